From an optimization exercise on the open Yosys and OpenROAD flow, aimed at small area, a short achievable clock period and few clock cycles per item; shortcuts taken in it are not production practice.
Where RTL was checked, it was by simulation tests only, not by an equivalence proof against the original.
Runs are listed by start time; runs that overlapped did not see each other's results, and the first one shown may already differ from the original design.
The series may have gaps, and a smaller design here may also do less where the tests do not look.
For run 2, only the layout was checked, not whether the RTL still works.
Power is estimated from default activity; no workload was simulated.

==> flow/design.v <==
module question1_c(
            input clk,
            input [63:0] plain_text,
            input [79:0] master_key,
            input rst,
            input start,
            output reg [63:0] out,
            output reg done);
reg  [4:0] rcounter;
reg [63:0] plain_text_new;
wire [63:0] new_cipher_text;
reg [79:0] key_in;
wire [79:0] new_key;
reg [63:0] cipher_old;
reg [79:0] key_old;
    KEY_SCHEDULE p7 (.key(key_in),.rcounter(rcounter),.key_out(new_key));
    round_module o7 (.in(plain_text_new),.key_in(key_in),.out(new_cipher_text));
always @(posedge clk) begin
if(rst)
    begin
    done <=0;
    out <=0;
    rcounter <=0;
    plain_text_new<=plain_text;
    key_in<=master_key;
    end
else
    begin
            if(0<=rcounter <= 24 && !done)
            begin
                if(start)
                begin
                key_in<=new_key;
                plain_text_new <= new_cipher_text;
                rcounter <=rcounter+1;
                end
            end
        if(rcounter == 24)
        begin
        key_old <= new_key;
        cipher_old <= new_cipher_text;
        end
        if(rcounter == 24)
        begin
        out <= new_key ^new_cipher_text;
         done<=1;
        end 
    end
end
endmodule
module round_module(input [63:0] in,
                 input [79:0] key_in,
                 output [63:0] out
    );
wire [79:0] key;
wire [63:0] step1;
wire [3:0] S1,S2,S3,S4,S5,S6,S7,S8,S9,S10,S11,S12,S13,S14,S15,S16;
wire [3:0] Block1_1,Block1_2,Block1_3,Block1_4;
wire [3:0] Block2_1,Block2_2,Block2_3,Block2_4;
wire [3:0] Block3_1,Block3_2,Block3_3,Block3_4;
wire [3:0] Block4_1,Block4_2,Block4_3,Block4_4;
wire [15:0] BLOCK1_OUT,BLOCK1_OKAY;
wire [15:0] BLOCK2_OUT,BLOCK2_OKAY;
wire [15:0] BLOCK3_OUT,BLOCK3_OKAY;
wire [15:0] BLOCK4_OUT,BLOCK4_OKAY;
ADD_ROUND_KEY u1(.in(in),.key(key_in),.out(step1));
SBOX_Layer_64to4 u2(.in(step1),.S1(S1),.S2(S2),.S3(S3),.S4(S4),.S5(S5),.S6(S6),.S7(S7),.S8(S8),.S9(S9),.S10(S10),.S11(S11),.S12(S12),.S13(S13),.S14(S14),.S15(S15),.S16(S16)); 
SBOX_LAYER SBOX1_1(.in(S1),.out(Block1_1));
SBOX_LAYER SBOX1_2(.in(S2),.out(Block1_2));
SBOX_LAYER SBOX1_3(.in(S3),.out(Block1_3));
SBOX_LAYER SBOX1_4(.in(S4),.out(Block1_4));
SBOX_LAYER SBOX2_1(.in(S5),.out(Block2_1));
SBOX_LAYER SBOX2_2(.in(S6),.out(Block2_2));
SBOX_LAYER SBOX2_3(.in(S7),.out(Block2_3));
SBOX_LAYER SBOX2_4(.in(S8),.out(Block2_4));
SBOX_LAYER SBOX3_1(.in(S9),.out(Block3_1));
SBOX_LAYER SBOX3_2(.in(S10),.out(Block3_2));
SBOX_LAYER SBOX3_3(.in(S11),.out(Block3_3));
SBOX_LAYER SBOX3_4(.in(S12),.out(Block3_4));
SBOX_LAYER SBOX4_1(.in(S13),.out(Block4_1));
SBOX_LAYER SBOX4_2(.in(S14),.out(Block4_2));
SBOX_LAYER SBOX4_3(.in(S15),.out(Block4_3));
SBOX_LAYER SBOX4_4(.in(S16),.out(Block4_4));
BLOCK_SHUFFLE BLCK1(.in0(Block1_1),.in1(Block1_2),.in2(Block1_3),.in3(Block1_4),.out(BLOCK1_OUT));
BLOCK_SHUFFLE BLCK2(.in0(Block2_1),.in1(Block2_2),.in2(Block2_3),.in3(Block2_4),.out(BLOCK2_OUT));
BLOCK_SHUFFLE BLCK3(.in0(Block3_1),.in1(Block3_2),.in2(Block3_3),.in3(Block3_4),.out(BLOCK3_OUT));
BLOCK_SHUFFLE BLCK4(.in0(Block4_1),.in1(Block4_2),.in2(Block4_3),.in3(Block4_4),.out(BLOCK4_OUT));
ROUND_Permutation1 SHIFT1(.in(BLOCK1_OUT),.out(BLOCK1_OKAY));
ROUND_Permutation4 SHIFT4(.in(BLOCK2_OUT),.out(BLOCK2_OKAY));
ROUND_Permutation7 SHIFT7(.in(BLOCK3_OUT),.out(BLOCK3_OKAY));
ROUND_Permutation9 SHIFT9(.in(BLOCK4_OUT),.out(BLOCK4_OKAY));
XOR_LAYER ENDED(.in1(BLOCK1_OKAY),.in2(BLOCK2_OKAY), .in3(BLOCK3_OKAY), .in4(BLOCK4_OKAY),.out(out));
endmodule
module ADD_ROUND_KEY(input [63:0] in,
                     input [79:0] key,
                     output [63:0] out);
assign out = key[63:0]^in;
endmodule
module SBOX_Layer_64to4(input[63:0] in,
                        output [3:0] S1,S2,S3,S4,S5,S6,S7,S8,S9,S10,S11,S12,S13,S14,S15,S16);             
assign S1 = in[3:0];
assign S2 = in[7:4];
assign S3 = in[11:8];
assign S4 = in[15:12];
assign S5 = in[19:16];
assign S6 = in[23:20];
assign S7 = in[27:24];
assign S8 = in[31:28];
assign S9 = in[35:32];
assign S10 = in[39:36];
assign S11 = in[43:40];
assign S12 = in[47:44];
assign S13 = in[51:48];
assign S14 = in[55:52];
assign S15 = in[59:56];
assign S16  = in[63:60];
endmodule
module SBOX_LAYER(
input [3:0] in,
output [3:0] out
);
assign out[0] = (!in[3]&!in[2]&in[1]) || (!in[2]&in[1]&in[0]) | (!in[3]&in[2]&!in[1]) | (in[2]&!in[1]&in[0]) | (in[3]&!in[2]&!in[1]&!in[0]) | (in[3]&in[2]&in[1]&!in[0]);
assign out[1] = (!in[3]&!in[2]&!in[0]) | (!in[3]&!in[1]&!in[0]) | (in[2]&in[1]&in[0])| (in[3]&!in[2]&in[0]) | (in[3]&in[2]&in[1]);
assign out[2] =(!in[3]&!in[2]&!in[1]) | (!in[2]&!in[1]&!in[0]) | (!in[3]&in[2]&!in[0]) | (in[3]&in[1]&in[0]) | (in[3]&in[2]&in[0]);
assign out[3] =(!in[3]&!in[2]&!in[0]) | (!in[3]&in[1]&!in[0]) | (!in[3]&in[2]&in[0]) | (in[3]&!in[1]&!in[0]) | (in[3]&!in[2]&in[1]&in[0]);
endmodule
module BLOCK_SHUFFLE(
input [3:0] in0,in1,in2,in3,
output [15:0] out);
wire [3:0] P0,P1,P2,P3;
assign P0 = in0[3:0];
assign P1 = in1[3:0];
assign P2 = in2[3:0];
assign P3 = in3[3:0];
assign out[3:0] = P2;
assign out[7:4] = P3;
assign out[11:8] = P0;
assign out[15:12] = P1;
endmodule
module ROUND_Permutation1(input [15:0] in,
                         output [15:0] out);
                         wire [15:0] Block1;
                                    assign Block1 = in[15:0];
                                    assign out[0] = Block1[15];
                                    assign out[15:1] = Block1[14:0];
endmodule
module ROUND_Permutation4(input [15:0] in,
                         output [15:0] out);
wire [15:0] Block2;
assign Block2 = in[15:0];
assign out[3:0] = Block2[15:12];
assign out[15:4] = Block2[11:0];
endmodule
module ROUND_Permutation7(input [15:0] in,
                         output [15:0] out);
wire [15:0] Block3;
assign Block3 = in[15:0];
assign out[6:0] = Block3[15:9];
assign out[15:7] = Block3[8:0];
endmodule
module ROUND_Permutation9(input [15:0] in,
                         output [15:0] out);
wire [15:0] Block4;
assign Block4 = in[15:0];
assign out[8:0] = Block4[15:7];
assign out[15:9] = Block4[6:0];
endmodule
module XOR_LAYER(input [15:0] in1,in2,in3,in4,
                 output [63:0] out);
assign out[15:0] = in4^in2^in1;
assign out[31:16] = in4^in2;
assign out[47:32] = in3^in1;
assign out[63:48] = in4^in3^in1;
                 endmodule
module KEY_SCHEDULE (input[79:0] key,
                    input [4:0] rcounter,
                    output [79:0] key_out);
wire[79:0] key_memory;
assign key_memory[12:0] = key[79:67];
assign key_memory[79:13] = key[66:0];
assign key_out[0] = (!key_memory[3]&!key_memory[2]&key_memory[1]) || (!key_memory[2]&key_memory[1]&key_memory[0]) | (!key_memory[3]&key_memory[2]&!key_memory[1]) | (key_memory[2]&!key_memory[1]&key_memory[0]) | (key_memory[3]&!key_memory[2]&!key_memory[1]&!key_memory[0]) | (key_memory[3]&key_memory[2]&key_memory[1]&!key_memory[0]);
assign key_out[1] = (!key_memory[3]&!key_memory[2]&!key_memory[0]) | (!key_memory[3]&!key_memory[1]&!key_memory[0]) | (key_memory[2]&key_memory[1]&key_memory[0])| (key_memory[3]&!key_memory[2]&key_memory[0]) | (key_memory[3]&key_memory[2]&key_memory[1]);
assign key_out[2] =(!key_memory[3]&!key_memory[2]&!key_memory[1]) | (!key_memory[2]&!key_memory[1]&!key_memory[0]) | (!key_memory[3]&key_memory[2]&!key_memory[0]) | (key_memory[3]&key_memory[1]&key_memory[0]) | (key_memory[3]&key_memory[2]&key_memory[0]);
assign key_out[3] =(!key_memory[3]&!key_memory[2]&!key_memory[0]) | (!key_memory[3]&key_memory[1]&!key_memory[0]) | (!key_memory[3]&key_memory[2]&key_memory[0]) | (key_memory[3]&!key_memory[1]&!key_memory[0]) | (key_memory[3]&!key_memory[2]&key_memory[1]&key_memory[0]);
assign key_out[63:59] = key_memory[63:59]^rcounter;
assign key_out[79:64] = key_memory[79:64];
assign key_out[58:4] = key_memory[58:4];
endmodule
module decryption(input clk,
                  input start,
                  input[63:0] ciphertext,
                  input [79:0] key_in,
                  output reg done,
                  output reg [63:0] message);
reg startdecryption;
reg [4:0] rcounter; 
reg [63:0] ciphertext_new;
reg [63:0] ciphertext_1st;
wire [63:0] plain_text;
wire [79:0] key;
wire [79:0] new_key;
reg [79:0] neededkey;
reg [79:0] schedulekey;
round_d o7 (.ciphertext(ciphertext_new),.key_in(neededkey[63:0]),.out(plain_text));
KEY_SCHEDULE_d p7 (.key(schedulekey),.rcounter(rcounter),.key_out(new_key));
KEY_FINDER_d l7 (.key(neededkey),.rcounter(rcounter),.key_output(key));
always @(posedge clk) begin
if(!start)
    begin
        done <= 0;
        schedulekey <= key_in;
        ciphertext_new <= ciphertext;
        startdecryption <= 0;
        rcounter <=0;
    end
else
    begin
        if(!done)
            begin
                if(0<=rcounter<=24 && !startdecryption)
                    begin
                    schedulekey <= new_key;
                    rcounter <= rcounter+1;
                          if(rcounter == 24)
                            begin
                                neededkey <= new_key;
                                startdecryption<=1;
                                rcounter<=5'd24;
                            end
                    end 
                    if(0<=rcounter<=24 && startdecryption || rcounter==31)
                        begin
                            neededkey<=key;
                        if(rcounter == 24)
                                    begin
                                        ciphertext_new <= neededkey ^ ciphertext;            
                                    end
                         else
                         ciphertext_new <=plain_text;
                          if(rcounter==31)
                        begin
                        message<=plain_text;
                        done <=1;
                        end
                         rcounter<=rcounter-1;
                        end
            end
    end
end
endmodule
module round_d(input[63:0] ciphertext,
             input[63:0] key_in,
             output [63:0] out);
wire [3:0] Block1_1,Block1_2,Block1_3,Block1_4;
wire [3:0] Block2_1,Block2_2,Block2_3,Block2_4;
wire [3:0] Block3_1,Block3_2,Block3_3,Block3_4;
wire [3:0] Block4_1,Block4_2,Block4_3,Block4_4;            
wire [15:0] BLOCK1_OUT,BLOCK1_OKAY;
wire [15:0] BLOCK2_OUT,BLOCK2_OKAY;
wire [15:0] BLOCK3_OUT,BLOCK3_OKAY;
wire [15:0] BLOCK4_OUT,BLOCK4_OKAY;
wire [3:0] S1,S2,S3,S4,S5,S6,S7,S8,S9,S10,S11,S12,S13,S14,S15,S16;
wire [63:0] step1;
NOT_XOR_LAYER s1(.in(ciphertext),.out1(BLOCK1_OUT),.out2(BLOCK2_OUT),.out3(BLOCK3_OUT),.out4(BLOCK4_OUT));
ROUND_Permutation9_d s2_4(.in(BLOCK4_OUT),.out(BLOCK4_OKAY));
ROUND_Permutation7_d s2_3(.in(BLOCK3_OUT),.out(BLOCK3_OKAY));
ROUND_Permutation4_d s2_2(.in(BLOCK2_OUT),.out(BLOCK2_OKAY));
ROUND_Permutation1_d s2_1(.in(BLOCK1_OUT),.out(BLOCK1_OKAY));
BLOCK_SHUFFLE_d s3_4(.in(BLOCK4_OKAY),.out0(Block4_1),.out1(Block4_2),.out2(Block4_3),.out3(Block4_4));
BLOCK_SHUFFLE_d s3_3(.in(BLOCK3_OKAY),.out0(Block3_1),.out1(Block3_2),.out2(Block3_3),.out3(Block3_4));
BLOCK_SHUFFLE_d s3_2(.in(BLOCK2_OKAY),.out0(Block2_1),.out1(Block2_2),.out2(Block2_3),.out3(Block2_4));
BLOCK_SHUFFLE_d s3_1(.in(BLOCK1_OKAY),.out0(Block1_1),.out1(Block1_2),.out2(Block1_3),.out3(Block1_4));
SBOX_LAYER_d SBOX1_1(.in(Block1_1),.out(S1));
SBOX_LAYER_d SBOX1_2(.in(Block1_2),.out(S2));
SBOX_LAYER_d SBOX1_3(.in(Block1_3),.out(S3));
SBOX_LAYER_d SBOX1_4(.in(Block1_4),.out(S4));
SBOX_LAYER_d SBOX2_1(.in(Block2_1),.out(S5));
SBOX_LAYER_d SBOX2_2(.in(Block2_2),.out(S6));
SBOX_LAYER_d SBOX2_3(.in(Block2_3),.out(S7));
SBOX_LAYER_d SBOX2_4(.in(Block2_4),.out(S8));
SBOX_LAYER_d SBOX3_1(.in(Block3_1),.out(S9));
SBOX_LAYER_d SBOX3_2(.in(Block3_2),.out(S10));
SBOX_LAYER_d SBOX3_3(.in(Block3_3),.out(S11));
SBOX_LAYER_d SBOX3_4(.in(Block3_4),.out(S12));
SBOX_LAYER_d SBOX4_1(.in(Block4_1),.out(S13));
SBOX_LAYER_d SBOX4_2(.in(Block4_2),.out(S14));
SBOX_LAYER_d SBOX4_3(.in(Block4_3),.out(S15));
SBOX_LAYER_d SBOX4_4(.in(Block4_4),.out(S16));
SBOX_Layer_4to64 s5(.S1(S1),.S2(S2),.S3(S3),.S4(S4),.S5(S5),.S6(S6),.S7(S7),.S8(S8),.S9(S9),.S10(S10),.S11(S11),.S12(S12),.S13(S13),.S14(S14),.S15(S15),.S16(S16),.out(step1));
ADD_ROUND_KEY_d s6(.in(step1),.key({16'b0,key_in}),.out(out));
endmodule
module NOT_XOR_LAYER(output [15:0] out1,out2,out3,out4,
                 input [63:0] in);
assign out1 = in[31:16]^in[15:0];
assign out2 = in[63:48]^in[47:32]^in[31:16];
assign out3 = in[47:32]^in[31:16]^in[15:0];
assign out4 = in[47:32]^in[63:48];
endmodule                 
module SBOX_LAYER_d(input [3:0] in,
            output [3:0] out);
wire A,B,C,D;
assign A=in[3];
assign B=in[2];
assign C=in[1];
assign D=in[0];
assign out[0] = (!B&!C&D) | (!A&C&!D)|(!B&C&!D) | (!A&B&!C) | (A&B&C&D);
assign out[1] = (!A&!B&!C) | (!A&!B&D) |(A&!B&C) |(A&C&D) | (!A&B&C&!D) | (A&B&!C&!D);
assign out[2] = (!A&C&D) | (!A&B&D) |(!A&B&C)|(A&!B&!C) | (A&!B&!D) | (A&!C&!D);
assign out[3] = (!B&!C&!D) | (!A&!B&C) |(!A&C&!D) | (B&!C&D) | (A&B&D);
endmodule                 
module SBOX_Layer_4to64(output [63:0] out,
                        input [3:0] S1,S2,S3,S4,S5,S6,S7,S8,S9,S10,S11,S12,S13,S14,S15,S16);             
assign out[3:0]=S1;
assign out[7:4]=S2;
assign out[11:8]=S3;
assign out[15:12]=S4;
assign out[19:16]=S5;
assign out[23:20]=S6;
assign out[27:24]=S7;
assign out[31:28]=S8;
assign out[35:32]=S9;
assign out[39:36]=S10;
assign out[43:40]=S11;
assign out[47:44]=S12;
assign out[51:48]=S13;
assign out[55:52]=S14;
assign out[59:56]=S15;
assign out[63:60]=S16;
endmodule
module ROUND_Permutation1_d(input [15:0] in,
                         output [15:0] out);
                         wire [15:0] Block1;
                                    assign Block1 = in[15:0];
                                    assign out[15] = Block1[0];
                                    assign out[14:0] = Block1[15:1];
endmodule
module ROUND_Permutation4_d(input [15:0] in,
                         output [15:0] out);
wire [15:0] Block2;
assign Block2 = in[15:0];
assign out[15:12] = Block2[3:0];
assign out[11:0] = Block2[15:4];
endmodule
module ROUND_Permutation7_d(input [15:0] in,
                         output [15:0] out);
wire [15:0] Block3;
assign Block3 = in[15:0];
assign out[15:9] = Block3[6:0];
assign out[8:0] = Block3[15:7];
endmodule
module ROUND_Permutation9_d(input [15:0] in,
                         output [15:0] out);
wire [15:0] Block4;
assign Block4 = in[15:0];
assign out[15:7] = Block4[8:0];
assign out[6:0] = Block4[15:9];
endmodule
module BLOCK_SHUFFLE_d(
input [15:0] in,
output [3:0] out0,out1,out2,out3);
assign out2 = in[3:0];
assign out3 = in[7:4];
assign out0 = in[11:8];
assign out1 = in[15:12];
endmodule
module ADD_ROUND_KEY_d(input [63:0] in,
                     input [79:0] key,
                     output [63:0] out);
assign out = key[63:0]^in;
endmodule
module KEY_SCHEDULE_d (input[79:0] key,
                    input [4:0] rcounter,
                    output [79:0] key_out);
wire[79:0] key_memory;
assign key_memory[12:0] = key[79:67];
assign key_memory[79:13] = key[66:0];
assign key_out[0] = (!key_memory[3]&!key_memory[2]&key_memory[1]) || (!key_memory[2]&key_memory[1]&key_memory[0]) | (!key_memory[3]&key_memory[2]&!key_memory[1]) | (key_memory[2]&!key_memory[1]&key_memory[0]) | (key_memory[3]&!key_memory[2]&!key_memory[1]&!key_memory[0]) | (key_memory[3]&key_memory[2]&key_memory[1]&!key_memory[0]);
assign key_out[1] = (!key_memory[3]&!key_memory[2]&!key_memory[0]) | (!key_memory[3]&!key_memory[1]&!key_memory[0]) | (key_memory[2]&key_memory[1]&key_memory[0])| (key_memory[3]&!key_memory[2]&key_memory[0]) | (key_memory[3]&key_memory[2]&key_memory[1]);
assign key_out[2] =(!key_memory[3]&!key_memory[2]&!key_memory[1]) | (!key_memory[2]&!key_memory[1]&!key_memory[0]) | (!key_memory[3]&key_memory[2]&!key_memory[0]) | (key_memory[3]&key_memory[1]&key_memory[0]) | (key_memory[3]&key_memory[2]&key_memory[0]);
assign key_out[3] =(!key_memory[3]&!key_memory[2]&!key_memory[0]) | (!key_memory[3]&key_memory[1]&!key_memory[0]) | (!key_memory[3]&key_memory[2]&key_memory[0]) | (key_memory[3]&!key_memory[1]&!key_memory[0]) | (key_memory[3]&!key_memory[2]&key_memory[1]&key_memory[0]);
assign key_out[63:59] = key_memory[63:59]^rcounter;
assign key_out[79:64] = key_memory[79:64];
assign key_out[58:4] = key_memory[58:4];
endmodule
module KEY_FINDER_d (input[79:0] key,
                    input [4:0] rcounter,
                    output [79:0] key_output);
wire[79:0] key_memory;
wire A,B,C,D;
assign A = key[3];
assign B = key[2];
assign C = key[1];
assign D = key[0];
assign key_memory[63:59] = key[63:59]^rcounter;
assign key_memory[0] =(!B&!C&D) | (!A&C&!D)|(!B&C&!D) | (!A&B&!C) | (A&B&C&D);  
assign key_memory[1] = (!A&!B&!C) | (!A&!B&D) |(A&!B&C) |(A&C&D) | (!A&B&C&!D) | (A&B&!C&!D);
assign key_memory[2] = (!A&C&D) | (!A&B&D) |(!A&B&C)|(A&!B&!C) | (A&!B&!D) | (A&!C&!D);
assign key_memory[3] = (!B&!C&!D) | (!A&!B&C) |(!A&C&!D) | (B&!C&D) | (A&B&D);
assign key_memory[58:4] = key[58:4];
assign key_memory[79:64] = key[79:64];
assign key_output[79:67] = key_memory[12:0];
assign key_output[66:0] = key_memory[79:13];
endmodule
module boron_codec(
    input         clk,
    input         rst,
    input         enc_start,
    input  [63:0] enc_plain,
    input  [79:0] enc_key,
    output [63:0] enc_out,
    output        enc_done,
    input         dec_start,
    input  [63:0] dec_cipher,
    input  [79:0] dec_key,
    output [63:0] dec_out,
    output        dec_done
);
question1_c u_enc (.clk(clk),.plain_text(enc_plain),.master_key(enc_key),.rst(rst),.start(enc_start),.out(enc_out),.done(enc_done));
decryption  u_dec (.clk(clk),.start(dec_start),.ciphertext(dec_cipher),.key_in(dec_key),.done(dec_done),.message(dec_out));
endmodule
==> flow/run.sh <==
#!/bin/bash
# synth_recipe.tcl (not shown) runs the flow's synth.tcl, then flattens the netlist and writes it again
# the make line also repeats each setting of config.mk as NAME=value (left out here)
make -C /OpenROAD-flow-scripts/flow DESIGN_CONFIG=/design/flow/config.mk WORK_HOME=/design/flow/orfs CLKGATE_MAP_FILE= SYNTH_SCRIPT=/design/flow/synth_recipe.tcl finish
==> flow/config.mk <==
export PLATFORM = sky130hd
export DESIGN_NAME = boron_codec
export DESIGN_NICKNAME = boron_codec
export VERILOG_FILES = /design/flow/design.v
export SDC_FILE = /design/flow/constraint.sdc
export NUM_CORES = 4
export LEC_CHECK = 0
export CAP_MARGIN = 20
export CORE_MARGIN = 2
export CORE_UTILIZATION = 40
export PLACE_DENSITY = 0.6
export SLEW_MARGIN = 20
==> flow/constraint.sdc <==
create_clock -name core_clock -period 4.0 [get_ports {clk}]
set_input_delay 0.8000 -clock core_clock [delete_from_list [all_inputs] [get_ports {clk}]]
set_output_delay 0.8000 -clock core_clock [all_outputs]
set_load 0.01 [all_outputs]
==> flow_summary.html, run 1 <==
<table>
<tr><th>Metric</th><th>Value</th></tr>
<tr><th colspan="2">Status</th></tr>
<tr><td>Run status</td><td>finished clean</td></tr>
<tr><th colspan="2">Placed design</th></tr>
<tr><td>Placed cell count</td><td>3936</td></tr>
<tr><td>Cell Area, Placed</td><td>0.0346 mm²</td></tr>
<tr><td>Port Buffers</td><td>421</td></tr>
<tr><td>Routability congestion estimate from global placement</td><td>0.907</td></tr>
<tr><td>Detailed Place HPWL</td><td>75.6 mm</td></tr>
<tr><th colspan="2">Layout</th></tr>
<tr><td>Area of the multi-input gates</td><td>0.0143 mm²</td></tr>
<tr><td>Share of layout cells above drive strength 1</td><td>10.9%</td></tr>
<tr><td>Leading cell types in the layout, fill and taps excluded</td><td>edfxtp_1 (432), clkdlybuf4s50_1 (419), nand2_1 (393), xnor2_1 (265), nor2_1 (200)</td></tr>
<tr><td>Most frequent standard cell in the layout excluding fill and tap cells</td><td>edfxtp_1</td></tr>
<tr><td>Nets</td><td>3334</td></tr>
<tr><td>Total of fill cells in the finished design</td><td>6470</td></tr>
<tr><td>Synthesis-to-finish area growth</td><td>24.4%</td></tr>
<tr><td>Filler-free cell count of the finished design</td><td>4048</td></tr>
<tr><td>Final design instance area without fill</td><td>0.0364 mm²</td></tr>
<tr><td>Combined flip-flop and latch cell area</td><td>0.0145 mm²</td></tr>
<tr><td>Core Util, Final</td><td>50.0%</td></tr>
<tr><th colspan="2">Logic synthesis</th></tr>
<tr><td>Ys flop type</td><td>edfxtp_1</td></tr>
<tr><td>Cell types with the largest area share after synthesis</td><td>edfxtp_1 (44%), xnor2_1 (7.9%), mux2_2 (6.8%)</td></tr>
<tr><td>#FFs+latches synth</td><td>509</td></tr>
<tr><td>Number of nets produced by synthesis</td><td>2949</td></tr>
<tr><td>Unique masters post-synth</td><td>69</td></tr>
<tr><td>Cell taking the most area after synthesis</td><td>edfxtp_1</td></tr>
<tr><td>Post-synth EDFFs</td><td>432</td></tr>
<tr><td>Syn avg cell area</td><td>11.0 µm²</td></tr>
<tr><td>Top-area cell type share of the netlist area</td><td>44.3%</td></tr>
<tr><td>Portion of the post-synthesis area used by sequential elements</td><td>49.6%</td></tr>
<tr><td>Synth Instances</td><td>2652</td></tr>
<tr><td>Synthesis Warnings</td><td>2</td></tr>
<tr><td>Combined area of all synthesized cells</td><td>0.0293 mm²</td></tr>
<tr><td>Async set or reset register ratio after synthesis</td><td>0%</td></tr>
<tr><th colspan="2">Clock tree</th></tr>
<tr><td>Quantity of hold-fixing buffers added after cts</td><td>0</td></tr>
<tr><td>Total clock buffers created by CTS</td><td>58</td></tr>
<tr><td>Clock latency at the later pin of the worst-skew pair</td><td>0.64 ns</td></tr>
<tr><td>Clock-pin slew reported for the worst setup and hold paths after clock tree synthesis</td><td>0.06 ns</td></tr>
<tr><td># resized after CTS</td><td>0</td></tr>
<tr><td>H-tree levels</td><td>2</td></tr>
<tr><td>CTS tree</td><td>yes</td></tr>
<tr><td>Buffer levels on the longest clock path</td><td>3</td></tr>
<tr><td>Post-CTS setup buffer count</td><td>0</td></tr>
<tr><td>CTS Sinks</td><td>509</td></tr>
<tr><td>Clock root buffer</td><td>clkbuf_16</td></tr>
<tr><th colspan="2">Floorplan</th></tr>
<tr><td>Number of placed I/O pins</td><td>422</td></tr>
<tr><td>Full die area</td><td>0.0753 mm²</td></tr>
<tr><td>Starting utilization of the core area</td><td>40.2%</td></tr>
<tr><td>Die width</td><td>274 µm</td></tr>
<tr><td>Floorplan die height</td><td>274 µm</td></tr>
<tr><td>Total core area</td><td>0.0727 mm²</td></tr>
<tr><td>Row Count</td><td>99</td></tr>
<tr><th colspan="2">Global route</th></tr>
<tr><td>Via count of the first global-routing pass</td><td>21700</td></tr>
<tr><td>Number of antenna violations at the first check in global routing</td><td>7</td></tr>
<tr><td>GR Util met3</td><td>3.37%</td></tr>
<tr><td>Met1 track utilization from global routing</td><td>36.9%</td></tr>
<tr><td>Largest net degree at the start of global routing</td><td>107</td></tr>
<tr><td>M2 GR Usage</td><td>39.2%</td></tr>
<tr><td>Gr busiest metal</td><td>met2</td></tr>
<tr><td>Total track usage</td><td>25.7%</td></tr>
<tr><td>Remaining Overflow, GRT</td><td>0</td></tr>
<tr><td>Global-route wire length before repair</td><td>142 mm</td></tr>
<tr><th colspan="2">Critical path</th></tr>
<tr><td>CP Max Fanout</td><td>9</td></tr>
<tr><td>Crit start category</td><td>register</td></tr>
<tr><td>Endpoint kind of the worst setup timing path</td><td>register</td></tr>
<tr><td>Number of buffer and inverter stages on the critical path</td><td>0</td></tr>
<tr><td>Family with the most delay on the worst path</td><td>XOR/XNOR gates</td></tr>
<tr><td>Origin of the worst setup path</td><td>u_enc.key_in[26]</td></tr>
<tr><td>WS Path Type</td><td>register to register</td></tr>
<tr><td>Cell repeated most along the worst path</td><td>xnor2_1</td></tr>
<tr><td>Slowest cell on crit path</td><td>xnor2_1</td></tr>
<tr><td>R2r startpoint</td><td>u_enc.key_in[26]</td></tr>
<tr><td>Data arrival time of the worst path</td><td>3.44 ns</td></tr>
<tr><td>Req. time, crit path</td><td>4.39 ns</td></tr>
<tr><td>Worst path max stage delay</td><td>0.76 ns</td></tr>
<tr><td>Cell Chain, Critical Path</td><td>xnor2_1 -&gt; nand3_1 -&gt; a21boi_0 -&gt; xnor2_1 -&gt; xnor2_1 -&gt; mux2_2</td></tr>
<tr><td>Number of cells on the worst reg-to-reg path</td><td>6</td></tr>
<tr><td>CP Depth</td><td>6</td></tr>
<tr><th colspan="2">Drt</th></tr>
<tr><td>Detailed-route wire length per cell</td><td>24.6 µm</td></tr>
<tr><td>Final wirelength</td><td>99.5 mm</td></tr>
<tr><td>Via density per instance</td><td>5.57</td></tr>
<tr><td>Remaining antenna violation count</td><td>0</td></tr>
<tr><td>Router iterations before antenna repair</td><td>10</td></tr>
<tr><td>Routed vias</td><td>22600</td></tr>
<tr><td>Drc violations</td><td>0</td></tr>
<tr><td>Drt first-iter violations</td><td>2080</td></tr>
<tr><th colspan="2">Power and ir drop</th></tr>
<tr><td>IR drop worst, VDD</td><td>518 µV</td></tr>
<tr><td>Power density normalized to cell area</td><td>993 mW/mm²</td></tr>
<tr><td>Leakage component of the power</td><td>13.1 nW</td></tr>
<tr><th colspan="2">Min path</th></tr>
<tr><td>Path class of the lowest-slack min-delay path</td><td>register to register</td></tr>
<tr><td>Hold path startpoint</td><td>u_enc.out[50]</td></tr>
<tr><td>Min-Delay Path Depth</td><td>2</td></tr>
<tr><th colspan="2">Run</th></tr>
<tr><td>Number of maximum-capacitance constraint violations</td><td>0</td></tr>
<tr><th colspan="2">STA</th></tr>
<tr><td>Worst clock skew on the final layout</td><td>0.0321 ns</td></tr>
<tr><td>Minimum clock period</td><td>3.05 ns</td></tr>
<tr><td>Slew headroom</td><td>28.5%</td></tr>
<tr><td>Final hold violation count</td><td>0</td></tr>
<tr><td>Crit share post-route</td><td>76.3%</td></tr>
<tr><td>Unrepaired setup endpoints after global routing</td><td>no</td></tr>
<tr><td>Least-Margin Pin Slew</td><td>1.07 ns</td></tr>
<tr><td>Max-slew violation total from the final report</td><td>0</td></tr>
<tr><td>Number of endpoints failing setup at the final stage</td><td>0</td></tr>
<tr><td>Fmax</td><td>327 MHz</td></tr>
<tr><td>Post-Route Setup TNS</td><td>0 ns</td></tr>
</table>
==> through the flow <==
step / hold WS (ns) / power, mW / setup slack (ns)
global placement: 0.446 / 30.1 / 1.09
global route: 0.471 / 38.1 / 0.773
finish: 0.449 / 36.1 / 0.946
floorplan: 0.476 / 24.7 / 0.0113
CTS: 0.450 / 35.9 / 0.958
detailed placement: 0.442 / 30.6 / 0.966
==> flip-flops by register name (all words and copies together), names as in the netlist <==
name and cells:
u_enc.out 64, u_dec.message 64, u_dec.rcounter 5, u_enc.done 1
u_dec.done 1, u_dec.startdecryption 1, u_dec.neededkey 80, u_dec.ciphertext_new 64
u_enc.key_in 80, u_enc.rcounter 5, u_dec.schedulekey 80, u_enc.plain_text_new 64
==> layout make-up <==
cell class	instances	area share [%]
Clock inverter	31	0.736
Tap cell	959	3.30
Multi-Input combinational cell	2008	39.3
Sequential cell	509	39.9
Timing Repair Buffer	450	12.4
Antenna cell	4	0.0275
Inverter	10	0.103
Clock buffer	77	4.27
==> logic make-up (layout without fill, tap and decap cells) <==
| family | Yosys count | in the layout | synth area share [%] |
|---|---|---|---|
| AOI/OAI and AO/OA | 499 | 499 | 11.3 |
| xor gates and xnor gates | 492 | 492 | 17.1 |
| adders and majority gates | 8 | 8 | 0.316 |
| buffers and inverters | 135 | 568 | 1.73 |
| DFF | 509 | 509 | 49.6 |
| muxes | 198 | 198 | 7.53 |
| other | 0 | 4 | 0 |
| and+or+nand+nor | 811 | 811 | 12.4 |
==> final timing paths <==
kind	endpoint	slack, ns
worst max-delay path	u_enc.plain_text_new[5]	0.95
worst min-delay path	u_enc.out[50]	0.45
worst max register to register	u_enc.plain_text_new[5]	0.95
worst min register to register	u_enc.out[50]	0.45
==> synth_stat cells (33+ instances only) <==
cell type  count
edfxtp_1     432
o21a_1        40
nor2_1       201
a221o_1       33
o21ai_0      153
nand3_1       51
nand2_1      393
a21oi_1      107
a211oi_1      54
dfxtp_1       77
clkbuf_1     119
xor2_1       175
nor3_1        44
xnor2_1      265
mux2_2       177
==> routing by layer <==
layer | share of wire (%) | wire (µm)
met4 | 3.8 | 3760
met3 | 6.6 | 6530
met2 | 45 | 44600
met1 | 45 | 44700
met5 | 0.016 | 16
==> report_power, final <==
| group | switching [mW] | internal (mW) | total, mW |
|---|---|---|---|
| registers | 0.939 | 7.73 | 8.67 |
| logic | 12.6 | 9.64 | 22.2 |
| clock network | 2.30 | 2.93 | 5.23 |
| total | 15.8 | 20.3 | 36.1 |
==> worst reg2reg max path, cell delays in order (launching register included) <==
cell and delay (ns):
edfxtp_1 0.44, xnor2_1 0.63, nand3_1 0.22, a21boi_0 0.20
xnor2_1 0.76, xnor2_1 0.26, mux2_2 0.32
Testbench counts, summed over its fixed seeds: cycles 9,992, items 256.
==> inputs of run 2 (changes only) <==
==> flow/design.v (replaced) <==
module question1_c(
            input clk,
            input [63:0] plain_text,
            input [79:0] master_key,
            input rst,
            input start,
            output [63:0] out,
            output reg done);
function [3:0] sbox;
    input [3:0] x;
    case (x)
        4'h0: sbox = 4'hE; 4'h1: sbox = 4'h4; 4'h2: sbox = 4'hB; 4'h3: sbox = 4'h1;
        4'h4: sbox = 4'h7; 4'h5: sbox = 4'h9; 4'h6: sbox = 4'hC; 4'h7: sbox = 4'hA;
        4'h8: sbox = 4'hD; 4'h9: sbox = 4'h2; 4'hA: sbox = 4'h0; 4'hB: sbox = 4'hF;
        4'hC: sbox = 4'h8; 4'hD: sbox = 4'h5; 4'hE: sbox = 4'h3; default: sbox = 4'h6;
    endcase
endfunction
function [79:0] ks;
    input [79:0] k;
    input [4:0] r;
    reg [79:0] m;
    begin
        m = {k[66:0], k[79:67]};
        ks = {m[79:64], m[63:59] ^ r, m[58:4], sbox(m[3:0])};
    end
endfunction
function [15:0] rotl16;
    input [15:0] x;
    input integer n;
    rotl16 = (x << n) | (x >> (16 - n));
endfunction
function [63:0] rnd;
    input [63:0] x;
    reg [63:0] t;
    reg [15:0] b1, b2, b3, b4;
    integer i;
    begin
        for (i = 0; i < 16; i = i + 1)
            t[4*i +: 4] = sbox(x[4*i +: 4]);
        b1 = rotl16(t[15:0], 9);
        b2 = rotl16(t[31:16], 12);
        b3 = rotl16(t[47:32], 15);
        b4 = rotl16(t[63:48], 1);
        rnd = {b4 ^ b3 ^ b1, b3 ^ b1, b4 ^ b2, b4 ^ b2 ^ b1};
    end
endfunction
reg [63:0] state;
reg [79:0] key;
reg [4:0]  rcounter;
reg        fin, seen;
wire [79:0] next_key = ks(key, rcounter);
assign out = state;
always @(posedge clk) begin
    if (rst) begin
        state    <= plain_text ^ master_key[63:0];
        key      <= master_key;
        rcounter <= 5'd0;
        fin      <= 1'b0;
        seen     <= 1'b0;
        done     <= 1'b0;
    end else begin
        key      <= next_key;
        rcounter <= rcounter + 5'd1;
        if (!fin)
            state <= rnd(state) ^ next_key[63:0];
        if (rcounter == 5'd24)
            fin <= 1'b1;
        seen <= seen | start;
        done <= (fin | (rcounter == 5'd24)) & (seen | start);
    end
end
endmodule
module decryption(input clk,
                  input start,
                  input [63:0] ciphertext,
                  input [79:0] key_in,
                  output reg done,
                  output [63:0] message);
function [3:0] sbox;
    input [3:0] x;
    case (x)
        4'h0: sbox = 4'hE; 4'h1: sbox = 4'h4; 4'h2: sbox = 4'hB; 4'h3: sbox = 4'h1;
        4'h4: sbox = 4'h7; 4'h5: sbox = 4'h9; 4'h6: sbox = 4'hC; 4'h7: sbox = 4'hA;
        4'h8: sbox = 4'hD; 4'h9: sbox = 4'h2; 4'hA: sbox = 4'h0; 4'hB: sbox = 4'hF;
        4'hC: sbox = 4'h8; 4'hD: sbox = 4'h5; 4'hE: sbox = 4'h3; default: sbox = 4'h6;
    endcase
endfunction
function [3:0] isbox;
    input [3:0] x;
    case (x)
        4'hE: isbox = 4'h0; 4'h4: isbox = 4'h1; 4'hB: isbox = 4'h2; 4'h1: isbox = 4'h3;
        4'h7: isbox = 4'h4; 4'h9: isbox = 4'h5; 4'hC: isbox = 4'h6; 4'hA: isbox = 4'h7;
        4'hD: isbox = 4'h8; 4'h2: isbox = 4'h9; 4'h0: isbox = 4'hA; 4'hF: isbox = 4'hB;
        4'h8: isbox = 4'hC; 4'h5: isbox = 4'hD; 4'h3: isbox = 4'hE; default: isbox = 4'hF;
    endcase
endfunction
function [79:0] ks;
    input [79:0] k;
    input [4:0] r;
    reg [79:0] m;
    begin
        m = {k[66:0], k[79:67]};
        ks = {m[79:64], m[63:59] ^ r, m[58:4], sbox(m[3:0])};
    end
endfunction
function [79:0] kf;
    input [79:0] k;
    input [4:0] r;
    reg [79:0] m;
    begin
        m = {k[79:64], k[63:59] ^ r, k[58:4], isbox(k[3:0])};
        kf = {m[12:0], m[79:13]};
    end
endfunction
function [79:0] ks12;
    input [79:0] k;
    input hi;
    integer i;
    reg [79:0] t;
    begin
        t = k;
        for (i = 0; i < 12; i = i + 1)
            t = ks(t, hi ? 5'd13 + i : 5'd1 + i);
        ks12 = t;
    end
endfunction
function [15:0] rotr16;
    input [15:0] x;
    input integer n;
    rotr16 = (x >> n) | (x << (16 - n));
endfunction
function [63:0] irnd;
    input [63:0] x;
    reg [15:0] b1, b2, b3, b4;
    reg [63:0] t;
    integer i;
    begin
        b1 = rotr16(x[31:16] ^ x[15:0], 9);
        b2 = rotr16(x[63:48] ^ x[47:32] ^ x[31:16], 12);
        b3 = rotr16(x[47:32] ^ x[31:16] ^ x[15:0], 15);
        b4 = rotr16(x[47:32] ^ x[63:48], 1);
        t = {b4, b3, b2, b1};
        for (i = 0; i < 16; i = i + 1)
            irnd[4*i +: 4] = isbox(t[4*i +: 4]);
    end
endfunction
reg [63:0] state;
reg [79:0] key;
reg [4:0]  rcounter;
reg        sched1, sched2, run;
wire [79:0] key_s = ks12(key, sched2);
wire [79:0] key_f = kf(key, rcounter);
assign message = state;
always @(posedge clk) begin
    if (!start) begin
        key      <= ks(key_in, 5'd0);
        sched1   <= 1'b1;
        sched2   <= 1'b0;
        run      <= 1'b0;
        done     <= 1'b0;
        rcounter <= 5'd24;
    end else begin
        sched1 <= 1'b0;
        sched2 <= sched1;
        key <= (sched1 | sched2) ? key_s : key_f;
        if (sched2) begin
            state <= ciphertext ^ key_s[63:0];
            run   <= 1'b1;
        end
        if (run & !done) begin
            state    <= irnd(state) ^ key_f[63:0];
            rcounter <= rcounter - 5'd1;
            if (rcounter == 5'd0)
                done <= 1'b1;
        end
    end
end
endmodule
module boron_codec(
    input         clk,
    input         rst,
    input         enc_start,
    input  [63:0] enc_plain,
    input  [79:0] enc_key,
    output [63:0] enc_out,
    output        enc_done,
    input         dec_start,
    input  [63:0] dec_cipher,
    input  [79:0] dec_key,
    output [63:0] dec_out,
    output        dec_done
);
question1_c u_enc (.clk(clk),.plain_text(enc_plain),.master_key(enc_key),.rst(rst),.start(enc_start),.out(enc_out),.done(enc_done));
decryption  u_dec (.clk(clk),.start(dec_start),.ciphertext(dec_cipher),.key_in(dec_key),.done(dec_done),.message(dec_out));
endmodule
==> flow_summary.html, run 2 <==
<table>
<tr><th>Metric</th><th>Value</th></tr>
<tr><th colspan="2">STA</th></tr>
<tr><td>Unrepaired setup endpoints after global routing</td><td>no</td></tr>
<tr><td>Slew headroom</td><td>42.6% (+14 points)</td></tr>
<tr><td>Post-Route Setup TNS</td><td>0 ns (unchanged)</td></tr>
<tr><td>Worst clock skew on the final layout</td><td>0.0207 ns (-0.0114 ns)</td></tr>
<tr><td>Minimum clock period</td><td>2.94 ns (-0.110 ns)</td></tr>
<tr><td>Fmax</td><td>340 MHz (+3.7%)</td></tr>
<tr><td>Final hold violation count</td><td>0 (unchanged)</td></tr>
<tr><td>Number of endpoints failing setup at the final stage</td><td>0 (unchanged)</td></tr>
<tr><td>Max-slew violation total from the final report</td><td>0 (unchanged)</td></tr>
<tr><td>Crit share post-route</td><td>73.6% (-2.7 points)</td></tr>
<tr><td>Least-Margin Pin Slew</td><td>0.859 ns (-0.206 ns)</td></tr>
<tr><th colspan="2">Clock tree</th></tr>
<tr><td># resized after CTS</td><td>0 (unchanged)</td></tr>
<tr><td>Clock latency at the later pin of the worst-skew pair</td><td>0.61 ns (-0.03 ns)</td></tr>
<tr><td>Buffer levels on the longest clock path</td><td>3 (unchanged)</td></tr>
<tr><td>CTS Sinks</td><td>395 (-22%)</td></tr>
<tr><td>CTS tree</td><td>yes</td></tr>
<tr><td>Clock-pin slew reported for the worst setup and hold paths after clock tree synthesis</td><td>0.06 ns (about the same)</td></tr>
<tr><td>Quantity of hold-fixing buffers added after cts</td><td>0 (unchanged)</td></tr>
<tr><td>Clock root buffer</td><td>clkbuf_16</td></tr>
<tr><td>H-tree levels</td><td>2 (unchanged)</td></tr>
<tr><td>Total clock buffers created by CTS</td><td>48 (-17%)</td></tr>
<tr><td>Post-CTS setup buffer count</td><td>0 (unchanged)</td></tr>
<tr><th colspan="2">Drt</th></tr>
<tr><td>Router iterations before antenna repair</td><td>6 (-4)</td></tr>
<tr><td>Routed vias</td><td>21600 (-4.3%)</td></tr>
<tr><td>Final wirelength</td><td>95.5 mm (-4.1%)</td></tr>
<tr><td>Detailed-route wire length per cell</td><td>24.2 µm (-1.4%)</td></tr>
<tr><td>Remaining antenna violation count</td><td>0 (unchanged)</td></tr>
<tr><td>Drt first-iter violations</td><td>1859 (-11%)</td></tr>
<tr><td>Via density per instance</td><td>5.48 (-1.6%)</td></tr>
<tr><td>Drc violations</td><td>0 (unchanged)</td></tr>
<tr><th colspan="2">Global route</th></tr>
<tr><td>M2 GR Usage</td><td>45.0% (+5.8 points)</td></tr>
<tr><td>Met1 track utilization from global routing</td><td>35.6% (-1.3 points)</td></tr>
<tr><td>Global-route wire length before repair</td><td>137 mm (-3.8%)</td></tr>
<tr><td>GR Util met3</td><td>5.07% (+1.7 points)</td></tr>
<tr><td>Largest net degree at the start of global routing</td><td>115 (+7.5%)</td></tr>
<tr><td>Total track usage</td><td>27.7% (+2.0 points)</td></tr>
<tr><td>Number of antenna violations at the first check in global routing</td><td>4 (-3)</td></tr>
<tr><td>Remaining Overflow, GRT</td><td>0 (unchanged)</td></tr>
<tr><td>Gr busiest metal</td><td>met2</td></tr>
<tr><td>Via count of the first global-routing pass</td><td>21200 (-2.5%)</td></tr>
<tr><th colspan="2">Logic synthesis</th></tr>
<tr><td>Synthesis Warnings</td><td>2 (unchanged)</td></tr>
<tr><td>Synth cell count leaders</td><td>xnor2_1 (285), dfxtp_1 (267), nor2_1 (221), nand2_1 (181), a21oi_1 (174)</td></tr>
<tr><td>Synth Area in Compound Gates</td><td>14.0% (+2.7 points)</td></tr>
<tr><td>Async set or reset register ratio after synthesis</td><td>0% (unchanged)</td></tr>
<tr><td>Multiplexer fraction of the synthesized cell area</td><td>13.5% (+5.9 points)</td></tr>
<tr><td>Portion of the post-synthesis area used by sequential elements</td><td>35.6% (-14 points)</td></tr>
<tr><td>Main combinational cell family by area after synthesis</td><td>XOR/XNOR gates</td></tr>
<tr><td>Unique masters post-synth</td><td>96 (+39%)</td></tr>
<tr><td>Number of nets produced by synthesis</td><td>3021 (+2.4%)</td></tr>
<tr><td>#FFs+latches synth</td><td>395 (-22%)</td></tr>
<tr><td>Combined area of all synthesized cells</td><td>0.0258 mm² (-12%)</td></tr>
<tr><td>Adder-cell share of the synthesized area</td><td>4.27% (+4.0 points)</td></tr>
<tr><td>Cell with the most instances after synthesis</td><td>xnor2_1</td></tr>
<tr><td>Top-area cell type share of the netlist area</td><td>20.7% (-24 points)</td></tr>
<tr><td>Post-Synth XOR/XNOR Area</td><td>18.9% (+1.8 points)</td></tr>
<tr><td>Synth Instances</td><td>2653 (+0.038%)</td></tr>
<tr><td>Post-synth EDFFs</td><td>128 (-70%)</td></tr>
<tr><td>Cell types with the largest area share after synthesis</td><td>dfxtp_1 (21%), edfxtp_1 (15%), xnor2_1 (9.7%)</td></tr>
<tr><td>Ys flop type</td><td>dfxtp_1</td></tr>
<tr><td>Cell taking the most area after synthesis</td><td>dfxtp_1</td></tr>
<tr><td>Simple-gate share of the synthesized area</td><td>9.75% (-2.6 points)</td></tr>
<tr><td>Syn avg cell area</td><td>9.72 µm² (-12%)</td></tr>
<tr><th colspan="2">Floorplan</th></tr>
<tr><td>Floorplan die height</td><td>258 µm (-6.0%)</td></tr>
<tr><td>Row Count</td><td>93 (-6.1%)</td></tr>
<tr><td>Number of placed I/O pins</td><td>422 (unchanged)</td></tr>
<tr><td>Full die area</td><td>0.0665 mm² (-12%)</td></tr>
<tr><td>Starting utilization of the core area</td><td>40.2% (about the same)</td></tr>
<tr><td>Die width</td><td>258 µm (-6.0%)</td></tr>
<tr><td>Total core area</td><td>0.0641 mm² (-12%)</td></tr>
<tr><th colspan="2">Power and ir drop</th></tr>
<tr><td>Power density normalized to cell area</td><td>712 mW/mm² (-28%)</td></tr>
<tr><td>Leakage component of the power</td><td>12.8 nW (-2.2%)</td></tr>
<tr><td>IR drop worst, VDD</td><td>405 µV (-22%)</td></tr>
<tr><th colspan="2">Layout</th></tr>
<tr><td>Share of layout cells above drive strength 1</td><td>11.3% (+0.44 points)</td></tr>
<tr><td>Synthesis-to-finish area growth</td><td>25.5%</td></tr>
<tr><td>Filler-free cell count of the finished design</td><td>3937 (-2.7%)</td></tr>
<tr><td>Nets</td><td>3408 (+2.2%)</td></tr>
<tr><td>Final design instance area without fill</td><td>0.0324 mm² (-11%)</td></tr>
<tr><td>Most frequent standard cell in the layout excluding fill and tap cells</td><td>clkdlybuf4s50_1</td></tr>
<tr><td>Leading cell types in the layout, fill and taps excluded</td><td>clkdlybuf4s50_1 (419), xnor2_1 (285), dfxtp_1 (265), nor2_1 (221), nand2_1 (180)</td></tr>
<tr><td>Total of fill cells in the finished design</td><td>5867 (-9.3%)</td></tr>
<tr><th colspan="2">Critical path</th></tr>
<tr><td>WS Path Type</td><td>primary input to register</td></tr>
<tr><td>Endpoint kind of the worst setup timing path</td><td>register</td></tr>
<tr><td>Req. time, crit path</td><td>4.47 ns (+0.08 ns)</td></tr>
<tr><td>Cell Chain, Critical Path</td><td>clkdlybuf4s50_1 -&gt; inv_1 -&gt; ha_1 -&gt; mux2i_1 -&gt; nor2_1 -&gt; a211oi_1 -&gt; a21o_1 -&gt; inv_1 -&gt; ha_1 -&gt; inv_1 -&gt; mux4_2</td></tr>
<tr><td>Cell repeated most along the worst path</td><td>inv_1</td></tr>
<tr><td>Crit start category</td><td>primary input</td></tr>
<tr><td>Data arrival time of the worst path</td><td>3.41 ns (-0.03 ns)</td></tr>
<tr><td>CP Max Fanout</td><td>7 (-2)</td></tr>
<tr><td>Worst path max stage delay</td><td>0.57 ns (-0.19 ns)</td></tr>
<tr><td>Slowest cell on crit path</td><td>clkdlybuf4s50_1</td></tr>
<tr><th colspan="2">Placed design</th></tr>
<tr><td>Detailed Place HPWL</td><td>76.1 mm (+0.76%)</td></tr>
<tr><td>Routability congestion estimate from global placement</td><td>0.909 (+0.26%)</td></tr>
<tr><td>Placed cell count</td><td>3845 (-2.3%)</td></tr>
<tr><td>Cell Area, Placed</td><td>0.0309 mm² (-11%)</td></tr>
<tr><td>Port Buffers</td><td>421 (unchanged)</td></tr>
<tr><th colspan="2">Status</th></tr>
<tr><td>Run status</td><td>finished clean</td></tr>
<tr><th colspan="2">Min path</th></tr>
<tr><td>Path class of the lowest-slack min-delay path</td><td>register to register</td></tr>
<tr><th colspan="2">Run</th></tr>
<tr><td>Number of maximum-capacitance constraint violations</td><td>0 (unchanged)</td></tr>
</table>
==> run 2: cell count changes in the layout (fill, tap and decap cells not counted), sizes merged, moves of 31 or more <==
cell / delta
edfxtp: -304
nand2: -211
dfxtp: +190
mux2i: +105
inv: +99
ha: +71
a21oi: +69
a211oi: -38
a221o: -32
and4b: -31
nand2b: +31
==> run 2: stage by stage <==
step                      hold slack (ns)  total power, mW  util, %  setup WS [ns]
after floorplan                     0.421             14.8        -          0.284
after global placement              0.435             18.3     48.2          0.529
after detailed placement            0.447             18.7     48.2          0.430
after CTS                           0.458             23.1     50.5           1.06
after global routing                0.485             24.4     50.5          0.855
final                               0.462             23.1     50.5           1.06
==> run 2: area by class of cell <==
type                            count  area [µm²]  share of cell area, %
Timing Repair Buffer              464        4590                   14.2
Inverter                          109         409                   1.26
Antenna cell                        3        7.51                 0.0232
Tap cell                          855        1070                   3.30
Clock inverter                     20         156                  0.483
Sequential cell                   395        9190                   28.4
Multi-Input combinational cell   2022       15600                   48.2
Clock buffer                       69        1350                   4.17
==> run 2: cell families (layout without fill, tap and decap cells) <==
| kind of cell | Yosys count | count (layout) |
|---|---|---|
| muxes | 300 | 300 |
| xor gates and xnor gates | 496 | 496 |
| buffers and inverters | 236 | 662 |
| other | 0 | 3 |
| and+or+nand+nor | 567 | 567 |
| adders and majority gates | 91 | 91 |
| AOI/OAI and AO/OA | 568 | 568 |
| DFF | 395 | 395 |
==> run 2: worst paths after layout <==
kind	slack, ns	cells after the start	endpoint	startpoint
max	1.06	11	u_dec.key_f[68]	dec_key[67]
min	0.46	2	u_enc.seen	u_enc.seen
max reg2reg	1.16	8	u_dec.key_s[64]	u_dec.sched1
min reg2reg	0.46	2	u_enc.seen	u_enc.seen
==> run 2: where the power goes <==
part	switching (mW)	internal [mW]	leakage, nW	total (mW)
Clock	1.84	2.42	0.741	4.26
Combinational	6.06	5.76	8.58	11.8
Sequential	1.41	5.56	3.50	6.97
Total	9.31	13.7	12.8	23.1
==> run 2: critical path, delay by kind of cell <==
kind	cells	cell delay (ns)
adder cells (fa/ha/maj)	2	0.68
buffers and inverters	4	0.82
AO/OA/AOI/OAI	2	0.45
AND/OR/NAND/NOR	1	0.06
multiplexers	2	0.61
==> run 2: routing by layer <==
layer,vias up,share of wire [%]
li1,10100,-
met1,10400,42
met2,909,46
met3,198,7.5
met4,2,4.8
met5,-,0.014
==> inputs of run 3 (changes only) <==
--- a/flow/design.v
+++ b/flow/design.v
@@ -8,12 +8,11 @@
             output reg done);
 function [3:0] sbox;
     input [3:0] x;
-    case (x)
-        4'h0: sbox = 4'hE; 4'h1: sbox = 4'h4; 4'h2: sbox = 4'hB; 4'h3: sbox = 4'h1;
-        4'h4: sbox = 4'h7; 4'h5: sbox = 4'h9; 4'h6: sbox = 4'hC; 4'h7: sbox = 4'hA;
-        4'h8: sbox = 4'hD; 4'h9: sbox = 4'h2; 4'hA: sbox = 4'h0; 4'hB: sbox = 4'hF;
-        4'hC: sbox = 4'h8; 4'hD: sbox = 4'h5; 4'hE: sbox = 4'h3; default: sbox = 4'h6;
-    endcase
+    reg [63:0] tbl;
+    begin
+        tbl = 64'h6358F02DAC971B4E;
+        sbox = tbl[4*x +: 4];
+    end
 endfunction
 function [79:0] ks;
     input [79:0] k;
@@ -49,6 +48,7 @@
 reg [4:0]  rcounter;
 reg        fin, seen;
 wire [79:0] next_key = ks(key, rcounter);
+wire [63:0] next_state = rnd(state) ^ next_key[63:0];
 assign out = state;
 always @(posedge clk) begin
     if (rst) begin
@@ -62,7 +62,7 @@
         key      <= next_key;
         rcounter <= rcounter + 5'd1;
         if (!fin)
-            state <= rnd(state) ^ next_key[63:0];
+            state <= next_state;
         if (rcounter == 5'd24)
             fin <= 1'b1;
         seen <= seen | start;
@@ -78,21 +78,19 @@
                   output [63:0] message);
 function [3:0] sbox;
     input [3:0] x;
-    case (x)
-        4'h0: sbox = 4'hE; 4'h1: sbox = 4'h4; 4'h2: sbox = 4'hB; 4'h3: sbox = 4'h1;
-        4'h4: sbox = 4'h7; 4'h5: sbox = 4'h9; 4'h6: sbox = 4'hC; 4'h7: sbox = 4'hA;
-        4'h8: sbox = 4'hD; 4'h9: sbox = 4'h2; 4'hA: sbox = 4'h0; 4'hB: sbox = 4'hF;
-        4'hC: sbox = 4'h8; 4'hD: sbox = 4'h5; 4'hE: sbox = 4'h3; default: sbox = 4'h6;
-    endcase
+    reg [63:0] tbl;
+    begin
+        tbl = 64'h6358F02DAC971B4E;
+        sbox = tbl[4*x +: 4];
+    end
 endfunction
 function [3:0] isbox;
     input [3:0] x;
-    case (x)
-        4'hE: isbox = 4'h0; 4'h4: isbox = 4'h1; 4'hB: isbox = 4'h2; 4'h1: isbox = 4'h3;
-        4'h7: isbox = 4'h4; 4'h9: isbox = 4'h5; 4'hC: isbox = 4'h6; 4'hA: isbox = 4'h7;
-        4'hD: isbox = 4'h8; 4'h2: isbox = 4'h9; 4'h0: isbox = 4'hA; 4'hF: isbox = 4'hB;
-        4'h8: isbox = 4'hC; 4'h5: isbox = 4'hD; 4'h3: isbox = 4'hE; default: isbox = 4'hF;
-    endcase
+    reg [63:0] tbl;
+    begin
+        tbl = 64'hB086275C4FD1E93A;
+        isbox = tbl[4*x +: 4];
+    end
 endfunction
 function [79:0] ks;
     input [79:0] k;
@@ -150,10 +148,13 @@
 reg        sched1, sched2, run;
 wire [79:0] key_s = ks12(key, sched2);
 wire [79:0] key_f = kf(key, rcounter);
+wire [79:0] key_l = ks(key_in, 5'd0);
+wire [63:0] state_w = ciphertext ^ key_s[63:0];
+wire [63:0] state_r = irnd(state) ^ key_f[63:0];
 assign message = state;
 always @(posedge clk) begin
     if (!start) begin
-        key      <= ks(key_in, 5'd0);
+        key      <= key_l;
         sched1   <= 1'b1;
         sched2   <= 1'b0;
         run      <= 1'b0;
@@ -164,11 +165,11 @@
         sched2 <= sched1;
         key <= (sched1 | sched2) ? key_s : key_f;
         if (sched2) begin
-            state <= ciphertext ^ key_s[63:0];
+            state <= state_w;
             run   <= 1'b1;
         end
         if (run & !done) begin
-            state    <= irnd(state) ^ key_f[63:0];
+            state    <= state_r;
             rcounter <= rcounter - 5'd1;
             if (rcounter == 5'd0)
                 done <= 1'b1;
--- a/flow/config.mk
+++ b/flow/config.mk
@@ -5,8 +5,10 @@
 export SDC_FILE = /design/flow/constraint.sdc
 export NUM_CORES = 4
 export LEC_CHECK = 0
+export ABC_CLOCK_PERIOD_IN_PS = 1500
 export CAP_MARGIN = 20
 export CORE_MARGIN = 2
 export CORE_UTILIZATION = 40
 export PLACE_DENSITY = 0.6
+export SETUP_SLACK_MARGIN = 2.2
 export SLEW_MARGIN = 20
==> flow_summary.html, run 3 <==
<table>
<tr><th>Metric</th><th>Value</th></tr>
<tr><th colspan="2">Status</th></tr>
<tr><td>Run status</td><td>finished clean</td></tr>
<tr><th colspan="2">Layout</th></tr>
<tr><td>Core Util, Final</td><td>65.5% (+15 points)</td></tr>
<tr><td>Most frequent standard cell in the layout excluding fill and tap cells</td><td>buf_6</td></tr>
<tr><td>Leading cell types in the layout, fill and taps excluded</td><td>buf_6 (292), clkdlybuf4s50_1 (289), buf_4 (276), nand2_1 (200), nor2_1 (166)</td></tr>
<tr><td>Final design instance area without fill</td><td>0.0378 mm² (+17%)</td></tr>
<tr><td>Nets</td><td>3710 (+8.9%)</td></tr>
<tr><td>Largest registers</td><td>u_dec.key x80, u_enc.key x80</td></tr>
<tr><td>Count of inserted antenna diode cells</td><td>0 (-3)</td></tr>
<tr><td>Share of layout cells above drive strength 1</td><td>43.1% (+32 points)</td></tr>
<tr><td>Synthesis-to-finish area growth</td><td>61.8%</td></tr>
<tr><td>Filler-free cell count of the finished design</td><td>4061 (+3.1%)</td></tr>
<tr><th colspan="2">Critical path</th></tr>
<tr><td>Endpoint kind of the worst setup timing path</td><td>register</td></tr>
<tr><td>Req. time, crit path</td><td>4.39 ns (-0.08 ns)</td></tr>
<tr><td>Worst path max stage delay</td><td>0.52 ns (-0.05 ns)</td></tr>
<tr><td>CP Max Fanout</td><td>4 (-3)</td></tr>
<tr><td>Cell Chain, Critical Path</td><td>inv_4 -&gt; ha_4 -&gt; nor2_4 -&gt; a21oi_2 -&gt; nand2_1 -&gt; o21a_1 -&gt; inv_2 -&gt; ha_4 -&gt; inv_4 -&gt; mux4_2 -&gt; xnor2_2 -&gt; mux2i_1</td></tr>
<tr><td>Reg2Reg Setup Slack</td><td>1.43 ns (+0.27 ns)</td></tr>
<tr><td>R2r startpoint</td><td>u_dec.key[28]</td></tr>
<tr><td>Slowest cell on crit path</td><td>mux4_2</td></tr>
<tr><td>Number of cells on the worst reg-to-reg path</td><td>12 (+4)</td></tr>
<tr><td>Endpoint of the worst register-to-register path</td><td>u_dec.state[29]</td></tr>
<tr><td>WS Path Type</td><td>register to register</td></tr>
<tr><td>Crit start category</td><td>register</td></tr>
<tr><td>Origin of the worst setup path</td><td>u_dec.key[28]</td></tr>
<tr><td>Data arrival time of the worst path</td><td>2.96 ns (-0.45 ns)</td></tr>
<tr><th colspan="2">Placed design</th></tr>
<tr><td>Routability congestion estimate from global placement</td><td>0.929 (+2.2%)</td></tr>
<tr><td>Worst setup timing slack at the placement stage</td><td>1.03 ns (+0.605 ns)</td></tr>
<tr><td>Detailed Place HPWL</td><td>69.9 mm (-8.2%)</td></tr>
<tr><td>Placed cell count</td><td>3508 (-8.8%)</td></tr>
<tr><td>Cell Area, Placed</td><td>0.0294 mm² (-4.8%)</td></tr>
<tr><td>Port Buffers</td><td>421 (unchanged)</td></tr>
<tr><th colspan="2">Drt</th></tr>
<tr><td>Remaining antenna violation count</td><td>0 (unchanged)</td></tr>
<tr><td>Detailed-route wire length per cell</td><td>24.1 µm (-0.81%)</td></tr>
<tr><td>Drt first-iter violations</td><td>1548 (-17%)</td></tr>
<tr><td>Drc violations</td><td>0 (unchanged)</td></tr>
<tr><td>Final wirelength</td><td>97.7 mm (+2.3%)</td></tr>
<tr><td>Router iterations before antenna repair</td><td>5 (-1)</td></tr>
<tr><td>Via density per instance</td><td>5.40 (-1.6%)</td></tr>
<tr><td>Routed vias</td><td>21900 (+1.5%)</td></tr>
<tr><th colspan="2">Power and ir drop</th></tr>
<tr><td>Power Internal</td><td>18.4 mW (+34%)</td></tr>
<tr><td>Power density normalized to cell area</td><td>836 mW/mm² (+17%)</td></tr>
<tr><td>Proportion of total power due to net switching</td><td>41.9% (+1.5 points)</td></tr>
<tr><td>Leakage component of the power</td><td>15.5 nW (+21%)</td></tr>
<tr><td>Power share of the clock group</td><td>11.8% (-6.7 points)</td></tr>
<tr><td>Sequential fraction of design power</td><td>16.4% (-14 points)</td></tr>
<tr><td>Overall power</td><td>31.6 mW (+37%)</td></tr>
<tr><td>Combinational cell fraction of total power</td><td>71.8% (+20 points)</td></tr>
<tr><td>IR drop worst, VDD</td><td>589 µV (+45%)</td></tr>
<tr><td>Switching pwr</td><td>13.2 mW (+42%)</td></tr>
<tr><th colspan="2">Logic synthesis</th></tr>
<tr><td>Synth Instances</td><td>2436 (-8.2%)</td></tr>
<tr><td>Portion of the post-synthesis area used by sequential elements</td><td>31.6% (-4.0 points)</td></tr>
<tr><td>Top-area cell type share of the netlist area</td><td>16.5% (-4.3 points)</td></tr>
<tr><td>Synth Area in Compound Gates</td><td>11.5% (-2.5 points)</td></tr>
<tr><td>Unique masters post-synth</td><td>70 (-27%)</td></tr>
<tr><td>Multiplexer fraction of the synthesized cell area</td><td>13.7% (+0.29 points)</td></tr>
<tr><td>Syn avg cell area</td><td>9.59 µm² (-1.4%)</td></tr>
<tr><td>Cell taking the most area after synthesis</td><td>edfxtp_1</td></tr>
<tr><td>Cell types with the largest area share after synthesis</td><td>edfxtp_1 (16%), dfxtp_1 (15%), xnor2_1 (8.8%)</td></tr>
<tr><td>Cell with the most instances after synthesis</td><td>xnor2_1</td></tr>
<tr><td>Simple-gate share of the synthesized area</td><td>9.88% (+0.13 points)</td></tr>
<tr><td>Synthesis Warnings</td><td>2 (unchanged)</td></tr>
<tr><td>Combined area of all synthesized cells</td><td>0.0234 mm² (-9.5%)</td></tr>
<tr><td>Synth cell count leaders</td><td>xnor2_1 (235), nand2_1 (214), xor2_1 (192), nor2_1 (189), dfxtp_1 (177)</td></tr>
<tr><td>Main combinational cell family by area after synthesis</td><td>XOR/XNOR gates</td></tr>
<tr><td>Adder-cell share of the synthesized area</td><td>8.56% (+4.3 points)</td></tr>
<tr><td>Ys flop type</td><td>dfxtp_1</td></tr>
<tr><td>#FFs+latches synth</td><td>305 (-23%)</td></tr>
<tr><td>Async set or reset register ratio after synthesis</td><td>0% (unchanged)</td></tr>
<tr><td>Number of nets produced by synthesis</td><td>2882 (-4.6%)</td></tr>
<tr><td>Post-Synth XOR/XNOR Area</td><td>20.1% (+1.2 points)</td></tr>
<tr><td>Post-synth EDFFs</td><td>128 (unchanged)</td></tr>
<tr><th colspan="2">Global route</th></tr>
<tr><td>Remaining Overflow, GRT</td><td>0 (unchanged)</td></tr>
<tr><td>Largest net degree at the start of global routing</td><td>135 (+17%)</td></tr>
<tr><td>Global-route wire length before repair</td><td>138 mm (+1.3%)</td></tr>
<tr><td>Via count of the first global-routing pass</td><td>21700 (+2.6%)</td></tr>
<tr><td>Number of antenna violations at the first check in global routing</td><td>2 (-2)</td></tr>
<tr><td>Total track usage</td><td>30.9% (+3.2 points)</td></tr>
<tr><th colspan="2">Clock tree</th></tr>
<tr><td>Clock latency at the later pin of the worst-skew pair</td><td>0.59 ns (-0.02 ns)</td></tr>
<tr><td>H-tree levels</td><td>2 (unchanged)</td></tr>
<tr><td>Total clock buffers created by CTS</td><td>40 (-17%)</td></tr>
<tr><td>Clock-pin slew reported for the worst setup and hold paths after clock tree synthesis</td><td>0.06 ns (about the same)</td></tr>
<tr><td>CTS tree</td><td>yes</td></tr>
<tr><td>Quantity of hold-fixing buffers added after cts</td><td>0 (unchanged)</td></tr>
<tr><td>Clock root buffer</td><td>clkbuf_16</td></tr>
<tr><td>CTS Sinks</td><td>305 (-23%)</td></tr>
<tr><td>Buffer levels on the longest clock path</td><td>3 (unchanged)</td></tr>
<tr><th colspan="2">Min path</th></tr>
<tr><td>Min-Delay Path Depth</td><td>1 (-1)</td></tr>
<tr><td>Hold EP</td><td>u_enc.key[68]</td></tr>
<tr><td>Path class of the lowest-slack min-delay path</td><td>register to register</td></tr>
<tr><td>Hold path startpoint</td><td>u_enc.key[55]</td></tr>
<tr><th colspan="2">STA</th></tr>
<tr><td>Least-Margin Pin Slew</td><td>0.848 ns (-0.0104 ns)</td></tr>
<tr><td>Minimum clock period</td><td>2.57 ns (-0.372 ns)</td></tr>
<tr><td>Fin Hold WS</td><td>0.460 ns (-0.00201 ns)</td></tr>
<tr><td>Number of endpoints failing setup at the final stage</td><td>0 (unchanged)</td></tr>
<tr><td>Crit share post-route</td><td>64.3% (-9.3 points)</td></tr>
<tr><td>Worst clock skew on the final layout</td><td>0.0286 ns (+0.00784 ns)</td></tr>
<tr><td>Post-route setup slack</td><td>1.43 ns (+0.372 ns)</td></tr>
<tr><td>Slew headroom</td><td>43.4% (+0.74 points)</td></tr>
<tr><td>Max-slew violation total from the final report</td><td>0 (unchanged)</td></tr>
<tr><td>Unrepaired setup endpoints after global routing</td><td>yes</td></tr>
<tr><td>Post-Route Setup TNS</td><td>0 ns (unchanged)</td></tr>
<tr><td>Final hold violation count</td><td>0 (unchanged)</td></tr>
<tr><td>Fmax</td><td>389 MHz (+14%)</td></tr>
<tr><th colspan="2">Floorplan</th></tr>
<tr><td>Starting utilization of the core area</td><td>40.5% (+0.24 points)</td></tr>
<tr><td>Die width</td><td>246 µm (-4.8%)</td></tr>
<tr><td>Total core area</td><td>0.0577 mm² (-10%)</td></tr>
<tr><td>Floorplan die height</td><td>246 µm (-4.8%)</td></tr>
<tr><td>Full die area</td><td>0.0603 mm² (-9.3%)</td></tr>
<tr><td>Row Count</td><td>88 (-5.4%)</td></tr>
<tr><td>Number of placed I/O pins</td><td>422 (unchanged)</td></tr>
<tr><th colspan="2">Run</th></tr>
<tr><td>Number of maximum-capacitance constraint violations</td><td>0 (unchanged)</td></tr>
</table>
[run 3: cell count changes after synthesis, sizes merged, moves of 32 or more]
cell and delta:
nand2 +32, dfxtp -90, buf -51, inv +32
mux2i -58, ha +78, nor2 -33, mux4 +33
mux2 -38, clkbuf +50, xnor2 -55
[run 3: worst max path at each step]
stage                           end  slack (ns)  cells after the start
floorplan            u_dec.state[0]        1.42                      5
global placement     u_dec.state[0]        1.05                     10
detailed placement   u_dec.state[0]        1.03                     10
CTS                 u_dec.state[41]        1.45                     12
global route        u_dec.state[41]        1.34                     12
finish              u_dec.state[29]        1.43                     12
[run 3: cells by family (layout without fill, tap and decap cells)]
logic type               after synthesis  count (layout)
adder cells (fa/ha/maj)              161             161
AO/OA/AOI/OAI                        466             466
flip-flops                           305             305
buffers and inverters                266            1120
multiplexers                         237             238
XOR/XNOR                             468             470
AND/OR/NAND/NOR                      533             536
[run 3: power by group through the flow]
| stage | Sequential [mW] | Combinational [mW] | Clock, mW |
|---|---|---|---|
| after floorplan | 5.15 | 10.4 | 0 |
| after global placement | 5.66 | 14.2 | 0 |
| after detailed placement | 5.69 | 14.5 | 0 |
| after CTS | 5.10 | 20.2 | 3.78 |
| after global routing | 5.24 | 24.0 | 3.89 |
| final | 5.19 | 22.7 | 3.73 |
[run 3: repair_timing]
action	CTS	global route
pin swaps	190	172
gates cloned	3	3
gates resized for setup	1026	332
endpoints found under the setup margin	395	373
setup buffers	372	101
[run 3: layout make-up]
cell class                 instances  area, µm²
fill                            4463      19900
sequential                       305       7460
multi-input combinational       1871      18700
clock buffer                      53       1120
inverter                         140        627
timing repair buffer             906       8670
clock inverter                    21        211
tap                              765        957
[run 3: per-layer routing]
layer	track usage, %	wire length [µm]
met5	0	10
met2	51.7	47100
met3	4.61	6510
met4	11.9	4130
met1	40.0	39900
[run 3: worst max-delay path: cells and delay by family, from the launching register on]
kind                       cells  cell delay (ns)
and+or+nand+nor                2             0.22
buffers and inverters          3             0.15
xor gates and xnor gates       1             0.15
AOI/OAI and AO/OA              2             0.24
DFF                            1             0.35
muxes                          2             0.76
adders and majority gates      2             0.51
Testbench counts for the RTL of run 3, summed over its fixed seeds: cycles 6,920, items 256.
==> inputs of run 4 (changes only) <==
--- a/flow/config.mk
+++ b/flow/config.mk
@@ -5,10 +5,8 @@
 export SDC_FILE = /design/flow/constraint.sdc
 export NUM_CORES = 4
 export LEC_CHECK = 0
-export ABC_CLOCK_PERIOD_IN_PS = 1500
 export CAP_MARGIN = 20
 export CORE_MARGIN = 2
 export CORE_UTILIZATION = 40
 export PLACE_DENSITY = 0.6
-export SETUP_SLACK_MARGIN = 2.2
 export SLEW_MARGIN = 20
==> flow_summary.html, run 4 <==
<table>
<tr><th>Metric</th><th>Value</th></tr>
<tr><th colspan="2">Status</th></tr>
<tr><td>Run status</td><td>finished clean</td></tr>
<tr><th colspan="2">Global route</th></tr>
<tr><td>Via count of the first global-routing pass</td><td>19000 (-12%)</td></tr>
<tr><td>Largest net degree at the start of global routing</td><td>131 (-3.0%)</td></tr>
<tr><td>Number of antenna violations at the first check in global routing</td><td>10 (+8)</td></tr>
<tr><td>Total track usage</td><td>27.5% (-3.3 points)</td></tr>
<tr><td>Remaining Overflow, GRT</td><td>0 (unchanged)</td></tr>
<tr><td>Global-route wire length before repair</td><td>122 mm (-12%)</td></tr>
<tr><th colspan="2">Critical path</th></tr>
<tr><td>CP Max Fanout</td><td>7 (+3)</td></tr>
<tr><td>Number of cells on the worst reg-to-reg path</td><td>11 (-1)</td></tr>
<tr><td>WS Path Type</td><td>register to register</td></tr>
<tr><td>Origin of the worst setup path</td><td>u_dec.key[42]</td></tr>
<tr><td>Endpoint of the worst register-to-register path</td><td>u_dec.state[41]</td></tr>
<tr><td>Worst setup path end</td><td>u_dec.state[41]</td></tr>
<tr><td>Endpoint kind of the worst setup timing path</td><td>register</td></tr>
<tr><td>Data arrival time of the worst path</td><td>3.63 ns (+0.67 ns)</td></tr>
<tr><td>Req. time, crit path</td><td>4.30 ns (-0.09 ns)</td></tr>
<tr><td>Crit start category</td><td>register</td></tr>
<tr><td>Reg2Reg Setup Slack</td><td>0.67 ns (-0.76 ns)</td></tr>
<tr><td>R2r startpoint</td><td>u_dec.key[42]</td></tr>
<tr><th colspan="2">Floorplan</th></tr>
<tr><td>Die width</td><td>246 µm (unchanged)</td></tr>
<tr><td>Full die area</td><td>0.0603 mm² (unchanged)</td></tr>
<tr><td>Row Count</td><td>88 (unchanged)</td></tr>
<tr><td>Floorplan die height</td><td>246 µm (unchanged)</td></tr>
<tr><td>Starting utilization of the core area</td><td>40.5% (unchanged)</td></tr>
<tr><td>Number of placed I/O pins</td><td>422 (unchanged)</td></tr>
<tr><td>Total core area</td><td>0.0577 mm² (unchanged)</td></tr>
<tr><th colspan="2">STA</th></tr>
<tr><td>Number of endpoints failing setup at the final stage</td><td>0 (unchanged)</td></tr>
<tr><td>Crit share post-route</td><td>83.2% (+19 points)</td></tr>
<tr><td>Post-Route Setup TNS</td><td>0 ns (unchanged)</td></tr>
<tr><td>Unrepaired setup endpoints after global routing</td><td>no</td></tr>
<tr><td>Final hold violation count</td><td>0 (unchanged)</td></tr>
<tr><td>Minimum clock period</td><td>3.33 ns (+0.759 ns)</td></tr>
<tr><td>Slew headroom</td><td>35.3% (-8.1 points)</td></tr>
<tr><td>Fmax</td><td>300 MHz (-23%)</td></tr>
<tr><td>Post-route setup slack</td><td>0.670 ns (-0.759 ns)</td></tr>
<tr><td>Least-Margin Pin Slew</td><td>0.963 ns (+0.115 ns)</td></tr>
<tr><td>Max-slew violation total from the final report</td><td>0 (unchanged)</td></tr>
<tr><td>Worst clock skew on the final layout</td><td>0.0227 ns (-0.00592 ns)</td></tr>
<tr><th colspan="2">Logic synthesis</th></tr>
<tr><td>Synth cell count leaders</td><td>xnor2_1 (235), nand2_1 (214), xor2_1 (192), nor2_1 (189), dfxtp_1 (177)</td></tr>
<tr><td>Synthesis Warnings</td><td>2 (unchanged)</td></tr>
<tr><td>Synth Instances</td><td>2436 (unchanged)</td></tr>
<tr><td>Top-area cell type share of the netlist area</td><td>16.5% (unchanged)</td></tr>
<tr><td>Cell with the most instances after synthesis</td><td>xnor2_1</td></tr>
<tr><td>Async set or reset register ratio after synthesis</td><td>0% (unchanged)</td></tr>
<tr><td>Cell taking the most area after synthesis</td><td>edfxtp_1</td></tr>
<tr><td>Number of nets produced by synthesis</td><td>2882 (unchanged)</td></tr>
<tr><td>Post-synth EDFFs</td><td>128 (unchanged)</td></tr>
<tr><td>Cell types with the largest area share after synthesis</td><td>edfxtp_1 (16%), dfxtp_1 (15%), xnor2_1 (8.8%)</td></tr>
<tr><td>Portion of the post-synthesis area used by sequential elements</td><td>31.6% (unchanged)</td></tr>
<tr><td>Unique masters post-synth</td><td>70 (unchanged)</td></tr>
<tr><td>#FFs+latches synth</td><td>305 (unchanged)</td></tr>
<tr><td>Ys flop type</td><td>dfxtp_1</td></tr>
<tr><td>Syn avg cell area</td><td>9.59 µm² (unchanged)</td></tr>
<tr><td>Combined area of all synthesized cells</td><td>0.0234 mm² (unchanged)</td></tr>
<tr><th colspan="2">Clock tree</th></tr>
<tr><td>CTS Sinks</td><td>305 (unchanged)</td></tr>
<tr><td>H-tree levels</td><td>2 (unchanged)</td></tr>
<tr><td>Clock root buffer</td><td>clkbuf_16</td></tr>
<tr><td>Clock latency at the later pin of the worst-skew pair</td><td>0.57 ns (-0.02 ns)</td></tr>
<tr><td>Clock-pin slew reported for the worst setup and hold paths after clock tree synthesis</td><td>0.06 ns (about the same)</td></tr>
<tr><td>Post-CTS setup buffer count</td><td>0 (-100%)</td></tr>
<tr><td>Total clock buffers created by CTS</td><td>38 (-5.0%)</td></tr>
<tr><td>CTS tree</td><td>yes</td></tr>
<tr><td>Quantity of hold-fixing buffers added after cts</td><td>0 (unchanged)</td></tr>
<tr><td># resized after CTS</td><td>0 (-100%)</td></tr>
<tr><td>Buffer levels on the longest clock path</td><td>3 (unchanged)</td></tr>
<tr><th colspan="2">Power and ir drop</th></tr>
<tr><td>Switching pwr</td><td>9.44 mW (-29%)</td></tr>
<tr><td>Leakage component of the power</td><td>12.0 nW (-23%)</td></tr>
<tr><td>Proportion of total power due to net switching</td><td>42.4% (+0.50 points)</td></tr>
<tr><td>Combinational cell fraction of total power</td><td>57.8% (-14 points)</td></tr>
<tr><td>IR drop worst, VDD</td><td>390 µV (-34%)</td></tr>
<tr><td>Power share of the clock group</td><td>17.0% (+5.2 points)</td></tr>
<tr><td>Power density normalized to cell area</td><td>754 mW/mm² (-9.8%)</td></tr>
<tr><td>Sequential fraction of design power</td><td>25.1% (+8.7 points)</td></tr>
<tr><td>Power Internal</td><td>12.9 mW (-30%)</td></tr>
<tr><th colspan="2">Min path</th></tr>
<tr><td>Path class of the lowest-slack min-delay path</td><td>register to register</td></tr>
<tr><th colspan="2">Layout</th></tr>
<tr><td>Synthesis-to-finish area growth</td><td>26.7%</td></tr>
<tr><td>Most frequent standard cell in the layout excluding fill and tap cells</td><td>clkdlybuf4s50_1</td></tr>
<tr><td>Total of fill cells in the finished design</td><td>5331 (+19%)</td></tr>
<tr><td>Filler-free cell count of the finished design</td><td>3591 (-12%)</td></tr>
<tr><td>Nets</td><td>3235 (-13%)</td></tr>
<tr><td>Share of layout cells above drive strength 1</td><td>10.2% (-33 points)</td></tr>
<tr><td>Leading cell types in the layout, fill and taps excluded</td><td>clkdlybuf4s50_1 (419), xnor2_1 (235), nand2_1 (214), xor2_1 (192), nor2_1 (187)</td></tr>
<tr><td>Largest registers</td><td>u_dec.key x80, u_enc.key x80</td></tr>
<tr><th colspan="2">Drt</th></tr>
<tr><td>Routed vias</td><td>19500 (-11%)</td></tr>
<tr><td>Via density per instance</td><td>5.44 (+0.67%)</td></tr>
<tr><td>Drt first-iter violations</td><td>1526 (-1.4%)</td></tr>
<tr><td>Detailed-route wire length per cell</td><td>23.8 µm (-0.86%)</td></tr>
<tr><td>Router iterations before antenna repair</td><td>8 (+3)</td></tr>
<tr><td>Drc violations</td><td>0 (unchanged)</td></tr>
<tr><td>Remaining antenna violation count</td><td>0 (unchanged)</td></tr>
<tr><td>Final wirelength</td><td>85.6 mm (-12%)</td></tr>
<tr><th colspan="2">Placed design</th></tr>
<tr><td>Worst setup timing slack at the placement stage</td><td>0.669 ns (-0.366 ns)</td></tr>
<tr><td>Detailed Place HPWL</td><td>68.5 mm (-2.0%)</td></tr>
<tr><td>Port Buffers</td><td>421 (unchanged)</td></tr>
<tr><td>Routability congestion estimate from global placement</td><td>0.959 (+3.1%)</td></tr>
<tr><td>Placed cell count</td><td>3514 (+0.17%)</td></tr>
<tr><th colspan="2">Run</th></tr>
<tr><td>Number of maximum-capacitance constraint violations</td><td>0 (unchanged)</td></tr>
</table>
[run 4: cell counts after synthesis]
No cell type changed its count.
[run 4: cells by family (layout without fill, tap and decap cells)]
logic type / after synthesis / in the layout / synth area share, %
fa+ha+maj: 161 / 161 / 8.56
xor+xnor: 468 / 468 / 20.1
buf+inv: 266 / 649 / 4.54
mux: 237 / 237 / 13.7
simple gates: 533 / 533 / 9.88
other cells: 0 / 7 / 0
flops: 305 / 305 / 31.6
compound gates: 466 / 466 / 11.5
[run 4: power by group through the flow]
stage	clock network [mW]	logic (mW)	registers, mW
global route	3.96	14.0	5.69
detailed placement	0	12.7	5.63
finish	3.80	12.9	5.61
global placement	0	12.5	5.59
floorplan	0	9.14	5.09
CTS	3.85	12.9	5.57
[run 4: cell type report]
class	count	area [µm²]	share of cell area, %
Timing Repair Buffer	439	4390	14.8
Clock buffer	51	1160	3.91
Antenna cell	7	17.5	0.0592
Tap cell	765	957	3.24
Inverter	140	526	1.78
Multi-Input combinational cell	1865	14900	50.5
Sequential cell	305	7390	25.0
Clock inverter	19	225	0.761
[run 4: per-stage QoR]
stage                     instance area [µm²]  hold slack, ns  utilization (%)  power (mW)
after floorplan                         23400           0.421                -        14.2
after global placement                  28200           0.438             48.9        18.1
after detailed placement                28200           0.446             48.9        18.4
after CTS                               29600           0.462             51.2        22.3
after global routing                    29600           0.472             51.3        23.7
final                                   29600           0.458             51.3        22.3
[run 4: critical path, stage by stage (launching register included)]
cell and delay (ns):
dfxtp_1 0.44, inv_1 0.13, ha_1 0.32, nor2b_1 0.17
a221oi_1 0.53, inv_1 0.14, ha_1 0.34, nor2_1 0.21
nor4_1 0.09, a311oi_1 0.45, xnor2_1 0.17, o211ai_1 0.09
[run 4: metal layers]
metal | part of all wire [%] | vias up | global-route usage [%]
li1 | - | 9139 | -
met5 | 0.048 | - | 0
met1 | 43 | 9522 | 36.7
met4 | 3.7 | 6 | 10.8
met3 | 6.9 | 139 | 3.99
met2 | 47 | 714 | 44.9
[run 4: worst min-delay path by stage]
stage / startpoint / to / slack, ns / cells after the start
global route: u_enc.key[56] / u_enc.key[69] / 0.47 / 1
finish: u_enc.key[56] / u_enc.key[69] / 0.46 / 1
CTS: u_enc.key[61] / u_enc.key[74] / 0.46 / 1
floorplan: u_enc.seen / u_enc.seen / 0.42 / 2
detailed placement: u_enc.key[61] / u_enc.key[74] / 0.45 / 1
global placement: u_enc.seen / u_enc.seen / 0.44 / 2
==> inputs of run 5 (changes only) <==
==> flow/design.v (replaced) <==
module question1_c(
            input clk,
            input [63:0] plain_text,
            input [79:0] master_key,
            input rst,
            input start,
            output [63:0] out,
            output reg done);
reg  [63:0] state;
reg  [79:0] key;
reg  [4:0]  rcounter;
reg         fin, seen;
wire [79:0] next_key;
wire [63:0] next_state;
boron_ks    u_ks  (.k(key), .r(rcounter), .o(next_key));
boron_round u_rnd (.x(state), .k(next_key[63:0]), .o(next_state));
assign out = state;
always @(posedge clk) begin
    if (rst) begin
        state    <= plain_text ^ master_key[63:0];
        key      <= master_key;
        rcounter <= 5'd0;
        fin      <= 1'b0;
        seen     <= 1'b0;
        done     <= 1'b0;
    end else begin
        key      <= next_key;
        rcounter <= rcounter + 5'd1;
        if (!fin)
            state <= next_state;
        if (rcounter == 5'd24)
            fin <= 1'b1;
        seen <= seen | start;
        done <= (fin | (rcounter == 5'd24)) & (seen | start);
    end
end
endmodule
module boron_sbox(input [3:0] a, output [3:0] y);
wire [63:0] tbl = 64'h6358F02DAC971B4E;
assign y = tbl[4*a +: 4];
endmodule
module boron_isbox(input [3:0] a, output [3:0] y);
wire [63:0] tbl = 64'hB086275C4FD1E93A;
assign y = tbl[4*a +: 4];
endmodule
module boron_ks(input [79:0] k, input [4:0] r, output [79:0] o);
wire [79:0] m = {k[66:0], k[79:67]};
wire [3:0] s;
boron_sbox u_s (.a(m[3:0]), .y(s));
assign o = {m[79:64], m[63:59] ^ r, m[58:4], s};
endmodule
module boron_kf(input [79:0] k, input [4:0] r, output [79:0] o);
wire [3:0] s;
boron_isbox u_s (.a(k[3:0]), .y(s));
wire [79:0] m = {k[79:64], k[63:59] ^ r, k[58:4], s};
assign o = {m[12:0], m[79:13]};
endmodule
module boron_round(input [63:0] x, input [63:0] k, output [63:0] o);
wire [63:0] t;
genvar i;
generate for (i = 0; i < 16; i = i + 1) begin : g_s
    boron_sbox u_s (.a(x[4*i +: 4]), .y(t[4*i +: 4]));
end endgenerate
boron_mix u_mix (.t(t), .k(k), .o(o));
endmodule
module boron_mix(input [63:0] t, input [63:0] k, output [63:0] o);
wire [15:0] b1 = {t[6:0],   t[15:7]};     
wire [15:0] b2 = {t[19:16], t[31:20]};    
wire [15:0] b3 = {t[32],    t[47:33]};    
wire [15:0] b4 = {t[62:48], t[63]};       
assign o = {b4 ^ b3 ^ b1, b3 ^ b1, b4 ^ b2, b4 ^ b2 ^ b1} ^ k;
endmodule
module decryption(input clk,
                  input start,
                  input [63:0] ciphertext,
                  input [79:0] key_in,
                  output reg done,
                  output [63:0] message);
reg  [63:0] state;
reg  [79:0] key;
reg  [4:0]  rcounter;
reg         sched1, sched2, run;
wire [79:0] key_l, key_f;
wire [79:0] key_c [0:12];
wire [63:0] state_r;
boron_ks u_kl (.k(key_in), .r(5'd0), .o(key_l));
assign key_c[0] = key;
genvar i;
generate for (i = 0; i < 12; i = i + 1) begin : g_ks
    localparam [4:0] RA = 1 + i, RB = 13 + i;
    boron_ks u_k (.k(key_c[i]), .r(sched2 ? RB : RA), .o(key_c[i+1]));
end endgenerate
boron_kf     u_kf  (.k(key), .r(rcounter), .o(key_f));
boron_iround u_rnd (.x(state), .k(key_f[63:0]), .o(state_r));
assign message = state;
always @(posedge clk) begin
    if (!start) begin
        key      <= key_l;
        sched1   <= 1'b1;
        sched2   <= 1'b0;
        run      <= 1'b0;
        done     <= 1'b0;
        rcounter <= 5'd24;
    end else begin
        sched1 <= 1'b0;
        sched2 <= sched1;
        key <= (sched1 | sched2) ? key_c[12] : key_f;
        if (sched2) begin
            state <= ciphertext ^ key_c[12][63:0];
            run   <= 1'b1;
        end
        if (run & !done) begin
            state    <= state_r;
            rcounter <= rcounter - 5'd1;
            if (rcounter == 5'd0)
                done <= 1'b1;
        end
    end
end
endmodule
module boron_iround(input [63:0] x, input [63:0] k, output [63:0] o);
wire [63:0] t, s;
boron_imix u_mix (.x(x), .t(t));
genvar i;
generate for (i = 0; i < 16; i = i + 1) begin : g_s
    boron_isbox u_s (.a(t[4*i +: 4]), .y(s[4*i +: 4]));
end endgenerate
assign o = s ^ k;
endmodule
module boron_imix(input [63:0] x, output [63:0] t);
wire [15:0] a1 = x[31:16] ^ x[15:0];
wire [15:0] a2 = x[63:48] ^ x[47:32] ^ x[31:16];
wire [15:0] a3 = x[47:32] ^ x[31:16] ^ x[15:0];
wire [15:0] a4 = x[47:32] ^ x[63:48];
assign t = {{a4[0],    a4[15:1]},      
            {a3[14:0], a3[15]},        
            {a2[11:0], a2[15:12]},     
            {a1[8:0],  a1[15:9]}};     
endmodule
module boron_codec(
    input         clk,
    input         rst,
    input         enc_start,
    input  [63:0] enc_plain,
    input  [79:0] enc_key,
    output [63:0] enc_out,
    output        enc_done,
    input         dec_start,
    input  [63:0] dec_cipher,
    input  [79:0] dec_key,
    output [63:0] dec_out,
    output        dec_done
);
question1_c u_enc (.clk(clk),.plain_text(enc_plain),.master_key(enc_key),.rst(rst),.start(enc_start),.out(enc_out),.done(enc_done));
decryption  u_dec (.clk(clk),.start(dec_start),.ciphertext(dec_cipher),.key_in(dec_key),.done(dec_done),.message(dec_out));
endmodule
==> flow/flow/run.sh (new file) <==
#!/bin/bash
# The standard layout, with every port buffered by the smallest buffer
# (sky130_fd_sc_hd__buf_1) instead of the clock-delay buffer buffer_ports
# picks by default. ORFS writes each step's log under orfs/logs/; make's own
# output goes to standard.log.
set -euo pipefail
export BUFFER_PORTS_ARGS="-buffer_cell sky130_fd_sc_hd__buf_1"
bash standard.sh > standard.log 2>&1
==> flow/standard.sh (new file) <==
#!/bin/bash
# synth_recipe.tcl (not shown) runs the flow's synth.tcl, then flattens the netlist and writes it again
# the make line also repeats each setting of config.mk as NAME=value (left out here)
make -C /OpenROAD-flow-scripts/flow DESIGN_CONFIG=/design/flow/config.mk WORK_HOME=/design/flow/orfs CLKGATE_MAP_FILE= SYNTH_SCRIPT=/design/flow/synth_recipe.tcl "${@:-finish}"
--- a/flow/config.mk
+++ b/flow/config.mk
@@ -5,8 +5,10 @@
 export SDC_FILE = /design/flow/constraint.sdc
 export NUM_CORES = 4
 export LEC_CHECK = 0
+export ABC_AREA = 1
 export CAP_MARGIN = 20
 export CORE_MARGIN = 2
 export CORE_UTILIZATION = 40
 export PLACE_DENSITY = 0.6
+export SETUP_SLACK_MARGIN = 1.9
 export SLEW_MARGIN = 20
removed: flow/run.sh
==> flow_summary.html, run 5 <==
<table>
<tr><th>Metric</th><th>Value</th></tr>
<tr><th colspan="2">Layout</th></tr>
<tr><td>Largest registers</td><td>u_dec.key x80, u_enc.key x80</td></tr>
<tr><td>Synthesis-to-finish area growth</td><td>30.0%</td></tr>
<tr><td>Share of layout cells above drive strength 1</td><td>18.7% (+8.5 points)</td></tr>
<tr><td>Most frequent standard cell in the layout excluding fill and tap cells</td><td>nand2_1</td></tr>
<tr><td>Nets</td><td>4883 (+51%)</td></tr>
<tr><td>Final design instance area without fill</td><td>0.0320 mm² (+8.0%)</td></tr>
<tr><td>Leading cell types in the layout, fill and taps excluded</td><td>nand2_1 (1322), buf_1 (390), nand3_1 (358), inv_1 (317), buf_4 (231)</td></tr>
<tr><td>Total of fill cells in the finished design</td><td>6107 (+15%)</td></tr>
<tr><th colspan="2">Logic synthesis</th></tr>
<tr><td>Post-synth EDFFs</td><td>128 (unchanged)</td></tr>
<tr><td>Ys flop type</td><td>dfxtp_1</td></tr>
<tr><td>Portion of the post-synthesis area used by sequential elements</td><td>30.0% (-1.6 points)</td></tr>
<tr><td>Synth Instances</td><td>3836 (+57%)</td></tr>
<tr><td>#FFs+latches synth</td><td>305 (unchanged)</td></tr>
<tr><td>Async set or reset register ratio after synthesis</td><td>0% (unchanged)</td></tr>
<tr><td>Synth cell count leaders</td><td>nand2_1 (1467), nand3_1 (393), inv_1 (389), o21ai_0 (252)</td></tr>
<tr><td>Cell with the most instances after synthesis</td><td>nand2_1</td></tr>
<tr><td>Combined area of all synthesized cells</td><td>0.0246 mm² (+5.3%)</td></tr>
<tr><td>Unique masters post-synth</td><td>50 (-29%)</td></tr>
<tr><td>Synthesis Warnings</td><td>2 (unchanged)</td></tr>
<tr><td>Syn avg cell area</td><td>6.41 µm² (-33%)</td></tr>
<tr><td>Cell types with the largest area share after synthesis</td><td>nand2_1 (22%), edfxtp_1 (16%), dfxtp_1 (14%)</td></tr>
<tr><td>Number of nets produced by synthesis</td><td>4278 (+48%)</td></tr>
<tr><td>Top-area cell type share of the netlist area</td><td>22.4% (+5.9 points)</td></tr>
<tr><td>Cell taking the most area after synthesis</td><td>nand2_1</td></tr>
<tr><th colspan="2">Drt</th></tr>
<tr><td>Drc violations</td><td>0 (unchanged)</td></tr>
<tr><td>Final wirelength</td><td>104 mm (+21%)</td></tr>
<tr><td>Routed vias</td><td>27800 (+43%)</td></tr>
<tr><td>Router iterations before antenna repair</td><td>6 (-2)</td></tr>
<tr><td>Via density per instance</td><td>5.29 (-2.6%)</td></tr>
<tr><td>Detailed-route wire length per cell</td><td>19.7 µm (-17%)</td></tr>
<tr><td>Drt first-iter violations</td><td>2508 (+64%)</td></tr>
<tr><td>Remaining antenna violation count</td><td>0 (unchanged)</td></tr>
<tr><th colspan="2">Placed design</th></tr>
<tr><td>Detailed Place HPWL</td><td>78.7 mm (+15%)</td></tr>
<tr><td>Routability congestion estimate from global placement</td><td>0.973 (+1.5%)</td></tr>
<tr><td>Port Buffers</td><td>421 (unchanged)</td></tr>
<tr><td>Cell Area, Placed</td><td>0.0269 mm² (-4.4%)</td></tr>
<tr><th colspan="2">STA</th></tr>
<tr><td>Post-Route Setup TNS</td><td>0 ns (unchanged)</td></tr>
<tr><td>Unrepaired setup endpoints after global routing</td><td>yes</td></tr>
<tr><td>Least-Margin Pin Slew</td><td>0.976 ns (+0.0121 ns)</td></tr>
<tr><td>Crit share post-route</td><td>54.8% (-28 points)</td></tr>
<tr><td>Number of endpoints failing setup at the final stage</td><td>0 (unchanged)</td></tr>
<tr><td>Slew headroom</td><td>34.9% (-0.44 points)</td></tr>
<tr><td>Worst clock skew on the final layout</td><td>0.0317 ns (+0.00906 ns)</td></tr>
<tr><td>Max-slew violation total from the final report</td><td>0 (unchanged)</td></tr>
<tr><td>Final hold violation count</td><td>0 (unchanged)</td></tr>
<tr><td>Minimum clock period</td><td>2.19 ns (-1.14 ns)</td></tr>
<tr><td>Fmax</td><td>456 MHz (+52%)</td></tr>
<tr><th colspan="2">Critical path</th></tr>
<tr><td>Req. time, crit path</td><td>4.34 ns (+0.04 ns)</td></tr>
<tr><td>Number of buffer and inverter stages on the critical path</td><td>2 (unchanged)</td></tr>
<tr><td>Cell repeated most along the worst path</td><td>nand2_2</td></tr>
<tr><td>Worst path max stage delay</td><td>0.37 ns (-0.16 ns)</td></tr>
<tr><td>Data arrival time of the worst path</td><td>2.53 ns (-1.10 ns)</td></tr>
<tr><td>Endpoint kind of the worst setup timing path</td><td>register</td></tr>
<tr><td>Slowest cell on crit path</td><td>dfxtp_4</td></tr>
<tr><td>CP Max Fanout</td><td>4 (-3)</td></tr>
<tr><td>WS Path Type</td><td>register to register</td></tr>
<tr><td>Family with the most delay on the worst path</td><td>simple AND/OR/NAND/NOR gates</td></tr>
<tr><td>Crit start category</td><td>register</td></tr>
<tr><td>Cell Chain, Critical Path</td><td>inv_4 -&gt; ha_4 -&gt; nand2_4 -&gt; o211ai_1 -&gt; nand2_2 -&gt; inv_2 -&gt; ha_4 -&gt; nor2_4 -&gt; a21oi_2 -&gt; or2_4 -&gt; nand2_4 -&gt; nand2_2 -&gt; nand3_2 -&gt; nand2_2</td></tr>
<tr><th colspan="2">Global route</th></tr>
<tr><td>Via count of the first global-routing pass</td><td>24600 (+30%)</td></tr>
<tr><td>GR Util met3</td><td>4.63% (+0.64 points)</td></tr>
<tr><td>Gr busiest metal</td><td>met2</td></tr>
<tr><td>Number of antenna violations at the first check in global routing</td><td>6 (-4)</td></tr>
<tr><td>Largest net degree at the start of global routing</td><td>190 (+45%)</td></tr>
<tr><td>Met1 track utilization from global routing</td><td>40.3% (+3.6 points)</td></tr>
<tr><td>Total track usage</td><td>30.8% (+3.3 points)</td></tr>
<tr><td>Global-route wire length before repair</td><td>147 mm (+20%)</td></tr>
<tr><td>M2 GR Usage</td><td>49.3% (+4.4 points)</td></tr>
<tr><td>Remaining Overflow, GRT</td><td>0 (unchanged)</td></tr>
<tr><th colspan="2">Floorplan</th></tr>
<tr><td>Row Count</td><td>90 (+2.3%)</td></tr>
<tr><td>Number of placed I/O pins</td><td>422 (unchanged)</td></tr>
<tr><td>Total core area</td><td>0.0606 mm² (+5.0%)</td></tr>
<tr><td>Die width</td><td>252 µm (+2.6%)</td></tr>
<tr><td>Full die area</td><td>0.0635 mm² (+5.2%)</td></tr>
<tr><td>Floorplan die height</td><td>252 µm (+2.6%)</td></tr>
<tr><td>Starting utilization of the core area</td><td>40.6% (+0.11 points)</td></tr>
<tr><th colspan="2">Power and ir drop</th></tr>
<tr><td>Overall power</td><td>21.4 mW (-4.0%)</td></tr>
<tr><td>Switching pwr</td><td>10.3 mW (+9.2%)</td></tr>
<tr><td>Proportion of total power due to net switching</td><td>48.2% (+5.8 points)</td></tr>
<tr><td>Power density normalized to cell area</td><td>669 mW/mm² (-11%)</td></tr>
<tr><td>Power Internal</td><td>11.1 mW (-14%)</td></tr>
<tr><td>Sequential fraction of design power</td><td>23.2% (-1.9 points)</td></tr>
<tr><td>IR drop worst, VDD</td><td>423 µV (+8.6%)</td></tr>
<tr><td>Leakage component of the power</td><td>15.5 nW (+30%)</td></tr>
<tr><td>Combinational cell fraction of total power</td><td>59.3% (+1.5 points)</td></tr>
<tr><td>Power share of the clock group</td><td>17.5% (+0.5 points)</td></tr>
<tr><th colspan="2">Clock tree</th></tr>
<tr><td>Clock-pin slew reported for the worst setup and hold paths after clock tree synthesis</td><td>0.06 ns (about the same)</td></tr>
<tr><td>CTS tree</td><td>yes</td></tr>
<tr><td>Total clock buffers created by CTS</td><td>39 (+2.6%)</td></tr>
<tr><td>Clock latency at the later pin of the worst-skew pair</td><td>0.59 ns (+0.02 ns)</td></tr>
<tr><td>Quantity of hold-fixing buffers added after cts</td><td>0 (unchanged)</td></tr>
<tr><td>Buffer levels on the longest clock path</td><td>3 (unchanged)</td></tr>
<tr><td>CTS Sinks</td><td>305 (unchanged)</td></tr>
<tr><td>H-tree levels</td><td>2 (unchanged)</td></tr>
<tr><td>Clock root buffer</td><td>clkbuf_16</td></tr>
<tr><th colspan="2">Min path</th></tr>
<tr><td>Path class of the lowest-slack min-delay path</td><td>primary input to register</td></tr>
<tr><th colspan="2">Status</th></tr>
<tr><td>Run status</td><td>finished clean</td></tr>
<tr><th colspan="2">Run</th></tr>
<tr><td>Number of maximum-capacitance constraint violations</td><td>0 (unchanged)</td></tr>
</table>
==> run 5: kinds of logic (layout without fill, tap and decap cells) <==
logic type / after synthesis / count (layout) / synth area share, %
adders and majority gates: 150 / 150 / 7.63
and+or+nand+nor: 2144 / 2144 / 35.9
DFF: 305 / 305 / 30.0
xor gates and xnor gates: 167 / 167 / 5.98
AOI/OAI and AO/OA: 548 / 548 / 12.1
other: 0 / 5 / 0
buffers and inverters: 522 / 1158 / 8.38
==> run 5: cell type report <==
type	count	area, µm²	share of cell area (%)
Multi-Input combinational cell	3009	16900	52.8
Clock inverter	14	136	0.427
Clock buffer	58	1200	3.76
Tap cell	782	978	3.06
Timing Repair Buffer	674	3700	11.6
Sequential cell	305	7440	23.3
Antenna cell	5	12.5	0.0391
Inverter	412	1600	5.00
==> run 5: through the flow <==
step	cells	utilization [%]	worst slack, ns	hold WS (ns)
floorplan	3836	-	1.35	0.396
global placement	4945	44.5	1.39	0.404
detailed placement	4945	44.5	1.36	0.403
CTS	5126	49.1	1.79	0.389
global route	5259	52.8	1.72	0.419
finish	5259	52.8	1.81	0.411
==> run 5: worst reg2reg max path: stages, from the launching register on <==
cell and delay [ns]:
dfxtp_4 0.37, inv_4 0.05, ha_4 0.27, nand2_4 0.05
o211ai_1 0.12, nand2_2 0.10, inv_2 0.09, ha_4 0.22
nor2_4 0.10, a21oi_2 0.04, or2_4 0.26, nand2_4 0.06
nand2_2 0.05, nand3_2 0.07, nand2_2 0.09
==> run 5: timing repair <==
action                     CTS  global route
pin swaps                   59           131
gates resized for setup    208           368
buffers inserted           109           128
setup endpoints to repair  220           164
==> run 5: final timing paths <==
check                      from  slack (ns)  depth (start not counted)               to
setup / recovery  u_dec.key[15]        1.81                         14  u_dec.state[16]
hold / removal      enc_key[66]        0.41                          3    u_enc.key[66]
setup reg to reg  u_dec.key[15]        1.81                         14  u_dec.state[16]
hold reg to reg   u_enc.key[66]        0.42                          2    u_enc.key[79]
==> run 5: metal layers <==
layer | vias up | share of wire, %
li1 | 13600 | -
met1 | 12700 | 41
met2 | 1214 | 45
met3 | 242 | 7.8
met4 | 2 | 5.6
met5 | - | 0.015
==> run 5: power groups by stage <==
| stage | logic (mW) | clock network [mW] | registers [mW] |
|---|---|---|---|
| after floorplan | 7.05 | 0 | 4.85 |
| after detailed placement | 9.81 | 0 | 5.21 |
| after CTS | 10.9 | 3.79 | 4.95 |
| final | 12.7 | 3.74 | 4.96 |
| after global routing | 14.1 | 3.89 | 5.00 |
| after global placement | 9.74 | 0 | 5.22 |
Testbench counts for the RTL of run 5, summed over its fixed seeds: cycles 6,920, items 256.
==> inputs of run 6 (changes only) <==
--- a/flow/design.v
+++ b/flow/design.v
@@ -10,10 +10,17 @@
 reg  [79:0] key;
 reg  [4:0]  rcounter;
 reg         fin, seen;
-wire [79:0] next_key;
+wire [79:0] key_m = {key[66:0], key[79:67]};     
+wire [3:0]  key_s;
+wire [79:0] next_key = {key_m[79:64], key_m[63:59] ^ rcounter, key_m[58:4], key_s};
+wire [63:0] sb;
 wire [63:0] next_state;
-boron_ks    u_ks  (.k(key), .r(rcounter), .o(next_key));
-boron_round u_rnd (.x(state), .k(next_key[63:0]), .o(next_state));
+boron_sbox u_ks (.a(key_m[3:0]), .y(key_s));
+genvar i;
+generate for (i = 0; i < 16; i = i + 1) begin : g_s
+    boron_sbox u_s (.a(state[4*i +: 4]), .y(sb[4*i +: 4]));
+end endgenerate
+boron_mix u_mix (.t(sb), .k(next_key[63:0]), .o(next_state));
 assign out = state;
 always @(posedge clk) begin
     if (rst) begin
@@ -43,26 +50,6 @@
 wire [63:0] tbl = 64'hB086275C4FD1E93A;
 assign y = tbl[4*a +: 4];
 endmodule
-module boron_ks(input [79:0] k, input [4:0] r, output [79:0] o);
-wire [79:0] m = {k[66:0], k[79:67]};
-wire [3:0] s;
-boron_sbox u_s (.a(m[3:0]), .y(s));
-assign o = {m[79:64], m[63:59] ^ r, m[58:4], s};
-endmodule
-module boron_kf(input [79:0] k, input [4:0] r, output [79:0] o);
-wire [3:0] s;
-boron_isbox u_s (.a(k[3:0]), .y(s));
-wire [79:0] m = {k[79:64], k[63:59] ^ r, k[58:4], s};
-assign o = {m[12:0], m[79:13]};
-endmodule
-module boron_round(input [63:0] x, input [63:0] k, output [63:0] o);
-wire [63:0] t;
-genvar i;
-generate for (i = 0; i < 16; i = i + 1) begin : g_s
-    boron_sbox u_s (.a(x[4*i +: 4]), .y(t[4*i +: 4]));
-end endgenerate
-boron_mix u_mix (.t(t), .k(k), .o(o));
-endmodule
 module boron_mix(input [63:0] t, input [63:0] k, output [63:0] o);
 wire [15:0] b1 = {t[6:0],   t[15:7]};     
 wire [15:0] b2 = {t[19:16], t[31:20]};    
@@ -80,18 +67,30 @@
 reg  [79:0] key;
 reg  [4:0]  rcounter;
 reg         sched1, sched2, run;
-wire [79:0] key_l, key_f;
+wire [79:0] kl_m = {key_in[66:0], key_in[79:67]};
+wire [3:0]  kl_s;
+boron_sbox u_kl (.a(kl_m[3:0]), .y(kl_s));
+wire [79:0] key_l = {kl_m[79:64], kl_m[63:59], kl_m[58:4], kl_s};
 wire [79:0] key_c [0:12];
-wire [63:0] state_r;
-boron_ks u_kl (.k(key_in), .r(5'd0), .o(key_l));
 assign key_c[0] = key;
 genvar i;
 generate for (i = 0; i < 12; i = i + 1) begin : g_ks
     localparam [4:0] RA = 1 + i, RB = 13 + i;
-    boron_ks u_k (.k(key_c[i]), .r(sched2 ? RB : RA), .o(key_c[i+1]));
+    wire [79:0] m = {key_c[i][66:0], key_c[i][79:67]};
+    wire [3:0]  s;
+    boron_sbox u_s (.a(m[3:0]), .y(s));
+    assign key_c[i+1] = {m[79:64], m[63:59] ^ (sched2 ? RB : RA), m[58:4], s};
 end endgenerate
-boron_kf     u_kf  (.k(key), .r(rcounter), .o(key_f));
-boron_iround u_rnd (.x(state), .k(key_f[63:0]), .o(state_r));
+wire [3:0]  kf_s;
+boron_isbox u_kf (.a(key[3:0]), .y(kf_s));
+wire [79:0] kf_m = {key[79:64], key[63:59] ^ rcounter, key[58:4], kf_s};
+wire [79:0] key_f = {kf_m[12:0], kf_m[79:13]};
+wire [63:0] t, sb;
+boron_imix u_mix (.x(state), .t(t));
+generate for (i = 0; i < 16; i = i + 1) begin : g_s
+    boron_isbox u_s (.a(t[4*i +: 4]), .y(sb[4*i +: 4]));
+end endgenerate
+wire [63:0] state_r = sb ^ key_f[63:0];
 assign message = state;
 always @(posedge clk) begin
     if (!start) begin
@@ -117,15 +116,6 @@
         end
     end
 end
-endmodule
-module boron_iround(input [63:0] x, input [63:0] k, output [63:0] o);
-wire [63:0] t, s;
-boron_imix u_mix (.x(x), .t(t));
-genvar i;
-generate for (i = 0; i < 16; i = i + 1) begin : g_s
-    boron_isbox u_s (.a(t[4*i +: 4]), .y(s[4*i +: 4]));
-end endgenerate
-assign o = s ^ k;
 endmodule
 module boron_imix(input [63:0] x, output [63:0] t);
 wire [15:0] a1 = x[31:16] ^ x[15:0];
==> flow/flow/run.sh (replaced) <==
#!/bin/bash
# The standard layout (standard.sh) with two changes:
#  - synthesis maps with ABC's &nf mapper (nf.script) instead of the ORFS
#    speed script, without 4-input muxes and without half-adder extraction
#    (synth.tcl, otherwise the standard flow's own synth_recipe.tcl);
#  - every port is buffered by sky130_fd_sc_hd__buf_1 instead of the
#    clock-delay buffer buffer_ports picks by default.
# ORFS writes each step's log under orfs/logs/; make's output goes to
# standard.log.
set -euo pipefail
here=$(cd "$(dirname "${BASH_SOURCE[0]}")" && pwd)
export BUFFER_PORTS_ARGS="-buffer_cell sky130_fd_sc_hd__buf_1"
export MY_ABC_SCRIPT="$here/nf.script"
grep -q 'SYNTH_SCRIPT=' standard.sh
sed "s#SYNTH_SCRIPT=[^ ]*#SYNTH_SCRIPT=$here/synth.tcl#" standard.sh > my_standard.sh
grep -q "SYNTH_SCRIPT=$here/synth.tcl" my_standard.sh
bash my_standard.sh > standard.log 2>&1
==> flow/flow/nf.script (new file) <==
&get -n
&st
&dch
&nf
&put
topo
stime -c
==> flow/flow/synth.tcl (new file) <==
proc synth {args} { yosys synth -nofsm -noshare {*}$args }
# Technology mapping: ABC's &nf mapper (area recovery, no buffering) in place
# of the ORFS scripts, without the 4-input muxes, and no half-adder
# extraction; OpenROAD's repair sizes and buffers the critical paths.
proc abc {args} {
  set i [lsearch -exact $args -script]
  if {$i >= 0} { lset args [expr {$i + 1}] $::env(MY_ABC_SCRIPT) }
  foreach c {mux4_1 mux4_2 mux4_4} { lappend args -dont_use sky130_fd_sc_hd__$c }
  yosys abc {*}$args
}
proc extract_fa {args} {}
source $::env(SCRIPTS_DIR)/synth.tcl
# left out here: clear keep_hierarchy, flatten, clean up, hide names made inside functions, write 1_2_yosys.v
--- a/flow/config.mk
+++ b/flow/config.mk
@@ -5,10 +5,10 @@
 export SDC_FILE = /design/flow/constraint.sdc
 export NUM_CORES = 4
 export LEC_CHECK = 0
-export ABC_AREA = 1
 export CAP_MARGIN = 20
 export CORE_MARGIN = 2
 export CORE_UTILIZATION = 40
 export PLACE_DENSITY = 0.6
 export SETUP_SLACK_MARGIN = 1.9
 export SLEW_MARGIN = 20
+export SYNTH_HIERARCHICAL = 1
==> flow_summary.html, run 6 <==
<table>
<tr><th>Metric</th><th>Value</th></tr>
<tr><th colspan="2">Drt</th></tr>
<tr><td>Router iterations before antenna repair</td><td>5 (-1)</td></tr>
<tr><td>Remaining antenna violation count</td><td>0 (unchanged)</td></tr>
<tr><td>Routed vias</td><td>19000 (-32%)</td></tr>
<tr><td>Via density per instance</td><td>5.31 (+0.33%)</td></tr>
<tr><td>Final wirelength</td><td>74.0 mm (-29%)</td></tr>
<tr><td>Drt first-iter violations</td><td>1701 (-32%)</td></tr>
<tr><td>Detailed-route wire length per cell</td><td>20.7 µm (+4.9%)</td></tr>
<tr><td>Drc violations</td><td>0 (unchanged)</td></tr>
<tr><th colspan="2">Floorplan</th></tr>
<tr><td>Die width</td><td>228 µm (-9.5%)</td></tr>
<tr><td>Floorplan die height</td><td>228 µm (-9.5%)</td></tr>
<tr><td>Starting utilization of the core area</td><td>40.3% (-0.31 points)</td></tr>
<tr><td>Number of placed I/O pins</td><td>422 (unchanged)</td></tr>
<tr><td>Total core area</td><td>0.0499 mm² (-18%)</td></tr>
<tr><td>Row Count</td><td>82 (-8.9%)</td></tr>
<tr><td>Full die area</td><td>0.0520 mm² (-18%)</td></tr>
<tr><th colspan="2">Layout</th></tr>
<tr><td>Combined flip-flop and latch cell area</td><td>0.00745 mm² (+0.22%)</td></tr>
<tr><td>Area of the multi-input gates</td><td>0.0136 mm² (-19%)</td></tr>
<tr><td>Leading cell types in the layout, fill and taps excluded</td><td>buf_1 (395), xnor2_1 (290), nand2_1 (270), nor2_1 (261), xor2_1 (201)</td></tr>
<tr><td>Largest registers</td><td>u_dec.key x80, u_enc.key x80</td></tr>
<tr><td>Total of fill cells in the finished design</td><td>4699 (-23%)</td></tr>
<tr><td>Synthesis-to-finish area growth</td><td>31.1%</td></tr>
<tr><td>Core Util, Final</td><td>52.8% (+0.070 points)</td></tr>
<tr><td>Nets</td><td>3166 (-35%)</td></tr>
<tr><td>Most frequent standard cell in the layout excluding fill and tap cells</td><td>buf_1</td></tr>
<tr><td>Share of layout cells above drive strength 1</td><td>15.1% (-3.6 points)</td></tr>
<tr><td>Filler-free cell count of the finished design</td><td>3577 (-32%)</td></tr>
<tr><th colspan="2">STA</th></tr>
<tr><td>Worst clock skew on the final layout</td><td>0.0293 ns (-0.00242 ns)</td></tr>
<tr><td>Post-Route Setup TNS</td><td>0 ns (unchanged)</td></tr>
<tr><td>Fin Hold WS</td><td>0.440 ns (+0.0288 ns)</td></tr>
<tr><td>Final hold violation count</td><td>0 (unchanged)</td></tr>
<tr><td>Number of endpoints failing setup at the final stage</td><td>0 (unchanged)</td></tr>
<tr><td>Max-slew violation total from the final report</td><td>0 (unchanged)</td></tr>
<tr><td>Unrepaired setup endpoints after global routing</td><td>yes</td></tr>
<tr><td>Fmax</td><td>452 MHz (-1.0%)</td></tr>
<tr><td>Slew headroom</td><td>31.9% (-2.9 points)</td></tr>
<tr><td>Crit share post-route</td><td>55.3% (+0.57 points)</td></tr>
<tr><td>Least-Margin Pin Slew</td><td>1.02 ns (+0.0443 ns)</td></tr>
<tr><td>Minimum clock period</td><td>2.21 ns (+0.0228 ns)</td></tr>
<tr><th colspan="2">Min path</th></tr>
<tr><td>Path class of the lowest-slack min-delay path</td><td>register to register</td></tr>
<tr><td>Hold path startpoint</td><td>u_enc.key[65]</td></tr>
<tr><th colspan="2">Clock tree</th></tr>
<tr><td>Clock root buffer</td><td>clkbuf_16</td></tr>
<tr><td>Buffer levels on the longest clock path</td><td>3 (unchanged)</td></tr>
<tr><td>Clock latency at the later pin of the worst-skew pair</td><td>0.57 ns (-0.02 ns)</td></tr>
<tr><td>CTS tree</td><td>yes</td></tr>
<tr><td>Quantity of hold-fixing buffers added after cts</td><td>0 (unchanged)</td></tr>
<tr><td>CTS Sinks</td><td>305 (unchanged)</td></tr>
<tr><td>Total clock buffers created by CTS</td><td>38 (-2.6%)</td></tr>
<tr><td>H-tree levels</td><td>2 (unchanged)</td></tr>
<tr><td>Clock-pin slew reported for the worst setup and hold paths after clock tree synthesis</td><td>0.06 ns (about the same)</td></tr>
<tr><th colspan="2">Critical path</th></tr>
<tr><td>Slowest cell on crit path</td><td>edfxtp_1</td></tr>
<tr><td>Req. time, crit path</td><td>3.20 ns (-1.14 ns)</td></tr>
<tr><td>Crit start category</td><td>register</td></tr>
<tr><td>Worst path max stage delay</td><td>0.56 ns (+0.19 ns)</td></tr>
<tr><td>Endpoint kind of the worst setup timing path</td><td>output pin</td></tr>
<tr><td>Data arrival time of the worst path</td><td>1.41 ns (-1.12 ns)</td></tr>
<tr><td>R2r startpoint</td><td>u_dec.state[7]</td></tr>
<tr><td>Origin of the worst setup path</td><td>u_dec.state[7]</td></tr>
<tr><td>Cell repeated most along the worst path</td><td>buf_6</td></tr>
<tr><td>CP Max Fanout</td><td>3 (-1)</td></tr>
<tr><td>Cell Chain, Critical Path</td><td>buf_6 -&gt; buf_6</td></tr>
<tr><td>WS Path Type</td><td>register to output pin</td></tr>
<tr><th colspan="2">Logic synthesis</th></tr>
<tr><td>Combined area of all synthesized cells</td><td>0.0201 mm² (-18%)</td></tr>
<tr><td>Unique masters post-synth</td><td>28 (-44%)</td></tr>
<tr><td>Synth cell count leaders</td><td>xnor2_1 (324), nand2_1 (273), o21ai_0 (265), nor2_1 (263), xor2_1 (233)</td></tr>
<tr><td>Number of nets produced by synthesis</td><td>2535 (-41%)</td></tr>
<tr><td>Cell with the most instances after synthesis</td><td>xnor2_1</td></tr>
<tr><td>Post-synth EDFFs</td><td>128 (unchanged)</td></tr>
<tr><td>Cell types with the largest area share after synthesis</td><td>edfxtp_1 (19%), dfxtp_1 (18%), xnor2_1 (14%)</td></tr>
<tr><td>Top-area cell type share of the netlist area</td><td>19.1% (-3.3 points)</td></tr>
<tr><td>Syn avg cell area</td><td>8.95 µm² (+40%)</td></tr>
<tr><td>Cell taking the most area after synthesis</td><td>edfxtp_1</td></tr>
<tr><td>#FFs+latches synth</td><td>305 (unchanged)</td></tr>
<tr><td>Async set or reset register ratio after synthesis</td><td>0% (unchanged)</td></tr>
<tr><td>Ys flop type</td><td>dfxtp_1</td></tr>
<tr><td>Synthesis Warnings</td><td>8 (+6)</td></tr>
<tr><td>Synth Instances</td><td>2243 (-42%)</td></tr>
<tr><td>Portion of the post-synthesis area used by sequential elements</td><td>36.8% (+6.7 points)</td></tr>
<tr><th colspan="2">Global route</th></tr>
<tr><td>Global-route wire length before repair</td><td>106 mm (-28%)</td></tr>
<tr><td>Total track usage</td><td>26.8% (-4.0 points)</td></tr>
<tr><td>Largest net degree at the start of global routing</td><td>170 (-11%)</td></tr>
<tr><td>Number of antenna violations at the first check in global routing</td><td>5 (-1)</td></tr>
<tr><td>Remaining Overflow, GRT</td><td>0 (unchanged)</td></tr>
<tr><td>Via count of the first global-routing pass</td><td>17500 (-29%)</td></tr>
<tr><th colspan="2">Power and ir drop</th></tr>
<tr><td>IR drop worst, VDD</td><td>451 µV (+6.5%)</td></tr>
<tr><td>Leakage component of the power</td><td>9.92 nW (-36%)</td></tr>
<tr><td>Power density normalized to cell area</td><td>846 mW/mm² (+26%)</td></tr>
<tr><td>Overall power</td><td>22.3 mW (+4.2%)</td></tr>
<tr><th colspan="2">Status</th></tr>
<tr><td>Run status</td><td>finished clean</td></tr>
<tr><th colspan="2">Placed design</th></tr>
<tr><td>Routability congestion estimate from global placement</td><td>0.928 (-4.7%)</td></tr>
<tr><td>Port Buffers</td><td>421 (unchanged)</td></tr>
<tr><td>Detailed Place HPWL</td><td>54.4 mm (-31%)</td></tr>
<tr><td>Placed cell count</td><td>3346 (-32%)</td></tr>
<tr><th colspan="2">Run</th></tr>
<tr><td>Number of maximum-capacitance constraint violations</td><td>0 (unchanged)</td></tr>
</table>
==> run 6: cell families (layout without fill, tap and decap cells) <==
| kind of cell | Yosys count | count (layout) | share of synthesized area, % |
|---|---|---|---|
| AOI/OAI and AO/OA | 522 | 522 | 13.9 |
| buffers and inverters | 20 | 679 | 0.374 |
| muxes | 111 | 111 | 6.22 |
| xor gates and xnor gates | 589 | 589 | 28.1 |
| DFF | 305 | 305 | 36.8 |
| other | 0 | 2 | 0 |
| and+or+nand+nor | 696 | 697 | 14.7 |
==> run 6: repair_timing <==
| action | CTS | global route |
|---|---|---|
| pin swaps | 23 | 62 |
| resized for setup | 119 | 236 |
| setup buffers | 72 | 87 |
| endpoints found under the setup margin | 226 | 164 |
| gates cloned | 1 | 0 |
==> run 6: metrics by stage <==
step | cell area, µm² | setup WS (ns)
after floorplan | 20100 | 0.849
after global placement | 22700 | 1.28
after detailed placement | 22700 | 1.26
after CTS | 24900 | 1.81
after global routing | 26300 | 1.75
final | 26300 | 1.79
==> run 6: worst max-delay path, delay by kind of cell, from the launching register on <==
kind     cells  cell delay, ns
buf+inv      2            0.30
flops        1            0.56
==> run 6: report_power, final <==
part | switching (mW) | internal (mW) | leakage (nW)
sequential | 1.12 | 4.30 | 2.75
clock | 1.48 | 2.06 | 0.608
combinational | 7.14 | 6.20 | 6.56
==> run 6: layer usage <==
metal	track usage (%)	vias to the layer above	wire, µm
li1	-	8970	-
met1	36.4	9089	31400
met2	42.4	784	33900
met3	5.15	146	5990
met4	9.66	4	2700
met5	0	-	28
==> run 6: per-module statistics from Yosys, one instance, submodules excluded, excerpt <==
module       cells  copies in the design  flops+latches
boron_isbox     17                    17              0
boron_mix      128                     1              0
decryption     775                     1            153
boron_imix      64                     1              0
boron_sbox      18                    30              0
question1_c    447                     1            152
==> run 6: path summary, 6_finish.rpt <==
path / endpoint / cells after the start / slack [ns]
worst max-delay path: dec_out[7] / 2 / 1.79
worst min-delay path: u_enc.key[78] / 1 / 0.44
worst min register to register: u_enc.key[78] / 1 / 0.44
worst max register to register: u_dec.state[43] / 8 / 1.81
==> run 6: cell type report <==
type | count | share of cell area, %
multi-input combinational | 1919 | 51.6
sequential | 305 | 28.3
timing repair buffer | 590 | 11.8
clock buffer | 57 | 4.35
tap | 672 | 3.19
clock inverter | 12 | 0.428
inverter | 20 | 0.290
antenna | 2 | 0.0190
Testbench counts for the RTL of run 6, summed over its fixed seeds: cycles 6,920, items 256.
==> inputs of run 7 (changes only) <==
--- a/flow/design.v
+++ b/flow/design.v
@@ -67,6 +67,7 @@
 reg  [79:0] key;
 reg  [4:0]  rcounter;
 reg         sched1, sched2, run;
+reg         hi, ksched;
 wire [79:0] kl_m = {key_in[66:0], key_in[79:67]};
 wire [3:0]  kl_s;
 boron_sbox u_kl (.a(kl_m[3:0]), .y(kl_s));
@@ -79,7 +80,7 @@
     wire [79:0] m = {key_c[i][66:0], key_c[i][79:67]};
     wire [3:0]  s;
     boron_sbox u_s (.a(m[3:0]), .y(s));
-    assign key_c[i+1] = {m[79:64], m[63:59] ^ (sched2 ? RB : RA), m[58:4], s};
+    assign key_c[i+1] = {m[79:64], m[63:59] ^ (hi ? RB : RA), m[58:4], s};
 end endgenerate
 wire [3:0]  kf_s;
 boron_isbox u_kf (.a(key[3:0]), .y(kf_s));
@@ -97,13 +98,17 @@
         key      <= key_l;
         sched1   <= 1'b1;
         sched2   <= 1'b0;
+        hi       <= 1'b0;
+        ksched   <= 1'b1;
         run      <= 1'b0;
         done     <= 1'b0;
         rcounter <= 5'd24;
     end else begin
         sched1 <= 1'b0;
         sched2 <= sched1;
-        key <= (sched1 | sched2) ? key_c[12] : key_f;
+        hi     <= hi | sched1;
+        ksched <= sched1;
+        key <= ksched ? key_c[12] : key_f;
         if (sched2) begin
             state <= ciphertext ^ key_c[12][63:0];
             run   <= 1'b1;
--- a/flow/config.mk
+++ b/flow/config.mk
@@ -7,8 +7,8 @@
 export LEC_CHECK = 0
 export CAP_MARGIN = 20
 export CORE_MARGIN = 2
-export CORE_UTILIZATION = 40
-export PLACE_DENSITY = 0.6
-export SETUP_SLACK_MARGIN = 1.9
+export CORE_UTILIZATION = 60
+export PLACE_DENSITY = 0.72
+export SETUP_SLACK_MARGIN = 1.8
 export SLEW_MARGIN = 20
 export SYNTH_HIERARCHICAL = 1
==> flow_summary.html, run 7 <==
<table>
<tr><th>Metric</th><th>Value</th></tr>
<tr><th colspan="2">Global route</th></tr>
<tr><td>Number of antenna violations at the first check in global routing</td><td>3 (-2)</td></tr>
<tr><td>Via count of the first global-routing pass</td><td>16900 (-3.3%)</td></tr>
<tr><td>Global-route wire length before repair</td><td>96.3 mm (-9.4%)</td></tr>
<tr><td>Largest net degree at the start of global routing</td><td>159 (-6.5%)</td></tr>
<tr><td>Total track usage</td><td>35.6% (+8.8 points)</td></tr>
<tr><td>Remaining Overflow, GRT</td><td>0 (unchanged)</td></tr>
<tr><th colspan="2">Drt</th></tr>
<tr><td>Detailed-route wire length per cell</td><td>20.3 µm (-2.1%)</td></tr>
<tr><td>Router iterations before antenna repair</td><td>6 (+1)</td></tr>
<tr><td>Routed vias</td><td>18500 (-2.6%)</td></tr>
<tr><td>Drc violations</td><td>0 (unchanged)</td></tr>
<tr><td>Via density per instance</td><td>5.70 (+7.3%)</td></tr>
<tr><td>Final wirelength</td><td>65.7 mm (-11%)</td></tr>
<tr><td>Drt first-iter violations</td><td>1817 (+6.8%)</td></tr>
<tr><td>Remaining antenna violation count</td><td>0 (unchanged)</td></tr>
<tr><th colspan="2">Clock tree</th></tr>
<tr><td>Buffer levels on the longest clock path</td><td>3 (unchanged)</td></tr>
<tr><td>Total clock buffers created by CTS</td><td>35 (-7.9%)</td></tr>
<tr><td>Clock root buffer</td><td>clkbuf_16</td></tr>
<tr><td>Clock-pin slew reported for the worst setup and hold paths after clock tree synthesis</td><td>0.06 ns (about the same)</td></tr>
<tr><td>H-tree levels</td><td>2 (unchanged)</td></tr>
<tr><td>Quantity of hold-fixing buffers added after cts</td><td>0 (unchanged)</td></tr>
<tr><td>CTS Sinks</td><td>307 (+0.66%)</td></tr>
<tr><td>CTS tree</td><td>yes</td></tr>
<tr><td>Clock latency at the later pin of the worst-skew pair</td><td>0.52 ns (-0.05 ns)</td></tr>
<tr><th colspan="2">Power and ir drop</th></tr>
<tr><td>Proportion of total power due to net switching</td><td>44.5% (+0.84 points)</td></tr>
<tr><td>Sequential fraction of design power</td><td>27.0% (+2.7 points)</td></tr>
<tr><td>Combinational cell fraction of total power</td><td>57.5% (-2.4 points)</td></tr>
<tr><td>Power share of the clock group</td><td>15.5% (-0.4 points)</td></tr>
<tr><td>Power density normalized to cell area</td><td>854 mW/mm² (+0.93%)</td></tr>
<tr><td>Leakage component of the power</td><td>9.15 nW (-7.7%)</td></tr>
<tr><td>Power Internal</td><td>11.7 mW (-7.0%)</td></tr>
<tr><td>Switching pwr</td><td>9.37 mW (-3.8%)</td></tr>
<tr><td>IR drop worst, VDD</td><td>500 µV (+11%)</td></tr>
<tr><td>Overall power</td><td>21.0 mW (-5.6%)</td></tr>
<tr><th colspan="2">Logic synthesis</th></tr>
<tr><td>Async set or reset register ratio after synthesis</td><td>0% (unchanged)</td></tr>
<tr><td>Synthesis Warnings</td><td>8 (unchanged)</td></tr>
<tr><td>Number of nets produced by synthesis</td><td>2539 (+0.16%)</td></tr>
<tr><td>Cell with the most instances after synthesis</td><td>xnor2_1</td></tr>
<tr><td>Synth cell count leaders</td><td>xnor2_1 (325), o21ai_0 (266), nor2_1 (256), nand2_1 (249), xor2_1 (233)</td></tr>
<tr><td>Cell taking the most area after synthesis</td><td>edfxtp_1</td></tr>
<tr><td>Ys flop type</td><td>dfxtp_1</td></tr>
<tr><td>#FFs+latches synth</td><td>307 (+0.66%)</td></tr>
<tr><td>Combined area of all synthesized cells</td><td>0.0203 mm² (+1.0%)</td></tr>
<tr><td>Unique masters post-synth</td><td>32 (+14%)</td></tr>
<tr><td>Synth Instances</td><td>2247 (+0.18%)</td></tr>
<tr><td>Top-area cell type share of the netlist area</td><td>18.9% (-0.20 points)</td></tr>
<tr><td>Cell types with the largest area share after synthesis</td><td>edfxtp_1 (19%), dfxtp_1 (18%), xnor2_1 (14%)</td></tr>
<tr><td>Post-synth EDFFs</td><td>128 (unchanged)</td></tr>
<tr><td>Syn avg cell area</td><td>9.03 µm² (+0.85%)</td></tr>
<tr><td>Portion of the post-synthesis area used by sequential elements</td><td>36.6% (-0.18 points)</td></tr>
<tr><th colspan="2">Placed design</th></tr>
<tr><td>Detailed Place HPWL</td><td>49.6 mm (-8.9%)</td></tr>
<tr><td>Port Buffers</td><td>421 (unchanged)</td></tr>
<tr><td>Routability congestion estimate from global placement</td><td>0.956 (+3.0%)</td></tr>
<tr><th colspan="2">Floorplan</th></tr>
<tr><td>Row Count</td><td>67 (-18%)</td></tr>
<tr><td>Floorplan die height</td><td>188 µm (-18%)</td></tr>
<tr><td>Full die area</td><td>0.0353 mm² (-32%)</td></tr>
<tr><td>Die width</td><td>188 µm (-18%)</td></tr>
<tr><td>Starting utilization of the core area</td><td>60.7% (+20 points)</td></tr>
<tr><td>Number of placed I/O pins</td><td>422 (unchanged)</td></tr>
<tr><td>Total core area</td><td>0.0334 mm² (-33%)</td></tr>
<tr><th colspan="2">Layout</th></tr>
<tr><td>Leading cell types in the layout, fill and taps excluded</td><td>buf_1 (419), xnor2_1 (306), nor2_1 (255), nand2_1 (249), o21ai_0 (217)</td></tr>
<tr><td>Total of fill cells in the finished design</td><td>2681 (-43%)</td></tr>
<tr><td>Nets</td><td>3060 (-3.3%)</td></tr>
<tr><td>Synthesis-to-finish area growth</td><td>21.4%</td></tr>
<tr><td>Share of layout cells above drive strength 1</td><td>8.41% (-6.6 points)</td></tr>
<tr><td>Most frequent standard cell in the layout excluding fill and tap cells</td><td>buf_1</td></tr>
<tr><td>Largest registers</td><td>u_dec.key x80, u_enc.key x80</td></tr>
<tr><th colspan="2">Critical path</th></tr>
<tr><td>Data arrival time of the worst path</td><td>2.47 ns (+1.06 ns)</td></tr>
<tr><td>Worst path max stage delay</td><td>0.54 ns (-0.02 ns)</td></tr>
<tr><td>Family with the most delay on the worst path</td><td>XOR/XNOR gates</td></tr>
<tr><td>Number of buffer and inverter stages on the critical path</td><td>1 (-1)</td></tr>
<tr><td>Endpoint kind of the worst setup timing path</td><td>register</td></tr>
<tr><td>Slowest cell on crit path</td><td>xor3_2</td></tr>
<tr><td>Cell repeated most along the worst path</td><td>o21ai_0</td></tr>
<tr><td>Crit start category</td><td>register</td></tr>
<tr><td>Req. time, crit path</td><td>4.24 ns (+1.04 ns)</td></tr>
<tr><td>CP Max Fanout</td><td>4 (+1)</td></tr>
<tr><td>Cell Chain, Critical Path</td><td>xor3_2 -&gt; buf_6 -&gt; nor3_1 -&gt; o21ai_0 -&gt; o21ai_0 -&gt; xor2_1 -&gt; nand2_1 -&gt; o21ai_0</td></tr>
<tr><td>WS Path Type</td><td>register to register</td></tr>
<tr><th colspan="2">Status</th></tr>
<tr><td>Run status</td><td>finished clean</td></tr>
<tr><th colspan="2">STA</th></tr>
<tr><td>Final hold violation count</td><td>0 (unchanged)</td></tr>
<tr><td>Fmax</td><td>448 MHz (-0.84%)</td></tr>
<tr><td>Slew headroom</td><td>42.5% (+11 points)</td></tr>
<tr><td>Minimum clock period</td><td>2.23 ns (+0.0188 ns)</td></tr>
<tr><td>Number of endpoints failing setup at the final stage</td><td>0 (unchanged)</td></tr>
<tr><td>Max-slew violation total from the final report</td><td>0 (unchanged)</td></tr>
<tr><td>Worst clock skew on the final layout</td><td>0.0157 ns (-0.0136 ns)</td></tr>
<tr><td>Post-Route Setup TNS</td><td>0 ns (unchanged)</td></tr>
<tr><td>Least-Margin Pin Slew</td><td>0.862 ns (-0.158 ns)</td></tr>
<tr><td>Unrepaired setup endpoints after global routing</td><td>yes</td></tr>
<tr><td>Crit share post-route</td><td>55.8% (+0.47 points)</td></tr>
<tr><th colspan="2">Run</th></tr>
<tr><td>Number of maximum-capacitance constraint violations</td><td>0 (unchanged)</td></tr>
<tr><th colspan="2">Min path</th></tr>
<tr><td>Path class of the lowest-slack min-delay path</td><td>register to register</td></tr>
</table>
-- run 7: cell families after synthesis --
group,synth area share [%]
compound gates,12.9
xor+xnor,27.8
buf+inv,0.518
flops,36.6
mux,6.15
simple gates,16.0
-- run 7: final timing paths --
kind,end,cells past startpoint,slack (ns),from
worst max-delay path,u_dec.state[31],8,1.77,u_dec.state[26]
worst min-delay path,u_enc.key[69],1,0.44,u_enc.key[56]
worst min register to register,u_enc.key[69],1,0.44,u_enc.key[56]
worst max register to register,u_dec.state[31],8,1.77,u_dec.state[26]
-- run 7: stage by stage --
stage	hold slack, ns	setup WS (ns)	std cells	utilization (%)	instance area, µm²
CTS	0.439	1.80	3192	71.4	23900
finish	0.435	1.77	3245	73.7	24600
global placement	0.413	1.58	3127	67.6	22600
global route	0.448	1.66	3245	73.7	24600
detailed placement	0.419	1.54	3127	67.6	22600
floorplan	0.410	0.878	2247	-	20300
-- run 7: power groups by stage --
stage	Clock [mW]	Sequential, mW	Combinational [mW]
finish	3.27	5.68	12.1
detailed placement	0	5.69	11.1
CTS	3.28	5.64	11.3
floorplan	0	5.48	8.33
global placement	0	5.63	10.8
global route	3.39	5.79	13.2
-- run 7: final cells by class --
type,count,area [µm²],share of cell area (%)
diodes,3,7.51,0.0305
clock buffers,52,1070,4.36
clock inverters,11,88.8,0.360
inverters,28,105,0.426
multi-input cells,1912,13200,53.7
flip-flops and latches,307,7470,30.3
well taps,448,561,2.27
repair buffers,484,2110,8.57
-- run 7: repair_timing --
action,in CTS,in global routing
setup buffers,2,50
endpoints found under the setup margin,47,95
resized for setup,38,128
pin swaps,0,21
-- run 7: Yosys stat by module (local to each module, per instance), a selection --
module / flops+latches / area, µm²
boron_imix: 0 / 1040
boron_isbox: 0 / 92.6
boron_mix: 0 / 1120
decryption: 155 / 7410
boron_sbox: 0 / 110
question1_c: 152 / 5850
-- run 7: worst reg2reg max path: stages (launching register included) --
cell and delay, ns:
edfxtp_1 0.48, xor3_2 0.54, buf_6 0.15, nor3_1 0.24
o21ai_0 0.14, o21ai_0 0.13, xor2_1 0.12, nand2_1 0.09
o21ai_0 0.08
-- run 7: layer usage --
metal	routed length, µm	vias up	global-route usage (%)
li1	-	8735	-
met1	28300	8744	51.5
met2	29000	881	54.3
met3	5870	135	4.90
met4	2510	0	13.6
met5	0	-	0
Testbench counts for the RTL of run 7, summed over its fixed seeds: cycles 6,920, items 256.
==> inputs of run 8 (changes only) <==
--- a/flow/design.v
+++ b/flow/design.v
@@ -67,7 +67,6 @@
 reg  [79:0] key;
 reg  [4:0]  rcounter;
 reg         sched1, sched2, run;
-reg         hi, ksched;
 wire [79:0] kl_m = {key_in[66:0], key_in[79:67]};
 wire [3:0]  kl_s;
 boron_sbox u_kl (.a(kl_m[3:0]), .y(kl_s));
@@ -80,7 +79,7 @@
     wire [79:0] m = {key_c[i][66:0], key_c[i][79:67]};
     wire [3:0]  s;
     boron_sbox u_s (.a(m[3:0]), .y(s));
-    assign key_c[i+1] = {m[79:64], m[63:59] ^ (hi ? RB : RA), m[58:4], s};
+    assign key_c[i+1] = {m[79:64], m[63:59] ^ (sched2 ? RB : RA), m[58:4], s};
 end endgenerate
 wire [3:0]  kf_s;
 boron_isbox u_kf (.a(key[3:0]), .y(kf_s));
@@ -98,17 +97,13 @@
         key      <= key_l;
         sched1   <= 1'b1;
         sched2   <= 1'b0;
-        hi       <= 1'b0;
-        ksched   <= 1'b1;
         run      <= 1'b0;
         done     <= 1'b0;
         rcounter <= 5'd24;
     end else begin
         sched1 <= 1'b0;
         sched2 <= sched1;
-        hi     <= hi | sched1;
-        ksched <= sched1;
-        key <= ksched ? key_c[12] : key_f;
+        key <= (sched1 | sched2) ? key_c[12] : key_f;
         if (sched2) begin
             state <= ciphertext ^ key_c[12][63:0];
             run   <= 1'b1;
==> flow_summary.html, run 8 <==
<table>
<tr><th>Metric</th><th>Value</th></tr>
<tr><th colspan="2">Status</th></tr>
<tr><td>Run status</td><td>finished clean</td></tr>
<tr><th colspan="2">Layout</th></tr>
<tr><td>Combined flip-flop and latch cell area</td><td>0.00744 mm² (-0.50%)</td></tr>
<tr><td>Area of the multi-input gates</td><td>0.0130 mm² (-1.4%)</td></tr>
<tr><td>Largest registers</td><td>u_dec.key x80, u_enc.key x80</td></tr>
<tr><td>Final design instance area without fill</td><td>0.0243 mm² (-1.6%)</td></tr>
<tr><td>Leading cell types in the layout, fill and taps excluded</td><td>buf_1 (417), xnor2_1 (309), nand2_1 (273), nor2_1 (261), o21ai_0 (224)</td></tr>
<tr><td>Most frequent standard cell in the layout excluding fill and tap cells</td><td>buf_1</td></tr>
<tr><td>Nets</td><td>3043 (-0.56%)</td></tr>
<tr><td>Synthesis-to-finish area growth</td><td>20.7%</td></tr>
<tr><td>Total of fill cells in the finished design</td><td>2696 (+0.56%)</td></tr>
<tr><td>Filler-free cell count of the finished design</td><td>3226 (-0.59%)</td></tr>
<tr><td>Core Util, Final</td><td>72.9% (-0.81 points)</td></tr>
<tr><td>Share of layout cells above drive strength 1</td><td>7.38% (-1.0 points)</td></tr>
<tr><td>Count of inserted antenna diode cells</td><td>0 (-3)</td></tr>
<tr><th colspan="2">STA</th></tr>
<tr><td>Fin Hold WS</td><td>0.443 ns (+0.00799 ns)</td></tr>
<tr><td>Minimum clock period</td><td>2.31 ns (+0.0775 ns)</td></tr>
<tr><td>Max-slew violation total from the final report</td><td>0 (unchanged)</td></tr>
<tr><td>Worst clock skew on the final layout</td><td>0.0163 ns (+0.000501 ns)</td></tr>
<tr><td>Unrepaired setup endpoints after global routing</td><td>yes</td></tr>
<tr><td>Crit share post-route</td><td>57.8% (+1.9 points)</td></tr>
<tr><td>Fmax</td><td>433 MHz (-3.4%)</td></tr>
<tr><td>Number of endpoints failing setup at the final stage</td><td>0 (unchanged)</td></tr>
<tr><td>Least-Margin Pin Slew</td><td>0.936 ns (+0.0738 ns)</td></tr>
<tr><td>Final hold violation count</td><td>0 (unchanged)</td></tr>
<tr><td>Slew headroom</td><td>37.6% (-4.9 points)</td></tr>
<tr><td>Post-Route Setup TNS</td><td>0 ns (unchanged)</td></tr>
<tr><th colspan="2">Power and ir drop</th></tr>
<tr><td>IR drop worst, VDD</td><td>635 µV (+27%)</td></tr>
<tr><td>Combinational cell fraction of total power</td><td>57.0% (-0.5 points)</td></tr>
<tr><td>Power density normalized to cell area</td><td>842 mW/mm² (-1.4%)</td></tr>
<tr><td>Leakage component of the power</td><td>8.96 nW (-2.1%)</td></tr>
<tr><td>Switching pwr</td><td>9.12 mW (-2.6%)</td></tr>
<tr><td>Proportion of total power due to net switching</td><td>44.7% (+0.17 points)</td></tr>
<tr><td>Power share of the clock group</td><td>15.8% (+0.3 points)</td></tr>
<tr><td>Sequential fraction of design power</td><td>27.3% (+0.3 points)</td></tr>
<tr><td>Power Internal</td><td>11.3 mW (-3.2%)</td></tr>
<tr><th colspan="2">Logic synthesis</th></tr>
<tr><td>Async set or reset register ratio after synthesis</td><td>0% (unchanged)</td></tr>
<tr><td>Simple-gate share of the synthesized area</td><td>14.7% (-1.3 points)</td></tr>
<tr><td>Cell taking the most area after synthesis</td><td>edfxtp_1</td></tr>
<tr><td>Portion of the post-synthesis area used by sequential elements</td><td>36.8% (+0.18 points)</td></tr>
<tr><td>Synth Instances</td><td>2243 (-0.18%)</td></tr>
<tr><td>Ys flop type</td><td>dfxtp_1</td></tr>
<tr><td>Top-area cell type share of the netlist area</td><td>19.1% (+0.20 points)</td></tr>
<tr><td>Synth cell count leaders</td><td>xnor2_1 (324), nand2_1 (273), o21ai_0 (265), nor2_1 (263), xor2_1 (233)</td></tr>
<tr><td>Main combinational cell family by area after synthesis</td><td>XOR/XNOR gates</td></tr>
<tr><td>Multiplexer fraction of the synthesized cell area</td><td>6.22% (+0.064 points)</td></tr>
<tr><td>Unique masters post-synth</td><td>28 (-13%)</td></tr>
<tr><td>#FFs+latches synth</td><td>305 (-0.65%)</td></tr>
<tr><td>Cell types with the largest area share after synthesis</td><td>edfxtp_1 (19%), dfxtp_1 (18%), xnor2_1 (14%)</td></tr>
<tr><td>Synthesis Warnings</td><td>8 (unchanged)</td></tr>
<tr><td>Post-Synth XOR/XNOR Area</td><td>28.1% (+0.24 points)</td></tr>
<tr><td>Cell with the most instances after synthesis</td><td>xnor2_1</td></tr>
<tr><td>Post-synth EDFFs</td><td>128 (unchanged)</td></tr>
<tr><td>Syn avg cell area</td><td>8.95 µm² (-0.85%)</td></tr>
<tr><td>Combined area of all synthesized cells</td><td>0.0201 mm² (-1.0%)</td></tr>
<tr><td>Synth Area in Compound Gates</td><td>13.9% (+0.96 points)</td></tr>
<tr><td>Number of nets produced by synthesis</td><td>2535 (-0.16%)</td></tr>
<tr><td>Adder-cell share of the synthesized area</td><td>0% (unchanged)</td></tr>
<tr><th colspan="2">Drt</th></tr>
<tr><td>Met2 WL post-DR</td><td>33.6 mm (+16%)</td></tr>
<tr><td>DR WL met3</td><td>5.41 mm (-7.7%)</td></tr>
<tr><td>Detailed-route wire length per cell</td><td>20.9 µm (+3.1%)</td></tr>
<tr><td>Routed met1 length</td><td>24.6 mm (-13%)</td></tr>
<tr><td>Router iterations before antenna repair</td><td>5 (-1)</td></tr>
<tr><td>Final wirelength</td><td>67.4 mm (+2.5%)</td></tr>
<tr><td>Drt first-iter violations</td><td>1507 (-17%)</td></tr>
<tr><td>Remaining antenna violation count</td><td>0 (unchanged)</td></tr>
<tr><td>Routed vias</td><td>18600 (+0.40%)</td></tr>
<tr><td>Top layer used by detailed routing</td><td>met5</td></tr>
<tr><td>Via density per instance</td><td>5.76 (+0.99%)</td></tr>
<tr><td>Drc violations</td><td>0 (unchanged)</td></tr>
<tr><th colspan="2">Global route</th></tr>
<tr><td>Remaining Overflow, GRT</td><td>0 (unchanged)</td></tr>
<tr><td>Via count of the first global-routing pass</td><td>17400 (+3.2%)</td></tr>
<tr><td>Global-route wire length before repair</td><td>98.8 mm (+2.5%)</td></tr>
<tr><td>Number of antenna violations at the first check in global routing</td><td>1 (-2)</td></tr>
<tr><td>Largest net degree at the start of global routing</td><td>113 (-29%)</td></tr>
<tr><td>Total track usage</td><td>36.7% (+1.1 points)</td></tr>
<tr><th colspan="2">Placed design</th></tr>
<tr><td>Placed cell count</td><td>3127 (unchanged)</td></tr>
<tr><td>Port Buffers</td><td>421 (unchanged)</td></tr>
<tr><td>Routability congestion estimate from global placement</td><td>0.992 (+3.8%)</td></tr>
<tr><td>Cell Area, Placed</td><td>0.0224 mm² (-0.81%)</td></tr>
<tr><td>Detailed Place HPWL</td><td>51.0 mm (+2.9%)</td></tr>
<tr><th colspan="2">Floorplan</th></tr>
<tr><td>Full die area</td><td>0.0350 mm² (-1.0%)</td></tr>
<tr><td>Row Count</td><td>67 (unchanged)</td></tr>
<tr><td>Number of placed I/O pins</td><td>422 (unchanged)</td></tr>
<tr><td>Die width</td><td>187 µm (-0.50%)</td></tr>
<tr><td>Floorplan die height</td><td>187 µm (-0.50%)</td></tr>
<tr><td>Total core area</td><td>0.0333 mm² (-0.50%)</td></tr>
<tr><td>Starting utilization of the core area</td><td>60.4% (-0.32 points)</td></tr>
<tr><th colspan="2">Critical path</th></tr>
<tr><td>Cell Chain, Critical Path</td><td>xnor2_1 -&gt; a21oi_1 -&gt; o21ai_0 -&gt; xnor2_1 -&gt; o21ai_0</td></tr>
<tr><td>Data arrival time of the worst path</td><td>2.55 ns (+0.08 ns)</td></tr>
<tr><td>Req. time, crit path</td><td>4.24 ns (about the same)</td></tr>
<tr><td>WS Path Type</td><td>register to register</td></tr>
<tr><td>Family with the most delay on the worst path</td><td>compound AO/OA/AOI/OAI gates</td></tr>
<tr><td>Number of buffer and inverter stages on the critical path</td><td>0 (-1)</td></tr>
<tr><td>Crit start category</td><td>register</td></tr>
<tr><td>Worst path max stage delay</td><td>0.53 ns (about the same)</td></tr>
<tr><td>CP Max Fanout</td><td>8 (+4)</td></tr>
<tr><td>Slowest cell on crit path</td><td>dfxtp_1</td></tr>
<tr><td>Endpoint kind of the worst setup timing path</td><td>register</td></tr>
<tr><th colspan="2">Clock tree</th></tr>
<tr><td>H-tree levels</td><td>2 (unchanged)</td></tr>
<tr><td>Total clock buffers created by CTS</td><td>35 (unchanged)</td></tr>
<tr><td>Clock root buffer</td><td>clkbuf_16</td></tr>
<tr><td>Buffer levels on the longest clock path</td><td>3 (unchanged)</td></tr>
<tr><td>CTS tree</td><td>yes</td></tr>
<tr><td>Clock-pin slew reported for the worst setup and hold paths after clock tree synthesis</td><td>0.06 ns (about the same)</td></tr>
<tr><td>CTS Sinks</td><td>305 (-0.65%)</td></tr>
<tr><td>Clock latency at the later pin of the worst-skew pair</td><td>0.53 ns (about the same)</td></tr>
<tr><th colspan="2">Run</th></tr>
<tr><td>Number of maximum-capacitance constraint violations</td><td>0 (unchanged)</td></tr>
<tr><th colspan="2">Min path</th></tr>
<tr><td>Path class of the lowest-slack min-delay path</td><td>register to register</td></tr>
</table>
run 8: logic make-up after synthesis:
kind of cell | count (synthesis)
simple gates | 696
xor+xnor | 589
compound gates | 522
flops | 305
mux | 111
buf+inv | 20
run 8: stage by stage:
step                      setup WS, ns  power (mW)
after CTS                         1.80        19.9
after detailed placement          1.39        16.4
after global routing              1.73        21.7
after global placement            1.46        16.2
final                             1.69        20.4
after floorplan                  0.849        13.5
run 8: worst paths after layout:
check	startpoint	end	slack, ns	cells past startpoint
setup / recovery	u_dec.key[55]	u_dec.state[51]	1.69	5
hold / removal	u_enc.key[63]	u_enc.key[76]	0.44	1
setup reg to reg	u_dec.key[55]	u_dec.state[51]	1.69	5
hold reg to reg	u_enc.key[63]	u_enc.key[76]	0.44	1
run 8: power by group through the flow:
stage               logic (mW)  clock network (mW)  registers (mW)
global route              12.6                3.36            5.68
floorplan                 8.12                   0            5.39
finish                    11.6                3.22            5.57
global placement          10.6                   0            5.53
CTS                       11.1                3.23            5.53
detailed placement        10.9                   0            5.58
run 8: layer usage:
metal	track usage (%)	vias up
li1	-	8702
met5	0	-
met2	65.9	948
met1	42.5	8720
met4	17.9	2
met3	5.76	197
run 8: layout make-up:
cell class	instances	share of cell area [%]
Clock buffer	50	4.27
Multi-Input combinational cell	1919	53.8
Timing Repair Buffer	470	8.23
Clock inverter	14	0.449
Inverter	20	0.315
Sequential cell	305	30.7
Tap cell	448	2.31
run 8: timing repair:
item,in CTS,in global routing
buffers inserted,3,31
pin swaps,1,16
endpoints found under the hold margin,0,0
gates resized for setup,44,97
hold buffers,0,0
cloned,0,1
setup endpoints to repair,56,97
run 8: per-module statistics from Yosys (local to each module, per instance), excerpt:
module / flip-flops and latches / cell area, µm² / cells
boron_imix: 0 / 1040 / 64
decryption: 153 / 7200 / 775
boron_sbox: 0 / 110 / 18
boron_mix: 0 / 1120 / 128
question1_c: 152 / 5850 / 447
boron_isbox: 0 / 92.6 / 17
Testbench counts for the RTL of run 8, summed over its fixed seeds: cycles 6,920, items 256.
==> inputs of run 9 (changes only) <==
--- a/flow/design.v
+++ b/flow/design.v
@@ -67,6 +67,7 @@
 reg  [79:0] key;
 reg  [4:0]  rcounter;
 reg         sched1, sched2, run;
+reg         hi, ksched;
 wire [79:0] kl_m = {key_in[66:0], key_in[79:67]};
 wire [3:0]  kl_s;
 boron_sbox u_kl (.a(kl_m[3:0]), .y(kl_s));
@@ -79,7 +80,7 @@
     wire [79:0] m = {key_c[i][66:0], key_c[i][79:67]};
     wire [3:0]  s;
     boron_sbox u_s (.a(m[3:0]), .y(s));
-    assign key_c[i+1] = {m[79:64], m[63:59] ^ (sched2 ? RB : RA), m[58:4], s};
+    assign key_c[i+1] = {m[79:64], m[63:59] ^ (hi ? RB : RA), m[58:4], s};
 end endgenerate
 wire [3:0]  kf_s;
 boron_isbox u_kf (.a(key[3:0]), .y(kf_s));
@@ -97,13 +98,17 @@
         key      <= key_l;
         sched1   <= 1'b1;
         sched2   <= 1'b0;
+        hi       <= 1'b0;
+        ksched   <= 1'b1;
         run      <= 1'b0;
         done     <= 1'b0;
         rcounter <= 5'd24;
     end else begin
         sched1 <= 1'b0;
         sched2 <= sched1;
-        key <= (sched1 | sched2) ? key_c[12] : key_f;
+        hi     <= hi | sched1;
+        ksched <= sched1;
+        key <= ksched ? key_c[12] : key_f;
         if (sched2) begin
             state <= ciphertext ^ key_c[12][63:0];
             run   <= 1'b1;
--- a/flow/config.mk
+++ b/flow/config.mk
@@ -7,8 +7,8 @@
 export LEC_CHECK = 0
 export CAP_MARGIN = 20
 export CORE_MARGIN = 2
-export CORE_UTILIZATION = 60
-export PLACE_DENSITY = 0.72
-export SETUP_SLACK_MARGIN = 1.8
+export CORE_UTILIZATION = 55
+export PLACE_DENSITY = 0.68
+export SETUP_SLACK_MARGIN = 1.85
 export SLEW_MARGIN = 20
 export SYNTH_HIERARCHICAL = 1
==> flow_summary.html, run 9 <==
<table>
<tr><th>Metric</th><th>Value</th></tr>
<tr><th colspan="2">Status</th></tr>
<tr><td>Run status</td><td>finished clean</td></tr>
<tr><th colspan="2">Logic synthesis</th></tr>
<tr><td>Number of nets produced by synthesis</td><td>2539 (+0.16%)</td></tr>
<tr><td>Synthesis Warnings</td><td>8 (unchanged)</td></tr>
<tr><td>Cell types with the largest area share after synthesis</td><td>edfxtp_1 (19%), dfxtp_1 (18%), xnor2_1 (14%)</td></tr>
<tr><td>Main combinational cell family by area after synthesis</td><td>XOR/XNOR gates</td></tr>
<tr><td>Syn avg cell area</td><td>9.03 µm² (+0.85%)</td></tr>
<tr><td>Top-area cell type share of the netlist area</td><td>18.9% (-0.20 points)</td></tr>
<tr><td>Ys flop type</td><td>dfxtp_1</td></tr>
<tr><td>Simple-gate share of the synthesized area</td><td>16.0% (+1.3 points)</td></tr>
<tr><td>Async set or reset register ratio after synthesis</td><td>0% (unchanged)</td></tr>
<tr><td>Multiplexer fraction of the synthesized cell area</td><td>6.15% (-0.064 points)</td></tr>
<tr><td>Synth Area in Compound Gates</td><td>12.9% (-0.96 points)</td></tr>
<tr><td>Post-synth EDFFs</td><td>128 (unchanged)</td></tr>
<tr><td>Cell with the most instances after synthesis</td><td>xnor2_1</td></tr>
<tr><td>#FFs+latches synth</td><td>307 (+0.66%)</td></tr>
<tr><td>Synth cell count leaders</td><td>xnor2_1 (325), o21ai_0 (266), nor2_1 (256), nand2_1 (249), xor2_1 (233)</td></tr>
<tr><td>Cell taking the most area after synthesis</td><td>edfxtp_1</td></tr>
<tr><td>Portion of the post-synthesis area used by sequential elements</td><td>36.6% (-0.18 points)</td></tr>
<tr><td>Post-Synth XOR/XNOR Area</td><td>27.8% (-0.24 points)</td></tr>
<tr><td>Combined area of all synthesized cells</td><td>0.0203 mm² (+1.0%)</td></tr>
<tr><td>Adder-cell share of the synthesized area</td><td>0% (unchanged)</td></tr>
<tr><td>Unique masters post-synth</td><td>32 (+14%)</td></tr>
<tr><td>Synth Instances</td><td>2247 (+0.18%)</td></tr>
<tr><th colspan="2">STA</th></tr>
<tr><td>Worst clock skew on the final layout</td><td>0.0239 ns (+0.00768 ns)</td></tr>
<tr><td>Final hold violation count</td><td>0 (unchanged)</td></tr>
<tr><td>Post-route setup slack</td><td>1.82 ns (+0.134 ns)</td></tr>
<tr><td>Max-slew violation total from the final report</td><td>0 (unchanged)</td></tr>
<tr><td>Crit share post-route</td><td>54.4% (-3.3 points)</td></tr>
<tr><td>Unrepaired setup endpoints after global routing</td><td>yes</td></tr>
<tr><td>Fmax</td><td>459 MHz (+6.2%)</td></tr>
<tr><td>Least-Margin Pin Slew</td><td>0.992 ns (+0.0566 ns)</td></tr>
<tr><td>Post-Route Setup TNS</td><td>0 ns (unchanged)</td></tr>
<tr><td>Slew headroom</td><td>33.8% (-3.8 points)</td></tr>
<tr><td>Number of endpoints failing setup at the final stage</td><td>0 (unchanged)</td></tr>
<tr><td>Minimum clock period</td><td>2.18 ns (-0.134 ns)</td></tr>
<tr><th colspan="2">Layout</th></tr>
<tr><td>Synthesis-to-finish area growth</td><td>24.3%</td></tr>
<tr><td>Largest registers</td><td>u_dec.key x80, u_enc.key x80</td></tr>
<tr><td>Leading cell types in the layout, fill and taps excluded</td><td>buf_1 (419), xnor2_1 (302), nor2_1 (255), nand2_1 (248), xor2_1 (204)</td></tr>
<tr><td>Nets</td><td>3096 (+1.7%)</td></tr>
<tr><td>Filler-free cell count of the finished design</td><td>3302 (+2.4%)</td></tr>
<tr><td>Most frequent standard cell in the layout excluding fill and tap cells</td><td>buf_1</td></tr>
<tr><td>Share of layout cells above drive strength 1</td><td>10.6% (+3.2 points)</td></tr>
<tr><td>Total of fill cells in the finished design</td><td>3034 (+13%)</td></tr>
<tr><th colspan="2">Power and ir drop</th></tr>
<tr><td>Sequential fraction of design power</td><td>26.1% (-1.2 points)</td></tr>
<tr><td>Power density normalized to cell area</td><td>858 mW/mm² (+1.9%)</td></tr>
<tr><td>IR drop worst, VDD</td><td>576 µV (-9.2%)</td></tr>
<tr><td>Power Internal</td><td>12.1 mW (+7.3%)</td></tr>
<tr><td>Switching pwr</td><td>9.53 mW (+4.4%)</td></tr>
<tr><td>Leakage component of the power</td><td>9.42 nW (+5.1%)</td></tr>
<tr><td>Proportion of total power due to net switching</td><td>44.0% (-0.67 points)</td></tr>
<tr><td>Power share of the clock group</td><td>16.2% (+0.4 points)</td></tr>
<tr><td>Combinational cell fraction of total power</td><td>57.7% (+0.7 points)</td></tr>
<tr><th colspan="2">Drt</th></tr>
<tr><td>Drt first-iter violations</td><td>1616 (+7.2%)</td></tr>
<tr><td>Via density per instance</td><td>5.59 (-2.9%)</td></tr>
<tr><td>Remaining antenna violation count</td><td>0 (unchanged)</td></tr>
<tr><td>Final wirelength</td><td>66.1 mm (-1.9%)</td></tr>
<tr><td>Detailed-route wire length per cell</td><td>20.0 µm (-4.2%)</td></tr>
<tr><td>Met2 WL post-DR</td><td>28.4 mm (-15%)</td></tr>
<tr><td>Top layer used by detailed routing</td><td>met5</td></tr>
<tr><td>DR WL met3</td><td>5.81 mm (+7.3%)</td></tr>
<tr><td>Routed met1 length</td><td>29.8 mm (+21%)</td></tr>
<tr><td>Router iterations before antenna repair</td><td>7 (+2)</td></tr>
<tr><td>Drc violations</td><td>0 (unchanged)</td></tr>
<tr><td>Routed vias</td><td>18500 (-0.58%)</td></tr>
<tr><th colspan="2">Global route</th></tr>
<tr><td>Global-route wire length before repair</td><td>94.1 mm (-4.7%)</td></tr>
<tr><td>Number of antenna violations at the first check in global routing</td><td>2 (+1)</td></tr>
<tr><td>Remaining Overflow, GRT</td><td>0 (unchanged)</td></tr>
<tr><td>Largest net degree at the start of global routing</td><td>159 (+41%)</td></tr>
<tr><td>Via count of the first global-routing pass</td><td>16400 (-6.2%)</td></tr>
<tr><td>Total track usage</td><td>32.4% (-4.3 points)</td></tr>
<tr><th colspan="2">Floorplan</th></tr>
<tr><td>Full die area</td><td>0.0384 mm² (+10%)</td></tr>
<tr><td>Number of placed I/O pins</td><td>422 (unchanged)</td></tr>
<tr><td>Floorplan die height</td><td>196 µm (+4.9%)</td></tr>
<tr><td>Total core area</td><td>0.0364 mm² (+9.5%)</td></tr>
<tr><td>Row Count</td><td>70 (+4.5%)</td></tr>
<tr><td>Starting utilization of the core area</td><td>55.7% (-4.7 points)</td></tr>
<tr><td>Die width</td><td>196 µm (+4.9%)</td></tr>
<tr><th colspan="2">Critical path</th></tr>
<tr><td>Crit start category</td><td>register</td></tr>
<tr><td>CP Max Fanout</td><td>4 (-4)</td></tr>
<tr><td>WS Path Type</td><td>register to output pin</td></tr>
<tr><td>Family with the most delay on the worst path</td><td>flip-flops</td></tr>
<tr><td>Number of buffer and inverter stages on the critical path</td><td>2 (+2)</td></tr>
<tr><td>Req. time, crit path</td><td>3.20 ns (-1.04 ns)</td></tr>
<tr><td>Worst path max stage delay</td><td>0.51 ns (-0.02 ns)</td></tr>
<tr><td>Data arrival time of the worst path</td><td>1.38 ns (-1.17 ns)</td></tr>
<tr><td>Endpoint kind of the worst setup timing path</td><td>output pin</td></tr>
<tr><td>Slowest cell on crit path</td><td>edfxtp_1</td></tr>
<tr><td>Cell Chain, Critical Path</td><td>buf_4 -&gt; buf_1</td></tr>
<tr><th colspan="2">Clock tree</th></tr>
<tr><td>H-tree levels</td><td>2 (unchanged)</td></tr>
<tr><td>Total clock buffers created by CTS</td><td>38 (+8.6%)</td></tr>
<tr><td>CTS tree</td><td>yes</td></tr>
<tr><td>Buffer levels on the longest clock path</td><td>3 (unchanged)</td></tr>
<tr><td>CTS Sinks</td><td>307 (+0.66%)</td></tr>
<tr><td>Clock latency at the later pin of the worst-skew pair</td><td>0.53 ns (about the same)</td></tr>
<tr><td>Clock root buffer</td><td>clkbuf_16</td></tr>
<tr><td>Clock-pin slew reported for the worst setup and hold paths after clock tree synthesis</td><td>0.06 ns (about the same)</td></tr>
<tr><th colspan="2">Placed design</th></tr>
<tr><td>Port Buffers</td><td>421 (unchanged)</td></tr>
<tr><td>Routability congestion estimate from global placement</td><td>0.945 (-4.7%)</td></tr>
<tr><td>Detailed Place HPWL</td><td>49.1 mm (-3.7%)</td></tr>
<tr><td>Worst setup timing slack at the placement stage</td><td>1.12 ns (-0.273 ns)</td></tr>
<tr><td>Placed cell count</td><td>3147 (+0.64%)</td></tr>
<tr><th colspan="2">Run</th></tr>
<tr><td>Number of maximum-capacitance constraint violations</td><td>0 (unchanged)</td></tr>
<tr><th colspan="2">Min path</th></tr>
<tr><td>Path class of the lowest-slack min-delay path</td><td>register to register</td></tr>
</table>
==> run 9: cell families (layout without fill, tap and decap cells) <==
group	count (synthesis)	count (layout)
simple gates	730	732
xor+xnor	590	590
compound gates	481	481
flops	307	307
mux	111	111
buf+inv	28	612
other cells	0	1
==> run 9: worst register-to-register path, cell delays in order, from the launching register on <==
cell      delay [ns]
edfxtp_1        0.50
xor3_2          0.59
nor3_1          0.26
o21ai_1         0.12
o21ai_2         0.13
xor2_1          0.12
nand2_1         0.09
o21ai_0         0.08
==> run 9: metrics by stage <==
| step | total power, mW | hold WS [ns] | cell area [µm²] | util, % |
|---|---|---|---|---|
| CTS | 20.6 | 0.437 | 24100 | 66.3 |
| global placement | 16.5 | 0.416 | 22600 | 62.1 |
| finish | 21.7 | 0.434 | 25200 | 69.2 |
| global route | 23.0 | 0.455 | 25200 | 69.2 |
| detailed placement | 16.8 | 0.422 | 22600 | 62.1 |
| floorplan | 13.8 | 0.410 | 20300 | - |
==> run 9: timing repair <==
| item | in CTS | in global routing |
|---|---|---|
| gates resized for setup | 58 | 171 |
| buffers inserted | 13 | 70 |
| gates cloned | 2 | 0 |
| pin swaps | 2 | 56 |
| endpoints found under the setup margin | 112 | 115 |
| hold buffers | 0 | 0 |
==> run 9: worst paths after layout <==
check                    endpoint  cells after the start  slack (ns)       startpoint
hold / removal      u_enc.key[66]                      1        0.43    u_enc.key[53]
setup / recovery      dec_out[28]                      2        1.82  u_dec.state[28]
hold reg to reg     u_enc.key[66]                      1        0.43    u_enc.key[53]
setup reg to reg  u_dec.state[19]                      7        1.83  u_dec.state[28]
==> run 9: per-module statistics from Yosys (local to each module, per instance), excerpt <==
module / cells / copies in the design
boron_sbox: 18 / 30
decryption: 779 / 1
boron_isbox: 17 / 17
boron_mix: 128 / 1
question1_c: 447 / 1
boron_imix: 64 / 1
==> run 9: cell type report <==
class	count	area [µm²]	area share [%]
multi-input combinational	1914	13400	53.2
sequential	307	7490	29.7
timing repair buffer	515	2360	9.37
clock buffer	53	1100	4.36
tap	468	586	2.32
clock inverter	16	163	0.645
inverter	28	105	0.417
antenna	1	2.50	0.00992
==> run 9: layer usage <==
metal | GRT usage (%) | vias to the layer above
met5 | 0 | -
met4 | 11.3 | 2
met3 | 6.22 | 129
met2 | 46.7 | 776
met1 | 48.4 | 8756
li1 | - | 8798
==> run 9: power by group through the flow <==
stage | registers [mW] | logic, mW | clock network (mW)
4_1_cts | 5.62 | 11.4 | 3.53
2_1_floorplan | 5.48 | 8.33 | 0
3_5_place_dp | 5.67 | 11.1 | 0
3_3_place_gp | 5.62 | 10.9 | 0
6_report | 5.65 | 12.5 | 3.51
5_1_grt | 5.77 | 13.6 | 3.67
Testbench counts for the RTL of run 9, summed over its fixed seeds: cycles 6,920, items 256.
==> inputs of run 10 (changes only) <==
--- a/flow/config.mk
+++ b/flow/config.mk
@@ -7,8 +7,9 @@
 export LEC_CHECK = 0
 export CAP_MARGIN = 20
 export CORE_MARGIN = 2
-export CORE_UTILIZATION = 55
-export PLACE_DENSITY = 0.68
-export SETUP_SLACK_MARGIN = 1.85
+export CORE_UTILIZATION = 60
+export GPL_ROUTABILITY_DRIVEN = 0
+export PLACE_DENSITY = 0.72
+export SETUP_SLACK_MARGIN = 1.8
 export SLEW_MARGIN = 20
 export SYNTH_HIERARCHICAL = 1
==> flow_summary.html, run 10 <==
<table>
<tr><th>Metric</th><th>Value</th></tr>
<tr><th colspan="2">Status</th></tr>
<tr><td>Run status</td><td>finished clean</td></tr>
<tr><th colspan="2">Power and ir drop</th></tr>
<tr><td>Sequential fraction of design power</td><td>26.7% (+0.6 points)</td></tr>
<tr><td>IR drop worst, VDD</td><td>464 µV (-19%)</td></tr>
<tr><td>Power density normalized to cell area</td><td>859 mW/mm² (+0.12%)</td></tr>
<tr><td>Power share of the clock group</td><td>15.9% (-0.3 points)</td></tr>
<tr><td>Power Internal</td><td>11.8 mW (-2.9%)</td></tr>
<tr><td>Overall power</td><td>21.1 mW (-2.4%)</td></tr>
<tr><td>Proportion of total power due to net switching</td><td>44.3% (+0.25 points)</td></tr>
<tr><td>Switching pwr</td><td>9.35 mW (-1.9%)</td></tr>
<tr><td>Leakage component of the power</td><td>9.11 nW (-3.3%)</td></tr>
<tr><td>Combinational cell fraction of total power</td><td>57.4% (-0.3 points)</td></tr>
<tr><th colspan="2">Clock tree</th></tr>
<tr><td>Total clock buffers created by CTS</td><td>36 (-5.3%)</td></tr>
<tr><td>Clock-pin slew reported for the worst setup and hold paths after clock tree synthesis</td><td>0.06 ns (about the same)</td></tr>
<tr><td>Clock latency at the later pin of the worst-skew pair</td><td>0.53 ns (about the same)</td></tr>
<tr><td>H-tree levels</td><td>2 (unchanged)</td></tr>
<tr><td>CTS tree</td><td>yes</td></tr>
<tr><td>Buffer levels on the longest clock path</td><td>3 (unchanged)</td></tr>
<tr><td>Quantity of hold-fixing buffers added after cts</td><td>0 (unchanged)</td></tr>
<tr><td>CTS Sinks</td><td>307 (unchanged)</td></tr>
<tr><td>Clock root buffer</td><td>clkbuf_16</td></tr>
<tr><th colspan="2">STA</th></tr>
<tr><td>Number of endpoints failing setup at the final stage</td><td>0 (unchanged)</td></tr>
<tr><td>Slew headroom</td><td>46.6% (+13 points)</td></tr>
<tr><td>Worst clock skew on the final layout</td><td>0.0148 ns (-0.00916 ns)</td></tr>
<tr><td>Minimum clock period</td><td>2.21 ns (+0.0330 ns)</td></tr>
<tr><td>Unrepaired setup endpoints after global routing</td><td>yes</td></tr>
<tr><td>Fmax</td><td>453 MHz (-1.5%)</td></tr>
<tr><td>Post-Route Setup TNS</td><td>0 ns (unchanged)</td></tr>
<tr><td>Fin Hold WS</td><td>0.434 ns (+0.000381 ns)</td></tr>
<tr><td>Final hold violation count</td><td>0 (unchanged)</td></tr>
<tr><td>Crit share post-route</td><td>55.2% (+0.82 points)</td></tr>
<tr><td>Least-Margin Pin Slew</td><td>0.801 ns (-0.192 ns)</td></tr>
<tr><td>Max-slew violation total from the final report</td><td>0 (unchanged)</td></tr>
<tr><th colspan="2">Drt</th></tr>
<tr><td>Final wirelength</td><td>64.9 mm (-1.7%)</td></tr>
<tr><td>Router iterations before antenna repair</td><td>6 (-1)</td></tr>
<tr><td>Drc violations</td><td>0 (unchanged)</td></tr>
<tr><td>Detailed-route wire length per cell</td><td>20.1 µm (+0.30%)</td></tr>
<tr><td>Routed vias</td><td>18400 (-0.081%)</td></tr>
<tr><td>Remaining antenna violation count</td><td>0 (unchanged)</td></tr>
<tr><td>Drt first-iter violations</td><td>1903 (+18%)</td></tr>
<tr><td>Via density per instance</td><td>5.70 (+1.9%)</td></tr>
<tr><th colspan="2">Layout</th></tr>
<tr><td>Share of layout cells above drive strength 1</td><td>7.40% (-3.2 points)</td></tr>
<tr><td>Nets</td><td>3050 (-1.5%)</td></tr>
<tr><td>Synthesis-to-finish area growth</td><td>21.2%</td></tr>
<tr><td>Most frequent standard cell in the layout excluding fill and tap cells</td><td>buf_1</td></tr>
<tr><td>Final design instance area without fill</td><td>0.0246 mm² (-2.5%)</td></tr>
<tr><td>Largest registers</td><td>u_dec.key x80, u_enc.key x80</td></tr>
<tr><td>Total of fill cells in the finished design</td><td>2597 (-14%)</td></tr>
<tr><td>Leading cell types in the layout, fill and taps excluded</td><td>buf_1 (419), xnor2_1 (303), nor2_1 (254), nand2_1 (249), o21ai_0 (235)</td></tr>
<tr><th colspan="2">Global route</th></tr>
<tr><td>Largest net degree at the start of global routing</td><td>159 (unchanged)</td></tr>
<tr><td>Total track usage</td><td>35.2% (+2.8 points)</td></tr>
<tr><td>Via count of the first global-routing pass</td><td>16900 (+3.3%)</td></tr>
<tr><td>Global-route wire length before repair</td><td>95.1 mm (+0.99%)</td></tr>
<tr><td>Remaining Overflow, GRT</td><td>0 (unchanged)</td></tr>
<tr><td>Number of antenna violations at the first check in global routing</td><td>5 (+3)</td></tr>
<tr><td>Met1 track utilization from global routing</td><td>50.5% (+2.2 points)</td></tr>
<tr><td>M2 GR Usage</td><td>52.6% (+6.0 points)</td></tr>
<tr><td>Gr busiest metal</td><td>met2</td></tr>
<tr><td>GR Util met3</td><td>6.29% (+0.065 points)</td></tr>
<tr><th colspan="2">Critical path</th></tr>
<tr><td>Reg2Reg Setup Slack</td><td>1.83 ns (about the same)</td></tr>
<tr><td>Endpoint of the worst register-to-register path</td><td>u_dec.state[6]</td></tr>
<tr><td>CP Max Fanout</td><td>4 (unchanged)</td></tr>
<tr><td>WS Path Type</td><td>register to output pin</td></tr>
<tr><td>Endpoint kind of the worst setup timing path</td><td>output pin</td></tr>
<tr><td>Data arrival time of the worst path</td><td>1.41 ns (+0.03 ns)</td></tr>
<tr><td>R2r startpoint</td><td>u_dec.state[29]</td></tr>
<tr><td>Req. time, crit path</td><td>3.20 ns (about the same)</td></tr>
<tr><td>Number of cells on the worst reg-to-reg path</td><td>7 (unchanged)</td></tr>
<tr><td>Crit start category</td><td>register</td></tr>
<tr><th colspan="2">Logic synthesis</th></tr>
<tr><td>Synth cell count leaders</td><td>xnor2_1 (325), o21ai_0 (266), nor2_1 (256), nand2_1 (249), xor2_1 (233)</td></tr>
<tr><td>Top-area cell type share of the netlist area</td><td>18.9% (unchanged)</td></tr>
<tr><td>Portion of the post-synthesis area used by sequential elements</td><td>36.6% (unchanged)</td></tr>
<tr><td>#FFs+latches synth</td><td>307 (unchanged)</td></tr>
<tr><td>Cell types with the largest area share after synthesis</td><td>edfxtp_1 (19%), dfxtp_1 (18%), xnor2_1 (14%)</td></tr>
<tr><td>Combined area of all synthesized cells</td><td>0.0203 mm² (unchanged)</td></tr>
<tr><td>Post-synth EDFFs</td><td>128 (unchanged)</td></tr>
<tr><td>Async set or reset register ratio after synthesis</td><td>0% (unchanged)</td></tr>
<tr><td>Ys flop type</td><td>dfxtp_1</td></tr>
<tr><td>Syn avg cell area</td><td>9.03 µm² (unchanged)</td></tr>
<tr><td>Number of nets produced by synthesis</td><td>2539 (unchanged)</td></tr>
<tr><td>Unique masters post-synth</td><td>32 (unchanged)</td></tr>
<tr><td>Synthesis Warnings</td><td>8 (unchanged)</td></tr>
<tr><td>Cell taking the most area after synthesis</td><td>edfxtp_1</td></tr>
<tr><td>Cell with the most instances after synthesis</td><td>xnor2_1</td></tr>
<tr><td>Synth Instances</td><td>2247 (unchanged)</td></tr>
<tr><th colspan="2">Floorplan</th></tr>
<tr><td>Floorplan die height</td><td>188 µm (-4.2%)</td></tr>
<tr><td>Starting utilization of the core area</td><td>60.7% (+5.0 points)</td></tr>
<tr><td>Number of placed I/O pins</td><td>422 (unchanged)</td></tr>
<tr><td>Total core area</td><td>0.0334 mm² (-8.2%)</td></tr>
<tr><td>Row Count</td><td>67 (-4.3%)</td></tr>
<tr><td>Die width</td><td>188 µm (-4.2%)</td></tr>
<tr><td>Full die area</td><td>0.0353 mm² (-8.2%)</td></tr>
<tr><th colspan="2">Min path</th></tr>
<tr><td>Hold EP</td><td>u_enc.key[75]</td></tr>
<tr><td>Path class of the lowest-slack min-delay path</td><td>register to register</td></tr>
<tr><td>Min-Delay Path Depth</td><td>1 (unchanged)</td></tr>
<tr><td>Hold path startpoint</td><td>u_enc.key[62]</td></tr>
<tr><th colspan="2">Placed design</th></tr>
<tr><td>Detailed Place HPWL</td><td>48.7 mm (-0.78%)</td></tr>
<tr><td>Cell Area, Placed</td><td>0.0226 mm² (unchanged)</td></tr>
<tr><td>Port Buffers</td><td>421 (unchanged)</td></tr>
<tr><th colspan="2">Run</th></tr>
<tr><td>Number of maximum-capacitance constraint violations</td><td>0 (unchanged)</td></tr>
</table>
==> run 10: cell types whose count changed in the layout (fill, tap and decap cells not counted), moves of 14 or more <==
cell and delta:
xor2_2 -14, buf_4 -41, xor2_1 +15, o21ai_2 -16, o21ai_0 +44, o21ai_1 -28
==> run 10: what timing repair did <==
action                                  in CTS  in global routing
cloned                                       0                  0
endpoints found under the setup margin      36                 95
setup buffers                                0                 41
resized for setup                           23                107
pin swaps                                    0                 16
==> run 10: layout make-up <==
class	count	area, µm²	share of cell area [%]
tap	448	561	2.28
sequential	307	7470	30.4
clock inverter	10	60.1	0.244
timing repair buffer	473	2050	8.35
multi-input combinational	1912	13200	53.6
clock buffer	54	1140	4.66
antenna	5	12.5	0.0509
inverter	28	105	0.427
==> run 10: logic make-up after synthesis <==
family	after synthesis	synth area share [%]
buf+inv	28	0.518
compound gates	481	12.9
mux	111	6.15
xor+xnor	590	27.8
simple gates	730	16.0
flops	307	36.6
==> run 10: worst max-delay path by stage <==
| stage | start | to | cells after the start |
|---|---|---|---|
| after floorplan | u_dec.run | u_dec.state[0] | 3 |
| after global placement | u_dec.key[15] | u_dec.state[15] | 8 |
| after detailed placement | u_dec.key[30] | u_dec.state[27] | 8 |
| after CTS | u_dec.key[30] | u_dec.state[27] | 8 |
| after global routing | u_dec.state[19] | u_dec.state[10] | 8 |
| final | u_dec.state[24] | dec_out[24] | 2 |
==> run 10: routing by layer <==
layer | wire length, µm | share of wire, %
met5 | 0 | 0
met4 | 2710 | 4.2
met3 | 6420 | 9.9
met2 | 28100 | 43
met1 | 27700 | 43
==> run 10: power groups by stage <==
stage	Sequential, mW	Clock [mW]	Combinational [mW]
floorplan	5.48	0	8.33
global placement	5.59	0	10.8
detailed placement	5.66	0	11.0
CTS	5.61	3.38	11.3
global route	5.75	3.48	13.2
finish	5.64	3.36	12.1
==> run 10: Yosys stat by module (local to each module, per instance), excerpt <==
module       flip-flops and latches  cells
decryption                      155    779
question1_c                     152    447
boron_mix                         0    128
boron_imix                        0     64
boron_sbox                        0     18
boron_isbox                       0     17
==> run 10: worst max-delay path, stage by stage (launching register included) <==
cell and delay, ns:
edfxtp_1 0.55, buf_4 0.18, buf_1 0.15
==> run 10: stage by stage <==
stage / utilization (%) / cells / setup WS, ns
after floorplan: - / 2247 / 0.878
after global placement: 67.6 / 3127 / 1.73
after detailed placement: 67.6 / 3127 / 1.52
after CTS: 71.5 / 3191 / 1.79
after global routing: 73.5 / 3237 / 1.75
final: 73.5 / 3237 / 1.79
==> inputs of run 11 (changes only) <==
--- a/flow/config.mk
+++ b/flow/config.mk
@@ -7,9 +7,9 @@
 export LEC_CHECK = 0
 export CAP_MARGIN = 20
 export CORE_MARGIN = 2
-export CORE_UTILIZATION = 60
+export CORE_UTILIZATION = 65
 export GPL_ROUTABILITY_DRIVEN = 0
-export PLACE_DENSITY = 0.72
+export PLACE_DENSITY = 0.75
 export SETUP_SLACK_MARGIN = 1.8
 export SLEW_MARGIN = 20
 export SYNTH_HIERARCHICAL = 1
==> flow_summary.html, run 11 <==
<table>
<tr><th>Metric</th><th>Value</th></tr>
<tr><th colspan="2">Status</th></tr>
<tr><td>Run status</td><td>finished clean</td></tr>
<tr><th colspan="2">Floorplan</th></tr>
<tr><td>Die width</td><td>181 µm (-3.8%)</td></tr>
<tr><td>Full die area</td><td>0.0326 mm² (-7.5%)</td></tr>
<tr><td>Total core area</td><td>0.0307 mm² (-8.3%)</td></tr>
<tr><td>Starting utilization of the core area</td><td>66.2% (+5.5 points)</td></tr>
<tr><td>Row Count</td><td>64 (-4.5%)</td></tr>
<tr><td>Number of placed I/O pins</td><td>422 (unchanged)</td></tr>
<tr><td>Floorplan die height</td><td>181 µm (-3.8%)</td></tr>
<tr><th colspan="2">Global route</th></tr>
<tr><td>Number of antenna violations at the first check in global routing</td><td>2 (-3)</td></tr>
<tr><td>Remaining Overflow, GRT</td><td>0 (unchanged)</td></tr>
<tr><td>Largest net degree at the start of global routing</td><td>147 (-7.5%)</td></tr>
<tr><td>Total track usage</td><td>37.8% (+2.6 points)</td></tr>
<tr><td>Via count of the first global-routing pass</td><td>17100 (+1.1%)</td></tr>
<tr><td>Global-route wire length before repair</td><td>95.5 mm (+0.49%)</td></tr>
<tr><th colspan="2">Drt</th></tr>
<tr><td>Remaining antenna violation count</td><td>0 (unchanged)</td></tr>
<tr><td>Drc violations</td><td>0 (unchanged)</td></tr>
<tr><td>Detailed-route wire length per cell</td><td>20.6 µm (+2.4%)</td></tr>
<tr><td>Met2 WL post-DR</td><td>29.6 mm (+5.2%)</td></tr>
<tr><td>Router iterations before antenna repair</td><td>6 (unchanged)</td></tr>
<tr><td>DR WL met3</td><td>7.31 mm (+14%)</td></tr>
<tr><td>Final wirelength</td><td>65.5 mm (+0.91%)</td></tr>
<tr><td>Top layer used by detailed routing</td><td>met4</td></tr>
<tr><td>Via density per instance</td><td>5.95 (+4.3%)</td></tr>
<tr><td>Routed vias</td><td>19000 (+2.8%)</td></tr>
<tr><td>Routed met1 length</td><td>26.4 mm (-4.6%)</td></tr>
<tr><td>Drt first-iter violations</td><td>2028 (+6.6%)</td></tr>
<tr><th colspan="2">Layout</th></tr>
<tr><td>Filler-free cell count of the finished design</td><td>3189 (-1.5%)</td></tr>
<tr><td>Most frequent standard cell in the layout excluding fill and tap cells</td><td>buf_1</td></tr>
<tr><td>Share of layout cells above drive strength 1</td><td>7.63% (+0.23 points)</td></tr>
<tr><td>Largest registers</td><td>u_dec.key x80, u_enc.key x80</td></tr>
<tr><td>Synthesis-to-finish area growth</td><td>20.8%</td></tr>
<tr><td>Leading cell types in the layout, fill and taps excluded</td><td>buf_1 (419), xnor2_1 (303), nor2_1 (255), nand2_1 (249), o21ai_0 (226)</td></tr>
<tr><td>Nets</td><td>3053 (+0.098%)</td></tr>
<tr><th colspan="2">Clock tree</th></tr>
<tr><td>H-tree levels</td><td>2 (unchanged)</td></tr>
<tr><td>Clock root buffer</td><td>clkbuf_16</td></tr>
<tr><td>CTS tree</td><td>yes</td></tr>
<tr><td>Total clock buffers created by CTS</td><td>37 (+2.8%)</td></tr>
<tr><td>Buffer levels on the longest clock path</td><td>3 (unchanged)</td></tr>
<tr><td>Clock-pin slew reported for the worst setup and hold paths after clock tree synthesis</td><td>0.06 ns (about the same)</td></tr>
<tr><td>CTS Sinks</td><td>307 (unchanged)</td></tr>
<tr><td>Clock latency at the later pin of the worst-skew pair</td><td>0.53 ns (about the same)</td></tr>
<tr><th colspan="2">Critical path</th></tr>
<tr><td>Data arrival time of the worst path</td><td>2.45 ns (+1.04 ns)</td></tr>
<tr><td>R2r startpoint</td><td>u_enc.state[37]</td></tr>
<tr><td>Req. time, crit path</td><td>4.25 ns (+1.05 ns)</td></tr>
<tr><td>CP Max Fanout</td><td>7 (+3)</td></tr>
<tr><td>WS Path Type</td><td>register to register</td></tr>
<tr><td>Endpoint kind of the worst setup timing path</td><td>register</td></tr>
<tr><td>Origin of the worst setup path</td><td>u_enc.state[37]</td></tr>
<tr><td>Crit start category</td><td>register</td></tr>
<tr><th colspan="2">Logic synthesis</th></tr>
<tr><td>Cell taking the most area after synthesis</td><td>edfxtp_1</td></tr>
<tr><td>Cell with the most instances after synthesis</td><td>xnor2_1</td></tr>
<tr><td>Synth cell count leaders</td><td>xnor2_1 (325), o21ai_0 (266), nor2_1 (256), nand2_1 (249), xor2_1 (233)</td></tr>
<tr><td>Top-area cell type share of the netlist area</td><td>18.9% (unchanged)</td></tr>
<tr><td>Unique masters post-synth</td><td>32 (unchanged)</td></tr>
<tr><td>Cell types with the largest area share after synthesis</td><td>edfxtp_1 (19%), dfxtp_1 (18%), xnor2_1 (14%)</td></tr>
<tr><td>Combined area of all synthesized cells</td><td>0.0203 mm² (unchanged)</td></tr>
<tr><td>Portion of the post-synthesis area used by sequential elements</td><td>36.6% (unchanged)</td></tr>
<tr><td>Async set or reset register ratio after synthesis</td><td>0% (unchanged)</td></tr>
<tr><td>Post-synth EDFFs</td><td>128 (unchanged)</td></tr>
<tr><td>Number of nets produced by synthesis</td><td>2539 (unchanged)</td></tr>
<tr><td>Synthesis Warnings</td><td>8 (unchanged)</td></tr>
<tr><td>Syn avg cell area</td><td>9.03 µm² (unchanged)</td></tr>
<tr><td>Synth Instances</td><td>2247 (unchanged)</td></tr>
<tr><td>Ys flop type</td><td>dfxtp_1</td></tr>
<tr><td>#FFs+latches synth</td><td>307 (unchanged)</td></tr>
<tr><th colspan="2">STA</th></tr>
<tr><td>Final hold violation count</td><td>0 (unchanged)</td></tr>
<tr><td>Number of endpoints failing setup at the final stage</td><td>0 (unchanged)</td></tr>
<tr><td>Slew headroom</td><td>39.6% (-7.0 points)</td></tr>
<tr><td>Worst clock skew on the final layout</td><td>0.0193 ns (+0.00451 ns)</td></tr>
<tr><td>Least-Margin Pin Slew</td><td>0.906 ns (+0.105 ns)</td></tr>
<tr><td>Max-slew violation total from the final report</td><td>0 (unchanged)</td></tr>
<tr><td>Unrepaired setup endpoints after global routing</td><td>yes</td></tr>
<tr><td>Minimum clock period</td><td>2.20 ns (-0.00485 ns)</td></tr>
<tr><td>Post-Route Setup TNS</td><td>0 ns (unchanged)</td></tr>
<tr><td>Crit share post-route</td><td>55.1% (-0.12 points)</td></tr>
<tr><td>Fmax</td><td>454 MHz (+0.22%)</td></tr>
<tr><th colspan="2">Run</th></tr>
<tr><td>Number of maximum-capacitance constraint violations</td><td>0 (unchanged)</td></tr>
<tr><th colspan="2">Power and ir drop</th></tr>
<tr><td>Leakage component of the power</td><td>9.14 nW (+0.25%)</td></tr>
<tr><td>IR drop worst, VDD</td><td>672 µV (+45%)</td></tr>
<tr><td>Power density normalized to cell area</td><td>868 mW/mm² (+1.0%)</td></tr>
<tr><th colspan="2">Placed design</th></tr>
<tr><td>Placed cell count</td><td>3076 (-1.6%)</td></tr>
<tr><td>Detailed Place HPWL</td><td>48.3 mm (-0.80%)</td></tr>
<tr><td>Port Buffers</td><td>421 (unchanged)</td></tr>
<tr><th colspan="2">Min path</th></tr>
<tr><td>Hold path startpoint</td><td>u_enc.key[51]</td></tr>
<tr><td>Path class of the lowest-slack min-delay path</td><td>register to register</td></tr>
</table>
-- run 11: modules after synthesis (local to each module, per instance), excerpt --
module | area [µm²] | flip-flops and latches | cells
decryption | 7410 | 155 | 779
question1_c | 5850 | 152 | 447
boron_mix | 1120 | 0 | 128
boron_isbox | 92.6 | 0 | 17
boron_imix | 1040 | 0 | 64
boron_sbox | 110 | 0 | 18
-- run 11: final cells by class --
class                   count  area, µm²
diodes                      3       7.51
clock buffers              56       1160
clock inverters            12       90.1
fillers                  2088       6150
inverters                  28        105
multi-input cells        1913      13100
flip-flops and latches    307       7480
well taps                 396        495
repair buffers            474       2050
-- run 11: routing by layer --
metal	track usage, %	up-vias
li1	-	8736
met1	53.8	8946
met2	58.6	1115
met3	6.19	162
met4	12.6	0
met5	0	-
-- run 11: critical path, stage by stage, from the launching register on --
cell      delay (ns)
edfxtp_1        0.53
xor2_1          0.23
xnor2_1         0.43
xor2_2          0.38
xnor2_1         0.17
nor2_1          0.13
a21oi_1         0.05
-- run 11: stage by stage --
step                      setup WS, ns  power, mW  hold slack, ns  utilization, %  cell area, µm²
after floorplan                  0.878       13.8           0.410               -           20300
after global placement            1.25       16.4           0.416            73.5           22500
after detailed placement          1.23       16.7           0.426            73.5           22500
after CTS                         1.76       20.5           0.439            77.9           23900
after global routing              1.68       22.5           0.447            79.9           24500
final                             1.80       21.3           0.433            79.9           24500
-- run 11: path summary, 6_finish.rpt --
check | endpoint | slack [ns] | cells past startpoint
max | u_enc.state[51] | 1.80 | 6
min | u_enc.key[64] | 0.43 | 1
max reg2reg | u_enc.state[51] | 1.80 | 6
min reg2reg | u_enc.key[64] | 0.43 | 1
-- run 11: where the power goes --
part	internal [mW]	total, mW	leakage, nW	switching [mW]
Clock	2.07	3.45	0.619	1.38
Sequential	4.35	5.69	2.77	1.34
Combinational	5.36	12.1	5.75	6.78
Total	11.8	21.3	9.14	9.51
-- run 11: cell families (layout without fill, tap and decap cells) --
family / after synthesis / count (layout) / synth area share, %
and+or+nand+nor: 730 / 731 / 16.0
xor gates and xnor gates: 590 / 590 / 27.8
muxes: 111 / 111 / 6.15
DFF: 307 / 307 / 36.6
buffers and inverters: 28 / 570 / 0.518
AOI/OAI and AO/OA: 481 / 481 / 12.9
other: 0 / 3 / 0
-- run 11: timing repair --
| action | 4_1_cts | 5_1_grt |
|---|---|---|
| hold buffers | 0 | 0 |
| pin swaps | 2 | 27 |
| setup buffers | 0 | 41 |
| gates resized for setup | 40 | 101 |
| endpoints found under the setup margin | 70 | 95 |
| cloned | 1 | 0 |
==> inputs of run 12 (changes only) <==
--- a/flow/config.mk
+++ b/flow/config.mk
@@ -7,9 +7,9 @@
 export LEC_CHECK = 0
 export CAP_MARGIN = 20
 export CORE_MARGIN = 2
-export CORE_UTILIZATION = 65
+export CORE_UTILIZATION = 60
 export GPL_ROUTABILITY_DRIVEN = 0
-export PLACE_DENSITY = 0.75
-export SETUP_SLACK_MARGIN = 1.8
+export PLACE_DENSITY = 0.72
+export SETUP_SLACK_MARGIN = 1.75
 export SLEW_MARGIN = 20
 export SYNTH_HIERARCHICAL = 1
==> flow_summary.html, run 12 <==
<table>
<tr><th>Metric</th><th>Value</th></tr>
<tr><th colspan="2">Status</th></tr>
<tr><td>Run status</td><td>finished clean</td></tr>
<tr><th colspan="2">Layout</th></tr>
<tr><td>Share of layout cells above drive strength 1</td><td>5.65% (-2.0 points)</td></tr>
<tr><td>Synthesis-to-finish area growth</td><td>19.5%</td></tr>
<tr><td>Most frequent standard cell in the layout excluding fill and tap cells</td><td>buf_1</td></tr>
<tr><td>Leading cell types in the layout, fill and taps excluded</td><td>buf_1 (419), xnor2_1 (310), nor2_1 (255), nand2_1 (248), o21ai_0 (241)</td></tr>
<tr><td>Area of the multi-input gates</td><td>0.0130 mm² (-0.72%)</td></tr>
<tr><td>Combined flip-flop and latch cell area</td><td>0.00745 mm² (-0.33%)</td></tr>
<tr><td>Final design instance area without fill</td><td>0.0242 mm² (-1.1%)</td></tr>
<tr><td>Largest registers</td><td>u_dec.key x80, u_enc.key x80</td></tr>
<tr><td>Total of fill cells in the finished design</td><td>2647 (+27%)</td></tr>
<tr><td>Core Util, Final</td><td>72.5% (-7.5 points)</td></tr>
<tr><td>Nets</td><td>3026 (-0.88%)</td></tr>
<tr><th colspan="2">Power and ir drop</th></tr>
<tr><td>Power share of the clock group</td><td>16.1% (about the same)</td></tr>
<tr><td>Combinational cell fraction of total power</td><td>56.7% (-0.3 points)</td></tr>
<tr><td>Leakage component of the power</td><td>8.92 nW (-2.3%)</td></tr>
<tr><td>Proportion of total power due to net switching</td><td>44.4% (-0.30 points)</td></tr>
<tr><td>Power Internal</td><td>11.6 mW (-1.8%)</td></tr>
<tr><td>Power density normalized to cell area</td><td>858 mW/mm² (-1.2%)</td></tr>
<tr><td>Switching pwr</td><td>9.22 mW (-3.0%)</td></tr>
<tr><td>Sequential fraction of design power</td><td>27.2% (+0.4 points)</td></tr>
<tr><td>IR drop worst, VDD</td><td>463 µV (-31%)</td></tr>
<tr><th colspan="2">Global route</th></tr>
<tr><td>Remaining Overflow, GRT</td><td>0 (unchanged)</td></tr>
<tr><td>Via count of the first global-routing pass</td><td>16900 (-1.1%)</td></tr>
<tr><td>Number of antenna violations at the first check in global routing</td><td>6 (+4)</td></tr>
<tr><td>Total track usage</td><td>35.2% (-2.6 points)</td></tr>
<tr><td>Largest net degree at the start of global routing</td><td>159 (+8.2%)</td></tr>
<tr><td>Global-route wire length before repair</td><td>95.1 mm (-0.47%)</td></tr>
<tr><th colspan="2">Logic synthesis</th></tr>
<tr><td>Async set or reset register ratio after synthesis</td><td>0% (unchanged)</td></tr>
<tr><td>Synth Instances</td><td>2247 (unchanged)</td></tr>
<tr><td>Synthesis Warnings</td><td>8 (unchanged)</td></tr>
<tr><td>#FFs+latches synth</td><td>307 (unchanged)</td></tr>
<tr><td>Syn avg cell area</td><td>9.03 µm² (unchanged)</td></tr>
<tr><td>Number of nets produced by synthesis</td><td>2539 (unchanged)</td></tr>
<tr><td>Cell with the most instances after synthesis</td><td>xnor2_1</td></tr>
<tr><td>Cell taking the most area after synthesis</td><td>edfxtp_1</td></tr>
<tr><td>Unique masters post-synth</td><td>32 (unchanged)</td></tr>
<tr><td>Post-synth EDFFs</td><td>128 (unchanged)</td></tr>
<tr><td>Synth cell count leaders</td><td>xnor2_1 (325), o21ai_0 (266), nor2_1 (256), nand2_1 (249), xor2_1 (233)</td></tr>
<tr><td>Portion of the post-synthesis area used by sequential elements</td><td>36.6% (unchanged)</td></tr>
<tr><td>Top-area cell type share of the netlist area</td><td>18.9% (unchanged)</td></tr>
<tr><td>Combined area of all synthesized cells</td><td>0.0203 mm² (unchanged)</td></tr>
<tr><td>Ys flop type</td><td>dfxtp_1</td></tr>
<tr><td>Cell types with the largest area share after synthesis</td><td>edfxtp_1 (19%), dfxtp_1 (18%), xnor2_1 (14%)</td></tr>
<tr><th colspan="2">Drt</th></tr>
<tr><td>Routed vias</td><td>18300 (-3.2%)</td></tr>
<tr><td>Drt first-iter violations</td><td>1863 (-8.1%)</td></tr>
<tr><td>Router iterations before antenna repair</td><td>6 (unchanged)</td></tr>
<tr><td>Drc violations</td><td>0 (unchanged)</td></tr>
<tr><td>Via density per instance</td><td>5.71 (-4.0%)</td></tr>
<tr><td>Final wirelength</td><td>64.5 mm (-1.6%)</td></tr>
<tr><td>Remaining antenna violation count</td><td>0 (unchanged)</td></tr>
<tr><td>Detailed-route wire length per cell</td><td>20.1 µm (-2.3%)</td></tr>
<tr><th colspan="2">Critical path</th></tr>
<tr><td>Worst path max stage delay</td><td>0.59 ns (+0.06 ns)</td></tr>
<tr><td>Endpoint kind of the worst setup timing path</td><td>register</td></tr>
<tr><td>R2r startpoint</td><td>u_dec.state[24]</td></tr>
<tr><td>Origin of the worst setup path</td><td>u_dec.state[24]</td></tr>
<tr><td>Slowest cell on crit path</td><td>xor3_2</td></tr>
<tr><td>Cell Chain, Critical Path</td><td>xor3_2 -&gt; o21ai_0 -&gt; xnor2_1 -&gt; xor2_1 -&gt; nand2_1 -&gt; o21ai_0</td></tr>
<tr><td>CP Max Fanout</td><td>6 (-1)</td></tr>
<tr><td>Req. time, crit path</td><td>4.27 ns (+0.02 ns)</td></tr>
<tr><td>Crit start category</td><td>register</td></tr>
<tr><td>WS Path Type</td><td>register to register</td></tr>
<tr><td>Cell repeated most along the worst path</td><td>o21ai_0</td></tr>
<tr><td>Data arrival time of the worst path</td><td>2.50 ns (+0.05 ns)</td></tr>
<tr><th colspan="2">Floorplan</th></tr>
<tr><td>Floorplan die height</td><td>188 µm (+4.0%)</td></tr>
<tr><td>Full die area</td><td>0.0353 mm² (+8.1%)</td></tr>
<tr><td>Number of placed I/O pins</td><td>422 (unchanged)</td></tr>
<tr><td>Starting utilization of the core area</td><td>60.7% (-5.5 points)</td></tr>
<tr><td>Die width</td><td>188 µm (+4.0%)</td></tr>
<tr><td>Row Count</td><td>67 (+4.7%)</td></tr>
<tr><td>Total core area</td><td>0.0334 mm² (+9.1%)</td></tr>
<tr><th colspan="2">STA</th></tr>
<tr><td>Slew headroom</td><td>46.0% (+6.4 points)</td></tr>
<tr><td>Fmax</td><td>448 MHz (-1.3%)</td></tr>
<tr><td>Number of endpoints failing setup at the final stage</td><td>0 (unchanged)</td></tr>
<tr><td>Unrepaired setup endpoints after global routing</td><td>yes</td></tr>
<tr><td>Max-slew violation total from the final report</td><td>0 (unchanged)</td></tr>
<tr><td>Least-Margin Pin Slew</td><td>0.810 ns (-0.0957 ns)</td></tr>
<tr><td>Fin Hold WS</td><td>0.437 ns (+0.00377 ns)</td></tr>
<tr><td>Post-Route Setup TNS</td><td>0 ns (unchanged)</td></tr>
<tr><td>Worst clock skew on the final layout</td><td>0.0188 ns (-0.000487 ns)</td></tr>
<tr><td>Crit share post-route</td><td>55.8% (+0.71 points)</td></tr>
<tr><td>Minimum clock period</td><td>2.23 ns (+0.0285 ns)</td></tr>
<tr><td>Final hold violation count</td><td>0 (unchanged)</td></tr>
<tr><th colspan="2">Clock tree</th></tr>
<tr><td>CTS tree</td><td>yes</td></tr>
<tr><td>Total clock buffers created by CTS</td><td>36 (-2.7%)</td></tr>
<tr><td>Clock latency at the later pin of the worst-skew pair</td><td>0.53 ns (about the same)</td></tr>
<tr><td>Clock-pin slew reported for the worst setup and hold paths after clock tree synthesis</td><td>0.06 ns (about the same)</td></tr>
<tr><td>CTS Sinks</td><td>307 (unchanged)</td></tr>
<tr><td>Quantity of hold-fixing buffers added after cts</td><td>0 (unchanged)</td></tr>
<tr><td>H-tree levels</td><td>2 (unchanged)</td></tr>
<tr><td>Clock root buffer</td><td>clkbuf_16</td></tr>
<tr><td>Buffer levels on the longest clock path</td><td>3 (unchanged)</td></tr>
<tr><th colspan="2">Min path</th></tr>
<tr><td>Hold path startpoint</td><td>u_enc.key[52]</td></tr>
<tr><td>Path class of the lowest-slack min-delay path</td><td>register to register</td></tr>
<tr><th colspan="2">Run</th></tr>
<tr><td>Number of maximum-capacitance constraint violations</td><td>0 (unchanged)</td></tr>
<tr><th colspan="2">Placed design</th></tr>
<tr><td>Cell Area, Placed</td><td>0.0226 mm² (+0.37%)</td></tr>
<tr><td>Port Buffers</td><td>421 (unchanged)</td></tr>
<tr><td>Detailed Place HPWL</td><td>48.7 mm (+0.80%)</td></tr>
</table>
run 12: cell types whose count changed in the layout (fill, tap and decap cells not counted), moves of 6 or more:
| cell | delta |
|---|---|
| buf_4 | -25 |
| o21ai_0 | +15 |
| xnor2_2 | -7 |
| o21ai_1 | -10 |
| xor3_2 | -11 |
| dfxtp_1 | +6 |
| dfxtp_4 | -7 |
| xnor2_1 | +7 |
| xor3_1 | +11 |
run 12: per-layer routing:
metal / global-route usage, % / up-vias / routed length [µm]
li1: - / 8673 / -
met1: 50.6 / 8591 / 27400
met2: 52.6 / 947 / 28100
met3: 6.20 / 136 / 6540
met4: 13.9 / 0 / 2560
met5: 0 / - / 0
run 12: area by class of cell:
type                    count  share of cell area, %
diodes                      5                 0.0516
clock buffers              54                   4.72
clock inverters            10                  0.248
inverters                  28                  0.434
multi-input cells        1912                   53.8
flip-flops and latches    307                   30.7
well taps                 448                   2.31
repair buffers            449                   7.73
run 12: power by group through the flow:
stage	sequential (mW)	combinational (mW)	clock [mW]
after floorplan	5.48	8.33	0
after global placement	5.59	10.8	0
after detailed placement	5.66	11.0	0
after CTS	5.61	11.2	3.38
after global routing	5.76	12.9	3.48
final	5.65	11.8	3.35
run 12: path summary, 6_finish.rpt:
kind	slack, ns	endpoint	depth (start not counted)
max reg2reg	1.77	u_dec.state[29]	6
min	0.44	u_enc.key[65]	1
max	1.77	u_dec.state[29]	6
min reg2reg	0.44	u_enc.key[65]	1
run 12: worst max-delay path, delay by kind of cell, from the launching register on:
family                    cells  cell delay, ns
AOI/OAI and AO/OA             2            0.35
xor gates and xnor gates      3            0.89
and+or+nand+nor               1            0.15
DFF                           1            0.56
run 12: Yosys stat by module, one instance, submodules excluded, a selection:
module	cells	times used	cell area, µm²
boron_imix	64	1	1040
question1_c	447	1	5850
decryption	779	1	7410
boron_isbox	17	17	92.6
boron_sbox	18	30	110
boron_mix	128	1	1120
run 12: kinds of logic (layout without fill, tap and decap cells):
family	Yosys count	in the layout	share of synthesized area, %
XOR/XNOR	590	590	27.8
flip-flops	307	307	36.6
other	0	5	0
multiplexers	111	111	6.15
buffers and inverters	28	541	0.518
AND/OR/NAND/NOR	730	730	16.0
AO/OA/AOI/OAI	481	481	12.9
run 12: metrics by stage:
step / worst slack [ns] / std cells / total power [mW]
6_report: 1.77 / 3213 / 20.8
5_1_grt: 1.68 / 3213 / 22.1
4_1_cts: 1.73 / 3191 / 20.2
3_5_place_dp: 1.52 / 3127 / 16.7
3_3_place_gp: 1.73 / 3127 / 16.4
2_1_floorplan: 0.878 / 2247 / 13.8
run 12: what timing repair did:
action,4_1_cts,5_1_grt
pin swaps,0,8
gates resized for setup,10,78
endpoints found under the setup margin,24,73
setup buffers,0,17
==> inputs of run 13 (changes only) <==
--- a/flow/config.mk
+++ b/flow/config.mk
@@ -10,6 +10,6 @@
 export CORE_UTILIZATION = 60
 export GPL_ROUTABILITY_DRIVEN = 0
 export PLACE_DENSITY = 0.72
-export SETUP_SLACK_MARGIN = 1.75
+export SETUP_SLACK_MARGIN = 1.9
 export SLEW_MARGIN = 20
 export SYNTH_HIERARCHICAL = 1
==> flow_summary.html, run 13 <==
<table>
<tr><th>Metric</th><th>Value</th></tr>
<tr><th colspan="2">Status</th></tr>
<tr><td>Run status</td><td>finished clean</td></tr>
<tr><th colspan="2">STA</th></tr>
<tr><td>Worst clock skew on the final layout</td><td>0.0219 ns (+0.00311 ns)</td></tr>
<tr><td>Fmax</td><td>453 MHz (+1.1%)</td></tr>
<tr><td>Number of endpoints failing setup at the final stage</td><td>0 (unchanged)</td></tr>
<tr><td>Minimum clock period</td><td>2.21 ns (-0.0236 ns)</td></tr>
<tr><td>Post-Route Setup TNS</td><td>0 ns (unchanged)</td></tr>
<tr><td>Slew headroom</td><td>32.3% (-14 points)</td></tr>
<tr><td>Least-Margin Pin Slew</td><td>1.02 ns (+0.206 ns)</td></tr>
<tr><td>Max-slew violation total from the final report</td><td>0 (unchanged)</td></tr>
<tr><td>Crit share post-route</td><td>55.2% (-0.59 points)</td></tr>
<tr><td>Final hold violation count</td><td>0 (unchanged)</td></tr>
<tr><td>Unrepaired setup endpoints after global routing</td><td>yes</td></tr>
<tr><th colspan="2">Min path</th></tr>
<tr><td>Path class of the lowest-slack min-delay path</td><td>register to register</td></tr>
<tr><td>Min-Delay Path Depth</td><td>1 (unchanged)</td></tr>
<tr><td>Hold EP</td><td>u_enc.key[66]</td></tr>
<tr><td>Hold path startpoint</td><td>u_enc.key[53]</td></tr>
<tr><th colspan="2">Critical path</th></tr>
<tr><td>Data arrival time of the worst path</td><td>2.45 ns (-0.05 ns)</td></tr>
<tr><td>CP Max Fanout</td><td>6 (unchanged)</td></tr>
<tr><td>R2r startpoint</td><td>u_dec.state[26]</td></tr>
<tr><td>Number of cells on the worst reg-to-reg path</td><td>8 (+2)</td></tr>
<tr><td>Endpoint kind of the worst setup timing path</td><td>register</td></tr>
<tr><td>Req. time, crit path</td><td>4.25 ns (-0.02 ns)</td></tr>
<tr><td>Endpoint of the worst register-to-register path</td><td>u_dec.state[29]</td></tr>
<tr><td>Reg2Reg Setup Slack</td><td>1.79 ns (+0.02 ns)</td></tr>
<tr><td>Crit start category</td><td>register</td></tr>
<tr><td>WS Path Type</td><td>register to register</td></tr>
<tr><th colspan="2">Clock tree</th></tr>
<tr><td>H-tree levels</td><td>2 (unchanged)</td></tr>
<tr><td>Clock root buffer</td><td>clkbuf_16</td></tr>
<tr><td>Buffer levels on the longest clock path</td><td>3 (unchanged)</td></tr>
<tr><td>Clock-pin slew reported for the worst setup and hold paths after clock tree synthesis</td><td>0.06 ns (about the same)</td></tr>
<tr><td>CTS tree</td><td>yes</td></tr>
<tr><td>Clock latency at the later pin of the worst-skew pair</td><td>0.53 ns (about the same)</td></tr>
<tr><td>CTS Sinks</td><td>307 (unchanged)</td></tr>
<tr><td>Total clock buffers created by CTS</td><td>37 (+2.8%)</td></tr>
<tr><td>Quantity of hold-fixing buffers added after cts</td><td>0 (unchanged)</td></tr>
<tr><th colspan="2">Global route</th></tr>
<tr><td>Largest net degree at the start of global routing</td><td>159 (unchanged)</td></tr>
<tr><td>Global-route wire length before repair</td><td>94.9 mm (-0.16%)</td></tr>
<tr><td>Via count of the first global-routing pass</td><td>16800 (-0.66%)</td></tr>
<tr><td>Remaining Overflow, GRT</td><td>0 (unchanged)</td></tr>
<tr><td>Total track usage</td><td>35.0% (-0.17 points)</td></tr>
<tr><td>Number of antenna violations at the first check in global routing</td><td>6 (unchanged)</td></tr>
<tr><th colspan="2">Drt</th></tr>
<tr><td>Met2 WL post-DR</td><td>28.7 mm (+2.2%)</td></tr>
<tr><td>Routed vias</td><td>18700 (+1.7%)</td></tr>
<tr><td>Detailed-route wire length per cell</td><td>20.1 µm (about the same)</td></tr>
<tr><td>Drt first-iter violations</td><td>1853 (-0.54%)</td></tr>
<tr><td>Remaining antenna violation count</td><td>0 (unchanged)</td></tr>
<tr><td>Via density per instance</td><td>5.69 (-0.39%)</td></tr>
<tr><td>Top layer used by detailed routing</td><td>met4</td></tr>
<tr><td>Router iterations before antenna repair</td><td>6 (unchanged)</td></tr>
<tr><td>DR WL met3</td><td>6.64 mm (+1.6%)</td></tr>
<tr><td>Routed met1 length</td><td>28.1 mm (+2.5%)</td></tr>
<tr><td>Drc violations</td><td>0 (unchanged)</td></tr>
<tr><td>Final wirelength</td><td>65.9 mm (+2.1%)</td></tr>
<tr><th colspan="2">Power and ir drop</th></tr>
<tr><td>Leakage component of the power</td><td>9.53 nW (+6.8%)</td></tr>
<tr><td>Overall power</td><td>22.0 mW (+5.8%)</td></tr>
<tr><td>Power density normalized to cell area</td><td>866 mW/mm² (+0.93%)</td></tr>
<tr><td>IR drop worst, VDD</td><td>615 µV (+33%)</td></tr>
<tr><th colspan="2">Logic synthesis</th></tr>
<tr><td>Syn avg cell area</td><td>9.03 µm² (unchanged)</td></tr>
<tr><td>Number of nets produced by synthesis</td><td>2539 (unchanged)</td></tr>
<tr><td>Cell with the most instances after synthesis</td><td>xnor2_1</td></tr>
<tr><td>Top-area cell type share of the netlist area</td><td>18.9% (unchanged)</td></tr>
<tr><td>Ys flop type</td><td>dfxtp_1</td></tr>
<tr><td>Unique masters post-synth</td><td>32 (unchanged)</td></tr>
<tr><td>Combined area of all synthesized cells</td><td>0.0203 mm² (unchanged)</td></tr>
<tr><td>#FFs+latches synth</td><td>307 (unchanged)</td></tr>
<tr><td>Synth cell count leaders</td><td>xnor2_1 (325), o21ai_0 (266), nor2_1 (256), nand2_1 (249), xor2_1 (233)</td></tr>
<tr><td>Cell taking the most area after synthesis</td><td>edfxtp_1</td></tr>
<tr><td>Portion of the post-synthesis area used by sequential elements</td><td>36.6% (unchanged)</td></tr>
<tr><td>Synthesis Warnings</td><td>8 (unchanged)</td></tr>
<tr><td>Async set or reset register ratio after synthesis</td><td>0% (unchanged)</td></tr>
<tr><td>Post-synth EDFFs</td><td>128 (unchanged)</td></tr>
<tr><td>Synth Instances</td><td>2247 (unchanged)</td></tr>
<tr><td>Cell types with the largest area share after synthesis</td><td>edfxtp_1 (19%), dfxtp_1 (18%), xnor2_1 (14%)</td></tr>
<tr><th colspan="2">Placed design</th></tr>
<tr><td>Detailed Place HPWL</td><td>48.2 mm (-1.1%)</td></tr>
<tr><td>Port Buffers</td><td>421 (unchanged)</td></tr>
<tr><th colspan="2">Layout</th></tr>
<tr><td>Leading cell types in the layout, fill and taps excluded</td><td>buf_1 (411), xnor2_1 (292), nor2_1 (254), nand2_1 (243), xor2_1 (201)</td></tr>
<tr><td>Nets</td><td>3089 (+2.1%)</td></tr>
<tr><td>Most frequent standard cell in the layout excluding fill and tap cells</td><td>buf_1</td></tr>
<tr><td>Synthesis-to-finish area growth</td><td>25.2%</td></tr>
<tr><td>Share of layout cells above drive strength 1</td><td>11.7% (+6.1 points)</td></tr>
<tr><td>Largest registers</td><td>u_dec.key x80, u_enc.key x80</td></tr>
<tr><th colspan="2">Floorplan</th></tr>
<tr><td>Full die area</td><td>0.0353 mm² (unchanged)</td></tr>
<tr><td>Row Count</td><td>67 (unchanged)</td></tr>
<tr><td>Total core area</td><td>0.0334 mm² (unchanged)</td></tr>
<tr><td>Die width</td><td>188 µm (unchanged)</td></tr>
<tr><td>Starting utilization of the core area</td><td>60.7% (unchanged)</td></tr>
<tr><td>Floorplan die height</td><td>188 µm (unchanged)</td></tr>
<tr><td>Number of placed I/O pins</td><td>422 (unchanged)</td></tr>
<tr><th colspan="2">Run</th></tr>
<tr><td>Number of maximum-capacitance constraint violations</td><td>0 (unchanged)</td></tr>
</table>
run 13: how the worst max path moves through the flow:
| stage | from | to | slack (ns) | depth (start not counted) |
|---|---|---|---|---|
| after floorplan | u_dec.run | u_dec.state[0] | 0.88 | 3 |
| after global placement | dec_start | u_dec.state[20] | 1.57 | 5 |
| after detailed placement | dec_start | u_dec.state[7] | 1.56 | 5 |
| after CTS | u_dec.state[24] | dec_out[24] | 1.84 | 2 |
| after global routing | u_dec.state[52] | u_dec.state[26] | 1.78 | 7 |
| final | u_dec.state[26] | u_dec.state[29] | 1.79 | 8 |
run 13: final cells by class:
class	instances	area, µm²
clock buffer	59	1200
timing repair buffer	511	2380
multi-input combinational	1912	13600
inverter	28	105
sequential	307	7480
tap	448	561
fill	2488	8040
clock inverter	9	81.3
antenna	7	17.5
run 13: report_power, final:
part / internal [mW] / switching (mW)
clock: 2.14 / 1.37
combinational: 5.84 / 7.00
sequential: 4.35 / 1.30
total: 12.3 / 9.67
run 13: what timing repair did:
| action | CTS | global route |
|---|---|---|
| endpoints found under the hold margin | 0 | 0 |
| pin swaps | 7 | 54 |
| setup endpoints to repair | 79 | 147 |
| cloned | 0 | 0 |
| resized for setup | 75 | 209 |
| setup buffers | 12 | 66 |
run 13: kinds of logic after synthesis:
kind of cell | Yosys count | share of synthesized area, %
XOR/XNOR | 590 | 27.8
flip-flops | 307 | 36.6
multiplexers | 111 | 6.15
AND/OR/NAND/NOR | 730 | 16.0
buffers and inverters | 28 | 0.518
AO/OA/AOI/OAI | 481 | 12.9
run 13: layer usage:
layer | global-route usage (%) | vias up
met2 | 51.8 | 978
met3 | 7.75 | 142
met1 | 50.0 | 8748
met4 | 13.3 | 0
li1 | - | 8795
met5 | 0 | -
run 13: critical path, cell delays in order (launching register included):
cell	delay, ns
edfxtp_1	0.40
buf_4	0.18
xor3_2	0.47
or2_0	0.25
o21ai_1	0.10
xnor2_1	0.10
xor2_1	0.16
nand2_1	0.17
o21ai_1	0.11
run 13: stage by stage:
stage	worst slack (ns)	instances	area (µm²)	util, %	hold slack (ns)
2_1_floorplan	0.878	2247	20300	-	0.410
3_3_place_gp	1.57	3128	22600	67.5	0.414
3_5_place_dp	1.56	3128	22600	67.5	0.419
4_1_cts	1.84	3208	24200	72.2	0.438
5_1_grt	1.78	3280	25400	76.0	0.459
6_report	1.79	3281	25400	76.0	0.434
run 13: modules after synthesis, one instance, submodules excluded, excerpt:
| module | cells inside | copies in the design |
|---|---|---|
| boron_mix | 128 | 1 |
| boron_sbox | 18 | 30 |
| boron_isbox | 17 | 17 |
| question1_c | 447 | 1 |
| boron_imix | 64 | 1 |
| decryption | 779 | 1 |

==> what the ideal ports hide <==
The flow's constraints put no driver on any port. The routed layouts listed below were extracted and timed again, unchanged, in two steps. Step 1 sets driving cells, clkbuf_16 on the clock port and buf_2 on the other inputs (assumed; they add their load-dependent delay and slew). Step 2 times the ports against the registers' clock, not the clock port: input delays grow and output delays shrink by t, the midpoint of the rising clock arrivals with the driver on. Three values: ideal ports, drivers, drivers and shift; two values: the first two.
| run | t, ns | setup WS [ns] | hold WS [ns] | worst slew at a driven data input, ns |
|---|---|---|---|---|
| run 1 | 0.697 | 0.946 / 0.946 / 0.946 | 0.449 / 0.449 / 0.449 | 0.12 |
| run 2 | 0.665 | 1.056 / 1.095 / 0.431 | 0.462 / 0.462 / 0.462 | 0.10 |
| run 3 | 0.641 | 1.429 / 1.429 / 1.429 | 0.460 / 0.460 / 0.460 | 0.11 |
| run 4 | 0.623 | 0.670 / 0.670 / 0.670 | 0.458 / 0.458 / 0.458 | 0.12 |
| run 5 | 0.643 | 1.809 / 1.743 / 1.459 | 0.411 / 0.369 / 0.420 | 0.11 |
| run 6 | 0.618 | 1.786 / 1.726 / 1.397 | 0.440 / 0.409 / 0.440 | 0.10 |
| run 7 | 0.562 | 1.767 / 1.752 / 1.487 | 0.435 / 0.435 / 0.435 | 0.10 |
| run 8 | 0.572 | 1.690 / 1.690 / 1.402 | 0.443 / 0.443 / 0.443 | 0.09 |
| run 9 | 0.579 | 1.824 / 1.768 / 1.433 | 0.434 / 0.434 / 0.434 | 0.10 |
| run 10 | 0.571 | 1.791 / 1.739 / 1.690 | 0.434 / 0.434 / 0.434 | 0.11 |
| run 11 | 0.577 | 1.796 / 1.757 / 1.568 | 0.433 / 0.433 / 0.433 | 0.09 |
| run 12 | 0.573 | 1.767 / 1.719 / 1.691 | 0.437 / 0.437 / 0.437 | 0.10 |
| run 13 | 0.572 | 1.791 / 1.763 / 1.473 | 0.434 / 0.434 / 0.434 | 0.11 |
After both steps every run listed still meets setup and hold. The setup slack of run 2, which loses most, moves by +0.039 ns with the drivers and by -0.625 ns with both steps.
